Context: an optimization exercise on an open-source flow, tuned for small area. The choices shown serve that exercise and are no tape-out recipe.
Where RTL was checked, it was by simulation tests only, not by an equivalence proof against the original.
Order is by start time. A run may have started before the one above it ended, and the first run may already hold edits.
Not every run is shown, and edits may drop behaviour that the tests do not exercise.
No functional check of the RTL was part of runs 1, 4 and 5.

## run.sh

```bash
#!/bin/bash
# synth_recipe.tcl (not shown) runs the flow's synth.tcl, then flattens the netlist and writes it again
# the make line also repeats each setting of config.mk as NAME=value (left out here)
make -C /OpenROAD-flow-scripts/flow DESIGN_CONFIG=/design/flow/config.mk WORK_HOME=/design/flow/orfs CLKGATE_MAP_FILE= SYNTH_SCRIPT=/design/flow/synth_recipe.tcl finish
```

## config.mk

```make
export PLATFORM = sky130hd
export DESIGN_NAME = complex_multiplier
export DESIGN_NICKNAME = complex_multiplier
export VERILOG_FILES = /design/flow/design.v
export SDC_FILE = /design/flow/constraint.sdc
export NUM_CORES = 4
export LEC_CHECK = 0
export CAP_MARGIN = 20
export CORE_MARGIN = 2
export CORE_UTILIZATION = 40
export SLEW_MARGIN = 20
```

## constraint.sdc

```tcl
create_clock -name core_clock -period 10.0 [get_ports {i_clk}]
set_input_delay 2.0000 -clock core_clock [delete_from_list [all_inputs] [get_ports {i_clk}]]
set_output_delay 2.0000 -clock core_clock [all_outputs]
set_load 0.01 [all_outputs]
```

## design.v

```verilog
`timescale 1ns / 1ps
module complex_multiplier#(parameter INPUT_DATA_WIDTH = 16)
    (
        input  wire                                    i_clk,
        input  wire                                    i_rst,
        input  wire signed [INPUT_DATA_WIDTH-1:0]      i_real_h,
        input  wire signed [INPUT_DATA_WIDTH-1:0]      i_imag_h,
        input  wire signed [INPUT_DATA_WIDTH-1:0]      i_real_y,
        input  wire signed [INPUT_DATA_WIDTH-1:0]      i_imag_y,
        output reg  signed [INPUT_DATA_WIDTH*2:0]      o_real,
        output reg  signed [INPUT_DATA_WIDTH*2:0]      o_imag
    );
    reg signed [INPUT_DATA_WIDTH*2-1:0] ac;
    reg signed [INPUT_DATA_WIDTH*2-1:0] ad;
    reg signed [INPUT_DATA_WIDTH*2-1:0] cb;
    reg signed [INPUT_DATA_WIDTH*2-1:0] bd;
    always@(posedge i_clk) begin
        if(i_rst)begin
            o_real <= 0;
            o_imag <= 0;
            ac     <= 0;
            ad     <= 0;
            cb     <= 0;
            bd     <= 0;
        end         
        else begin
            ac <= i_real_h * i_real_y;
            ad <= i_real_h * i_imag_y;
            cb <= i_real_y * i_imag_h;
            bd <= i_imag_h * i_imag_y;
            o_real <= ac - bd;
            o_imag <= ad + cb;
        end
    end
endmodule
```

==> results of run 1 <==
## sequential cells by signal, indices dropped and copies added (netlist names)
name / count
ac: 32
ad: 32
bd: 32
cb: 32
o_imag: 33
o_real: 33
## per-stage QoR
stage | std cells | setup WS, ns | utilization, % | hold WS, ns | instance area [sq um]
3_3_place_gp | 6744 | 0.7741 | 43.38 | 0.5325 | 50540
6_report | 6779 | 1.083 | 43.90 | 0.5540 | 51150
3_5_place_dp | 6744 | 0.6766 | 43.38 | 0.5260 | 50540
5_1_grt | 6777 | 0.7429 | 43.89 | 0.5569 | 51140
2_1_floorplan | 5189 | 2.053 | - | 0.4783 | 47160
4_1_cts | 6776 | 1.207 | 43.89 | 0.5456 | 51140
## kinds of logic (layout without fill, tap and decap cells)
| group | after synthesis | count (layout) |
|---|---|---|
| adders and majority gates | 1442 | 1442 |
| DFF | 194 | 194 |
| other | 0 | 3 |
| muxes | 7 | 7 |
| AOI/OAI and AO/OA | 443 | 443 |
| buffers and inverters | 1422 | 1485 |
| xor gates and xnor gates | 160 | 160 |
| and+or+nand+nor | 1521 | 1521 |
## Yosys cell counts, types with 4 or more instances
master     count  area share, %
o41ai_1        5          0.093
a21oi_1      114            1.2
o22ai_1        4          0.053
o31ai_1        8           0.13
o221a_2        4          0.096
nand2b_1      31           0.41
buf_1          4          0.032
o211ai_1       7           0.11
mux2_2         5           0.12
nor3b_1        7           0.11
o2111ai_1      4          0.074
a31oi_1       16           0.21
o21ai_0       76           0.81
a21o_1        64            1.0
inv_1       1204            9.6
nor3_1        50           0.53
and3_1        28           0.37
nor2b_1       40           0.53
or3_1         13           0.17
nor4_1         6          0.080
xnor2_1      104            1.9
a2111oi_0      6           0.11
a211o_1        5          0.093
nand3_1       23           0.24
a21boi_0       4          0.064
ha_1         392             10
nand2_1      531            4.2
nand4_1       14           0.19
o311ai_0       5          0.093
and2_1       514            6.8
nor2_1       244            1.9
o21a_1        35           0.56
o31a_1         4          0.074
dfxtp_1      194            8.2
a211oi_1      25           0.40
clkbuf_1     214            1.7
a41oi_1        4          0.074
fa_1        1050             45
o21bai_1      23           0.37
xor2_1        56            1.0
## layout by cell type (no fill, tap or decap), drive strengths merged, types with 14 or more instances in the layout
cell type	instances
inv	1210
fa	1050
nand2	531
and2	514
ha	392
nor2	244
dfxtp	194
clkdlybuf4s50	130
buf	119
a21oi	114
xnor2	104
o21ai	76
a21o	64
xor2	56
nor3	50
nor2b	41
o21a	35
nand2b	31
and3	28
a211oi	25
o21bai	23
nand3	23
clkbuf	18
a31oi	16
nand4	14
or3	14
## worst register-to-register path, cell delays in order, from the launching register on
cell and delay, ns:
dfxtp_1 0.38, inv_1 0.08, ha_1 0.35, and4_1 0.26, a221oi_1 0.23, o21ai_0 0.18, o21ai_0 0.55, nand3b_1 0.24
a21oi_1 0.38, a21boi_0 0.20, o21a_1 0.20, nor3_1 0.59
## per-layer routing
layer	global-route usage [%]	up-vias	share of wire [%]
met4	5.253	10	2.3
met5	0	-	0.049
li1	-	15540	-
met3	2.752	135	6.2
met1	31.15	17600	45
met2	36.18	882	46
## worst max-delay path by stage
| stage | start | endpoint | slack [ns] |
|---|---|---|---|
| 6_report | i_imag_y[7] | bd[27] | 1.08 |
| 5_1_grt | i_real_y[15] | cb[28] | 0.74 |
| 2_1_floorplan | i_real_h[15] | ad[30] | 2.05 |
| 4_1_cts | i_imag_y[7] | bd[27] | 1.21 |
| 3_5_place_dp | i_imag_y[7] | bd[27] | 0.68 |
| 3_3_place_gp | i_imag_y[7] | bd[27] | 0.77 |
## cell type report
class,instances,area (sq um),share of cell area [%]
repair buffers,249,2286,4.469
clock buffers,18,439.2,0.8586
well taps,1524,1907,3.728
multi-input cells,3573,37940,74.18
inverters,1204,4519,8.836
clock inverters,14,161.4,0.3156
flip-flops and latches,194,3884,7.593
diodes,3,7.507,0.01468
==> results_dict.tcl, run 1 <==
set metrics [dict create \
    crit_type "in2reg" \
    crit_arrival_ns 9.31 \
    cp_top_family "adder cells" \
    synth_compound_area_share_pct 6.344 \
    cp.required_ns 10.39 \
    r2r_start "bd[11]" \
    grt_max_degree 69 \
    fin_setup_tns_ns 0 \
    dr.pass1.iters 6 \
    reg2reg_slack_ns 6.20 \
    cts.clk_slew.worst_paths_ns 0.09 \
    synth_mux_area_share_pct 0.1618 \
    clock_latency_ns 0.50 \
    synth_cell_types 73 \
    post_drt_via_cell_ratio 5.040 \
    cap_viol_max_count 0 \
    cp.buffers_inverters 5 \
    port_buffers 131 \
    synth_fa_ha_area_share_pct 54.97 \
    yosys_warnings 1 \
    top_level_ports 132 \
    die_w_microns 347.4 \
    dieArea_sq_um 120700 \
    grt_pass1_wl_mm 205.6 \
    cts_made_buffers 17 \
    hold_depth 2 \
    status "timing/DRC/antenna clean" \
    critical_path_depth 21 \
    initial_core_util_pct 40.47 \
    grt_pass1_vias 36090 \
    yosys.area_share.xor_xnor_pct 2.971 \
    yosys.area_share.simple_pct 16.00 \
    synth-seq-area-share_pct 8.235 \
    clock_sinks 194 \
    r2r_end "o_real[26]" \
    syn2layout_area_growth_pct 8.455 \
    fmax_mhz 112.1 \
    cts-root-buf "clkbuf_16" \
    routed_wl_mm 127.6 \
    place_congestion 0.9179 \
    cpMaxStageDelayCell "clkdlybuf4s50_1" \
    slew_violations 0 \
    min_from "bd[0]" \
    syn_inst 5189 \
    async_flop_share_pct 0 \
    grtUsageTotal_pct 22.08 \
    nNetsFinal 6747 \
    critPathMaxFanout 17 \
    max_stage_delay_ns 1.23 \
    syn_avg_cell_area_sq_um 9.089 \
    final.min_clock_period_ns 8.918 \
    worstSetupEndpointType "flop" \
    cts_tree "done" \
    grt_setup_unrepaired "false" \
    cts-hold-fix-buffers 0 \
    die_h_microns 347.4 \
    cts_buffer_depth 2 \
    maxSlewHeadroom_pct 22.32 \
    final.period_utilization_pct 89.18 \
    antenna_found_initial 16 \
    cp_cell_sequence "clkdlybuf4s50_1, buf_4, nand2_1, fa_1, inv_1, fa_1, fa_1, fa_1, fa_1, inv_1, fa_1, inv_1, ha_1, a21o_1, a21o_1, a21o_1, or3b_2, o221ai_1, o21ai_0, a21oi_1, mux2_2" \
    synth_top_family_by_area "adder cells" \
    antenna_left 0 \
    fin_skew_ns 0.02930 \
    grt_overflow 0 \
    synthFlopType "dfxtp_1" \
    max_slew.worst_pin.slew_ns 1.162 \
    wl_per_cell_microns 18.83 \
    post-route-drc-count 0 \
    path_common_cell "fa_1" \
    drive_gt1_share_pct 3.446 \
    hold-path-endpoint "o_real[0]" \
    worst_hold_path_type "reg2reg" \
    rows 125 \
    synth_seq_cells 194 \
    hold_viol 0 \
    start_kind "primary input" \
    vias 34170 \
    cts-htree-levels 4 \
    fillers 11350 \
    drt_iter0_markers 2042 \
    core_sq_um 116500 \
    cts_resized 0 \
    post_cts_buffers 0 \
    synth_area_sq_um 47160 \
    reg2reg_depth 11 \
    synth_edf_count 0 \
    final-setup-viol-count 0 \
    hpwl_mm 107.0 \
]
Power of run 1 is not shown: default switching activity piles up to over one toggle a cycle in this logic, so the estimate is an artifact.
## Run 2: large edit since run 1, in outline
design.v: 35 -> 1935 lines; modules unchanged: 0
  complex_multiplier: edited, 34 -> 1927 lines, shown in part
  cm_fa: new, 4 lines
  cm_ha: new, 4 lines
  code outside the modules changed too, not shown
==> module complex_multiplier, changes in run 2, first 49 of 1946 lines <==
@@ -1,4 +1,4 @@
-module complex_multiplier#(parameter INPUT_DATA_WIDTH = 16)
+module complex_multiplier #(parameter INPUT_DATA_WIDTH = 16)
     (
         input  wire                                    i_clk,
         input  wire                                    i_rst,
@@ -9,26 +9,1919 @@
         output reg  signed [INPUT_DATA_WIDTH*2:0]      o_real,
         output reg  signed [INPUT_DATA_WIDTH*2:0]      o_imag
     );
-    reg signed [INPUT_DATA_WIDTH*2-1:0] ac;
-    reg signed [INPUT_DATA_WIDTH*2-1:0] ad;
-    reg signed [INPUT_DATA_WIDTH*2-1:0] cb;
-    reg signed [INPUT_DATA_WIDTH*2-1:0] bd;
-    always@(posedge i_clk) begin
-        if(i_rst)begin
-            o_real <= 0;
-            o_imag <= 0;
-            ac     <= 0;
-            ad     <= 0;
-            cb     <= 0;
-            bd     <= 0;
-        end         
-        else begin
-            ac <= i_real_h * i_real_y;
-            ad <= i_real_h * i_imag_y;
-            cb <= i_real_y * i_imag_h;
-            bd <= i_imag_h * i_imag_y;
-            o_real <= ac - bd;
-            o_imag <= ad + cb;
+    reg [15:0] a, b, c, d;
+    always @(posedge i_clk) begin
+        a <= i_real_h;
+        b <= i_imag_h;
+        if (i_rst) begin
+            c <= 16'd0;
+            d <= 16'd0;
+        end else begin
+            c <= i_real_y;
+            d <= i_imag_y;
+        end
+    end
+    wire c_one0 = c[0] ^ 1'b0;
+    wire c_two0 = (c[1] & ~c[0] & ~1'b0) | (~c[1] & c[0] & 1'b0);
+    wire p1 = (c_one0 & a[0]) ^ c[1];
+    wire p2 = ((c_one0 & a[1]) | (c_two0 & a[0])) ^ c[1];
+    wire p3 = ((c_one0 & a[2]) | (c_two0 & a[1])) ^ c[1];
+    wire p4 = ((c_one0 & a[3]) | (c_two0 & a[2])) ^ c[1];
+    wire p5 = ((c_one0 & a[4]) | (c_two0 & a[3])) ^ c[1];
==> module cm_fa as of run 2 <==
module cm_fa (input wire a, input wire b, input wire ci, output wire s, output wire co);
    assign s  = a ^ b ^ ci;
    assign co = (a & b) | (ci & (a ^ b));
endmodule
==> module cm_ha as of run 2 <==
module cm_ha (input wire a, input wire b, output wire s, output wire co);
    assign s  = a ^ b;
    assign co = a & b;
endmodule
--- a/config.mk
+++ b/config.mk
@@ -5,7 +5,10 @@
 export SDC_FILE = /design/flow/constraint.sdc
 export NUM_CORES = 4
 export LEC_CHECK = 0
+export ABC_AREA = 1
 export CAP_MARGIN = 20
 export CORE_MARGIN = 2
 export CORE_UTILIZATION = 40
 export SLEW_MARGIN = 20
+export SYNTH_HIERARCHICAL = 1
+export SYNTH_MINIMUM_KEEP_SIZE = 0
==> results_dict.tcl, run 2 <==
set metrics [dict create \
    synth_cell_types 33 \
    syn2layout_area_growth_pct 10.11 \
    max_stage_delay_ns 0.60 \
    syn_avg_cell_area_sq_um 9.702 \
    post-route-drc-count 0 \
    synth_top_area_share_pct 40.99 \
    layout_common_cells "fa_1 (522), xor2_1 (480), o22ai_1 (436)" \
    clock_latency_ns 0.54 \
    hpwl_mm 71.97 \
    async_flop_share_pct 0 \
    cts-htree-levels 4 \
    top_level_ports 132 \
    yosysTopAreaCell "fa_1" \
    cts_resized 0 \
    hold_slack_ns 1.012 \
    fillers 6140 \
    fmax_mhz 116.7 \
    nNetsFinal 3277 \
    fin_skew_ns 0.02642 \
    maxSlewHeadroom_pct 27.45 \
    crit_arrival_ns 8.93 \
    top_regs "o_imag x33, o_real x33" \
    routed_wl_mm 103.4 \
    dr.pass1.iters 8 \
    final.min_clock_period_ns 8.572 \
    grt_pass1_wl_mm 152.0 \
    cts-root-buf "clkbuf_16" \
    fin_setup_tns_ns 0 \
    die_h_microns 256.5 \
    path_common_cell "fa_1" \
    wl_per_cell_microns 29.77 \
    multi_input_area_sq_um 20990 \
    seqCellArea_sq_um 2613 \
    antenna_left 0 \
    layout_commonest_cell "fa_1" \
    cts_tree "done" \
    critPathMaxFanout 30 \
    max_slew.worst_pin.slew_ns 1.087 \
    grt_max_degree 70 \
    cts.clk_slew.worst_paths_ns 0.07 \
    grtUsageTotal_pct 31.68 \
    synth-seq-area-share_pct 10.21 \
    vias 21740 \
    cts_buffer_depth 2 \
    port_buffers 131 \
    grt_overflow 0 \
    post_drt_via_cell_ratio 6.259 \
    post_cts_buffers 0 \
    synth_area_sq_um 25500 \
    rows 92 \
    reg2reg_slack_ns 1.43 \
    antenna_found_initial 2 \
    worstSetupEndpointType "flop" \
    clock_sinks 130 \
    final.period_utilization_pct 85.72 \
    yosys_warnings 7 \
    cpMaxStageDelayCell "fa_1" \
    grt_setup_unrepaired "false" \
    cp_top_family "adder cells" \
    synth_area_leaders "fa_1 (41%), xor2_1 (16%), o22ai_1 (11%)" \
    synth_seq_cells 130 \
    start_kind "flop" \
    dieArea_sq_um 65780 \
    drt_iter0_markers 2564 \
    cap_viol_max_count 0 \
    slew_violations 0 \
    worst_hold_path_type "reg2reg" \
    synth.most_common_cell "fa_1" \
    status "timing/DRC/antenna clean" \
    fin_cells 3474 \
    diodes 0 \
    synthFlopType "dfxtp_1" \
    placed_cells 3442 \
    die_w_microns 256.5 \
    drive_gt1_share_pct 9.132 \
    cp.buffers_inverters 2 \
    syn_inst 2628 \
    crit_type "reg2reg" \
    cts-hold-fix-buffers 0 \
    initial_core_util_pct 40.42 \
    place_congestion 1.011 \
    hold_viol 0 \
    core_sq_um 63080 \
    grt_pass1_vias 23320 \
    ys_top_cells_by_count "fa_1 (522), xor2_1 (480), o22ai_1 (436), nor2_1 (166), inv_1 (161)" \
    synth_edf_count 0 \
    fin_util_pct 44.51 \
    final-setup-viol-count 0 \
    cp.required_ns 10.36 \
    cts_made_buffers 17 \
]
-- run 2: changes by cell type after synthesis, sizes merged, moves of 138 or more --
cell,delta
buf,+138
nand2,-378
and2,-514
inv,-1023
fa,-528
xor2,+424
ha,-318
o22ai,+450
-- run 2: worst min-delay path, cell delays in order (launching register included) --
cell and delay (ns):
dfxtp_1 0.39, nand2_1 0.10, xor2_1 0.08, ha_1 0.31, inv_1 0.05, nor2_1 0.03
-- run 2: per-layer routing --
metal  up-vias  track usage, %  part of all wire [%]
met5         -               0                 0.039
li1       8640               -                     -
met2      1685           47.57                    43
met4         6           21.51                   7.8
met1     10950           38.35                    36
met3       468           10.98                    12
-- run 2: cells by family after synthesis --
logic type / count (synthesis) / share of synthesized area, %
AO/OA/AOI/OAI: 601 / 14.60
adder cells (fa/ha/maj): 596 / 44.62
XOR/XNOR: 486 / 16.69
buffers and inverters: 454 / 7.783
AND/OR/NAND/NOR: 359 / 6.065
flip-flops: 130 / 10.21
other: 2 / 0.02945
-- run 2: modules after synthesis (local to each module, per instance) --
module / area (sq um) / cells inside / flip-flops and latches / copies in the design
complex_multiplier: 14200 / 2038 / 130 / 1
cm_fa: 20.02 / 1 / 0 / 522
cm_ha: 12.51 / 1 / 0 / 68
-- run 2: per-stage QoR --
stage          setup WS [ns]  area (sq um)
6_report               1.428         28070
3_5_place_dp           1.474         27500
3_3_place_gp           1.511         27480
5_1_grt                1.111         28070
2_1_floorplan          2.493         25500
4_1_cts                1.486         28070
-- run 2: area by class of cell --
| type | instances | share of cell area [%] |
|---|---|---|
| Clock buffer | 18 | 1.529 |
| Clock inverter | 14 | 0.5081 |
| Inverter | 183 | 2.447 |
| Multi-Input combinational cell | 2046 | 74.75 |
| Sequential cell | 130 | 9.306 |
| Tap cell | 846 | 3.770 |
| Timing Repair Buffer | 237 | 7.692 |
-- run 2: final timing paths --
check	cells after the start	start	to
setup / recovery	26	d[13]	o_imag[26]
hold / removal	5	d[0]	o_imag[0]
setup reg to reg	26	d[13]	o_imag[26]
hold reg to reg	5	d[0]	o_imag[0]
Power of run 2 is left out for the same reason.
==> run 3: too many edits to list; what changed since run 2 <==
design.v: 1935 -> 1807 lines; modules unchanged: 2
  complex_multiplier: edited, 1927 -> 1799 lines, shown in part
==> module complex_multiplier, changes in run 3, first 36 of 3673 lines <==
@@ -9,1912 +9,1784 @@
         output reg  signed [INPUT_DATA_WIDTH*2:0]      o_real,
         output reg  signed [INPUT_DATA_WIDTH*2:0]      o_imag
     );
-    reg [15:0] a, b, c, d;
+    wire [15:0] cg = i_rst ? 16'd0 : i_real_y;
+    wire [15:0] dg = i_rst ? 16'd0 : i_imag_y;
+    wire s_1, c_2;
+    cm_ha us_1 (.a(i_real_h[0]), .b(i_imag_h[0]), .s(s_1), .co(c_2));
+    wire s_3, c_4;
+    cm_fa us_3 (.a(i_real_h[1]), .b(i_imag_h[1]), .ci(c_2), .s(s_3), .co(c_4));
+    wire s_5, c_6;
+    cm_fa us_5 (.a(i_real_h[2]), .b(i_imag_h[2]), .ci(c_4), .s(s_5), .co(c_6));
+    wire s_7, c_8;
+    cm_fa us_7 (.a(i_real_h[3]), .b(i_imag_h[3]), .ci(c_6), .s(s_7), .co(c_8));
+    wire s_9, c_10;
+    cm_fa us_9 (.a(i_real_h[4]), .b(i_imag_h[4]), .ci(c_8), .s(s_9), .co(c_10));
+    wire s_11, c_12;
+    cm_fa us_11 (.a(i_real_h[5]), .b(i_imag_h[5]), .ci(c_10), .s(s_11), .co(c_12));
+    wire s_13, c_14;
+    cm_fa us_13 (.a(i_real_h[6]), .b(i_imag_h[6]), .ci(c_12), .s(s_13), .co(c_14));
+    wire s_15, c_16;
+    cm_fa us_15 (.a(i_real_h[7]), .b(i_imag_h[7]), .ci(c_14), .s(s_15), .co(c_16));
+    wire s_17, c_18;
+    cm_fa us_17 (.a(i_real_h[8]), .b(i_imag_h[8]), .ci(c_16), .s(s_17), .co(c_18));
+    wire s_19, c_20;
+    cm_fa us_19 (.a(i_real_h[9]), .b(i_imag_h[9]), .ci(c_18), .s(s_19), .co(c_20));
+    wire s_21, c_22;
+    cm_fa us_21 (.a(i_real_h[10]), .b(i_imag_h[10]), .ci(c_20), .s(s_21), .co(c_22));
+    wire s_23, c_24;
+    cm_ha us_23 (.a(i_real_h[11]), .b(i_imag_h[11]), .s(s_23), .co(c_24));
+    wire s_25, c_26;
+    cm_fa us_25 (.a(i_real_h[12]), .b(i_imag_h[12]), .ci(c_24), .s(s_25), .co(c_26));
+    wire s_27, c_28;
+    cm_fa us_27 (.a(i_real_h[13]), .b(i_imag_h[13]), .ci(c_26), .s(s_27), .co(c_28));
+    wire s_29, c_30;
==> results_dict.tcl, run 3 <==
set metrics [dict create \
    status "timing/DRC/antenna clean" \
    die_w_microns 247.8 \
    layout_common_cells "fa_1 (508), xor2_1 (419), o22ai_1 (365)" \
    clock_sinks 165 \
    clock_latency_ns 0.50 \
    nNetsFinal 3010 \
    slew_violations 0 \
    layout_commonest_cell "fa_1" \
    max_slew.worst_pin.slew_ns 1.087 \
    synth_area_sq_um 23770 \
    hold_viol 0 \
    synth_area_leaders "fa_1 (43%), xor2_1 (15%), dfxtp_1 (14%)" \
    cts.clk_slew.worst_paths_ns 0.07 \
    die_h_microns 247.8 \
    core_sq_um 58910 \
    post_cts_buffers 0 \
    yosys_warnings 7 \
    rows 89 \
    fin_skew_ns 0.02086 \
    antenna_found_initial 1 \
    cts-root-buf "clkbuf_16" \
    maxSlewHeadroom_pct 27.56 \
    post_drt_via_cell_ratio 5.614 \
    cts-htree-levels 4 \
    grt_max_degree 45 \
    fin_setup_tns_ns 0 \
    grt_pass1_vias 18740 \
    synth.most_common_cell "fa_1" \
    port_buffers 131 \
    fmax_mhz 105.8 \
    dieArea_sq_um 61390 \
    syn2layout_area_growth_pct 10.46 \
    hpwl_mm 58.52 \
    final.period_utilization_pct 94.56 \
    synth_edf_count 0 \
    place_congestion 0.9355 \
    top_regs "o_imag x33, o_real x33" \
    diodes 0 \
    critPathMaxFanout 16 \
    ys_top_cells_by_count "fa_1 (508), xor2_1 (419), o22ai_1 (365), inv_1 (186), dfxtp_1 (165)" \
    initial_core_util_pct 40.35 \
    synth_seq_cells 165 \
    synth_cell_types 34 \
    cts_tree "done" \
    dr.pass1.iters 5 \
    placed_cells 3133 \
    syn_avg_cell_area_sq_um 10.15 \
    grt_setup_unrepaired "false" \
    vias 17770 \
    grt_overflow 0 \
    worstSetupEndpointType "flop" \
    routed_wl_mm 72.01 \
    cts_resized 0 \
    cts_buffer_depth 2 \
    grtUsageTotal_pct 24.35 \
    fin_cells 3165 \
    yosysTopAreaCell "fa_1" \
    crit_arrival_ns 9.81 \
    cap_viol_max_count 0 \
    final.min_clock_period_ns 9.456 \
    drive_gt1_share_pct 5.017 \
    crit_type "reg2reg" \
    start_kind "flop" \
    cts-hold-fix-buffers 0 \
    cp.required_ns 10.36 \
    drt_iter0_markers 1692 \
    synth-seq-area-share_pct 13.90 \
    synthFlopType "dfxtp_1" \
    top_level_ports 132 \
    grt_pass1_wl_mm 110.5 \
    synth_top_area_share_pct 42.79 \
    cts_made_buffers 17 \
    async_flop_share_pct 0 \
    post-route-drc-count 0 \
    antenna_left 0 \
    wl_per_cell_microns 22.75 \
    syn_inst 2341 \
    worst_hold_path_type "reg2reg" \
    final-setup-viol-count 0 \
]
## run 3: cell count changes after synthesis, sizes merged, moves of 16 or more
| cell | delta |
|---|---|
| o22ai | -88 |
| o21ai | -20 |
| nor2 | -34 |
| xor2 | -61 |
| inv | +16 |
| dfxtp | +35 |
| buf | -49 |
| clkbuf | -59 |
| ha | -17 |
## run 3: modules after synthesis, one instance, submodules excluded
module	cells	flip-flops and latches	copies in the design	cell area (sq um)
complex_multiplier	1786	165	1	13010
cm_fa	1	0	508	20.02
cm_ha	1	0	47	12.51
## run 3: critical path, stage by stage, from the launching register on
cell and delay [ns]:
dfxtp_1 0.72, nor2_1 0.21, a21oi_2 0.67, o22ai_1 0.18, xor2_1 0.20, fa_1 0.43, fa_1 0.47, fa_1 0.48
fa_1 0.57, ha_1 0.24, fa_1 0.45, fa_1 0.40, fa_1 0.52, fa_1 0.45, fa_1 0.43, fa_1 0.39
fa_1 0.38, fa_1 0.38, fa_1 0.38, fa_1 0.49, inv_1 0.05, nor2_1 0.14, nand2_2 0.08, nand2_2 0.22
ha_1 0.22, xnor2_1 0.12, nor2_1 0.05
## run 3: per-stage QoR
step,utilization (%),hold WS (ns),setup WS [ns],cell area (sq um)
floorplan,-,0.7466,1.655,23770
global placement,43.59,0.9282,0.7182,25680
detailed placement,43.59,0.9179,0.6170,25680
CTS,44.57,0.9407,0.6169,26250
global route,44.57,0.9697,0.1960,26250
finish,44.57,0.9332,0.5439,26250
## run 3: kinds of logic after synthesis
logic type	share of synthesized area (%)
flops	13.90
other cells	0.01578
fa+ha+maj	45.79
xor+xnor	15.92
compound gates	12.60
simple gates	5.528
buf+inv	6.254
## run 3: path summary, 6_finish.rpt
check                           startpoint          to  slack, ns  cells after the start
worst max-delay path                  c[7]  o_real[26]       0.54                     26
worst min-delay path                 s3[0]   o_real[0]       0.93                      5
worst max register to register        c[7]  o_real[26]       0.54                     26
worst min register to register       s3[0]   o_real[0]       0.93                      5
## run 3: cell type report
class | count | area [sq um]
clock buffer | 18 | 439.2
clock inverter | 14 | 135.1
fill | 5552 | 32650
inverter | 198 | 745.7
multi-input combinational | 1816 | 18980
sequential | 165 | 3303
tap | 773 | 967.2
timing repair buffer | 181 | 1682
## run 3: per-layer routing
| metal | wire length [microns] | global-route usage, % |
|---|---|---|
| met4 | 5269 | 16.48 |
| met2 | 34150 | 38.58 |
| met5 | 0 | 0 |
| met1 | 27590 | 30.52 |
| met3 | 5002 | 4.206 |
Power of run 3 is left out for the same reason.
## Run 4: large edit since run 3, in outline
design.v: 1807 -> 1769 lines; modules unchanged: 2
  complex_multiplier: edited, 1799 -> 1761 lines, shown in part
==> module complex_multiplier, changes in run 4, first 48 of 2614 lines <==
@@ -9,8 +9,8 @@
         output reg  signed [INPUT_DATA_WIDTH*2:0]      o_real,
         output reg  signed [INPUT_DATA_WIDTH*2:0]      o_imag
     );
-    wire [15:0] cg = i_rst ? 16'd0 : i_real_y;
-    wire [15:0] dg = i_rst ? 16'd0 : i_imag_y;
+    wire [15:0] cg = i_real_y;
+    wire [15:0] dg = i_imag_y;
     wire s_1, c_2;
     cm_ha us_1 (.a(i_real_h[0]), .b(i_imag_h[0]), .s(s_1), .co(c_2));
     wire s_3, c_4;
@@ -145,6 +145,7 @@
     wire [16:0] s3_d = {q_129, q_127, q_125, q_123, q_121, q_120, s_107, s_105, s_103, s_101, s_99, s_97, s_95, s_93, s_91, s_89, s_87};
     reg [15:0] a, b, c;
     reg [16:0] s1, s2, s3;
+    reg        r;
     always @(posedge i_clk) begin
         a  <= i_real_h;
         b  <= i_imag_h;
@@ -152,6 +153,7 @@
         s1 <= s1_d;
         s2 <= s2_d;
         s3 <= s3_d;
+        r  <= i_rst;
     end
     wire c_one0 = c[0] ^ 1'b0;
     wire c_two0 = (c[1] & ~c[0] & ~1'b0) | (~c[1] & c[0] & 1'b0);
@@ -321,1474 +323,1434 @@
     wire p_279 = ((c_one7 & s1[16]) | (c_two7 & s1[15])) ^ c[15];
     wire p_280 = ~(((c_one7 & s1[16]) | (c_two7 & s1[16])) ^ c[15]);
     wire g_281 = c[15];
-    wire n_282 = ~p_266;
-    wire n_283 = ~p_267;
-    wire n_284 = ~p_269;
-    wire n_285 = ~p_271;
-    wire n_286 = ~p_273;
-    wire n_287 = ~p_275;
-    wire n_288 = ~p_277;
-    wire n_289 = ~p_279;
+    wire s_282, c_283;
+    cm_fa us_282 (.a(g_243), .b(p_140), .ci(p_157), .s(s_282), .co(c_283));
+    wire s_284, c_285;
+    cm_fa us_284 (.a(p_141), .b(p_158), .ci(p_175), .s(s_284), .co(c_285));
+    wire s_286, c_287;
+    cm_fa us_286 (.a(g_262), .b(p_142), .ci(p_159), .s(s_286), .co(c_287));
+    wire s_288, c_289;
+    cm_fa us_288 (.a(p_176), .b(p_193), .ci(p_210), .s(s_288), .co(c_289));
     wire s_290, c_291;
==> results_dict.tcl, run 4 <==
set metrics [dict create \
    status "timing/DRC/antenna clean" \
    fmax_mhz 110.9 \
    core_sq_um 57920 \
    synth_top_area_share_pct 41.11 \
    die_w_microns 246.5 \
    hold_viol 0 \
    slew_violations 0 \
    reg2reg_depth 26 \
    cts-hold-fix-buffers 0 \
    nNetsFinal 2995 \
    worst_hold_path_type "reg2reg" \
    rows 88 \
    hold_slack_ns 0.8701 \
    top_level_ports 132 \
    final.min_clock_period_ns 9.019 \
    synth_cell_types 32 \
    synth_edf_count 0 \
    fin_area_sq_um 25950 \
    ys_top_cells_by_count "fa_1 (483), xor2_1 (393), o22ai_1 (352), inv_1 (182), dfxtp_1 (166)" \
    place_congestion 0.9387 \
    cts-root-buf "clkbuf_16" \
    crit_arrival_ns 9.40 \
    yosys_warnings 7 \
    routed_wl_mm 72.85 \
    cts_resized 0 \
    synth_seq_cells 166 \
    drive_gt1_share_pct 5.036 \
    hpwl_mm 58.11 \
    diodes 0 \
    post_cts_buffers 0 \
    min_from "b[0]" \
    grt_overflow 0 \
    final-setup-viol-count 0 \
    grt_max_degree 34 \
    initial_core_util_pct 40.62 \
    start_kind "flop" \
    top_regs "o_imag x33, o_real x33" \
    synth_area_sq_um 23520 \
    async_flop_share_pct 0 \
    cts_made_buffers 17 \
    critPathMaxFanout 17 \
    cts.clk_slew.worst_paths_ns 0.07 \
    antenna_found_initial 0 \
    yosysTopAreaCell "fa_1" \
    fin_setup_tns_ns 0 \
    clock_sinks 166 \
    post-route-drc-count 0 \
    worstSetupEndpointType "flop" \
    clock_latency_ns 0.50 \
    layout_common_cells "fa_1 (483), xor2_1 (393), o22ai_1 (352)" \
    r2r_end "o_imag[26]" \
    synth-seq-area-share_pct 14.13 \
    post_dp_cell_area_sq_um 25320 \
    grt_setup_unrepaired "false" \
    final.period_utilization_pct 90.19 \
    grtUsageTotal_pct 24.98 \
    cts_buffer_depth 2 \
    grt_pass1_wl_mm 112.7 \
    maxSlewHeadroom_pct 33.64 \
    hold_depth 5 \
    syn_inst 2343 \
    port_buffers 131 \
    fin_skew_ns 0.01499 \
    hold-path-endpoint "o_real[0]" \
    dieArea_sq_um 60760 \
    reg2reg_slack_ns 0.98 \
    wl_per_cell_microns 23.14 \
    antenna_left 0 \
    grt_pass1_vias 18960 \
    layout_commonest_cell "fa_1" \
    cts_tree "done" \
    drt_iter0_markers 1708 \
    r2r_start "c[5]" \
    crit_type "reg2reg" \
    syn_avg_cell_area_sq_um 10.04 \
    post_drt_via_cell_ratio 5.694 \
    max_slew.worst_pin.slew_ns 0.9954 \
    cts-htree-levels 4 \
    vias 17920 \
    die_h_microns 246.5 \
    syn2layout_area_growth_pct 10.31 \
    cp.required_ns 10.38 \
    synthFlopType "dfxtp_1" \
    synth.most_common_cell "fa_1" \
    synth_area_leaders "fa_1 (41%), xor2_1 (15%), dfxtp_1 (14%)" \
    dr.pass1.iters 5 \
    cap_viol_max_count 0 \
]
-- run 4: area by class of cell --
type,count,area [sq um]
Clock buffer,21,460.4
Tap cell,765,957.2
Sequential cell,166,3323
Fill cell,5607,31970
Inverter,200,750.7
Timing Repair Buffer,169,1597
Clock inverter,10,168.9
Multi-Input combinational cell,1817,18690
-- run 4: metal layers --
metal  global-route usage, %  up-vias  wire length, microns
met5                       0        -                     0
met4                   13.98        0                  4313
met3                   3.791      168                  4988
met2                   39.57      870                 33940
met1                   32.74     9105                 29610
li1                        -     7781                     -
-- run 4: worst max path at each step --
stage / startpoint / to / slack, ns / depth (start not counted)
after floorplan: c[5] / o_imag[26] / 1.89 / 27
after global placement: c[5] / o_real[26] / 1.14 / 25
after detailed placement: c[3] / o_imag[26] / 1.04 / 26
after CTS: c[3] / o_imag[26] / 1.03 / 26
after global routing: c[3] / o_imag[26] / 0.65 / 26
final: c[5] / o_imag[26] / 0.98 / 26
-- run 4: worst max-delay path, stage by stage, from the launching register on --
cell and delay, ns:
dfxtp_1 0.43, buf_4 0.28, a21oi_2 0.67, o22ai_1 0.17, xor2_1 0.22, fa_1 0.47
fa_1 0.45, fa_1 0.54, fa_1 0.42, ha_1 0.33, fa_1 0.45, fa_1 0.52
fa_1 0.42, ha_1 0.20, fa_1 0.39, fa_1 0.39, fa_1 0.39, fa_1 0.40
fa_1 0.39, fa_1 0.48, inv_1 0.05, nor2_1 0.12, nand2_2 0.08, nand2_2 0.21
ha_1 0.22, xnor2_1 0.12, nor2_1 0.07
-- run 4: logic make-up after synthesis --
logic type / count (synthesis) / synth area share, %
adder cells (fa/ha/maj): 558 / 45.10
AO/OA/AOI/OAI: 513 / 13.25
XOR/XNOR: 406 / 15.12
buffers and inverters: 360 / 6.442
AND/OR/NAND/NOR: 340 / 5.968
flip-flops: 166 / 14.13
-- run 4: Yosys stat by module, one instance, submodules excluded --
module              cells inside  flip-flops and latches
cm_fa                          1                       0
cm_ha                          1                       0
complex_multiplier          1811                     166
-- run 4: stage by stage --
stage / worst slack [ns] / util (%) / std cells
6_report: 0.9806 / 44.80 / 3148
3_5_place_dp: 1.040 / 43.72 / 3117
3_3_place_gp: 1.144 / 43.72 / 3117
2_1_floorplan: 1.889 / - / 2343
5_1_grt: 0.6504 / 44.80 / 3148
4_1_cts: 1.026 / 44.80 / 3148
Power of run 4 is left out for the same reason.
==> run 5: changes to the inputs <==
--- a/config.mk
+++ b/config.mk
@@ -9,6 +9,9 @@
 export CAP_MARGIN = 20
 export CORE_MARGIN = 2
 export CORE_UTILIZATION = 40
+export CTS_BUF_LIST = sky130_fd_sc_hd__clkbuf_8
+export CTS_CLUSTER_DIAMETER = 50
+export CTS_CLUSTER_SIZE = 20
 export SLEW_MARGIN = 20
 export SYNTH_HIERARCHICAL = 1
 export SYNTH_MINIMUM_KEEP_SIZE = 0
==> results_dict.tcl, run 5 <==
set metrics [dict create \
    synth_edf_count 0 \
    ys_top_cells_by_count "fa_1 (483), xor2_1 (393), o22ai_1 (352), inv_1 (182), dfxtp_1 (166)" \
    hold_viol 0 \
    critPathMaxFanout 16 \
    placed_cells 3117 \
    synth_cell_types 32 \
    post-route-drc-count 0 \
    syn2layout_area_growth_pct 9.511 \
    initial_core_util_pct 40.62 \
    fin_setup_tns_ns 0 \
    yosys_warnings 7 \
    drive_gt1_share_pct 5.036 \
    cts_tree "done" \
    layout_common_cells "fa_1 (483), xor2_1 (393), o22ai_1 (352)" \
    grt_overflow 0 \
    antenna_left 0 \
    synth_area_leaders "fa_1 (41%), xor2_1 (15%), dfxtp_1 (14%)" \
    async_flop_share_pct 0 \
    core_sq_um 57920 \
    nNetsFinal 2995 \
    cts-htree-levels 4 \
    cts_resized 0 \
    antenna_found_initial 1 \
    grt_pass1_vias 18990 \
    fillers 5626 \
    top_level_ports 132 \
    place_congestion 0.9387 \
    maxSlewHeadroom_pct 36.06 \
    syn_avg_cell_area_sq_um 10.04 \
    synth-seq-area-share_pct 14.13 \
    final.period_utilization_pct 89.97 \
    layout_commonest_cell "fa_1" \
    synth_seq_cells 166 \
    pre_cts_ws_ns 1.040 \
    hpwl_mm 58.11 \
    post_cts_buffers 0 \
    cts.clk_slew.worst_paths_ns 0.10 \
    dieArea_sq_um 60760 \
    grt_setup_unrepaired "false" \
    cts-hold-fix-buffers 0 \
    grt_max_degree 34 \
    finalWorstSetupSlack_ns 1.003 \
    syn_inst 2343 \
    max_slew.worst_pin.slew_ns 0.9589 \
    multi_input_area_sq_um 18690 \
    worstSetupEndpointType "flop" \
    fin_skew_ns 0.01743 \
    synth_top_area_share_pct 41.11 \
    routed_wl_mm 72.64 \
    die_h_microns 246.5 \
    cts-root-buf "clkbuf_8" \
    status "timing/DRC/antenna clean" \
    fin_cells 3149 \
    yosysTopAreaCell "fa_1" \
    drt_iter0_markers 1649 \
    seqCellArea_sq_um 3323 \
    top_regs "o_imag x33, o_real x33" \
    cts_buffer_depth 2 \
    crit_arrival_ns 9.46 \
    hold_slack_ns 0.8639 \
    crit_type "reg2reg" \
    final.min_clock_period_ns 8.997 \
    cts_made_buffers 17 \
    wl_per_cell_microns 23.07 \
    clock_latency_ns 0.58 \
    port_buffers 131 \
    die_w_microns 246.5 \
    worst_hold_path_type "reg2reg" \
    vias 17970 \
    synth_area_sq_um 23520 \
    rows 88 \
    post_drt_via_cell_ratio 5.705 \
    start_kind "flop" \
    final-setup-viol-count 0 \
    clock_sinks 166 \
    cap_viol_max_count 0 \
    slew_violations 0 \
    dr.pass1.iters 5 \
    grtUsageTotal_pct 24.93 \
    cp.required_ns 10.46 \
    grt_pass1_wl_mm 112.7 \
    fmax_mhz 111.1 \
    synthFlopType "dfxtp_1" \
    synth.most_common_cell "fa_1" \
]
==> run 5: cell counts after synthesis <==
No cell type changed its count.
==> run 5: per-module statistics from Yosys, one instance, submodules excluded <==
| module | area (sq um) | copies in the design |
|---|---|---|
| cm_ha | 12.51 | 49 |
| complex_multiplier | 13240 | 1 |
| cm_fa | 20.02 | 483 |
==> run 5: cells by family after synthesis <==
| group | Yosys count | share of synthesized area, % |
|---|---|---|
| adder cells (fa/ha/maj) | 558 | 45.10 |
| AND/OR/NAND/NOR | 340 | 5.968 |
| AO/OA/AOI/OAI | 513 | 13.25 |
| flip-flops | 166 | 14.13 |
| XOR/XNOR | 406 | 15.12 |
| buffers and inverters | 360 | 6.442 |
==> run 5: final cells by class <==
| cell class | count | area share, % |
|---|---|---|
| diodes | 1 | 0.009714 |
| repair buffers | 169 | 6.198 |
| multi-input cells | 1817 | 72.56 |
| clock buffers | 19 | 1.015 |
| clock inverters | 12 | 0.6849 |
| flip-flops and latches | 166 | 12.90 |
| inverters | 200 | 2.914 |
| well taps | 765 | 3.716 |
==> run 5: path summary, 6_finish.rpt <==
kind / startpoint / to / slack (ns) / depth (start not counted)
hold reg to reg: r / o_imag[20] / 0.86 / 4
hold / removal: r / o_imag[20] / 0.86 / 4
setup / recovery: c[5] / o_imag[26] / 1.00 / 26
setup reg to reg: c[5] / o_imag[26] / 1.00 / 26
==> run 5: critical path: stages, from the launching register on <==
cell	delay, ns
dfxtp_1	0.56
nor2_1	0.16
a21oi_2	0.64
o22ai_1	0.17
xor2_1	0.20
fa_1	0.46
fa_1	0.47
fa_1	0.54
fa_1	0.42
ha_1	0.33
fa_1	0.45
fa_1	0.52
fa_1	0.42
ha_1	0.20
fa_1	0.39
fa_1	0.39
fa_1	0.39
fa_1	0.40
fa_1	0.39
fa_1	0.48
inv_1	0.05
nor2_1	0.12
nand2_2	0.08
nand2_2	0.22
ha_1	0.22
xnor2_1	0.12
nor2_1	0.07
==> run 5: metrics by stage <==
step / area (sq um) / utilization [%]
4_1_cts: 25760 / 44.47
6_report: 25760 / 44.48
3_5_place_dp: 25320 / 43.72
3_3_place_gp: 25320 / 43.72
5_1_grt: 25760 / 44.48
2_1_floorplan: 23520 / -
==> run 5: routing by layer <==
metal / vias up / wire, microns / GRT usage, % / part of all wire (%)
met3: 189 / 5145 / 3.606 / 7.1
li1: 7783 / - / - / -
met5: - / 0 / 0 / 0
met1: 9087 / 29250 / 32.70 / 40
met4: 0 / 4596 / 14.71 / 6.3
met2: 907 / 33650 / 39.25 / 46
Power of run 5 is left out for the same reason.
==> run 6: too many edits to list; what changed since run 5 <==
design.v: 1769 -> 1735 lines; modules unchanged: 2
  complex_multiplier: edited, 1761 -> 1727 lines, shown in part
==> module complex_multiplier, changes in run 6, first 32 of 2309 lines <==
@@ -346,715 +346,715 @@
     wire s_302, c_303;
     cm_fa us_302 (.a(p_196), .b(p_213), .ci(p_230), .s(s_302), .co(c_303));
     wire s_304, c_305;
-    cm_fa us_304 (.a(p_146), .b(p_163), .ci(p_180), .s(s_304), .co(c_305));
+    cm_ha us_304 (.a(p_247), .b(p_264), .s(s_304), .co(c_305));
     wire s_306, c_307;
-    cm_fa us_306 (.a(p_197), .b(p_214), .ci(p_231), .s(s_306), .co(c_307));
+    cm_fa us_306 (.a(p_146), .b(p_163), .ci(p_180), .s(s_306), .co(c_307));
     wire s_308, c_309;
-    cm_fa us_308 (.a(p_147), .b(p_164), .ci(p_181), .s(s_308), .co(c_309));
+    cm_fa us_308 (.a(p_197), .b(p_214), .ci(p_231), .s(s_308), .co(c_309));
     wire s_310, c_311;
-    cm_fa us_310 (.a(p_198), .b(p_215), .ci(p_232), .s(s_310), .co(c_311));
+    cm_ha us_310 (.a(p_248), .b(p_265), .s(s_310), .co(c_311));
     wire s_312, c_313;
-    cm_fa us_312 (.a(p_165), .b(p_182), .ci(p_199), .s(s_312), .co(c_313));
+    cm_fa us_312 (.a(p_147), .b(p_164), .ci(p_181), .s(s_312), .co(c_313));
     wire s_314, c_315;
-    cm_fa us_314 (.a(p_216), .b(p_233), .ci(p_250), .s(s_314), .co(c_315));
+    cm_fa us_314 (.a(p_198), .b(p_215), .ci(p_232), .s(s_314), .co(c_315));
     wire s_316, c_317;
-    cm_fa us_316 (.a(p_166), .b(p_183), .ci(p_200), .s(s_316), .co(c_317));
+    cm_ha us_316 (.a(p_249), .b(p_266), .s(s_316), .co(c_317));
     wire s_318, c_319;
-    cm_fa us_318 (.a(p_217), .b(p_234), .ci(p_251), .s(s_318), .co(c_319));
+    cm_fa us_318 (.a(p_165), .b(p_182), .ci(p_199), .s(s_318), .co(c_319));
     wire s_320, c_321;
-    cm_fa us_320 (.a(p_184), .b(p_201), .ci(p_218), .s(s_320), .co(c_321));
+    cm_fa us_320 (.a(p_216), .b(p_233), .ci(p_250), .s(s_320), .co(c_321));
     wire s_322, c_323;
-    cm_fa us_322 (.a(p_185), .b(p_202), .ci(p_219), .s(s_322), .co(c_323));
removed: run.sh
==> flow/run.sh (new file) <==
#!/bin/bash
# Layout flow: the standard flow (standard.sh), except that the port
# buffers use the smallest buffer cell, sky130_fd_sc_hd__buf_1.
set -euo pipefail
echo 'export BUFFER_PORTS_ARGS = -buffer_cell sky130_fd_sc_hd__buf_1' >> config.mk
bash standard.sh > standard.log 2>&1
==> standard.sh (new file) <==
#!/bin/bash
# synth_recipe.tcl (not shown) runs the flow's synth.tcl, then flattens the netlist and writes it again
# the make line also repeats each setting of config.mk as NAME=value (left out here)
make -C /OpenROAD-flow-scripts/flow DESIGN_CONFIG=/design/flow/config.mk WORK_HOME=/design/flow/orfs CLKGATE_MAP_FILE= SYNTH_SCRIPT=/design/flow/synth_recipe.tcl "${@:-finish}"
--- a/config.mk
+++ b/config.mk
@@ -10,8 +10,7 @@
 export CORE_MARGIN = 2
 export CORE_UTILIZATION = 40
 export CTS_BUF_LIST = sky130_fd_sc_hd__clkbuf_8
-export CTS_CLUSTER_DIAMETER = 50
-export CTS_CLUSTER_SIZE = 20
 export SLEW_MARGIN = 20
 export SYNTH_HIERARCHICAL = 1
 export SYNTH_MINIMUM_KEEP_SIZE = 0
+export BUFFER_PORTS_ARGS = -buffer_cell sky130_fd_sc_hd__buf_1
==> results_dict.tcl, run 6 <==
set metrics [dict create \
    status "timing/DRC/antenna clean" \
    yosysTopAreaCell "fa_1" \
    cts-htree-levels 4 \
    nNetsFinal 2944 \
    post_cts_buffers 0 \
    clock_sinks 166 \
    layout_commonest_cell "fa_1" \
    synth-seq-area-share_pct 14.30 \
    seqCellArea_sq_um 3323 \
    grt_overflow 0 \
    yosys_warnings 7 \
    hold_viol 0 \
    synth_mux_area_share_pct 0 \
    final.period_utilization_pct 92.50 \
    crit_arrival_ns 9.68 \
    grt.busiest_layer "met2" \
    yosys.area_share.simple_pct 5.658 \
    cts-root-buf "clkbuf_8" \
    async_flop_share_pct 0 \
    syn2layout_area_growth_pct 6.068 \
    hold-path-endpoint "o_real[32]" \
    cts.clk_slew.worst_paths_ns 0.11 \
    synth_fa_ha_area_share_pct 45.16 \
    vias 17700 \
    clock_latency_ns 0.58 \
    final.min_clock_period_ns 9.250 \
    dr.pass1.iters 8 \
    yosys.area_share.xor_xnor_pct 15.30 \
    cts-hold-fix-buffers 0 \
    final-setup-viol-count 0 \
    die_h_microns 245.0 \
    use_met3_pct 4.155 \
    synth_top_area_share_pct 41.61 \
    synth.most_common_cell "fa_1" \
    ys_top_cells_by_count "fa_1 (483), xor2_1 (393), o22ai_1 (352), inv_1 (182), dfxtp_1 (166)" \
    grt_max_degree 45 \
    path_common_cell "fa_1" \
    synth_compound_area_share_pct 13.17 \
    cap_viol_max_count 0 \
    min_from "r" \
    fillers 5599 \
    grt_setup_unrepaired "false" \
    slew_violations 0 \
    synthFlopType "dfxtp_1" \
    port_buffers 131 \
    r2r_end "o_imag[29]" \
    dieArea_sq_um 60040 \
    die_w_microns 245.0 \
    max_stage_delay_ns 0.82 \
    hpwl_mm 56.49 \
    cts_tree "done" \
    initial_core_util_pct 40.36 \
    synth_top_family_by_area "adder cells" \
    critPathMaxFanout 21 \
    antenna_found_initial 2 \
    multi_input_area_sq_um 18430 \
    synth_area_sq_um 23240 \
    top_level_ports 132 \
    top_regs "o_imag x33, o_real x33" \
    crit_type "reg2reg" \
    rows 88 \
    synth_seq_cells 166 \
    synth_area_leaders "fa_1 (42%), xor2_1 (15%), dfxtp_1 (14%)" \
    post_drt_via_cell_ratio 5.696 \
    post-route-drc-count 0 \
    synth_edf_count 0 \
    antenna_left 0 \
    drt_iter0_markers 1607 \
    maxSlewHeadroom_pct 33.66 \
    use_met1_pct 31.75 \
    fin_setup_tns_ns 0 \
    grt_pass1_wl_mm 109.7 \
    met2_usage_pct 38.25 \
    grt_pass1_vias 18710 \
    grtUsageTotal_pct 24.44 \
    r2r_start "c[1]" \
    fmax_mhz 108.1 \
    cts_made_buffers 17 \
    synth_cell_types 34 \
    max_slew.worst_pin.slew_ns 0.9937 \
    cts_resized 0 \
    hold_depth 4 \
    cp.required_ns 10.43 \
    drive_gt1_share_pct 5.722 \
    start_kind "flop" \
    reg2reg_slack_ns 0.75 \
    reg2reg_depth 28 \
    worst_hold_path_type "reg2reg" \
    worstSetupEndpointType "flop" \
    syn_avg_cell_area_sq_um 10.11 \
    finalWorstSetupSlack_ns 0.7497 \
    cts_buffer_depth 2 \
    syn_inst 2298 \
    place_congestion 0.9242 \
    pre_cts_ws_ns 0.7832 \
    wl_per_cell_microns 22.82 \
    routed_wl_mm 70.92 \
    layout_common_cells "fa_1 (483), xor2_1 (393), o22ai_1 (352)" \
    core_sq_um 57590 \
    fin_skew_ns 0.02442 \
    cpMaxStageDelayCell "dfxtp_1" \
]
## run 6: changes by cell type after synthesis, moves of 3 or more
cell	before	now
buf_4	16	10
buf_2	71	77
nor2_1	148	141
nor2_2	3	10
a21oi_1	76	60
ha_1	75	66
nand4_2	4	1
buf_1	29	26
nand2_1	149	130
o21ai_0	49	46
## run 6: cell families (layout without fill, tap and decap cells)
kind of cell,count (synthesis),count (layout)
and+or+nand+nor,320,320
AOI/OAI and AO/OA,498,498
xor gates and xnor gates,406,406
other,0,1
DFF,166,166
buffers and inverters,359,403
adders and majority gates,549,549
## run 6: final cells by class
type	instances	area share (%)
multi-input combinational	1773	74.77
sequential	166	13.48
tap	765	3.883
timing repair buffer	170	3.183
inverter	201	3.061
clock buffer	17	0.9492
clock inverter	15	0.6649
antenna	1	0.01015
## run 6: metrics by stage
step                      hold WS, ns  instance area, sq um  util (%)  std cells
after detailed placement       0.7766                 24250     42.11       3075
after global routing           0.8504                 24650     42.81       3108
after global placement         0.7762                 24250     42.11       3075
after floorplan                0.5588                 23240         -       2298
after CTS                      0.8092                 24650     42.80       3107
final                          0.8194                 24650     42.81       3108
## run 6: critical path: cells and delay by family, from the launching register on
kind	cells	cell delay, ns
adders and majority gates	16	6.31
and+or+nand+nor	8	0.84
DFF	1	0.82
AOI/OAI and AO/OA	2	0.78
xor gates and xnor gates	2	0.33
## run 6: worst max-delay path by stage
stage                     start         end  slack [ns]  depth (start not counted)
after floorplan            c[1]  o_imag[29]        1.80                         30
after global placement     c[1]  o_real[29]        0.88                         28
after detailed placement   c[1]  o_imag[29]        0.78                         28
after CTS                  c[1]  o_real[29]        0.76                         28
after global routing       c[1]  o_imag[29]        0.26                         28
final                      c[1]  o_imag[29]        0.75                         28
## run 6: modules after synthesis (local to each module, per instance)
module              area [sq um]  copies in the design  cells
complex_multiplier         13070                     1   1775
cm_fa                      20.02                   483      1
cm_ha                      12.51                    40      1
## run 6: routing by layer
layer	wire, microns	up-vias
met3	5294	182
met2	32950	884
met4	4532	2
met5	19	-
met1	28120	8987
li1	-	7648
Power of run 6 is left out for the same reason.
## Run 7: large edit since run 6, in outline
design.v: 1735 -> 1723 lines; modules unchanged: 2
  complex_multiplier: edited, 1727 -> 1715 lines, shown in part
==> module complex_multiplier, changes in run 7, first 37 of 2781 lines <==
@@ -34,115 +34,103 @@
     wire s_21, c_22;
     cm_fa us_21 (.a(i_real_h[10]), .b(i_imag_h[10]), .ci(c_20), .s(s_21), .co(c_22));
     wire s_23, c_24;
-    cm_ha us_23 (.a(i_real_h[11]), .b(i_imag_h[11]), .s(s_23), .co(c_24));
+    cm_fa us_23 (.a(i_real_h[11]), .b(i_imag_h[11]), .ci(c_22), .s(s_23), .co(c_24));
     wire s_25, c_26;
     cm_fa us_25 (.a(i_real_h[12]), .b(i_imag_h[12]), .ci(c_24), .s(s_25), .co(c_26));
     wire s_27, c_28;
-    cm_fa us_27 (.a(i_real_h[13]), .b(i_imag_h[13]), .ci(c_26), .s(s_27), .co(c_28));
+    cm_ha us_27 (.a(i_real_h[13]), .b(i_imag_h[13]), .s(s_27), .co(c_28));
     wire s_29, c_30;
     cm_fa us_29 (.a(i_real_h[14]), .b(i_imag_h[14]), .ci(c_28), .s(s_29), .co(c_30));
     wire s_31, c_32;
     cm_fa us_31 (.a(i_real_h[15]), .b(i_imag_h[15]), .ci(c_30), .s(s_31), .co(c_32));
     wire q_33 = i_real_h[15] ^ i_imag_h[15] ^ c_32;
-    wire q_34 = s_23 ^ c_22;
-    wire q_35 = s_25 ^ (c_22 & s_23);
-    wire t_36 = s_23 & s_25;
-    wire q_37 = s_27 ^ (c_22 & t_36);
-    wire t_38 = t_36 & s_27;
-    wire q_39 = s_29 ^ (c_22 & t_38);
-    wire t_40 = t_38 & s_29;
-    wire q_41 = s_31 ^ (c_22 & t_40);
-    wire t_42 = t_40 & s_31;
-    wire q_43 = q_33 ^ (c_22 & t_42);
-    wire [16:0] s1_d = {q_43, q_41, q_39, q_37, q_35, q_34, s_21, s_19, s_17, s_15, s_13, s_11, s_9, s_7, s_5, s_3, s_1};
-    wire q_44 = ~(dg[0] ^ ~cg[0]);
-    wire k_45 = dg[0] | ~cg[0];
+    wire q_34 = s_27 ^ c_26;
+    wire q_35 = s_29 ^ (c_26 & s_27);
+    wire t_36 = s_27 & s_29;
+    wire q_37 = s_31 ^ (c_26 & t_36);
+    wire t_38 = t_36 & s_31;
+    wire q_39 = q_33 ^ (c_26 & t_38);
+    wire [16:0] s1_d = {q_39, q_37, q_35, q_34, s_25, s_23, s_21, s_19, s_17, s_15, s_13, s_11, s_9, s_7, s_5, s_3, s_1};
+    wire q_40 = ~(dg[0] ^ ~cg[0]);
--- a/config.mk
+++ b/config.mk
@@ -6,11 +6,11 @@
 export NUM_CORES = 4
 export LEC_CHECK = 0
 export ABC_AREA = 1
-export CAP_MARGIN = 20
+export CAP_MARGIN = 0
 export CORE_MARGIN = 2
 export CORE_UTILIZATION = 40
 export CTS_BUF_LIST = sky130_fd_sc_hd__clkbuf_8
-export SLEW_MARGIN = 20
+export SLEW_MARGIN = 0
 export SYNTH_HIERARCHICAL = 1
 export SYNTH_MINIMUM_KEEP_SIZE = 0
 export BUFFER_PORTS_ARGS = -buffer_cell sky130_fd_sc_hd__buf_1
==> results_dict.tcl, run 7 <==
set metrics [dict create \
    status "timing/DRC/antenna clean" \
    cts_tree "done" \
    clock_latency_ns 0.58 \
    cts.clk_slew.worst_paths_ns 0.11 \
    synth_area_leaders "fa_1 (42%), xor2_1 (15%), dfxtp_1 (14%)" \
    grtUsageTotal_pct 24.46 \
    synth-seq-area-share_pct 14.35 \
    port_buffers 131 \
    drt-met1-wl_mm 28.55 \
    rows 88 \
    layout_commonest_cell "fa_1" \
    post-route-drc-count 0 \
    final-setup-viol-count 0 \
    synth_edf_count 0 \
    top_regs "o_imag x33, o_real x33" \
    pre_cts_ws_ns 0.7502 \
    cts-htree-levels 4 \
    start_kind "flop" \
    grt_pass1_vias 18370 \
    max_stage_delay_ns 0.87 \
    top_layer_used "met4" \
    layout_common_cells "fa_1 (483), xor2_1 (389), o22ai_1 (352)" \
    placed_cells 3062 \
    vias 17400 \
    grt_pass1_wl_mm 109.5 \
    cts-root-buf "clkbuf_8" \
    slew_violations 0 \
    synth_area_sq_um 23150 \
    fin_setup_tns_ns 0 \
    synth_seq_cells 166 \
    max_slew.worst_pin.slew_ns 1.060 \
    fillers 5665 \
    clock_sinks 166 \
    syn_inst 2286 \
    dr_wl_met3_mm 5.622 \
    hold_viol 0 \
    die_h_microns 244.6 \
    wl_per_cell_microns 22.72 \
    multi_input_area_sq_um 18330 \
    cts_buffer_depth 2 \
    path_common_cell "fa_1" \
    final.period_utilization_pct 92.63 \
    synthFlopType "dfxtp_1" \
    async_flop_share_pct 0 \
    syn_avg_cell_area_sq_um 10.13 \
    synth_top_area_share_pct 41.77 \
    critPathMaxFanout 21 \
    post_cts_buffers 0 \
    cp.required_ns 10.44 \
    final.min_clock_period_ns 9.263 \
    top_level_ports 132 \
    worstSetupEndpointType "flop" \
    dr.pass1.iters 9 \
    yosys_warnings 7 \
    ys_top_cells_by_count "fa_1 (483), xor2_1 (389), o22ai_1 (352), inv_1 (180), dfxtp_1 (166)" \
    synth_cell_types 30 \
    syn2layout_area_growth_pct 6.139 \
    fmax_mhz 108.0 \
    post_drt_via_cell_ratio 5.621 \
    antenna_left 0 \
    crit_type "reg2reg" \
    drt_iter0_markers 1646 \
    fin_cells 3096 \
    yosysTopAreaCell "fa_1" \
    cts_made_buffers 17 \
    crit_arrival_ns 9.70 \
    r2r_start "c[1]" \
    cpMaxStageDelayCell "dfxtp_1" \
    maxSlewHeadroom_pct 29.21 \
    dieArea_sq_um 59820 \
    grt_setup_unrepaired "false" \
    die_w_microns 244.6 \
    cap_viol_max_count 0 \
    nNetsFinal 2931 \
    worst_hold_path_type "reg2reg" \
    cts_resized 0 \
    finalWorstSetupSlack_ns 0.7372 \
    min_from "r" \
    initial_core_util_pct 40.28 \
    cts-hold-fix-buffers 0 \
    synth.most_common_cell "fa_1" \
    seqCellArea_sq_um 3323 \
    hpwl_mm 56.03 \
    routed_wl_mm 70.34 \
    wl_met2_mm 32.44 \
    fin_skew_ns 0.01972 \
    place_congestion 0.9277 \
    core_sq_um 57480 \
    grt_overflow 0 \
    crit_start "c[1]" \
    antenna_found_initial 2 \
    drive_gt1_share_pct 5.324 \
    grt_max_degree 45 \
    fin_util_pct 42.75 \
]
==> run 7: cell count changes in the layout (fill, tap and decap cells not counted), moves of 3 or more <==
cell	delta
o21ai_0	+3
nor2_1	+4
nand2_1	-5
inv_6	+5
a21oi_1	+5
xor2_1	-4
nor2_2	-5
==> run 7: layout make-up <==
type                       instances  area share [%]
sequential                       166           13.52
inverter                         199           3.040
multi-input combinational       1763           74.61
antenna                            2         0.02037
timing repair buffer             169           3.162
tap                              765           3.895
clock inverter                    15          0.7994
clock buffer                      17          0.9522
==> run 7: logic make-up (layout without fill, tap and decap cells) <==
logic type | Yosys count | after routing | synth area share, %
buf+inv | 357 | 400 | 6.469
fa+ha+maj | 549 | 549 | 45.33
simple gates | 309 | 309 | 5.377
xor+xnor | 401 | 401 | 15.17
other cells | 0 | 2 | 0
compound gates | 504 | 504 | 13.30
flops | 166 | 166 | 14.35
==> run 7: worst max-delay path, delay by kind of cell (launching register included) <==
kind / cells / cell delay, ns
flip-flops: 1 / 0.87
adder cells (fa/ha/maj): 16 / 6.27
XOR/XNOR: 2 / 0.34
AO/OA/AOI/OAI: 2 / 0.75
AND/OR/NAND/NOR: 8 / 0.87
==> run 7: path summary, 6_finish.rpt <==
kind	to	slack (ns)	depth (start not counted)
max reg2reg	o_imag[29]	0.74	28
min reg2reg	o_real[26]	0.78	4
min	o_real[26]	0.78	4
max	o_imag[29]	0.74	28
==> run 7: routing by layer <==
metal	track usage [%]	vias up
met5	0	-
met4	11.94	0
met3	4.763	165
met2	38.34	878
met1	32.46	8756
li1	-	7604
==> run 7: stage by stage <==
| stage | hold WS, ns | area, sq um |
|---|---|---|
| detailed placement | 0.7752 | 24140 |
| finish | 0.7789 | 24570 |
| global placement | 0.7726 | 24140 |
| global route | 0.8476 | 24570 |
| CTS | 0.7907 | 24570 |
| floorplan | 0.5026 | 23150 |
==> run 7: per-module statistics from Yosys (local to each module, per instance) <==
module / cell area [sq um] / times used
complex_multiplier: 12980 / 1
cm_ha: 12.51 / 40
cm_fa: 20.02 / 483
Power of run 7 is left out for the same reason.
==> run 8: changes to the inputs <==
--- a/config.mk
+++ b/config.mk
@@ -6,11 +6,11 @@
 export NUM_CORES = 4
 export LEC_CHECK = 0
 export ABC_AREA = 1
-export CAP_MARGIN = 0
+export CAP_MARGIN = 20
 export CORE_MARGIN = 2
 export CORE_UTILIZATION = 40
 export CTS_BUF_LIST = sky130_fd_sc_hd__clkbuf_8
-export SLEW_MARGIN = 0
+export SLEW_MARGIN = 20
 export SYNTH_HIERARCHICAL = 1
 export SYNTH_MINIMUM_KEEP_SIZE = 0
 export BUFFER_PORTS_ARGS = -buffer_cell sky130_fd_sc_hd__buf_1
==> results_dict.tcl, run 8 <==
set metrics [dict create \
    synth_area_sq_um 23150 \
    yosys.area_share.xor_xnor_pct 15.17 \
    placed_cells 3062 \
    yosys.area_share.simple_pct 5.378 \
    place_congestion 0.9277 \
    crit_type "reg2reg" \
    critical_path_depth 28 \
    yosysTopAreaCell "fa_1" \
    clock_latency_ns 0.58 \
    crit_arrival_ns 9.70 \
    syn_inst 2286 \
    post_drt_via_cell_ratio 5.621 \
    clock_sinks 166 \
    grt_pass1_wl_mm 109.5 \
    routed_wl_mm 70.34 \
    synth_cell_types 30 \
    synthFlopType "dfxtp_1" \
    fmax_mhz 108.0 \
    cts_buffer_depth 2 \
    port_buffers 131 \
    cts-htree-levels 4 \
    layout_commonest_cell "fa_1" \
    syn_avg_cell_area_sq_um 10.13 \
    critPathMaxFanout 21 \
    worstSetupEndpointType "flop" \
    cts-root-buf "clkbuf_8" \
    max_slew.worst_pin.slew_ns 1.060 \
    drt_iter0_markers 1646 \
    cts_tree "done" \
    synth_top_area_share_pct 41.77 \
    fin_setup_tns_ns 0 \
    core_sq_um 57480 \
    grt_pass1_vias 18370 \
    nNetsFinal 2931 \
    yosys_warnings 7 \
    cts_made_buffers 17 \
    maxSlewHeadroom_pct 29.21 \
    antenna_found_initial 2 \
    slew_violations 0 \
    die_w_microns 244.6 \
    cp_top_family "adder cells" \
    final-setup-viol-count 0 \
    worst_hold_path_type "reg2reg" \
    path_common_cell "fa_1" \
    synth_fa_ha_area_share_pct 45.33 \
    wl_met2_mm 32.44 \
    layout_common_cells "fa_1 (483), xor2_1 (389), o22ai_1 (352)" \
    vias 17400 \
    final.min_clock_period_ns 9.263 \
    fin_cells 3096 \
    top_layer_used "met4" \
    hold_depth 4 \
    cpMaxStageDelayCell "dfxtp_1" \
    async_flop_share_pct 0 \
    drt-met1-wl_mm 28.55 \
    antenna_left 0 \
    grt_setup_unrepaired "false" \
    synth_top_family_by_area "adder cells" \
    post_dp_cell_area_sq_um 24140 \
    synth_edf_count 0 \
    post_cts_buffers 0 \
    max_stage_delay_ns 0.87 \
    hold_viol 0 \
    dr.pass1.iters 9 \
    die_h_microns 244.6 \
    initial_core_util_pct 40.28 \
    cp.required_ns 10.44 \
    fin_skew_ns 0.01972 \
    grt_max_degree 45 \
    synth_area_leaders "fa_1 (42%), xor2_1 (15%), dfxtp_1 (14%)" \
    hpwl_mm 56.03 \
    grt_overflow 0 \
    syn2layout_area_growth_pct 6.139 \
    fin_area_sq_um 24570 \
    wl_per_cell_microns 22.72 \
    cts-hold-fix-buffers 0 \
    status "timing/DRC/antenna clean" \
    rows 88 \
    synth_compound_area_share_pct 13.30 \
    cts.clk_slew.worst_paths_ns 0.11 \
    final.period_utilization_pct 92.63 \
    start_kind "flop" \
    reg2reg_depth 28 \
    top_level_ports 132 \
    cp.buffers_inverters 0 \
    cap_viol_max_count 0 \
    dr_wl_met3_mm 5.622 \
    grtUsageTotal_pct 24.46 \
    synth.most_common_cell "fa_1" \
    drive_gt1_share_pct 5.324 \
    synth_mux_area_share_pct 0 \
    top_regs "o_imag x33, o_real x33" \
    cts_resized 0 \
    ys_top_cells_by_count "fa_1 (483), xor2_1 (389), o22ai_1 (352), inv_1 (180), dfxtp_1 (166)" \
    post-route-drc-count 0 \
    synth_seq_cells 166 \
    dieArea_sq_um 59820 \
    synth-seq-area-share_pct 14.35 \
]
==> run 8: cell counts after synthesis <==
Identical to the previous run, type by type.
==> run 8: cells by family after synthesis <==
group,count (synthesis)
fa+ha+maj,549
compound gates,504
xor+xnor,401
buf+inv,357
simple gates,309
flops,166
==> run 8: worst paths after layout <==
path                            slack (ns)  start          to
worst min-delay path                  0.78      r  o_real[26]
worst max register to register        0.74   c[1]  o_imag[29]
worst max-delay path                  0.74   c[1]  o_imag[29]
worst min register to register        0.78      r  o_real[26]
==> run 8: stage by stage <==
stage / hold WS [ns] / utilization (%) / worst slack (ns)
finish: 0.7789 / 42.75 / 0.7372
global route: 0.8476 / 42.75 / 0.2220
CTS: 0.7907 / 42.74 / 0.7354
detailed placement: 0.7752 / 42.00 / 0.7502
global placement: 0.7726 / 42.00 / 0.9167
floorplan: 0.5026 / - / 1.774
==> run 8: worst min-delay path: cells and delay by family, from the launching register on <==
kind / cells / cell delay [ns]
flops: 1 / 0.34
buf+inv: 1 / 0.23
simple gates: 3 / 0.18
==> run 8: layout make-up <==
class | instances | area, sq um
fillers | 5665 | 32900
multi-input cells | 1763 | 18330
flip-flops and latches | 166 | 3323
well taps | 765 | 957.2
repair buffers | 169 | 777.0
inverters | 199 | 747.0
clock buffers | 17 | 234.0
clock inverters | 15 | 196.4
diodes | 2 | 5.005
==> run 8: modules after synthesis (local to each module, per instance) <==
module	copies in the design	flip-flops and latches
complex_multiplier	1	166
cm_ha	40	0
cm_fa	483	0
==> run 8: metal layers <==
layer / global-route usage (%) / up-vias
met5: 0 / -
met4: 11.94 / 0
met3: 4.763 / 165
met2: 38.34 / 878
met1: 32.46 / 8756
li1: - / 7604
Power of run 8 is left out for the same reason.
==> run 9: changes to the inputs <==
==> flow/run.sh (replaced) <==
#!/bin/bash
# Layout flow: the standard flow (standard.sh), except that
#  - the port buffers use the smallest buffer cell, sky130_fd_sc_hd__buf_1;
#  - clock tree synthesis uses clkbuf_8 buffers and inserts no dummy loads.
set -euo pipefail
echo 'export BUFFER_PORTS_ARGS = -buffer_cell sky130_fd_sc_hd__buf_1' >> config.mk
echo 'export CTS_ARGS = -sink_clustering_enable -repair_clock_nets -buf_list sky130_fd_sc_hd__clkbuf_8 -dont_use_dummy_load -sink_clustering_size 25 -sink_clustering_max_diameter 80' >> config.mk
bash standard.sh > standard.log 2>&1
--- a/config.mk
+++ b/config.mk
@@ -14,3 +14,4 @@
 export SYNTH_HIERARCHICAL = 1
 export SYNTH_MINIMUM_KEEP_SIZE = 0
 export BUFFER_PORTS_ARGS = -buffer_cell sky130_fd_sc_hd__buf_1
+export CTS_ARGS = -sink_clustering_enable -repair_clock_nets -buf_list sky130_fd_sc_hd__clkbuf_8 -dont_use_dummy_load -sink_clustering_size 25 -sink_clustering_max_diameter 80
==> results_dict.tcl, run 9 <==
set metrics [dict create \
    post_drt_via_cell_ratio 5.630 \
    synth.most_common_cell "fa_1" \
    dr.pass1.iters 6 \
    drive_gt1_share_pct 4.710 \
    port_buffers 131 \
    cpMaxStageDelayCell "dfxtp_1" \
    cts.clk_slew.worst_paths_ns 0.09 \
    use_met3_pct 4.982 \
    die_h_microns 244.6 \
    antenna_left 0 \
    fmax_mhz 107.9 \
    drt_iter0_markers 1790 \
    synth_top_area_share_pct 41.77 \
    wl_per_cell_microns 22.80 \
    synth_cell_types 30 \
    syn_avg_cell_area_sq_um 10.13 \
    async_flop_share_pct 0 \
    ys_top_cells_by_count "fa_1 (483), xor2_1 (389), o22ai_1 (352), inv_1 (180), dfxtp_1 (166)" \
    die_w_microns 244.6 \
    core_sq_um 57480 \
    clock_sinks 166 \
    post_cts_buffers 0 \
    cts_buffer_depth 2 \
    worst_hold_path_type "reg2reg" \
    path_common_cell "fa_1" \
    start_kind "flop" \
    cts-root-buf "clkbuf_8" \
    nNetsFinal 2931 \
    crit_type "reg2reg" \
    grt_max_degree 45 \
    synth-seq-area-share_pct 14.35 \
    grt_pass1_wl_mm 109.1 \
    cts_tree "done" \
    grtUsageTotal_pct 24.40 \
    rows 88 \
    critPathMaxFanout 21 \
    layout_common_cells "fa_1 (483), xor2_1 (389), o22ai_1 (352)" \
    synth_area_leaders "fa_1 (42%), xor2_1 (15%), dfxtp_1 (14%)" \
    routed_wl_mm 70.22 \
    cts-hold-fix-buffers 0 \
    maxSlewHeadroom_pct 28.75 \
    grt_pass1_vias 18320 \
    hold_viol 0 \
    vias 17340 \
    cts_resized 0 \
    cts-htree-levels 4 \
    synth_edf_count 0 \
    grt.busiest_layer "met2" \
    yosysTopAreaCell "fa_1" \
    layout_commonest_cell "fa_1" \
    post-route-drc-count 0 \
    place_congestion 0.9277 \
    crit_arrival_ns 9.68 \
    cap_viol_max_count 0 \
    synthFlopType "dfxtp_1" \
    top_regs "o_imag x33, o_real x33" \
    grt_setup_unrepaired "false" \
    syn_inst 2286 \
    antenna_found_initial 1 \
    syn2layout_area_growth_pct 5.280 \
    top_level_ports 132 \
    clock_latency_ns 0.57 \
    slew_violations 0 \
    dieArea_sq_um 59820 \
    fin_setup_tns_ns 0 \
    fin_skew_ns 0.04651 \
    final.min_clock_period_ns 9.265 \
    synth_area_sq_um 23150 \
    met2_usage_pct 38.45 \
    use_met1_pct 32.21 \
    hpwl_mm 56.03 \
    grt_overflow 0 \
    max_stage_delay_ns 0.87 \
    max_slew.worst_pin.slew_ns 1.067 \
    cts_made_buffers 17 \
    cp.required_ns 10.42 \
    final-setup-viol-count 0 \
    yosys_warnings 7 \
    initial_core_util_pct 40.28 \
    final.period_utilization_pct 92.65 \
    status "timing/DRC/antenna clean" \
    worstSetupEndpointType "flop" \
    synth_seq_cells 166 \
]
-- run 9: kinds of logic (layout without fill, tap and decap cells) --
logic type               after synthesis  in the layout  synth area share [%]
flip-flops                           166            166                 14.35
adder cells (fa/ha/maj)              549            549                 45.33
other                                  0              1                     0
buffers and inverters                357            385                 6.469
AO/OA/AOI/OAI                        504            504                 13.30
XOR/XNOR                             401            401                 15.17
AND/OR/NAND/NOR                      309            309                 5.377
-- run 9: final cells by class --
type                    instances  area (sq um)
inverters                     199         747.0
multi-input cells            1763         18330
clock buffers                  17         234.0
flip-flops and latches        166          3323
well taps                     765         957.2
fillers                      5680         33100
diodes                          1         2.502
repair buffers                169         777.0
-- run 9: routing by layer --
| layer | routed length (microns) | vias to the layer above | part of all wire, % |
|---|---|---|---|
| li1 | - | 7582 | - |
| met1 | 28690 | 8752 | 41 |
| met2 | 32670 | 859 | 47 |
| met3 | 5404 | 147 | 7.7 |
| met4 | 3462 | 0 | 4.9 |
| met5 | 0 | - | 0 |
-- run 9: final timing paths --
check / start / endpoint / slack, ns / cells past startpoint
worst min register to register: r / o_real[26] / 0.78 / 4
worst max register to register: c[1] / o_real[29] / 0.74 / 28
worst min-delay path: r / o_real[26] / 0.78 / 4
worst max-delay path: c[1] / o_real[29] / 0.74 / 28
-- run 9: metrics by stage --
stage	utilization, %	hold WS (ns)	std cells	area [sq um]	setup WS, ns
after global placement	42.00	0.7726	3062	24140	0.9167
after detailed placement	42.00	0.7752	3062	24140	0.7502
after floorplan	-	0.5026	2286	23150	1.774
final	42.41	0.7758	3080	24370	0.7355
after CTS	42.40	0.7876	3079	24370	0.7274
after global routing	42.41	0.8350	3080	24370	0.2464
-- run 9: critical path: cells and delay by family (launching register included) --
family                   cells  cell delay [ns]
flip-flops                   1             0.87
AO/OA/AOI/OAI                2             0.75
adder cells (fa/ha/maj)     16             6.35
XOR/XNOR                     2             0.34
AND/OR/NAND/NOR              8             0.81
-- run 9: Yosys stat by module (local to each module, per instance) --
module | times used | cells | flip-flops and latches
complex_multiplier | 1 | 1763 | 166
cm_fa | 483 | 1 | 0
cm_ha | 40 | 1 | 0
Power of run 9 is left out for the same reason.
==> run 10: changes to the inputs <==
==> flow/run.sh (replaced) <==
#!/bin/bash
# Layout flow: the standard flow (standard.sh), except that
#  - the port buffers use the smallest buffer cell, sky130_fd_sc_hd__buf_1;
#  - clock tree synthesis uses clkbuf_8 buffers and inserts no dummy loads.
set -euo pipefail
echo 'export BUFFER_PORTS_ARGS = -buffer_cell sky130_fd_sc_hd__buf_1' >> config.mk
echo 'export CTS_ARGS = -sink_clustering_enable -repair_clock_nets -buf_list sky130_fd_sc_hd__clkbuf_8 -dont_use_dummy_load' >> config.mk
bash standard.sh > standard.log 2>&1
--- a/config.mk
+++ b/config.mk
@@ -14,4 +14,4 @@
 export SYNTH_HIERARCHICAL = 1
 export SYNTH_MINIMUM_KEEP_SIZE = 0
 export BUFFER_PORTS_ARGS = -buffer_cell sky130_fd_sc_hd__buf_1
-export CTS_ARGS = -sink_clustering_enable -repair_clock_nets -buf_list sky130_fd_sc_hd__clkbuf_8 -dont_use_dummy_load -sink_clustering_size 25 -sink_clustering_max_diameter 80
+export CTS_ARGS = -sink_clustering_enable -repair_clock_nets -buf_list sky130_fd_sc_hd__clkbuf_8 -dont_use_dummy_load
==> results_dict.tcl, run 10 <==
set metrics [dict create \
    max_stage_delay_ns 0.87 \
    synth_area_sq_um 23150 \
    slew_violations 0 \
    top_level_ports 132 \
    synth_cell_types 30 \
    synth_area_leaders "fa_1 (42%), xor2_1 (15%), dfxtp_1 (14%)" \
    async_flop_share_pct 0 \
    synth_top_area_share_pct 41.77 \
    core_sq_um 57480 \
    layout_commonest_cell "fa_1" \
    clock_sinks 166 \
    yosys_warnings 7 \
    final-setup-viol-count 0 \
    crit_arrival_ns 9.68 \
    final.min_clock_period_ns 9.265 \
    syn_avg_cell_area_sq_um 10.13 \
    crit_type "reg2reg" \
    cpMaxStageDelayCell "dfxtp_1" \
    status "timing/DRC/antenna clean" \
    cts-root-buf "clkbuf_8" \
    synth_edf_count 0 \
    ys_top_cells_by_count "fa_1 (483), xor2_1 (389), o22ai_1 (352), inv_1 (180), dfxtp_1 (166)" \
    syn2layout_area_growth_pct 5.280 \
    hold_viol 0 \
    cts-hold-fix-buffers 0 \
    cts_made_buffers 17 \
    reg2reg_slack_ns 0.74 \
    rows 88 \
    min_from "r" \
    post_cts_buffers 0 \
    fin_setup_tns_ns 0 \
    cts_buffer_depth 2 \
    place_congestion 0.9277 \
    dieArea_sq_um 59820 \
    synth_seq_cells 166 \
    synth.most_common_cell "fa_1" \
    post-route-drc-count 0 \
    critPathMaxFanout 21 \
    final.period_utilization_pct 92.65 \
    grt_overflow 0 \
    cap_viol_max_count 0 \
    hold_depth 4 \
    nNetsFinal 2931 \
    port_buffers 131 \
    cp_top_family "adder cells" \
    antenna_left 0 \
    wl_per_cell_microns 22.80 \
    antenna_found_initial 1 \
    cts_tree "done" \
    die_h_microns 244.6 \
    path_common_cell "fa_1" \
    cp.required_ns 10.42 \
    r2r_end "o_real[29]" \
    fillers 5680 \
    r2r_start "c[1]" \
    routed_wl_mm 70.22 \
    hpwl_mm 56.03 \
    yosysTopAreaCell "fa_1" \
    cts_resized 0 \
    synth-seq-area-share_pct 14.35 \
    worstSetupEndpointType "flop" \
    grt_setup_unrepaired "false" \
    max_slew.worst_pin.slew_ns 1.067 \
    post_drt_via_cell_ratio 5.630 \
    cp.buffers_inverters 0 \
    drt_iter0_markers 1790 \
    cts.clk_slew.worst_paths_ns 0.09 \
    die_w_microns 244.6 \
    grt_max_degree 45 \
    vias 17340 \
    top_regs "o_imag x33, o_real x33" \
    maxSlewHeadroom_pct 28.75 \
    dr.pass1.iters 6 \
    grt_pass1_vias 18320 \
    layout_common_cells "fa_1 (483), xor2_1 (389), o22ai_1 (352)" \
    worst_hold_path_type "reg2reg" \
    drive_gt1_share_pct 4.710 \
    start_kind "flop" \
    fmax_mhz 107.9 \
    clock_latency_ns 0.57 \
    grt_pass1_wl_mm 109.1 \
    fin_skew_ns 0.04651 \
    cts-htree-levels 4 \
    initial_core_util_pct 40.28 \
    synthFlopType "dfxtp_1" \
    syn_inst 2286 \
    hold-path-endpoint "o_real[26]" \
    grtUsageTotal_pct 24.40 \
    reg2reg_depth 28 \
]
[run 10: cell counts in the layout (fill, tap and decap cells not counted)]
Identical to the previous run, type by type.
[run 10: worst max path at each step]
stage | startpoint | end | cells after the start
2_1_floorplan | c[1] | o_imag[29] | 30
3_3_place_gp | c[1] | o_real[29] | 28
3_5_place_dp | c[1] | o_real[29] | 28
4_1_cts | c[1] | o_real[29] | 28
5_1_grt | c[1] | o_real[29] | 28
6_report | c[1] | o_real[29] | 28
[run 10: per-stage QoR]
step | cell area (sq um) | util (%) | hold WS (ns) | instances | setup slack, ns
finish | 24370 | 42.41 | 0.7758 | 3080 | 0.7355
global route | 24370 | 42.41 | 0.8350 | 3080 | 0.2464
CTS | 24370 | 42.40 | 0.7876 | 3079 | 0.7274
detailed placement | 24140 | 42.00 | 0.7752 | 3062 | 0.7502
global placement | 24140 | 42.00 | 0.7726 | 3062 | 0.9167
floorplan | 23150 | - | 0.5026 | 2286 | 1.774
[run 10: layer usage]
layer | up-vias | global-route usage (%) | share of wire [%]
met5 | - | 0 | 0
met4 | 0 | 11.53 | 4.9
met3 | 147 | 4.982 | 7.7
met2 | 859 | 38.45 | 47
met1 | 8752 | 32.21 | 41
li1 | 7582 | - | -
[run 10: cell families (layout without fill, tap and decap cells)]
family / after synthesis / count (layout) / share of synthesized area [%]
adder cells (fa/ha/maj): 549 / 549 / 45.33
AO/OA/AOI/OAI: 504 / 504 / 13.30
XOR/XNOR: 401 / 401 / 15.17
buffers and inverters: 357 / 385 / 6.469
AND/OR/NAND/NOR: 309 / 309 / 5.377
flip-flops: 166 / 166 / 14.35
other: 0 / 1 / 0
[run 10: area by class of cell]
class                   count  area (sq um)  share of cell area (%)
flip-flops and latches    166          3323                   13.63
multi-input cells        1763         18330                   75.22
repair buffers            169         777.0                   3.188
well taps                 765         957.2                   3.927
clock buffers              17         234.0                  0.9600
diodes                      1         2.502                 0.01027
inverters                 199         747.0                   3.065
[run 10: modules after synthesis (local to each module, per instance)]
module | flip-flops and latches | area [sq um] | cells | times used
complex_multiplier | 166 | 12980 | 1763 | 1
cm_fa | 0 | 20.02 | 1 | 483
cm_ha | 0 | 12.51 | 1 | 40
[run 10: worst reg2reg max path: cells and delay by family (launching register included)]
family	cells	cell delay (ns)
AO/OA/AOI/OAI	2	0.75
XOR/XNOR	2	0.34
adder cells (fa/ha/maj)	16	6.35
flip-flops	1	0.87
AND/OR/NAND/NOR	8	0.82
Power of run 10 is left out for the same reason.
==> run 11: too many edits to list; what changed since run 10 <==
design.v: 1723 -> 1699 lines; modules unchanged: 2
  complex_multiplier: edited, 1715 -> 1691 lines, shown in part
==> module complex_multiplier, changes in run 11, first 35 of 2783 lines <==
@@ -6,7 +6,7 @@
         input  wire signed [INPUT_DATA_WIDTH-1:0]      i_imag_h,
         input  wire signed [INPUT_DATA_WIDTH-1:0]      i_real_y,
         input  wire signed [INPUT_DATA_WIDTH-1:0]      i_imag_y,
-        output reg  signed [INPUT_DATA_WIDTH*2:0]      o_real,
+        output wire signed [INPUT_DATA_WIDTH*2:0]      o_real,
         output reg  signed [INPUT_DATA_WIDTH*2:0]      o_imag
     );
     wire [15:0] cg = i_real_y;
@@ -38,99 +38,81 @@
     wire s_25, c_26;
     cm_fa us_25 (.a(i_real_h[12]), .b(i_imag_h[12]), .ci(c_24), .s(s_25), .co(c_26));
     wire s_27, c_28;
-    cm_ha us_27 (.a(i_real_h[13]), .b(i_imag_h[13]), .s(s_27), .co(c_28));
+    cm_fa us_27 (.a(i_real_h[13]), .b(i_imag_h[13]), .ci(c_26), .s(s_27), .co(c_28));
     wire s_29, c_30;
     cm_fa us_29 (.a(i_real_h[14]), .b(i_imag_h[14]), .ci(c_28), .s(s_29), .co(c_30));
     wire s_31, c_32;
     cm_fa us_31 (.a(i_real_h[15]), .b(i_imag_h[15]), .ci(c_30), .s(s_31), .co(c_32));
     wire q_33 = i_real_h[15] ^ i_imag_h[15] ^ c_32;
-    wire q_34 = s_27 ^ c_26;
-    wire q_35 = s_29 ^ (c_26 & s_27);
-    wire t_36 = s_27 & s_29;
-    wire q_37 = s_31 ^ (c_26 & t_36);
-    wire t_38 = t_36 & s_31;
-    wire q_39 = q_33 ^ (c_26 & t_38);
-    wire [16:0] s1_d = {q_39, q_37, q_35, q_34, s_25, s_23, s_21, s_19, s_17, s_15, s_13, s_11, s_9, s_7, s_5, s_3, s_1};
-    wire q_40 = ~(dg[0] ^ ~cg[0]);
-    wire k_41 = dg[0] | ~cg[0];
+    wire [16:0] s1_d = {q_33, s_31, s_29, s_27, s_25, s_23, s_21, s_19, s_17, s_15, s_13, s_11, s_9, s_7, s_5, s_3, s_1};
+    wire q_34 = ~(dg[0] ^ ~cg[0]);
+    wire k_35 = dg[0] | ~cg[0];
+    wire s_36, c_37;
+    cm_fa us_36 (.a(dg[1]), .b(~cg[1]), .ci(k_35), .s(s_36), .co(c_37));
+    wire s_38, c_39;
==> results_dict.tcl, run 11 <==
set metrics [dict create \
    hold-path-endpoint "o_imag[18]" \
    cts_tree "done" \
    synth_edf_count 0 \
    grt_setup_unrepaired "false" \
    cts_resized 0 \
    post_cts_buffers 0 \
    worst_hold_path_type "reg2reg" \
    cts_made_buffers 17 \
    crit_arrival_ns 9.55 \
    r2r_end "real_q[30]" \
    yosysTopAreaCell "fa_1" \
    cts_buffer_depth 2 \
    r2r_start "b[3]" \
    synth-seq-area-share_pct 14.33 \
    cts.clk_slew.worst_paths_ns 0.10 \
    hold_depth 4 \
    grt_overflow 0 \
    start_kind "flop" \
    hpwl_mm 55.77 \
    syn2layout_area_growth_pct 5.535 \
    ys_top_cells_by_count "fa_1 (485), xor2_1 (379), o22ai_1 (335), inv_1 (178), dfxtp_1 (165)" \
    die_w_microns 244.1 \
    fin_cells 3053 \
    dieArea_sq_um 59580 \
    regMostFlops "o_imag" \
    min_from "r" \
    placed_cells 3035 \
    synth_area_sq_um 23060 \
    final-setup-viol-count 0 \
    cpMaxStageDelayCell "o21ai_2" \
    grtUsageTotal_pct 24.17 \
    initial_core_util_pct 40.19 \
    synthFlopType "dfxtp_1" \
    syn_inst 2250 \
    final.min_clock_period_ns 9.133 \
    synth_seq_cells 165 \
    cts-htree-levels 4 \
    critPathMaxFanout 18 \
    yosys_warnings 7 \
    nNetsFinal 2899 \
    grt_max_degree 47 \
    drive_gt1_share_pct 5.772 \
    maxSlewHeadroom_pct 32.45 \
    reg2reg_slack_ns 0.87 \
    post_drt_via_cell_ratio 5.682 \
    final.period_utilization_pct 91.33 \
    hold_viol 0 \
    finalWorstSetupSlack_ns 0.8672 \
    reg2reg_depth 28 \
    die_h_microns 244.1 \
    cts-root-buf "clkbuf_8" \
    fmax_mhz 109.5 \
    synth_cell_types 34 \
    rows 88 \
    cp.required_ns 10.42 \
    cts-hold-fix-buffers 0 \
    post-route-drc-count 0 \
    core_sq_um 57370 \
    synth_area_leaders "fa_1 (42%), xor2_1 (14%), dfxtp_1 (14%)" \
    fin_skew_ns 0.04200 \
    grt_pass1_vias 18020 \
    top_level_ports 132 \
    syn_avg_cell_area_sq_um 10.25 \
    worstSetupEndpointType "flop" \
    layout_common_cells "fa_1 (485), xor2_1 (379), o22ai_1 (335)" \
    status "timing/DRC/antenna clean" \
    drt_iter0_markers 1640 \
    clock_sinks 165 \
    synth.most_common_cell "fa_1" \
    top_regs "o_imag x33, real_q x32" \
    pre_cts_ws_ns 0.8248 \
    place_congestion 0.9405 \
    routed_wl_mm 69.17 \
    clock_latency_ns 0.59 \
    max_stage_delay_ns 0.61 \
    antenna_left 0 \
    slew_violations 0 \
    dr.pass1.iters 5 \
    fin_util_pct 42.42 \
    path_common_cell "fa_1" \
    largest_reg_flops 33 \
    synth_top_area_share_pct 42.11 \
    antenna_found_initial 0 \
    fin_setup_tns_ns 0 \
    grt_pass1_wl_mm 108.2 \
    cap_viol_max_count 0 \
    port_buffers 131 \
    layout_commonest_cell "fa_1" \
    vias 17350 \
    max_slew.worst_pin.slew_ns 1.012 \
    async_flop_share_pct 0 \
    crit_type "reg2reg" \
    wl_per_cell_microns 22.66 \
]
-- run 11: cell count changes in the layout (fill, tap and decap cells not counted), moves of 4 or more --
cell,previous run,this run
o22ai_1,352,335
nor2_1,144,135
o22ai_2,0,17
xor2_1,389,379
nand2_1,125,121
buf_4,38,48
ha_1,66,59
-- run 11: kinds of logic after synthesis --
logic type	share of synthesized area, %
flip-flops	14.33
buffers and inverters	6.523
adder cells (fa/ha/maj)	45.31
AO/OA/AOI/OAI	13.73
AND/OR/NAND/NOR	5.150
XOR/XNOR	14.96
-- run 11: per-module statistics from Yosys, one instance, submodules excluded --
module / copies in the design / cell area [sq um]
cm_fa: 485 / 20.02
cm_ha: 37 / 12.51
complex_multiplier: 1 / 12880
-- run 11: layout make-up --
class | instances | area [sq um]
fill | 5555 | 33030
multi-input combinational | 1731 | 18250
sequential | 165 | 3303
tap | 765 | 957.2
timing repair buffer | 179 | 852.1
inverter | 195 | 732.0
clock buffer | 17 | 234.0
antenna | 1 | 2.502
-- run 11: critical path, delay by kind of cell, from the launching register on --
family / cells / cell delay [ns]
adders and majority gates: 16 / 6.42
and+or+nand+nor: 7 / 0.65
buffers and inverters: 1 / 0.28
DFF: 1 / 0.50
AOI/OAI and AO/OA: 2 / 0.79
xor gates and xnor gates: 2 / 0.34
-- run 11: stage by stage --
stage                     cell area (sq um)  hold slack [ns]
after CTS                             24330           0.7526
after global placement                24100           0.7629
after global routing                  24330           0.7690
after detailed placement              24100           0.7594
final                                 24330           0.7290
after floorplan                       23060           0.5388
-- run 11: per-layer routing --
metal | GRT usage, % | part of all wire [%] | up-vias
met5 | 0 | 0 | -
met4 | 13.15 | 5.8 | 0
met3 | 3.918 | 7.1 | 168
met2 | 38.39 | 47 | 825
met1 | 31.65 | 40 | 8874
li1 | - | - | 7481
-- run 11: how the worst max path moves through the flow --
| stage | to | cells past startpoint | slack, ns | start |
|---|---|---|---|---|
| floorplan | o_imag[30] | 31 | 1.38 | c[1] |
| global placement | o_imag[30] | 30 | 0.96 | c[1] |
| detailed placement | real_q[30] | 28 | 0.82 | b[3] |
| CTS | real_q[30] | 28 | 0.81 | b[3] |
| global route | real_q[30] | 28 | 0.40 | b[3] |
| finish | real_q[30] | 28 | 0.87 | b[3] |
Power of run 11 is left out for the same reason.
==> run 12: changes to the inputs <==
--- a/design.v
+++ b/design.v
@@ -1034,9 +1034,9 @@
     wire s_974, c_975;
     cm_fa us_974 (.a(c_909), .b(s_910), .ci(c_973), .s(s_974), .co(c_975));
     wire s_976, c_977;
-    cm_ha us_976 (.a(c_911), .b(s_912), .s(s_976), .co(c_977));
+    cm_fa us_976 (.a(c_911), .b(s_912), .ci(c_975), .s(s_976), .co(c_977));
     wire s_978, c_979;
-    cm_fa us_978 (.a(c_913), .b(s_914), .ci(c_977), .s(s_978), .co(c_979));
+    cm_ha us_978 (.a(c_913), .b(s_914), .s(s_978), .co(c_979));
     wire s_980, c_981;
     cm_fa us_980 (.a(c_915), .b(s_916), .ci(c_979), .s(s_980), .co(c_981));
     wire s_982, c_983;
@@ -1047,24 +1047,24 @@
     cm_fa us_986 (.a(c_921), .b(s_922), .ci(c_985), .s(s_986), .co(c_987));
     wire s_988, c_989;
     cm_fa us_988 (.a(c_923), .b(s_924), .ci(c_987), .s(s_988), .co(c_989));
-    wire q_990 = s_976 ^ c_975;
-    wire q_991 = s_978 ^ (c_975 & s_976);
-    wire t_992 = s_976 & s_978;
-    wire q_993 = s_980 ^ (c_975 & t_992);
-    wire t_994 = t_992 & s_980;
-    wire q_995 = s_982 ^ (c_975 & t_994);
+    wire s_990, c_991;
+    cm_fa us_990 (.a(c_925), .b(s_926), .ci(c_989), .s(s_990), .co(c_991));
+    wire q_992 = s_978 ^ c_977;
+    wire q_993 = s_980 ^ (c_977 & s_978);
+    wire t_994 = s_978 & s_980;
+    wire q_995 = s_982 ^ (c_977 & t_994);
     wire t_996 = t_994 & s_982;
-    wire q_997 = s_984 ^ (c_975 & t_996);
+    wire q_997 = s_984 ^ (c_977 & t_996);
     wire t_998 = t_996 & s_984;
-    wire q_999 = s_986 ^ (c_975 & t_998);
+    wire q_999 = s_986 ^ (c_977 & t_998);
     wire t_1000 = t_998 & s_986;
-    wire q_1001 = s_988 ^ (c_975 & t_1000);
+    wire q_1001 = s_988 ^ (c_977 & t_1000);
     wire t_1002 = t_1000 & s_988;
-    wire k_1003 = c_989 | (c_975 & t_1002);
-    wire s_1004, c_1005;
-    cm_ha us_1004 (.a(c_925), .b(s_926), .s(s_1004), .co(c_1005));
+    wire q_1003 = s_990 ^ (c_977 & t_1002);
+    wire t_1004 = t_1002 & s_990;
+    wire k_1005 = c_991 | (c_977 & t_1004);
     wire s_1006, c_1007;
-    cm_fa us_1006 (.a(s_928), .b(c_927), .ci(c_1005), .s(s_1006), .co(c_1007));
+    cm_ha us_1006 (.a(s_928), .b(c_927), .s(s_1006), .co(c_1007));
     wire s_1008, c_1009;
     cm_fa us_1008 (.a(c_929), .b(s_930), .ci(c_1007), .s(s_1008), .co(c_1009));
     wire s_1010, c_1011;
@@ -1073,518 +1073,518 @@
     cm_fa us_1012 (.a(c_933), .b(s_934), .ci(c_1011), .s(s_1012), .co(c_1013));
     wire s_1014, c_1015;
     cm_fa us_1014 (.a(c_935), .b(s_936), .ci(c_1013), .s(s_1014), .co(c_1015));
-    wire q_1016 = s_1004 ^ k_1003;
-    wire q_1017 = s_1006 ^ (k_1003 & s_1004);
-    wire t_1018 = s_1004 & s_1006;
-    wire q_1019 = s_1008 ^ (k_1003 & t_1018);
-    wire t_1020 = t_1018 & s_1008;
-    wire q_1021 = s_1010 ^ (k_1003 & t_1020);
-    wire t_1022 = t_1020 & s_1010;
-    wire q_1023 = s_1012 ^ (k_1003 & t_1022);
-    wire t_1024 = t_1022 & s_1012;
-    wire q_1025 = s_1014 ^ (k_1003 & t_1024);
-    wire t_1026 = t_1024 & s_1014;
-    wire k_1027 = c_1015 | (k_1003 & t_1026);
+    wire q_1016 = s_1006 ^ k_1005;
+    wire q_1017 = s_1008 ^ (k_1005 & s_1006);
+    wire t_1018 = s_1006 & s_1008;
+    wire q_1019 = s_1010 ^ (k_1005 & t_1018);
+    wire t_1020 = t_1018 & s_1010;
+    wire q_1021 = s_1012 ^ (k_1005 & t_1020);
+    wire t_1022 = t_1020 & s_1012;
+    wire q_1023 = s_1014 ^ (k_1005 & t_1022);
+    wire t_1024 = t_1022 & s_1014;
+    wire k_1025 = c_1015 | (k_1005 & t_1024);
+    wire s_1026, c_1027;
+    cm_ha us_1026 (.a(s_938), .b(c_937), .s(s_1026), .co(c_1027));
     wire s_1028, c_1029;
-    cm_ha us_1028 (.a(s_938), .b(c_937), .s(s_1028), .co(c_1029));
-    wire s_1030, c_1031;
-    cm_fa us_1030 (.a(s_940), .b(c_939), .ci(c_1029), .s(s_1030), .co(c_1031));
-    wire q_1032 = s_942 ^ c_941 ^ c_1031;
-    wire q_1033 = s_1028 ^ k_1027;
-    wire q_1034 = s_1030 ^ (k_1027 & s_1028);
-    wire t_1035 = s_1028 & s_1030;
-    wire q_1036 = q_1032 ^ (k_1027 & t_1035);
-    wire [31:0] real_w = {q_1036, q_1034, q_1033, q_1025, q_1023, q_1021, q_1019, q_1017, q_1016, q_1001, q_999, q_997, q_995, q_993, q_991, q_990, s_974, s_972, s_970, s_968, s_966, s_964, s_962, s_960, s_958, s_956, s_954, s_952, s_950, s_948, s_946, s_944};
+    cm_fa us_1028 (.a(s_940), .b(c_939), .ci(c_1027), .s(s_1028), .co(c_1029));
+    wire q_1030 = s_942 ^ c_941 ^ c_1029;
+    wire q_1031 = s_1026 ^ k_1025;
+    wire q_1032 = s_1028 ^ (k_1025 & s_1026);
+    wire t_1033 = s_1026 & s_1028;
+    wire q_1034 = q_1030 ^ (k_1025 & t_1033);
+    wire [31:0] real_w = {q_1034, q_1032, q_1031, q_1023, q_1021, q_1019, q_1017, q_1016, q_1003, q_1001, q_999, q_997, q_995, q_993, q_992, s_976, s_974, s_972, s_970, s_968, s_966, s_964, s_962, s_960, s_958, s_956, s_954, s_952, s_950, s_948, s_946, s_944};
     wire a_one0 = a[0] ^ 1'b0;
     wire a_two0 = (a[1] & ~a[0] & ~1'b0) | (~a[1] & a[0] & 1'b0);
-    wire p_1037 = (a_one0 & s2[0]) ^ a[1];
-    wire p_1038 = ((a_one0 & s2[1]) | (a_two0 & s2[0])) ^ a[1];
-    wire p_1039 = ((a_one0 & s2[2]) | (a_two0 & s2[1])) ^ a[1];
-    wire p_1040 = ((a_one0 & s2[3]) | (a_two0 & s2[2])) ^ a[1];
-    wire p_1041 = ((a_one0 & s2[4]) | (a_two0 & s2[3])) ^ a[1];
-    wire p_1042 = ((a_one0 & s2[5]) | (a_two0 & s2[4])) ^ a[1];
-    wire p_1043 = ((a_one0 & s2[6]) | (a_two0 & s2[5])) ^ a[1];
-    wire p_1044 = ((a_one0 & s2[7]) | (a_two0 & s2[6])) ^ a[1];
-    wire p_1045 = ((a_one0 & s2[8]) | (a_two0 & s2[7])) ^ a[1];
-    wire p_1046 = ((a_one0 & s2[9]) | (a_two0 & s2[8])) ^ a[1];
-    wire p_1047 = ((a_one0 & s2[10]) | (a_two0 & s2[9])) ^ a[1];
-    wire p_1048 = ((a_one0 & s2[11]) | (a_two0 & s2[10])) ^ a[1];
-    wire p_1049 = ((a_one0 & s2[12]) | (a_two0 & s2[11])) ^ a[1];
-    wire p_1050 = ((a_one0 & s2[13]) | (a_two0 & s2[12])) ^ a[1];
-    wire p_1051 = ((a_one0 & s2[14]) | (a_two0 & s2[13])) ^ a[1];
-    wire p_1052 = ((a_one0 & s2[15]) | (a_two0 & s2[14])) ^ a[1];
-    wire p_1053 = ((a_one0 & s2[16]) | (a_two0 & s2[15])) ^ a[1];
-    wire p_1054 = ~(((a_one0 & s2[16]) | (a_two0 & s2[16])) ^ a[1]);
-    wire g_1055 = a[1];
+    wire p_1035 = (a_one0 & s2[0]) ^ a[1];
+    wire p_1036 = ((a_one0 & s2[1]) | (a_two0 & s2[0])) ^ a[1];
+    wire p_1037 = ((a_one0 & s2[2]) | (a_two0 & s2[1])) ^ a[1];
+    wire p_1038 = ((a_one0 & s2[3]) | (a_two0 & s2[2])) ^ a[1];
+    wire p_1039 = ((a_one0 & s2[4]) | (a_two0 & s2[3])) ^ a[1];
+    wire p_1040 = ((a_one0 & s2[5]) | (a_two0 & s2[4])) ^ a[1];
+    wire p_1041 = ((a_one0 & s2[6]) | (a_two0 & s2[5])) ^ a[1];
+    wire p_1042 = ((a_one0 & s2[7]) | (a_two0 & s2[6])) ^ a[1];
+    wire p_1043 = ((a_one0 & s2[8]) | (a_two0 & s2[7])) ^ a[1];
+    wire p_1044 = ((a_one0 & s2[9]) | (a_two0 & s2[8])) ^ a[1];
+    wire p_1045 = ((a_one0 & s2[10]) | (a_two0 & s2[9])) ^ a[1];
+    wire p_1046 = ((a_one0 & s2[11]) | (a_two0 & s2[10])) ^ a[1];
+    wire p_1047 = ((a_one0 & s2[12]) | (a_two0 & s2[11])) ^ a[1];
+    wire p_1048 = ((a_one0 & s2[13]) | (a_two0 & s2[12])) ^ a[1];
+    wire p_1049 = ((a_one0 & s2[14]) | (a_two0 & s2[13])) ^ a[1];
+    wire p_1050 = ((a_one0 & s2[15]) | (a_two0 & s2[14])) ^ a[1];
+    wire p_1051 = ((a_one0 & s2[16]) | (a_two0 & s2[15])) ^ a[1];
+    wire p_1052 = ~(((a_one0 & s2[16]) | (a_two0 & s2[16])) ^ a[1]);
+    wire g_1053 = a[1];
     wire a_one1 = a[2] ^ a[1];
     wire a_two1 = (a[3] & ~a[2] & ~a[1]) | (~a[3] & a[2] & a[1]);
-    wire p_1056 = (a_one1 & s2[0]) ^ a[3];
-    wire p_1057 = ((a_one1 & s2[1]) | (a_two1 & s2[0])) ^ a[3];
-    wire p_1058 = ((a_one1 & s2[2]) | (a_two1 & s2[1])) ^ a[3];
-    wire p_1059 = ((a_one1 & s2[3]) | (a_two1 & s2[2])) ^ a[3];
-    wire p_1060 = ((a_one1 & s2[4]) | (a_two1 & s2[3])) ^ a[3];
-    wire p_1061 = ((a_one1 & s2[5]) | (a_two1 & s2[4])) ^ a[3];
-    wire p_1062 = ((a_one1 & s2[6]) | (a_two1 & s2[5])) ^ a[3];
-    wire p_1063 = ((a_one1 & s2[7]) | (a_two1 & s2[6])) ^ a[3];
-    wire p_1064 = ((a_one1 & s2[8]) | (a_two1 & s2[7])) ^ a[3];
-    wire p_1065 = ((a_one1 & s2[9]) | (a_two1 & s2[8])) ^ a[3];
-    wire p_1066 = ((a_one1 & s2[10]) | (a_two1 & s2[9])) ^ a[3];
-    wire p_1067 = ((a_one1 & s2[11]) | (a_two1 & s2[10])) ^ a[3];
-    wire p_1068 = ((a_one1 & s2[12]) | (a_two1 & s2[11])) ^ a[3];
-    wire p_1069 = ((a_one1 & s2[13]) | (a_two1 & s2[12])) ^ a[3];
-    wire p_1070 = ((a_one1 & s2[14]) | (a_two1 & s2[13])) ^ a[3];
-    wire p_1071 = ((a_one1 & s2[15]) | (a_two1 & s2[14])) ^ a[3];
-    wire p_1072 = ((a_one1 & s2[16]) | (a_two1 & s2[15])) ^ a[3];
-    wire p_1073 = ~(((a_one1 & s2[16]) | (a_two1 & s2[16])) ^ a[3]);
-    wire g_1074 = a[3];
+    wire p_1054 = (a_one1 & s2[0]) ^ a[3];
+    wire p_1055 = ((a_one1 & s2[1]) | (a_two1 & s2[0])) ^ a[3];
+    wire p_1056 = ((a_one1 & s2[2]) | (a_two1 & s2[1])) ^ a[3];
+    wire p_1057 = ((a_one1 & s2[3]) | (a_two1 & s2[2])) ^ a[3];
+    wire p_1058 = ((a_one1 & s2[4]) | (a_two1 & s2[3])) ^ a[3];
+    wire p_1059 = ((a_one1 & s2[5]) | (a_two1 & s2[4])) ^ a[3];
+    wire p_1060 = ((a_one1 & s2[6]) | (a_two1 & s2[5])) ^ a[3];
+    wire p_1061 = ((a_one1 & s2[7]) | (a_two1 & s2[6])) ^ a[3];
+    wire p_1062 = ((a_one1 & s2[8]) | (a_two1 & s2[7])) ^ a[3];
+    wire p_1063 = ((a_one1 & s2[9]) | (a_two1 & s2[8])) ^ a[3];
+    wire p_1064 = ((a_one1 & s2[10]) | (a_two1 & s2[9])) ^ a[3];
+    wire p_1065 = ((a_one1 & s2[11]) | (a_two1 & s2[10])) ^ a[3];
+    wire p_1066 = ((a_one1 & s2[12]) | (a_two1 & s2[11])) ^ a[3];
+    wire p_1067 = ((a_one1 & s2[13]) | (a_two1 & s2[12])) ^ a[3];
+    wire p_1068 = ((a_one1 & s2[14]) | (a_two1 & s2[13])) ^ a[3];
+    wire p_1069 = ((a_one1 & s2[15]) | (a_two1 & s2[14])) ^ a[3];
+    wire p_1070 = ((a_one1 & s2[16]) | (a_two1 & s2[15])) ^ a[3];
+    wire p_1071 = ~(((a_one1 & s2[16]) | (a_two1 & s2[16])) ^ a[3]);
+    wire g_1072 = a[3];
     wire a_one2 = a[4] ^ a[3];
     wire a_two2 = (a[5] & ~a[4] & ~a[3]) | (~a[5] & a[4] & a[3]);
-    wire p_1075 = (a_one2 & s2[0]) ^ a[5];
-    wire p_1076 = ((a_one2 & s2[1]) | (a_two2 & s2[0])) ^ a[5];
-    wire p_1077 = ((a_one2 & s2[2]) | (a_two2 & s2[1])) ^ a[5];
-    wire p_1078 = ((a_one2 & s2[3]) | (a_two2 & s2[2])) ^ a[5];
-    wire p_1079 = ((a_one2 & s2[4]) | (a_two2 & s2[3])) ^ a[5];
-    wire p_1080 = ((a_one2 & s2[5]) | (a_two2 & s2[4])) ^ a[5];
-    wire p_1081 = ((a_one2 & s2[6]) | (a_two2 & s2[5])) ^ a[5];
-    wire p_1082 = ((a_one2 & s2[7]) | (a_two2 & s2[6])) ^ a[5];
-    wire p_1083 = ((a_one2 & s2[8]) | (a_two2 & s2[7])) ^ a[5];
-    wire p_1084 = ((a_one2 & s2[9]) | (a_two2 & s2[8])) ^ a[5];
-    wire p_1085 = ((a_one2 & s2[10]) | (a_two2 & s2[9])) ^ a[5];
-    wire p_1086 = ((a_one2 & s2[11]) | (a_two2 & s2[10])) ^ a[5];
-    wire p_1087 = ((a_one2 & s2[12]) | (a_two2 & s2[11])) ^ a[5];
-    wire p_1088 = ((a_one2 & s2[13]) | (a_two2 & s2[12])) ^ a[5];
-    wire p_1089 = ((a_one2 & s2[14]) | (a_two2 & s2[13])) ^ a[5];
-    wire p_1090 = ((a_one2 & s2[15]) | (a_two2 & s2[14])) ^ a[5];
-    wire p_1091 = ((a_one2 & s2[16]) | (a_two2 & s2[15])) ^ a[5];
-    wire p_1092 = ~(((a_one2 & s2[16]) | (a_two2 & s2[16])) ^ a[5]);
-    wire g_1093 = a[5];
+    wire p_1073 = (a_one2 & s2[0]) ^ a[5];
+    wire p_1074 = ((a_one2 & s2[1]) | (a_two2 & s2[0])) ^ a[5];
+    wire p_1075 = ((a_one2 & s2[2]) | (a_two2 & s2[1])) ^ a[5];
+    wire p_1076 = ((a_one2 & s2[3]) | (a_two2 & s2[2])) ^ a[5];
+    wire p_1077 = ((a_one2 & s2[4]) | (a_two2 & s2[3])) ^ a[5];
+    wire p_1078 = ((a_one2 & s2[5]) | (a_two2 & s2[4])) ^ a[5];
+    wire p_1079 = ((a_one2 & s2[6]) | (a_two2 & s2[5])) ^ a[5];
+    wire p_1080 = ((a_one2 & s2[7]) | (a_two2 & s2[6])) ^ a[5];
+    wire p_1081 = ((a_one2 & s2[8]) | (a_two2 & s2[7])) ^ a[5];
+    wire p_1082 = ((a_one2 & s2[9]) | (a_two2 & s2[8])) ^ a[5];
+    wire p_1083 = ((a_one2 & s2[10]) | (a_two2 & s2[9])) ^ a[5];
+    wire p_1084 = ((a_one2 & s2[11]) | (a_two2 & s2[10])) ^ a[5];
+    wire p_1085 = ((a_one2 & s2[12]) | (a_two2 & s2[11])) ^ a[5];
+    wire p_1086 = ((a_one2 & s2[13]) | (a_two2 & s2[12])) ^ a[5];
+    wire p_1087 = ((a_one2 & s2[14]) | (a_two2 & s2[13])) ^ a[5];
+    wire p_1088 = ((a_one2 & s2[15]) | (a_two2 & s2[14])) ^ a[5];
+    wire p_1089 = ((a_one2 & s2[16]) | (a_two2 & s2[15])) ^ a[5];
+    wire p_1090 = ~(((a_one2 & s2[16]) | (a_two2 & s2[16])) ^ a[5]);
+    wire g_1091 = a[5];
     wire a_one3 = a[6] ^ a[5];
     wire a_two3 = (a[7] & ~a[6] & ~a[5]) | (~a[7] & a[6] & a[5]);
-    wire p_1094 = (a_one3 & s2[0]) ^ a[7];
-    wire p_1095 = ((a_one3 & s2[1]) | (a_two3 & s2[0])) ^ a[7];
-    wire p_1096 = ((a_one3 & s2[2]) | (a_two3 & s2[1])) ^ a[7];
-    wire p_1097 = ((a_one3 & s2[3]) | (a_two3 & s2[2])) ^ a[7];
-    wire p_1098 = ((a_one3 & s2[4]) | (a_two3 & s2[3])) ^ a[7];
-    wire p_1099 = ((a_one3 & s2[5]) | (a_two3 & s2[4])) ^ a[7];
-    wire p_1100 = ((a_one3 & s2[6]) | (a_two3 & s2[5])) ^ a[7];
-    wire p_1101 = ((a_one3 & s2[7]) | (a_two3 & s2[6])) ^ a[7];
-    wire p_1102 = ((a_one3 & s2[8]) | (a_two3 & s2[7])) ^ a[7];
-    wire p_1103 = ((a_one3 & s2[9]) | (a_two3 & s2[8])) ^ a[7];
-    wire p_1104 = ((a_one3 & s2[10]) | (a_two3 & s2[9])) ^ a[7];
-    wire p_1105 = ((a_one3 & s2[11]) | (a_two3 & s2[10])) ^ a[7];
-    wire p_1106 = ((a_one3 & s2[12]) | (a_two3 & s2[11])) ^ a[7];
-    wire p_1107 = ((a_one3 & s2[13]) | (a_two3 & s2[12])) ^ a[7];
-    wire p_1108 = ((a_one3 & s2[14]) | (a_two3 & s2[13])) ^ a[7];
-    wire p_1109 = ((a_one3 & s2[15]) | (a_two3 & s2[14])) ^ a[7];
-    wire p_1110 = ((a_one3 & s2[16]) | (a_two3 & s2[15])) ^ a[7];
-    wire p_1111 = ~(((a_one3 & s2[16]) | (a_two3 & s2[16])) ^ a[7]);
-    wire g_1112 = a[7];
+    wire p_1092 = (a_one3 & s2[0]) ^ a[7];
+    wire p_1093 = ((a_one3 & s2[1]) | (a_two3 & s2[0])) ^ a[7];
+    wire p_1094 = ((a_one3 & s2[2]) | (a_two3 & s2[1])) ^ a[7];
+    wire p_1095 = ((a_one3 & s2[3]) | (a_two3 & s2[2])) ^ a[7];
+    wire p_1096 = ((a_one3 & s2[4]) | (a_two3 & s2[3])) ^ a[7];
+    wire p_1097 = ((a_one3 & s2[5]) | (a_two3 & s2[4])) ^ a[7];
+    wire p_1098 = ((a_one3 & s2[6]) | (a_two3 & s2[5])) ^ a[7];
+    wire p_1099 = ((a_one3 & s2[7]) | (a_two3 & s2[6])) ^ a[7];
+    wire p_1100 = ((a_one3 & s2[8]) | (a_two3 & s2[7])) ^ a[7];
+    wire p_1101 = ((a_one3 & s2[9]) | (a_two3 & s2[8])) ^ a[7];
+    wire p_1102 = ((a_one3 & s2[10]) | (a_two3 & s2[9])) ^ a[7];
+    wire p_1103 = ((a_one3 & s2[11]) | (a_two3 & s2[10])) ^ a[7];
+    wire p_1104 = ((a_one3 & s2[12]) | (a_two3 & s2[11])) ^ a[7];
+    wire p_1105 = ((a_one3 & s2[13]) | (a_two3 & s2[12])) ^ a[7];
+    wire p_1106 = ((a_one3 & s2[14]) | (a_two3 & s2[13])) ^ a[7];
+    wire p_1107 = ((a_one3 & s2[15]) | (a_two3 & s2[14])) ^ a[7];
+    wire p_1108 = ((a_one3 & s2[16]) | (a_two3 & s2[15])) ^ a[7];
+    wire p_1109 = ~(((a_one3 & s2[16]) | (a_two3 & s2[16])) ^ a[7]);
+    wire g_1110 = a[7];
     wire a_one4 = a[8] ^ a[7];
     wire a_two4 = (a[9] & ~a[8] & ~a[7]) | (~a[9] & a[8] & a[7]);
-    wire p_1113 = (a_one4 & s2[0]) ^ a[9];
-    wire p_1114 = ((a_one4 & s2[1]) | (a_two4 & s2[0])) ^ a[9];
-    wire p_1115 = ((a_one4 & s2[2]) | (a_two4 & s2[1])) ^ a[9];
-    wire p_1116 = ((a_one4 & s2[3]) | (a_two4 & s2[2])) ^ a[9];
-    wire p_1117 = ((a_one4 & s2[4]) | (a_two4 & s2[3])) ^ a[9];
-    wire p_1118 = ((a_one4 & s2[5]) | (a_two4 & s2[4])) ^ a[9];
-    wire p_1119 = ((a_one4 & s2[6]) | (a_two4 & s2[5])) ^ a[9];
-    wire p_1120 = ((a_one4 & s2[7]) | (a_two4 & s2[6])) ^ a[9];
-    wire p_1121 = ((a_one4 & s2[8]) | (a_two4 & s2[7])) ^ a[9];
-    wire p_1122 = ((a_one4 & s2[9]) | (a_two4 & s2[8])) ^ a[9];
-    wire p_1123 = ((a_one4 & s2[10]) | (a_two4 & s2[9])) ^ a[9];
-    wire p_1124 = ((a_one4 & s2[11]) | (a_two4 & s2[10])) ^ a[9];
-    wire p_1125 = ((a_one4 & s2[12]) | (a_two4 & s2[11])) ^ a[9];
-    wire p_1126 = ((a_one4 & s2[13]) | (a_two4 & s2[12])) ^ a[9];
-    wire p_1127 = ((a_one4 & s2[14]) | (a_two4 & s2[13])) ^ a[9];
-    wire p_1128 = ((a_one4 & s2[15]) | (a_two4 & s2[14])) ^ a[9];
-    wire p_1129 = ((a_one4 & s2[16]) | (a_two4 & s2[15])) ^ a[9];
-    wire p_1130 = ~(((a_one4 & s2[16]) | (a_two4 & s2[16])) ^ a[9]);
-    wire g_1131 = a[9];
+    wire p_1111 = (a_one4 & s2[0]) ^ a[9];
+    wire p_1112 = ((a_one4 & s2[1]) | (a_two4 & s2[0])) ^ a[9];
+    wire p_1113 = ((a_one4 & s2[2]) | (a_two4 & s2[1])) ^ a[9];
+    wire p_1114 = ((a_one4 & s2[3]) | (a_two4 & s2[2])) ^ a[9];
+    wire p_1115 = ((a_one4 & s2[4]) | (a_two4 & s2[3])) ^ a[9];
+    wire p_1116 = ((a_one4 & s2[5]) | (a_two4 & s2[4])) ^ a[9];
+    wire p_1117 = ((a_one4 & s2[6]) | (a_two4 & s2[5])) ^ a[9];
+    wire p_1118 = ((a_one4 & s2[7]) | (a_two4 & s2[6])) ^ a[9];
+    wire p_1119 = ((a_one4 & s2[8]) | (a_two4 & s2[7])) ^ a[9];
+    wire p_1120 = ((a_one4 & s2[9]) | (a_two4 & s2[8])) ^ a[9];
+    wire p_1121 = ((a_one4 & s2[10]) | (a_two4 & s2[9])) ^ a[9];
+    wire p_1122 = ((a_one4 & s2[11]) | (a_two4 & s2[10])) ^ a[9];
+    wire p_1123 = ((a_one4 & s2[12]) | (a_two4 & s2[11])) ^ a[9];
+    wire p_1124 = ((a_one4 & s2[13]) | (a_two4 & s2[12])) ^ a[9];
+    wire p_1125 = ((a_one4 & s2[14]) | (a_two4 & s2[13])) ^ a[9];
+    wire p_1126 = ((a_one4 & s2[15]) | (a_two4 & s2[14])) ^ a[9];
+    wire p_1127 = ((a_one4 & s2[16]) | (a_two4 & s2[15])) ^ a[9];
+    wire p_1128 = ~(((a_one4 & s2[16]) | (a_two4 & s2[16])) ^ a[9]);
+    wire g_1129 = a[9];
     wire a_one5 = a[10] ^ a[9];
     wire a_two5 = (a[11] & ~a[10] & ~a[9]) | (~a[11] & a[10] & a[9]);
-    wire p_1132 = (a_one5 & s2[0]) ^ a[11];
-    wire p_1133 = ((a_one5 & s2[1]) | (a_two5 & s2[0])) ^ a[11];
-    wire p_1134 = ((a_one5 & s2[2]) | (a_two5 & s2[1])) ^ a[11];
-    wire p_1135 = ((a_one5 & s2[3]) | (a_two5 & s2[2])) ^ a[11];
-    wire p_1136 = ((a_one5 & s2[4]) | (a_two5 & s2[3])) ^ a[11];
-    wire p_1137 = ((a_one5 & s2[5]) | (a_two5 & s2[4])) ^ a[11];
-    wire p_1138 = ((a_one5 & s2[6]) | (a_two5 & s2[5])) ^ a[11];
-    wire p_1139 = ((a_one5 & s2[7]) | (a_two5 & s2[6])) ^ a[11];
-    wire p_1140 = ((a_one5 & s2[8]) | (a_two5 & s2[7])) ^ a[11];
-    wire p_1141 = ((a_one5 & s2[9]) | (a_two5 & s2[8])) ^ a[11];
-    wire p_1142 = ((a_one5 & s2[10]) | (a_two5 & s2[9])) ^ a[11];
-    wire p_1143 = ((a_one5 & s2[11]) | (a_two5 & s2[10])) ^ a[11];
-    wire p_1144 = ((a_one5 & s2[12]) | (a_two5 & s2[11])) ^ a[11];
-    wire p_1145 = ((a_one5 & s2[13]) | (a_two5 & s2[12])) ^ a[11];
-    wire p_1146 = ((a_one5 & s2[14]) | (a_two5 & s2[13])) ^ a[11];
-    wire p_1147 = ((a_one5 & s2[15]) | (a_two5 & s2[14])) ^ a[11];
-    wire p_1148 = ((a_one5 & s2[16]) | (a_two5 & s2[15])) ^ a[11];
-    wire p_1149 = ~(((a_one5 & s2[16]) | (a_two5 & s2[16])) ^ a[11]);
-    wire g_1150 = a[11];
+    wire p_1130 = (a_one5 & s2[0]) ^ a[11];
+    wire p_1131 = ((a_one5 & s2[1]) | (a_two5 & s2[0])) ^ a[11];
+    wire p_1132 = ((a_one5 & s2[2]) | (a_two5 & s2[1])) ^ a[11];
+    wire p_1133 = ((a_one5 & s2[3]) | (a_two5 & s2[2])) ^ a[11];
+    wire p_1134 = ((a_one5 & s2[4]) | (a_two5 & s2[3])) ^ a[11];
+    wire p_1135 = ((a_one5 & s2[5]) | (a_two5 & s2[4])) ^ a[11];
+    wire p_1136 = ((a_one5 & s2[6]) | (a_two5 & s2[5])) ^ a[11];
+    wire p_1137 = ((a_one5 & s2[7]) | (a_two5 & s2[6])) ^ a[11];
+    wire p_1138 = ((a_one5 & s2[8]) | (a_two5 & s2[7])) ^ a[11];
+    wire p_1139 = ((a_one5 & s2[9]) | (a_two5 & s2[8])) ^ a[11];
+    wire p_1140 = ((a_one5 & s2[10]) | (a_two5 & s2[9])) ^ a[11];
+    wire p_1141 = ((a_one5 & s2[11]) | (a_two5 & s2[10])) ^ a[11];
+    wire p_1142 = ((a_one5 & s2[12]) | (a_two5 & s2[11])) ^ a[11];
+    wire p_1143 = ((a_one5 & s2[13]) | (a_two5 & s2[12])) ^ a[11];
+    wire p_1144 = ((a_one5 & s2[14]) | (a_two5 & s2[13])) ^ a[11];
+    wire p_1145 = ((a_one5 & s2[15]) | (a_two5 & s2[14])) ^ a[11];
+    wire p_1146 = ((a_one5 & s2[16]) | (a_two5 & s2[15])) ^ a[11];
+    wire p_1147 = ~(((a_one5 & s2[16]) | (a_two5 & s2[16])) ^ a[11]);
+    wire g_1148 = a[11];
     wire a_one6 = a[12] ^ a[11];
     wire a_two6 = (a[13] & ~a[12] & ~a[11]) | (~a[13] & a[12] & a[11]);
-    wire p_1151 = (a_one6 & s2[0]) ^ a[13];
-    wire p_1152 = ((a_one6 & s2[1]) | (a_two6 & s2[0])) ^ a[13];
-    wire p_1153 = ((a_one6 & s2[2]) | (a_two6 & s2[1])) ^ a[13];
-    wire p_1154 = ((a_one6 & s2[3]) | (a_two6 & s2[2])) ^ a[13];
-    wire p_1155 = ((a_one6 & s2[4]) | (a_two6 & s2[3])) ^ a[13];
-    wire p_1156 = ((a_one6 & s2[5]) | (a_two6 & s2[4])) ^ a[13];
-    wire p_1157 = ((a_one6 & s2[6]) | (a_two6 & s2[5])) ^ a[13];
-    wire p_1158 = ((a_one6 & s2[7]) | (a_two6 & s2[6])) ^ a[13];
-    wire p_1159 = ((a_one6 & s2[8]) | (a_two6 & s2[7])) ^ a[13];
-    wire p_1160 = ((a_one6 & s2[9]) | (a_two6 & s2[8])) ^ a[13];
-    wire p_1161 = ((a_one6 & s2[10]) | (a_two6 & s2[9])) ^ a[13];
-    wire p_1162 = ((a_one6 & s2[11]) | (a_two6 & s2[10])) ^ a[13];
-    wire p_1163 = ((a_one6 & s2[12]) | (a_two6 & s2[11])) ^ a[13];
-    wire p_1164 = ((a_one6 & s2[13]) | (a_two6 & s2[12])) ^ a[13];
-    wire p_1165 = ((a_one6 & s2[14]) | (a_two6 & s2[13])) ^ a[13];
-    wire p_1166 = ((a_one6 & s2[15]) | (a_two6 & s2[14])) ^ a[13];
-    wire p_1167 = ((a_one6 & s2[16]) | (a_two6 & s2[15])) ^ a[13];
-    wire p_1168 = ~(((a_one6 & s2[16]) | (a_two6 & s2[16])) ^ a[13]);
-    wire g_1169 = a[13];
+    wire p_1149 = (a_one6 & s2[0]) ^ a[13];
+    wire p_1150 = ((a_one6 & s2[1]) | (a_two6 & s2[0])) ^ a[13];
+    wire p_1151 = ((a_one6 & s2[2]) | (a_two6 & s2[1])) ^ a[13];
+    wire p_1152 = ((a_one6 & s2[3]) | (a_two6 & s2[2])) ^ a[13];
+    wire p_1153 = ((a_one6 & s2[4]) | (a_two6 & s2[3])) ^ a[13];
+    wire p_1154 = ((a_one6 & s2[5]) | (a_two6 & s2[4])) ^ a[13];
+    wire p_1155 = ((a_one6 & s2[6]) | (a_two6 & s2[5])) ^ a[13];
+    wire p_1156 = ((a_one6 & s2[7]) | (a_two6 & s2[6])) ^ a[13];
+    wire p_1157 = ((a_one6 & s2[8]) | (a_two6 & s2[7])) ^ a[13];
+    wire p_1158 = ((a_one6 & s2[9]) | (a_two6 & s2[8])) ^ a[13];
+    wire p_1159 = ((a_one6 & s2[10]) | (a_two6 & s2[9])) ^ a[13];
+    wire p_1160 = ((a_one6 & s2[11]) | (a_two6 & s2[10])) ^ a[13];
+    wire p_1161 = ((a_one6 & s2[12]) | (a_two6 & s2[11])) ^ a[13];
+    wire p_1162 = ((a_one6 & s2[13]) | (a_two6 & s2[12])) ^ a[13];
+    wire p_1163 = ((a_one6 & s2[14]) | (a_two6 & s2[13])) ^ a[13];
+    wire p_1164 = ((a_one6 & s2[15]) | (a_two6 & s2[14])) ^ a[13];
+    wire p_1165 = ((a_one6 & s2[16]) | (a_two6 & s2[15])) ^ a[13];
+    wire p_1166 = ~(((a_one6 & s2[16]) | (a_two6 & s2[16])) ^ a[13]);
+    wire g_1167 = a[13];
     wire a_one7 = a[14] ^ a[13];
     wire a_two7 = (a[15] & ~a[14] & ~a[13]) | (~a[15] & a[14] & a[13]);
-    wire p_1170 = (a_one7 & s2[0]) ^ a[15];
-    wire p_1171 = ((a_one7 & s2[1]) | (a_two7 & s2[0])) ^ a[15];
-    wire p_1172 = ((a_one7 & s2[2]) | (a_two7 & s2[1])) ^ a[15];
-    wire p_1173 = ((a_one7 & s2[3]) | (a_two7 & s2[2])) ^ a[15];
-    wire p_1174 = ((a_one7 & s2[4]) | (a_two7 & s2[3])) ^ a[15];
-    wire p_1175 = ((a_one7 & s2[5]) | (a_two7 & s2[4])) ^ a[15];
-    wire p_1176 = ((a_one7 & s2[6]) | (a_two7 & s2[5])) ^ a[15];
-    wire p_1177 = ((a_one7 & s2[7]) | (a_two7 & s2[6])) ^ a[15];
-    wire p_1178 = ((a_one7 & s2[8]) | (a_two7 & s2[7])) ^ a[15];
-    wire p_1179 = ((a_one7 & s2[9]) | (a_two7 & s2[8])) ^ a[15];
-    wire p_1180 = ((a_one7 & s2[10]) | (a_two7 & s2[9])) ^ a[15];
-    wire p_1181 = ((a_one7 & s2[11]) | (a_two7 & s2[10])) ^ a[15];
-    wire p_1182 = ((a_one7 & s2[12]) | (a_two7 & s2[11])) ^ a[15];
-    wire p_1183 = ((a_one7 & s2[13]) | (a_two7 & s2[12])) ^ a[15];
-    wire p_1184 = ((a_one7 & s2[14]) | (a_two7 & s2[13])) ^ a[15];
-    wire p_1185 = ((a_one7 & s2[15]) | (a_two7 & s2[14])) ^ a[15];
-    wire p_1186 = ((a_one7 & s2[16]) | (a_two7 & s2[15])) ^ a[15];
-    wire p_1187 = ~(((a_one7 & s2[16]) | (a_two7 & s2[16])) ^ a[15]);
-    wire g_1188 = a[15];
+    wire p_1168 = (a_one7 & s2[0]) ^ a[15];
+    wire p_1169 = ((a_one7 & s2[1]) | (a_two7 & s2[0])) ^ a[15];
+    wire p_1170 = ((a_one7 & s2[2]) | (a_two7 & s2[1])) ^ a[15];
+    wire p_1171 = ((a_one7 & s2[3]) | (a_two7 & s2[2])) ^ a[15];
+    wire p_1172 = ((a_one7 & s2[4]) | (a_two7 & s2[3])) ^ a[15];
+    wire p_1173 = ((a_one7 & s2[5]) | (a_two7 & s2[4])) ^ a[15];
+    wire p_1174 = ((a_one7 & s2[6]) | (a_two7 & s2[5])) ^ a[15];
+    wire p_1175 = ((a_one7 & s2[7]) | (a_two7 & s2[6])) ^ a[15];
+    wire p_1176 = ((a_one7 & s2[8]) | (a_two7 & s2[7])) ^ a[15];
+    wire p_1177 = ((a_one7 & s2[9]) | (a_two7 & s2[8])) ^ a[15];
+    wire p_1178 = ((a_one7 & s2[10]) | (a_two7 & s2[9])) ^ a[15];
+    wire p_1179 = ((a_one7 & s2[11]) | (a_two7 & s2[10])) ^ a[15];
+    wire p_1180 = ((a_one7 & s2[12]) | (a_two7 & s2[11])) ^ a[15];
+    wire p_1181 = ((a_one7 & s2[13]) | (a_two7 & s2[12])) ^ a[15];
+    wire p_1182 = ((a_one7 & s2[14]) | (a_two7 & s2[13])) ^ a[15];
+    wire p_1183 = ((a_one7 & s2[15]) | (a_two7 & s2[14])) ^ a[15];
+    wire p_1184 = ((a_one7 & s2[16]) | (a_two7 & s2[15])) ^ a[15];
+    wire p_1185 = ~(((a_one7 & s2[16]) | (a_two7 & s2[16])) ^ a[15]);
+    wire g_1186 = a[15];
+    wire s_1187, c_1188;
+    cm_fa us_1187 (.a(g_1167), .b(p_1047), .ci(p_1064), .s(s_1187), .co(c_1188));
     wire s_1189, c_1190;
-    cm_fa us_1189 (.a(g_1169), .b(p_1049), .ci(p_1066), .s(s_1189), .co(c_1190));
+    cm_fa us_1189 (.a(p_1048), .b(p_1065), .ci(p_1082), .s(s_1189), .co(c_1190));
     wire s_1191, c_1192;
-    cm_fa us_1191 (.a(p_1050), .b(p_1067), .ci(p_1084), .s(s_1191), .co(c_1192));
+    cm_fa us_1191 (.a(g_1186), .b(p_1049), .ci(p_1066), .s(s_1191), .co(c_1192));
     wire s_1193, c_1194;
-    cm_fa us_1193 (.a(g_1188), .b(p_1051), .ci(p_1068), .s(s_1193), .co(c_1194));
+    cm_fa us_1193 (.a(p_1083), .b(p_1100), .ci(p_1117), .s(s_1193), .co(c_1194));
     wire s_1195, c_1196;
-    cm_fa us_1195 (.a(p_1085), .b(p_1102), .ci(p_1119), .s(s_1195), .co(c_1196));
+    cm_fa us_1195 (.a(p_1050), .b(p_1067), .ci(p_1084), .s(s_1195), .co(c_1196));
     wire s_1197, c_1198;
-    cm_fa us_1197 (.a(p_1052), .b(p_1069), .ci(p_1086), .s(s_1197), .co(c_1198));
+    cm_fa us_1197 (.a(p_1101), .b(p_1118), .ci(p_1135), .s(s_1197), .co(c_1198));
     wire s_1199, c_1200;
-    cm_fa us_1199 (.a(p_1103), .b(p_1120), .ci(p_1137), .s(s_1199), .co(c_1200));
+    cm_fa us_1199 (.a(p_1051), .b(p_1068), .ci(p_1085), .s(s_1199), .co(c_1200));
     wire s_1201, c_1202;
-    cm_fa us_1201 (.a(p_1053), .b(p_1070), .ci(p_1087), .s(s_1201), .co(c_1202));
+    cm_fa us_1201 (.a(p_1102), .b(p_1119), .ci(p_1136), .s(s_1201), .co(c_1202));
     wire s_1203, c_1204;
-    cm_fa us_1203 (.a(p_1104), .b(p_1121), .ci(p_1138), .s(s_1203), .co(c_1204));
+    cm_fa us_1203 (.a(p_1052), .b(p_1069), .ci(p_1086), .s(s_1203), .co(c_1204));
     wire s_1205, c_1206;
-    cm_fa us_1205 (.a(p_1054), .b(p_1071), .ci(p_1088), .s(s_1205), .co(c_1206));
-    wire s_1207, c_1208;
-    cm_fa us_1207 (.a(p_1105), .b(p_1122), .ci(p_1139), .s(s_1207), .co(c_1208));
-    wire s_1209 = ~(p_1072 ^ p_1089);
-    wire c_1210 = p_1072 | p_1089;
-    wire s_1211, c_1212;
-    cm_fa us_1211 (.a(p_1106), .b(p_1123), .ci(p_1140), .s(s_1211), .co(c_1212));
-    wire s_1213 = ~(p_1073 ^ p_1090);
-    wire c_1214 = p_1073 | p_1090;
+    cm_fa us_1205 (.a(p_1103), .b(p_1120), .ci(p_1137), .s(s_1205), .co(c_1206));
+    wire s_1207 = ~(p_1070 ^ p_1087);
+    wire c_1208 = p_1070 | p_1087;
+    wire s_1209, c_1210;
+    cm_fa us_1209 (.a(p_1104), .b(p_1121), .ci(p_1138), .s(s_1209), .co(c_1210));
+    wire s_1211 = ~(p_1071 ^ p_1088);
+    wire c_1212 = p_1071 | p_1088;
+    wire s_1213, c_1214;
+    cm_fa us_1213 (.a(p_1105), .b(p_1122), .ci(p_1139), .s(s_1213), .co(c_1214));
     wire s_1215, c_1216;
-    cm_fa us_1215 (.a(p_1107), .b(p_1124), .ci(p_1141), .s(s_1215), .co(c_1216));
-    wire s_1217, c_1218;
-    cm_fa us_1217 (.a(p_1091), .b(p_1108), .ci(p_1125), .s(s_1217), .co(c_1218));
-    wire s_1219 = ~(p_1092 ^ p_1109);
-    wire c_1220 = p_1092 | p_1109;
+    cm_fa us_1215 (.a(p_1089), .b(p_1106), .ci(p_1123), .s(s_1215), .co(c_1216));
+    wire s_1217 = ~(p_1090 ^ p_1107);
+    wire c_1218 = p_1090 | p_1107;
+    wire s_1219, c_1220;
+    cm_fa us_1219 (.a(g_1110), .b(p_1041), .ci(p_1058), .s(s_1219), .co(c_1220));
     wire s_1221, c_1222;
-    cm_fa us_1221 (.a(g_1112), .b(p_1043), .ci(p_1060), .s(s_1221), .co(c_1222));
+    cm_fa us_1221 (.a(p_1042), .b(p_1059), .ci(p_1076), .s(s_1221), .co(c_1222));
     wire s_1223, c_1224;
-    cm_fa us_1223 (.a(p_1044), .b(p_1061), .ci(p_1078), .s(s_1223), .co(c_1224));
+    cm_fa us_1223 (.a(g_1129), .b(p_1043), .ci(p_1060), .s(s_1223), .co(c_1224));
     wire s_1225, c_1226;
-    cm_fa us_1225 (.a(g_1131), .b(p_1045), .ci(p_1062), .s(s_1225), .co(c_1226));
+    cm_fa us_1225 (.a(p_1077), .b(p_1094), .ci(p_1111), .s(s_1225), .co(c_1226));
     wire s_1227, c_1228;
-    cm_fa us_1227 (.a(p_1079), .b(p_1096), .ci(p_1113), .s(s_1227), .co(c_1228));
+    cm_fa us_1227 (.a(p_1044), .b(p_1061), .ci(p_1078), .s(s_1227), .co(c_1228));
     wire s_1229, c_1230;
-    cm_fa us_1229 (.a(p_1046), .b(p_1063), .ci(p_1080), .s(s_1229), .co(c_1230));
+    cm_fa us_1229 (.a(p_1095), .b(p_1112), .ci(c_433), .s(s_1229), .co(c_1230));
     wire s_1231, c_1232;
-    cm_fa us_1231 (.a(p_1097), .b(p_1114), .ci(c_433), .s(s_1231), .co(c_1232));
+    cm_fa us_1231 (.a(g_1148), .b(p_1045), .ci(p_1062), .s(s_1231), .co(c_1232));
     wire s_1233, c_1234;
-    cm_fa us_1233 (.a(g_1150), .b(p_1047), .ci(p_1064), .s(s_1233), .co(c_1234));
+    cm_fa us_1233 (.a(p_1079), .b(p_1096), .ci(p_1113), .s(s_1233), .co(c_1234));
     wire s_1235, c_1236;
-    cm_fa us_1235 (.a(p_1081), .b(p_1098), .ci(p_1115), .s(s_1235), .co(c_1236));
+    cm_fa us_1235 (.a(p_1130), .b(c_435), .ci(s_436), .s(s_1235), .co(c_1236));
     wire s_1237, c_1238;
-    cm_fa us_1237 (.a(p_1132), .b(c_435), .ci(s_436), .s(s_1237), .co(c_1238));
+    cm_fa us_1237 (.a(p_1046), .b(p_1063), .ci(p_1080), .s(s_1237), .co(c_1238));
     wire s_1239, c_1240;
-    cm_fa us_1239 (.a(p_1048), .b(p_1065), .ci(p_1082), .s(s_1239), .co(c_1240));
+    cm_fa us_1239 (.a(p_1097), .b(p_1114), .ci(p_1131), .s(s_1239), .co(c_1240));
     wire s_1241, c_1242;
-    cm_fa us_1241 (.a(p_1099), .b(p_1116), .ci(p_1133), .s(s_1241), .co(c_1242));
+    cm_fa us_1241 (.a(p_1081), .b(p_1098), .ci(p_1115), .s(s_1241), .co(c_1242));
     wire s_1243, c_1244;
-    cm_fa us_1243 (.a(p_1083), .b(p_1100), .ci(p_1117), .s(s_1243), .co(c_1244));
+    cm_fa us_1243 (.a(p_1132), .b(p_1149), .ci(s_1187), .s(s_1243), .co(c_1244));
     wire s_1245, c_1246;
-    cm_fa us_1245 (.a(p_1134), .b(p_1151), .ci(s_1189), .s(s_1245), .co(c_1246));
+    cm_fa us_1245 (.a(p_1099), .b(p_1116), .ci(p_1133), .s(s_1245), .co(c_1246));
     wire s_1247, c_1248;
-    cm_fa us_1247 (.a(p_1101), .b(p_1118), .ci(p_1135), .s(s_1247), .co(c_1248));
+    cm_fa us_1247 (.a(p_1150), .b(c_1188), .ci(s_1189), .s(s_1247), .co(c_1248));
     wire s_1249, c_1250;
-    cm_fa us_1249 (.a(p_1152), .b(c_1190), .ci(s_1191), .s(s_1249), .co(c_1250));
+    cm_fa us_1249 (.a(p_1134), .b(p_1151), .ci(p_1168), .s(s_1249), .co(c_1250));
     wire s_1251, c_1252;
-    cm_fa us_1251 (.a(p_1136), .b(p_1153), .ci(p_1170), .s(s_1251), .co(c_1252));
+    cm_fa us_1251 (.a(c_1190), .b(s_1191), .ci(s_1193), .s(s_1251), .co(c_1252));
     wire s_1253, c_1254;
-    cm_fa us_1253 (.a(c_1192), .b(s_1193), .ci(s_1195), .s(s_1253), .co(c_1254));
+    cm_fa us_1253 (.a(p_1152), .b(p_1169), .ci(c_1192), .s(s_1253), .co(c_1254));
     wire s_1255, c_1256;
-    cm_fa us_1255 (.a(p_1154), .b(p_1171), .ci(c_1194), .s(s_1255), .co(c_1256));
+    cm_fa us_1255 (.a(c_1194), .b(s_1195), .ci(s_1197), .s(s_1255), .co(c_1256));
     wire s_1257, c_1258;
-    cm_fa us_1257 (.a(c_1196), .b(s_1197), .ci(s_1199), .s(s_1257), .co(c_1258));
+    cm_fa us_1257 (.a(p_1153), .b(p_1170), .ci(c_1196), .s(s_1257), .co(c_1258));
     wire s_1259, c_1260;
-    cm_fa us_1259 (.a(p_1155), .b(p_1172), .ci(c_1198), .s(s_1259), .co(c_1260));
+    cm_fa us_1259 (.a(c_1198), .b(s_1199), .ci(s_1201), .s(s_1259), .co(c_1260));
     wire s_1261, c_1262;
-    cm_fa us_1261 (.a(c_1200), .b(s_1201), .ci(s_1203), .s(s_1261), .co(c_1262));
+    cm_fa us_1261 (.a(p_1154), .b(p_1171), .ci(c_1200), .s(s_1261), .co(c_1262));
     wire s_1263, c_1264;
-    cm_fa us_1263 (.a(p_1156), .b(p_1173), .ci(c_1202), .s(s_1263), .co(c_1264));
+    cm_fa us_1263 (.a(c_1202), .b(s_1203), .ci(s_1205), .s(s_1263), .co(c_1264));
     wire s_1265, c_1266;
-    cm_fa us_1265 (.a(c_1204), .b(s_1205), .ci(s_1207), .s(s_1265), .co(c_1266));
+    cm_fa us_1265 (.a(p_1155), .b(p_1172), .ci(c_1204), .s(s_1265), .co(c_1266));
     wire s_1267, c_1268;
-    cm_fa us_1267 (.a(p_1157), .b(p_1174), .ci(c_1206), .s(s_1267), .co(c_1268));
+    cm_fa us_1267 (.a(c_1206), .b(s_1207), .ci(s_1209), .s(s_1267), .co(c_1268));
     wire s_1269, c_1270;
-    cm_fa us_1269 (.a(c_1208), .b(s_1209), .ci(s_1211), .s(s_1269), .co(c_1270));
+    cm_fa us_1269 (.a(p_1156), .b(p_1173), .ci(c_1208), .s(s_1269), .co(c_1270));
     wire s_1271, c_1272;
-    cm_fa us_1271 (.a(p_1158), .b(p_1175), .ci(c_1210), .s(s_1271), .co(c_1272));
+    cm_fa us_1271 (.a(c_1210), .b(s_1211), .ci(s_1213), .s(s_1271), .co(c_1272));
     wire s_1273, c_1274;
-    cm_fa us_1273 (.a(c_1212), .b(s_1213), .ci(s_1215), .s(s_1273), .co(c_1274));
+    cm_fa us_1273 (.a(p_1140), .b(p_1157), .ci(p_1174), .s(s_1273), .co(c_1274));
     wire s_1275, c_1276;
-    cm_fa us_1275 (.a(p_1142), .b(p_1159), .ci(p_1176), .s(s_1275), .co(c_1276));
+    cm_fa us_1275 (.a(c_1212), .b(c_1214), .ci(s_1215), .s(s_1275), .co(c_1276));
     wire s_1277, c_1278;
-    cm_fa us_1277 (.a(c_1214), .b(c_1216), .ci(s_1217), .s(s_1277), .co(c_1278));
+    cm_fa us_1277 (.a(p_1124), .b(p_1141), .ci(p_1158), .s(s_1277), .co(c_1278));
     wire s_1279, c_1280;
-    cm_fa us_1279 (.a(p_1126), .b(p_1143), .ci(p_1160), .s(s_1279), .co(c_1280));
+    cm_fa us_1279 (.a(p_1175), .b(c_1216), .ci(s_1217), .s(s_1279), .co(c_1280));
     wire s_1281, c_1282;
-    cm_fa us_1281 (.a(p_1177), .b(c_1218), .ci(s_1219), .s(s_1281), .co(c_1282));
+    cm_fa us_1281 (.a(p_1108), .b(p_1125), .ci(p_1142), .s(s_1281), .co(c_1282));
     wire s_1283, c_1284;
-    cm_fa us_1283 (.a(p_1110), .b(p_1127), .ci(p_1144), .s(s_1283), .co(c_1284));
-    wire s_1285, c_1286;
-    cm_fa us_1285 (.a(p_1161), .b(p_1178), .ci(c_1220), .s(s_1285), .co(c_1286));
-    wire s_1287 = ~(p_1111 ^ p_1128);
-    wire c_1288 = p_1111 | p_1128;
+    cm_fa us_1283 (.a(p_1159), .b(p_1176), .ci(c_1218), .s(s_1283), .co(c_1284));
+    wire s_1285 = ~(p_1109 ^ p_1126);
+    wire c_1286 = p_1109 | p_1126;
+    wire s_1287, c_1288;
+    cm_fa us_1287 (.a(p_1143), .b(p_1160), .ci(p_1177), .s(s_1287), .co(c_1288));
     wire s_1289, c_1290;
-    cm_fa us_1289 (.a(p_1145), .b(p_1162), .ci(p_1179), .s(s_1289), .co(c_1290));
-    wire s_1291, c_1292;
-    cm_fa us_1291 (.a(p_1129), .b(p_1146), .ci(p_1163), .s(s_1291), .co(c_1292));
-    wire s_1293 = ~(p_1130 ^ p_1147);
-    wire c_1294 = p_1130 | p_1147;
+    cm_fa us_1289 (.a(p_1127), .b(p_1144), .ci(p_1161), .s(s_1289), .co(c_1290));
+    wire s_1291 = ~(p_1128 ^ p_1145);
+    wire c_1292 = p_1128 | p_1145;
+    wire s_1293, c_1294;
+    cm_fa us_1293 (.a(g_1091), .b(p_1039), .ci(p_1056), .s(s_1293), .co(c_1294));
     wire s_1295, c_1296;
-    cm_fa us_1295 (.a(g_1093), .b(p_1041), .ci(p_1058), .s(s_1295), .co(c_1296));
+    cm_fa us_1295 (.a(p_1040), .b(p_1057), .ci(p_1074), .s(s_1295), .co(c_1296));
     wire s_1297, c_1298;
-    cm_fa us_1297 (.a(p_1042), .b(p_1059), .ci(p_1076), .s(s_1297), .co(c_1298));
+    cm_fa us_1297 (.a(p_1075), .b(p_1092), .ci(s_1219), .s(s_1297), .co(c_1298));
     wire s_1299, c_1300;
-    cm_fa us_1299 (.a(p_1077), .b(p_1094), .ci(s_1221), .s(s_1299), .co(c_1300));
+    cm_fa us_1299 (.a(p_1093), .b(c_1220), .ci(s_1221), .s(s_1299), .co(c_1300));
     wire s_1301, c_1302;
-    cm_fa us_1301 (.a(p_1095), .b(c_1222), .ci(s_1223), .s(s_1301), .co(c_1302));
+    cm_fa us_1301 (.a(c_1222), .b(s_1223), .ci(s_1225), .s(s_1301), .co(c_1302));
     wire s_1303, c_1304;
-    cm_fa us_1303 (.a(c_1224), .b(s_1225), .ci(s_1227), .s(s_1303), .co(c_1304));
+    cm_fa us_1303 (.a(c_1224), .b(c_1226), .ci(s_1227), .s(s_1303), .co(c_1304));
     wire s_1305, c_1306;
-    cm_fa us_1305 (.a(c_1226), .b(c_1228), .ci(s_1229), .s(s_1305), .co(c_1306));
+    cm_fa us_1305 (.a(c_1228), .b(s_1231), .ci(s_1233), .s(s_1305), .co(c_1306));
     wire s_1307, c_1308;
-    cm_fa us_1307 (.a(c_1230), .b(s_1233), .ci(s_1235), .s(s_1307), .co(c_1308));
+    cm_fa us_1307 (.a(c_1232), .b(c_1234), .ci(s_1237), .s(s_1307), .co(c_1308));
     wire s_1309, c_1310;
-    cm_fa us_1309 (.a(c_1234), .b(c_1236), .ci(s_1239), .s(s_1309), .co(c_1310));
+    cm_fa us_1309 (.a(s_1239), .b(c_437), .ci(s_438), .s(s_1309), .co(c_1310));
     wire s_1311, c_1312;
-    cm_fa us_1311 (.a(s_1241), .b(c_437), .ci(s_438), .s(s_1311), .co(c_1312));
+    cm_fa us_1311 (.a(c_1238), .b(c_1240), .ci(s_1241), .s(s_1311), .co(c_1312));
     wire s_1313, c_1314;
-    cm_fa us_1313 (.a(c_1240), .b(c_1242), .ci(s_1243), .s(s_1313), .co(c_1314));
+    cm_fa us_1313 (.a(s_1243), .b(c_439), .ci(s_440), .s(s_1313), .co(c_1314));
     wire s_1315, c_1316;
-    cm_fa us_1315 (.a(s_1245), .b(c_439), .ci(s_440), .s(s_1315), .co(c_1316));
+    cm_fa us_1315 (.a(c_1242), .b(s_1245), .ci(c_1244), .s(s_1315), .co(c_1316));
     wire s_1317, c_1318;
-    cm_fa us_1317 (.a(c_1244), .b(s_1247), .ci(c_1246), .s(s_1317), .co(c_1318));
+    cm_fa us_1317 (.a(s_1247), .b(c_441), .ci(s_442), .s(s_1317), .co(c_1318));
     wire s_1319, c_1320;
-    cm_fa us_1319 (.a(s_1249), .b(c_441), .ci(s_442), .s(s_1319), .co(c_1320));
+    cm_fa us_1319 (.a(c_1246), .b(s_1249), .ci(c_1248), .s(s_1319), .co(c_1320));
     wire s_1321, c_1322;
-    cm_fa us_1321 (.a(c_1248), .b(s_1251), .ci(c_1250), .s(s_1321), .co(c_1322));
+    cm_fa us_1321 (.a(s_1251), .b(c_443), .ci(s_444), .s(s_1321), .co(c_1322));
     wire s_1323, c_1324;
-    cm_fa us_1323 (.a(s_1253), .b(c_443), .ci(s_444), .s(s_1323), .co(c_1324));
+    cm_fa us_1323 (.a(c_1250), .b(c_1252), .ci(s_1253), .s(s_1323), .co(c_1324));
     wire s_1325, c_1326;
-    cm_fa us_1325 (.a(c_1252), .b(c_1254), .ci(s_1255), .s(s_1325), .co(c_1326));
+    cm_fa us_1325 (.a(s_1255), .b(c_445), .ci(s_446), .s(s_1325), .co(c_1326));
     wire s_1327, c_1328;
-    cm_fa us_1327 (.a(s_1257), .b(c_445), .ci(s_446), .s(s_1327), .co(c_1328));
+    cm_fa us_1327 (.a(c_1254), .b(c_1256), .ci(s_1257), .s(s_1327), .co(c_1328));
     wire s_1329, c_1330;
-    cm_fa us_1329 (.a(c_1256), .b(c_1258), .ci(s_1259), .s(s_1329), .co(c_1330));
+    cm_fa us_1329 (.a(s_1259), .b(c_447), .ci(s_448), .s(s_1329), .co(c_1330));
     wire s_1331, c_1332;
-    cm_fa us_1331 (.a(s_1261), .b(c_447), .ci(s_448), .s(s_1331), .co(c_1332));
+    cm_fa us_1331 (.a(c_1258), .b(c_1260), .ci(s_1261), .s(s_1331), .co(c_1332));
     wire s_1333, c_1334;
-    cm_fa us_1333 (.a(c_1260), .b(c_1262), .ci(s_1263), .s(s_1333), .co(c_1334));
+    cm_fa us_1333 (.a(s_1263), .b(c_449), .ci(s_450), .s(s_1333), .co(c_1334));
     wire s_1335, c_1336;
-    cm_fa us_1335 (.a(s_1265), .b(c_449), .ci(s_450), .s(s_1335), .co(c_1336));
+    cm_fa us_1335 (.a(c_1262), .b(c_1264), .ci(s_1265), .s(s_1335), .co(c_1336));
     wire s_1337, c_1338;
-    cm_fa us_1337 (.a(c_1264), .b(c_1266), .ci(s_1267), .s(s_1337), .co(c_1338));
+    cm_fa us_1337 (.a(s_1267), .b(c_451), .ci(s_452), .s(s_1337), .co(c_1338));
     wire s_1339, c_1340;
-    cm_fa us_1339 (.a(s_1269), .b(c_451), .ci(s_452), .s(s_1339), .co(c_1340));
+    cm_fa us_1339 (.a(c_1266), .b(c_1268), .ci(s_1269), .s(s_1339), .co(c_1340));
     wire s_1341, c_1342;
-    cm_fa us_1341 (.a(c_1268), .b(c_1270), .ci(s_1271), .s(s_1341), .co(c_1342));
+    cm_fa us_1341 (.a(s_1271), .b(c_453), .ci(s_454), .s(s_1341), .co(c_1342));
     wire s_1343, c_1344;
-    cm_fa us_1343 (.a(s_1273), .b(c_453), .ci(s_454), .s(s_1343), .co(c_1344));
+    cm_fa us_1343 (.a(s_1273), .b(c_1270), .ci(c_1272), .s(s_1343), .co(c_1344));
     wire s_1345, c_1346;
-    cm_fa us_1345 (.a(s_1275), .b(c_1272), .ci(c_1274), .s(s_1345), .co(c_1346));
+    cm_fa us_1345 (.a(s_1275), .b(c_455), .ci(s_456), .s(s_1345), .co(c_1346));
     wire s_1347, c_1348;
-    cm_fa us_1347 (.a(s_1277), .b(c_455), .ci(s_456), .s(s_1347), .co(c_1348));
+    cm_fa us_1347 (.a(c_1274), .b(s_1277), .ci(c_1276), .s(s_1347), .co(c_1348));
     wire s_1349, c_1350;
-    cm_fa us_1349 (.a(c_1276), .b(s_1279), .ci(c_1278), .s(s_1349), .co(c_1350));
+    cm_fa us_1349 (.a(s_1279), .b(c_457), .ci(s_458), .s(s_1349), .co(c_1350));
     wire s_1351, c_1352;
-    cm_fa us_1351 (.a(s_1281), .b(c_457), .ci(s_458), .s(s_1351), .co(c_1352));
+    cm_fa us_1351 (.a(c_1278), .b(s_1281), .ci(c_1280), .s(s_1351), .co(c_1352));
     wire s_1353, c_1354;
-    cm_fa us_1353 (.a(c_1280), .b(s_1283), .ci(c_1282), .s(s_1353), .co(c_1354));
+    cm_fa us_1353 (.a(s_1283), .b(c_459), .ci(s_460), .s(s_1353), .co(c_1354));
     wire s_1355, c_1356;
-    cm_fa us_1355 (.a(s_1285), .b(c_459), .ci(s_460), .s(s_1355), .co(c_1356));
+    cm_fa us_1355 (.a(c_1282), .b(s_1285), .ci(s_1287), .s(s_1355), .co(c_1356));
     wire s_1357, c_1358;
-    cm_fa us_1357 (.a(c_1284), .b(s_1287), .ci(s_1289), .s(s_1357), .co(c_1358));
+    cm_fa us_1357 (.a(c_1284), .b(c_461), .ci(s_462), .s(s_1357), .co(c_1358));
     wire s_1359, c_1360;
-    cm_fa us_1359 (.a(c_1286), .b(c_461), .ci(s_462), .s(s_1359), .co(c_1360));
+    cm_fa us_1359 (.a(p_1178), .b(c_1286), .ci(c_1288), .s(s_1359), .co(c_1360));
     wire s_1361, c_1362;
-    cm_fa us_1361 (.a(p_1180), .b(c_1288), .ci(c_1290), .s(s_1361), .co(c_1362));
+    cm_fa us_1361 (.a(s_1289), .b(s_464), .ci(c_463), .s(s_1361), .co(c_1362));
     wire s_1363, c_1364;
-    cm_fa us_1363 (.a(s_1291), .b(s_464), .ci(c_463), .s(s_1363), .co(c_1364));
+    cm_fa us_1363 (.a(p_1162), .b(p_1179), .ci(c_1290), .s(s_1363), .co(c_1364));
     wire s_1365, c_1366;
-    cm_fa us_1365 (.a(p_1164), .b(p_1181), .ci(c_1292), .s(s_1365), .co(c_1366));
+    cm_fa us_1365 (.a(s_1291), .b(s_466), .ci(c_465), .s(s_1365), .co(c_1366));
     wire s_1367, c_1368;
-    cm_fa us_1367 (.a(s_1293), .b(s_466), .ci(c_465), .s(s_1367), .co(c_1368));
+    cm_fa us_1367 (.a(p_1146), .b(p_1163), .ci(p_1180), .s(s_1367), .co(c_1368));
     wire s_1369, c_1370;
-    cm_fa us_1369 (.a(p_1148), .b(p_1165), .ci(p_1182), .s(s_1369), .co(c_1370));
-    wire s_1371, c_1372;
-    cm_fa us_1371 (.a(c_1294), .b(c_467), .ci(s_468), .s(s_1371), .co(c_1372));
-    wire s_1373 = ~(p_1149 ^ p_1166);
-    wire c_1374 = p_1149 | p_1166;
+    cm_fa us_1369 (.a(c_1292), .b(c_467), .ci(s_468), .s(s_1369), .co(c_1370));
+    wire s_1371 = ~(p_1147 ^ p_1164);
+    wire c_1372 = p_1147 | p_1164;
+    wire s_1373, c_1374;
+    cm_fa us_1373 (.a(p_1181), .b(s_470), .ci(c_469), .s(s_1373), .co(c_1374));
     wire s_1375, c_1376;
-    cm_fa us_1375 (.a(p_1183), .b(s_470), .ci(c_469), .s(s_1375), .co(c_1376));
-    wire s_1377, c_1378;
-    cm_fa us_1377 (.a(p_1167), .b(p_1184), .ci(c_471), .s(s_1377), .co(c_1378));
-    wire s_1379 = ~(p_1168 ^ p_1185);
-    wire c_1380 = p_1168 | p_1185;
+    cm_fa us_1375 (.a(p_1165), .b(p_1182), .ci(c_471), .s(s_1375), .co(c_1376));
+    wire s_1377 = ~(p_1166 ^ p_1183);
+    wire c_1378 = p_1166 | p_1183;
+    wire s_1379, c_1380;
+    cm_fa us_1379 (.a(g_1053), .b(g_118), .ci(p_100), .s(s_1379), .co(c_1380));
     wire s_1381, c_1382;
-    cm_fa us_1381 (.a(g_1055), .b(g_118), .ci(p_100), .s(s_1381), .co(c_1382));
+    cm_fa us_1381 (.a(g_1072), .b(p_1037), .ci(p_1054), .s(s_1381), .co(c_1382));
     wire s_1383, c_1384;
-    cm_fa us_1383 (.a(g_1074), .b(p_1039), .ci(p_1056), .s(s_1383), .co(c_1384));
+    cm_fa us_1383 (.a(p_1038), .b(p_1055), .ci(s_422), .s(s_1383), .co(c_1384));
     wire s_1385, c_1386;
-    cm_fa us_1385 (.a(p_1040), .b(p_1057), .ci(s_422), .s(s_1385), .co(c_1386));
+    cm_fa us_1385 (.a(p_1073), .b(c_423), .ci(s_1293), .s(s_1385), .co(c_1386));
     wire s_1387, c_1388;
-    cm_fa us_1387 (.a(p_1075), .b(c_423), .ci(s_1295), .s(s_1387), .co(c_1388));
+    cm_fa us_1387 (.a(c_1294), .b(s_1295), .ci(c_425), .s(s_1387), .co(c_1388));
     wire s_1389, c_1390;
-    cm_fa us_1389 (.a(c_1296), .b(s_1297), .ci(c_425), .s(s_1389), .co(c_1390));
+    cm_fa us_1389 (.a(c_1296), .b(c_427), .ci(s_1297), .s(s_1389), .co(c_1390));
     wire s_1391, c_1392;
-    cm_fa us_1391 (.a(c_1298), .b(c_427), .ci(s_1299), .s(s_1391), .co(c_1392));
+    cm_fa us_1391 (.a(c_1298), .b(s_1299), .ci(c_429), .s(s_1391), .co(c_1392));
     wire s_1393, c_1394;
-    cm_fa us_1393 (.a(c_1300), .b(s_1301), .ci(c_429), .s(s_1393), .co(c_1394));
+    cm_fa us_1393 (.a(c_1300), .b(s_1301), .ci(c_431), .s(s_1393), .co(c_1394));
     wire s_1395, c_1396;
-    cm_fa us_1395 (.a(c_1302), .b(s_1303), .ci(c_431), .s(s_1395), .co(c_1396));
+    cm_fa us_1395 (.a(c_1302), .b(s_1303), .ci(s_434), .s(s_1395), .co(c_1396));
     wire s_1397, c_1398;
-    cm_fa us_1397 (.a(c_1304), .b(s_1305), .ci(s_434), .s(s_1397), .co(c_1398));
+    cm_fa us_1397 (.a(c_1304), .b(s_1305), .ci(c_1230), .s(s_1397), .co(c_1398));
     wire s_1399, c_1400;
-    cm_fa us_1399 (.a(c_1306), .b(s_1307), .ci(c_1232), .s(s_1399), .co(c_1400));
+    cm_fa us_1399 (.a(c_1306), .b(s_1307), .ci(c_1236), .s(s_1399), .co(c_1400));
     wire s_1401, c_1402;
-    cm_fa us_1401 (.a(c_1308), .b(s_1309), .ci(c_1238), .s(s_1401), .co(c_1402));
+    cm_fa us_1401 (.a(c_1308), .b(s_1311), .ci(c_1310), .s(s_1401), .co(c_1402));
     wire s_1403, c_1404;
-    cm_fa us_1403 (.a(c_1310), .b(s_1313), .ci(c_1312), .s(s_1403), .co(c_1404));
+    cm_fa us_1403 (.a(c_1312), .b(s_1315), .ci(c_1314), .s(s_1403), .co(c_1404));
     wire s_1405, c_1406;
-    cm_fa us_1405 (.a(c_1314), .b(s_1317), .ci(c_1316), .s(s_1405), .co(c_1406));
+    cm_fa us_1405 (.a(c_1316), .b(s_1319), .ci(c_1318), .s(s_1405), .co(c_1406));
     wire s_1407, c_1408;
-    cm_fa us_1407 (.a(c_1318), .b(s_1321), .ci(c_1320), .s(s_1407), .co(c_1408));
+    cm_fa us_1407 (.a(c_1320), .b(s_1323), .ci(c_1322), .s(s_1407), .co(c_1408));
     wire s_1409, c_1410;
-    cm_fa us_1409 (.a(c_1322), .b(s_1325), .ci(c_1324), .s(s_1409), .co(c_1410));
+    cm_fa us_1409 (.a(c_1324), .b(s_1327), .ci(c_1326), .s(s_1409), .co(c_1410));
     wire s_1411, c_1412;
-    cm_fa us_1411 (.a(c_1326), .b(s_1329), .ci(c_1328), .s(s_1411), .co(c_1412));
+    cm_fa us_1411 (.a(c_1328), .b(s_1331), .ci(c_1330), .s(s_1411), .co(c_1412));
     wire s_1413, c_1414;
-    cm_fa us_1413 (.a(c_1330), .b(s_1333), .ci(c_1332), .s(s_1413), .co(c_1414));
+    cm_fa us_1413 (.a(c_1332), .b(s_1335), .ci(c_1334), .s(s_1413), .co(c_1414));
     wire s_1415, c_1416;
-    cm_fa us_1415 (.a(c_1334), .b(s_1337), .ci(c_1336), .s(s_1415), .co(c_1416));
+    cm_fa us_1415 (.a(c_1336), .b(s_1339), .ci(c_1338), .s(s_1415), .co(c_1416));
     wire s_1417, c_1418;
-    cm_fa us_1417 (.a(c_1338), .b(s_1341), .ci(c_1340), .s(s_1417), .co(c_1418));
+    cm_fa us_1417 (.a(c_1340), .b(s_1343), .ci(c_1342), .s(s_1417), .co(c_1418));
     wire s_1419, c_1420;
-    cm_fa us_1419 (.a(c_1342), .b(s_1345), .ci(c_1344), .s(s_1419), .co(c_1420));
+    cm_fa us_1419 (.a(c_1344), .b(s_1347), .ci(c_1346), .s(s_1419), .co(c_1420));
     wire s_1421, c_1422;
-    cm_fa us_1421 (.a(c_1346), .b(s_1349), .ci(c_1348), .s(s_1421), .co(c_1422));
+    cm_fa us_1421 (.a(c_1348), .b(s_1351), .ci(c_1350), .s(s_1421), .co(c_1422));
     wire s_1423, c_1424;
-    cm_fa us_1423 (.a(c_1350), .b(s_1353), .ci(c_1352), .s(s_1423), .co(c_1424));
+    cm_fa us_1423 (.a(s_1355), .b(c_1352), .ci(c_1354), .s(s_1423), .co(c_1424));
     wire s_1425, c_1426;
-    cm_fa us_1425 (.a(s_1357), .b(c_1354), .ci(c_1356), .s(s_1425), .co(c_1426));
+    cm_fa us_1425 (.a(c_1356), .b(s_1359), .ci(c_1358), .s(s_1425), .co(c_1426));
     wire s_1427, c_1428;
-    cm_fa us_1427 (.a(c_1358), .b(s_1361), .ci(c_1360), .s(s_1427), .co(c_1428));
+    cm_fa us_1427 (.a(c_1360), .b(s_1363), .ci(s_1365), .s(s_1427), .co(c_1428));
     wire s_1429, c_1430;
-    cm_fa us_1429 (.a(c_1362), .b(s_1365), .ci(s_1367), .s(s_1429), .co(c_1430));
+    cm_fa us_1429 (.a(s_1367), .b(c_1364), .ci(c_1366), .s(s_1429), .co(c_1430));
     wire s_1431, c_1432;
-    cm_fa us_1431 (.a(s_1369), .b(c_1366), .ci(c_1368), .s(s_1431), .co(c_1432));
+    cm_fa us_1431 (.a(c_1368), .b(s_1371), .ci(c_1370), .s(s_1431), .co(c_1432));
     wire s_1433, c_1434;
-    cm_fa us_1433 (.a(c_1370), .b(s_1373), .ci(c_1372), .s(s_1433), .co(c_1434));
+    cm_fa us_1433 (.a(c_1372), .b(s_472), .ci(s_1375), .s(s_1433), .co(c_1434));
     wire s_1435, c_1436;
-    cm_fa us_1435 (.a(c_1374), .b(s_472), .ci(s_1377), .s(s_1435), .co(c_1436));
+    cm_fa us_1435 (.a(s_474), .b(s_1377), .ci(c_473), .s(s_1435), .co(c_1436));
     wire s_1437, c_1438;
-    cm_fa us_1437 (.a(s_474), .b(s_1379), .ci(c_473), .s(s_1437), .co(c_1438));
-    wire s_1439, c_1440;
-    cm_fa us_1439 (.a(p_1186), .b(p_249), .ci(c_475), .s(s_1439), .co(c_1440));
-    wire s_1441 = ~(p_1187 ^ p_250);
-    wire c_1442 = p_1187 | p_250;
+    cm_fa us_1437 (.a(p_1184), .b(p_249), .ci(c_475), .s(s_1437), .co(c_1438));
+    wire s_1439 = ~(p_1185 ^ p_250);
+    wire c_1440 = p_1185 | p_250;
+    wire s_1441, c_1442;
+    cm_fa us_1441 (.a(p_101), .b(p_1036), .ci(c_1380), .s(s_1441), .co(c_1442));
     wire s_1443, c_1444;
-    cm_fa us_1443 (.a(p_101), .b(p_1038), .ci(c_1382), .s(s_1443), .co(c_1444));
+    cm_ha us_1443 (.a(s_1381), .b(s_420), .s(s_1443), .co(c_1444));
     wire s_1445, c_1446;
-    cm_ha us_1445 (.a(s_1383), .b(s_420), .s(s_1445), .co(c_1446));
+    cm_fa us_1445 (.a(c_1382), .b(c_421), .ci(s_1383), .s(s_1445), .co(c_1446));
     wire s_1447, c_1448;
-    cm_fa us_1447 (.a(c_1384), .b(c_421), .ci(s_1385), .s(s_1447), .co(c_1448));
+    cm_fa us_1447 (.a(c_1384), .b(s_424), .ci(s_1385), .s(s_1447), .co(c_1448));
     wire s_1449, c_1450;
-    cm_fa us_1449 (.a(c_1386), .b(s_424), .ci(s_1387), .s(s_1449), .co(c_1450));
+    cm_fa us_1449 (.a(s_426), .b(c_1386), .ci(s_1387), .s(s_1449), .co(c_1450));
     wire s_1451, c_1452;
-    cm_fa us_1451 (.a(s_426), .b(c_1388), .ci(s_1389), .s(s_1451), .co(c_1452));
+    cm_fa us_1451 (.a(c_1388), .b(s_428), .ci(s_1389), .s(s_1451), .co(c_1452));
     wire s_1453, c_1454;
-    cm_fa us_1453 (.a(c_1390), .b(s_428), .ci(s_1391), .s(s_1453), .co(c_1454));
+    cm_fa us_1453 (.a(s_430), .b(c_1390), .ci(s_1391), .s(s_1453), .co(c_1454));
     wire s_1455, c_1456;
-    cm_fa us_1455 (.a(s_430), .b(c_1392), .ci(s_1393), .s(s_1455), .co(c_1456));
+    cm_fa us_1455 (.a(s_432), .b(c_1392), .ci(s_1393), .s(s_1455), .co(c_1456));
     wire s_1457, c_1458;
-    cm_fa us_1457 (.a(s_432), .b(c_1394), .ci(s_1395), .s(s_1457), .co(c_1458));
+    cm_fa us_1457 (.a(c_1394), .b(s_1229), .ci(s_1395), .s(s_1457), .co(c_1458));
     wire s_1459, c_1460;
-    cm_fa us_1459 (.a(c_1396), .b(s_1231), .ci(s_1397), .s(s_1459), .co(c_1460));
+    cm_fa us_1459 (.a(c_1396), .b(s_1235), .ci(s_1397), .s(s_1459), .co(c_1460));
     wire s_1461, c_1462;
-    cm_fa us_1461 (.a(c_1398), .b(s_1237), .ci(s_1399), .s(s_1461), .co(c_1462));
+    cm_fa us_1461 (.a(c_1398), .b(s_1309), .ci(s_1399), .s(s_1461), .co(c_1462));
     wire s_1463, c_1464;
-    cm_fa us_1463 (.a(c_1400), .b(s_1311), .ci(s_1401), .s(s_1463), .co(c_1464));
+    cm_fa us_1463 (.a(s_1313), .b(c_1400), .ci(s_1401), .s(s_1463), .co(c_1464));
     wire s_1465, c_1466;
-    cm_fa us_1465 (.a(s_1315), .b(c_1402), .ci(s_1403), .s(s_1465), .co(c_1466));
+    cm_fa us_1465 (.a(s_1317), .b(c_1402), .ci(s_1403), .s(s_1465), .co(c_1466));
     wire s_1467, c_1468;
-    cm_fa us_1467 (.a(s_1319), .b(c_1404), .ci(s_1405), .s(s_1467), .co(c_1468));
+    cm_fa us_1467 (.a(s_1321), .b(c_1404), .ci(s_1405), .s(s_1467), .co(c_1468));
     wire s_1469, c_1470;
-    cm_fa us_1469 (.a(s_1323), .b(c_1406), .ci(s_1407), .s(s_1469), .co(c_1470));
+    cm_fa us_1469 (.a(s_1325), .b(c_1406), .ci(s_1407), .s(s_1469), .co(c_1470));
     wire s_1471, c_1472;
-    cm_fa us_1471 (.a(s_1327), .b(c_1408), .ci(s_1409), .s(s_1471), .co(c_1472));
+    cm_fa us_1471 (.a(s_1329), .b(c_1408), .ci(s_1409), .s(s_1471), .co(c_1472));
     wire s_1473, c_1474;
-    cm_fa us_1473 (.a(s_1331), .b(c_1410), .ci(s_1411), .s(s_1473), .co(c_1474));
+    cm_fa us_1473 (.a(s_1333), .b(c_1410), .ci(s_1411), .s(s_1473), .co(c_1474));
     wire s_1475, c_1476;
-    cm_fa us_1475 (.a(s_1335), .b(c_1412), .ci(s_1413), .s(s_1475), .co(c_1476));
+    cm_fa us_1475 (.a(s_1337), .b(c_1412), .ci(s_1413), .s(s_1475), .co(c_1476));
     wire s_1477, c_1478;
-    cm_fa us_1477 (.a(s_1339), .b(c_1414), .ci(s_1415), .s(s_1477), .co(c_1478));
+    cm_fa us_1477 (.a(s_1341), .b(c_1414), .ci(s_1415), .s(s_1477), .co(c_1478));
     wire s_1479, c_1480;
-    cm_fa us_1479 (.a(s_1343), .b(c_1416), .ci(s_1417), .s(s_1479), .co(c_1480));
+    cm_fa us_1479 (.a(s_1345), .b(c_1416), .ci(s_1417), .s(s_1479), .co(c_1480));
     wire s_1481, c_1482;
-    cm_fa us_1481 (.a(s_1347), .b(c_1418), .ci(s_1419), .s(s_1481), .co(c_1482));
+    cm_fa us_1481 (.a(s_1349), .b(c_1418), .ci(s_1419), .s(s_1481), .co(c_1482));
     wire s_1483, c_1484;
-    cm_fa us_1483 (.a(s_1351), .b(c_1420), .ci(s_1421), .s(s_1483), .co(c_1484));
+    cm_fa us_1483 (.a(s_1353), .b(c_1420), .ci(s_1421), .s(s_1483), .co(c_1484));
     wire s_1485, c_1486;
-    cm_fa us_1485 (.a(s_1355), .b(c_1422), .ci(s_1423), .s(s_1485), .co(c_1486));
+    cm_fa us_1485 (.a(s_1357), .b(c_1422), .ci(s_1423), .s(s_1485), .co(c_1486));
     wire s_1487, c_1488;
-    cm_fa us_1487 (.a(s_1359), .b(c_1424), .ci(s_1425), .s(s_1487), .co(c_1488));
+    cm_fa us_1487 (.a(s_1361), .b(c_1424), .ci(s_1425), .s(s_1487), .co(c_1488));
     wire s_1489, c_1490;
-    cm_fa us_1489 (.a(s_1363), .b(c_1426), .ci(s_1427), .s(s_1489), .co(c_1490));
+    cm_fa us_1489 (.a(c_1362), .b(s_1427), .ci(c_1426), .s(s_1489), .co(c_1490));
     wire s_1491, c_1492;
-    cm_fa us_1491 (.a(c_1364), .b(s_1429), .ci(c_1428), .s(s_1491), .co(c_1492));
+    cm_fa us_1491 (.a(s_1369), .b(c_1428), .ci(s_1429), .s(s_1491), .co(c_1492));
     wire s_1493, c_1494;
-    cm_fa us_1493 (.a(s_1371), .b(c_1430), .ci(s_1431), .s(s_1493), .co(c_1494));
+    cm_fa us_1493 (.a(s_1373), .b(c_1430), .ci(s_1431), .s(s_1493), .co(c_1494));
     wire s_1495, c_1496;
-    cm_fa us_1495 (.a(s_1375), .b(c_1432), .ci(s_1433), .s(s_1495), .co(c_1496));
+    cm_fa us_1495 (.a(s_1433), .b(c_1374), .ci(c_1432), .s(s_1495), .co(c_1496));
     wire s_1497, c_1498;
-    cm_fa us_1497 (.a(s_1435), .b(c_1376), .ci(c_1434), .s(s_1497), .co(c_1498));
+    cm_fa us_1497 (.a(c_1376), .b(s_1435), .ci(c_1434), .s(s_1497), .co(c_1498));
     wire s_1499, c_1500;
     cm_fa us_1499 (.a(c_1378), .b(s_1437), .ci(c_1436), .s(s_1499), .co(c_1500));
     wire s_1501, c_1502;
-    cm_fa us_1501 (.a(c_1380), .b(s_1439), .ci(c_1438), .s(s_1501), .co(c_1502));
+    cm_ha us_1501 (.a(s_1439), .b(c_1438), .s(s_1501), .co(c_1502));
     wire s_1503, c_1504;
-    cm_ha us_1503 (.a(s_1441), .b(c_1440), .s(s_1503), .co(c_1504));
+    cm_ha us_1503 (.a(p_1035), .b(s_1379), .s(s_1503), .co(c_1504));
     wire s_1505, c_1506;
-    cm_ha us_1505 (.a(p_1037), .b(s_1381), .s(s_1505), .co(c_1506));
+    cm_ha us_1505 (.a(s_1441), .b(c_1504), .s(s_1505), .co(c_1506));
     wire s_1507, c_1508;
-    cm_ha us_1507 (.a(s_1443), .b(c_1506), .s(s_1507), .co(c_1508));
+    cm_fa us_1507 (.a(s_1443), .b(c_1442), .ci(c_1506), .s(s_1507), .co(c_1508));
     wire s_1509, c_1510;
-    cm_fa us_1509 (.a(s_1445), .b(c_1444), .ci(c_1508), .s(s_1509), .co(c_1510));
+    cm_fa us_1509 (.a(c_1444), .b(s_1445), .ci(c_1508), .s(s_1509), .co(c_1510));
     wire s_1511, c_1512;
     cm_fa us_1511 (.a(c_1446), .b(s_1447), .ci(c_1510), .s(s_1511), .co(c_1512));
     wire s_1513, c_1514;
@@ -1640,43 +1640,39 @@
     wire t_1563 = t_1561 & s_1549;
     wire k_1564 = c_1550 | (c_1536 & t_1563);
     wire s_1565, c_1566;
-    cm_ha us_1565 (.a(c_1486), .b(s_1487), .s(s_1565), .co(c_1566));
+    cm_ha us_1565 (.a(s_1487), .b(c_1486), .s(s_1565), .co(c_1566));
     wire s_1567, c_1568;
-    cm_fa us_1567 (.a(s_1489), .b(c_1488), .ci(c_1566), .s(s_1567), .co(c_1568));
+    cm_fa us_1567 (.a(c_1488), .b(s_1489), .ci(c_1566), .s(s_1567), .co(c_1568));
     wire s_1569, c_1570;
-    cm_fa us_1569 (.a(c_1490), .b(s_1491), .ci(c_1568), .s(s_1569), .co(c_1570));
+    cm_fa us_1569 (.a(s_1491), .b(c_1490), .ci(c_1568), .s(s_1569), .co(c_1570));
     wire s_1571, c_1572;
-    cm_fa us_1571 (.a(s_1493), .b(c_1492), .ci(c_1570), .s(s_1571), .co(c_1572));
+    cm_fa us_1571 (.a(c_1492), .b(s_1493), .ci(c_1570), .s(s_1571), .co(c_1572));
     wire s_1573, c_1574;
     cm_fa us_1573 (.a(c_1494), .b(s_1495), .ci(c_1572), .s(s_1573), .co(c_1574));
-    wire s_1575, c_1576;
-    cm_fa us_1575 (.a(c_1496), .b(s_1497), .ci(c_1574), .s(s_1575), .co(c_1576));
-    wire q_1577 = s_1565 ^ k_1564;
-    wire q_1578 = s_1567 ^ (k_1564 & s_1565);
-    wire t_1579 = s_1565 & s_1567;
-    wire q_1580 = s_1569 ^ (k_1564 & t_1579);
-    wire t_1581 = t_1579 & s_1569;
-    wire q_1582 = s_1571 ^ (k_1564 & t_1581);
-    wire t_1583 = t_1581 & s_1571;
-    wire q_1584 = s_1573 ^ (k_1564 & t_1583);
-    wire t_1585 = t_1583 & s_1573;
-    wire q_1586 = s_1575 ^ (k_1564 & t_1585);
-    wire t_1587 = t_1585 & s_1575;
-    wire k_1588 = c_1576 | (k_1564 & t_1587);
+    wire q_1575 = s_1565 ^ k_1564;
+    wire q_1576 = s_1567 ^ (k_1564 & s_1565);
+    wire t_1577 = s_1565 & s_1567;
+    wire q_1578 = s_1569 ^ (k_1564 & t_1577);
+    wire t_1579 = t_1577 & s_1569;
+    wire q_1580 = s_1571 ^ (k_1564 & t_1579);
+    wire t_1581 = t_1579 & s_1571;
+    wire q_1582 = s_1573 ^ (k_1564 & t_1581);
+    wire t_1583 = t_1581 & s_1573;
+    wire k_1584 = c_1574 | (k_1564 & t_1583);
+    wire s_1585, c_1586;
+    cm_ha us_1585 (.a(s_1497), .b(c_1496), .s(s_1585), .co(c_1586));
+    wire s_1587, c_1588;
+    cm_fa us_1587 (.a(s_1499), .b(c_1498), .ci(c_1586), .s(s_1587), .co(c_1588));
     wire s_1589, c_1590;
-    cm_ha us_1589 (.a(s_1499), .b(c_1498), .s(s_1589), .co(c_1590));
-    wire s_1591, c_1592;
-    cm_fa us_1591 (.a(s_1501), .b(c_1500), .ci(c_1590), .s(s_1591), .co(c_1592));
-    wire s_1593, c_1594;
-    cm_fa us_1593 (.a(s_1503), .b(c_1502), .ci(c_1592), .s(s_1593), .co(c_1594));
-    wire q_1595 = c_1442 ^ c_1504 ^ c_1594;
-    wire q_1596 = s_1589 ^ k_1588;
-    wire q_1597 = s_1591 ^ (k_1588 & s_1589);
-    wire t_1598 = s_1589 & s_1591;
-    wire q_1599 = s_1593 ^ (k_1588 & t_1598);
-    wire t_1600 = t_1598 & s_1593;
-    wire q_1601 = q_1595 ^ (k_1588 & t_1600);
-    wire [32:0] imag_w = {q_1601, q_1599, q_1597, q_1596, q_1586, q_1584, q_1582, q_1580, q_1578, q_1577, q_1562, q_1560, q_1558, q_1556, q_1554, q_1552, q_1551, s_1535, s_1533, s_1531, s_1529, s_1527, s_1525, s_1523, s_1521, s_1519, s_1517, s_1515, s_1513, s_1511, s_1509, s_1507, s_1505};
+    cm_fa us_1589 (.a(s_1501), .b(c_1500), .ci(c_1588), .s(s_1589), .co(c_1590));
+    wire q_1591 = c_1440 ^ c_1502 ^ c_1590;
+    wire q_1592 = s_1585 ^ k_1584;
+    wire q_1593 = s_1587 ^ (k_1584 & s_1585);
+    wire t_1594 = s_1585 & s_1587;
+    wire q_1595 = s_1589 ^ (k_1584 & t_1594);
+    wire t_1596 = t_1594 & s_1589;
+    wire q_1597 = q_1591 ^ (k_1584 & t_1596);
+    wire [32:0] imag_w = {q_1597, q_1595, q_1593, q_1592, q_1582, q_1580, q_1578, q_1576, q_1575, q_1562, q_1560, q_1558, q_1556, q_1554, q_1552, q_1551, s_1535, s_1533, s_1531, s_1529, s_1527, s_1525, s_1523, s_1521, s_1519, s_1517, s_1515, s_1513, s_1511, s_1509, s_1507, s_1505, s_1503};
     reg [31:0] real_q;
     assign o_real = {real_q[31], real_q};
     always @(posedge i_clk) begin
==> results_dict.tcl, run 12 <==
set metrics [dict create \
    grt_pass1_wl_mm 107.0 \
    synth_area_sq_um 22900 \
    seqCellArea_sq_um 3303 \
    hpwl_mm 55.58 \
    dieArea_sq_um 59190 \
    antenna_found_initial 1 \
    vias 17200 \
    cap_viol_max_count 0 \
    dr_wl_met3_mm 5.195 \
    grt_overflow 0 \
    post-route-drc-count 0 \
    ys_top_cells_by_count "fa_1 (485), xor2_1 (379), o22ai_1 (352), inv_1 (183), dfxtp_1 (165)" \
    max_slew.worst_pin.slew_ns 0.9455 \
    rows 87 \
    core_sq_um 56500 \
    clock_latency_ns 0.59 \
    reg2reg_slack_ns 0.62 \
    hold_viol 0 \
    cpMaxStageDelayCell "fa_1" \
    path_common_cell "fa_1" \
    top_regs "o_imag x33, real_q x32" \
    fin_area_sq_um 24320 \
    multi_input_area_sq_um 18100 \
    cts-hold-fix-buffers 0 \
    final.period_utilization_pct 93.78 \
    port_buffers 131 \
    synth_area_leaders "fa_1 (42%), xor2_1 (14%), dfxtp_1 (14%)" \
    cts_made_buffers 17 \
    place_congestion 0.9393 \
    regMostFlops "o_imag" \
    dr.pass1.iters 6 \
    cts_tree "done" \
    layout_commonest_cell "fa_1" \
    drive_gt1_share_pct 5.601 \
    async_flop_share_pct 0 \
    synth_seq_cells 165 \
    cts_resized 0 \
    grt_pass1_vias 18060 \
    antenna_left 0 \
    grt_setup_unrepaired "false" \
    top_level_ports 132 \
    hold_depth 4 \
    post_drt_via_cell_ratio 5.622 \
    clock_sinks 165 \
    synth_edf_count 0 \
    fin_util_pct 43.04 \
    fin_skew_ns 0.03972 \
    largest_reg_flops 33 \
    maxSlewHeadroom_pct 36.96 \
    synth.most_common_cell "fa_1" \
    die_h_microns 243.3 \
    die_w_microns 243.3 \
    syn_avg_cell_area_sq_um 10.19 \
    grtUsageTotal_pct 24.07 \
    cp.required_ns 10.44 \
    synth_top_area_share_pct 42.39 \
    final-setup-viol-count 0 \
    cts_buffer_depth 2 \
    drt_iter0_markers 1509 \
    reg2reg_depth 32 \
    slew_violations 0 \
    routed_wl_mm 68.79 \
    critPathMaxFanout 18 \
    max_stage_delay_ns 0.52 \
    syn2layout_area_growth_pct 6.173 \
    grt_max_degree 49 \
    wl_met2_mm 31.88 \
    worstSetupEndpointType "flop" \
    worst_hold_path_type "reg2reg" \
    wl_per_cell_microns 22.48 \
    synth_cell_types 31 \
    fin_setup_tns_ns 0 \
    status "timing/DRC/antenna clean" \
    yosysTopAreaCell "fa_1" \
    start_kind "flop" \
    cts-root-buf "clkbuf_8" \
    initial_core_util_pct 40.54 \
    drt-met1-wl_mm 27.80 \
    cts-htree-levels 4 \
    fillers 5498 \
    synthFlopType "dfxtp_1" \
    post_cts_buffers 0 \
    syn_inst 2248 \
    layout_common_cells "fa_1 (485), xor2_1 (379), o22ai_1 (352)" \
    top_layer_used "met4" \
    fmax_mhz 106.6 \
    crit_type "reg2reg" \
    crit_arrival_ns 9.82 \
    cts.clk_slew.worst_paths_ns 0.08 \
    yosys_warnings 7 \
    synth-seq-area-share_pct 14.42 \
    post_dp_cell_area_sq_um 24080 \
    nNetsFinal 2915 \
    final.min_clock_period_ns 9.378 \
]
-- run 12: per-module statistics from Yosys (local to each module, per instance) --
module | times used | cells
cm_fa | 485 | 1
cm_ha | 37 | 1
complex_multiplier | 1 | 1726
-- run 12: final timing paths --
kind,startpoint,end
setup reg to reg,c[1],o_imag[30]
hold / removal,r,real_q[27]
hold reg to reg,r,real_q[27]
setup / recovery,c[1],o_imag[30]
-- run 12: layout make-up --
type	instances	share of cell area, %
Inverter	197	3.041
Clock buffer	17	0.9622
Antenna cell	1	0.01029
Timing Repair Buffer	197	4.060
Multi-Input combinational cell	1727	74.45
Tap cell	756	3.890
Sequential cell	165	13.58
-- run 12: through the flow --
step           std cells  setup slack, ns  hold WS, ns
3_5_place_dp        3042           0.5700       0.7514
5_1_grt             3060           0.1339       0.7700
3_3_place_gp        3042           0.6703       0.7464
2_1_floorplan       2248           0.9979       0.5314
4_1_cts             3059           0.5795       0.7608
6_report            3060           0.6218       0.7526
-- run 12: kinds of logic after synthesis --
logic type	after synthesis	synth area share [%]
compound gates	498	13.27
xor+xnor	393	15.06
fa+ha+maj	544	45.62
buf+inv	356	6.539
flops	165	14.42
simple gates	292	5.091
-- run 12: metal layers --
layer	vias to the layer above	GRT usage (%)
li1	7496	-
met1	8756	31.21
met2	806	37.48
met3	144	5.144
met4	0	13.50
met5	-	0
-- run 12: critical path, delay by kind of cell, from the launching register on --
| kind | cells | cell delay, ns |
|---|---|---|
| XOR/XNOR | 2 | 0.34 |
| AND/OR/NAND/NOR | 9 | 0.93 |
| flip-flops | 1 | 0.44 |
| buffers and inverters | 2 | 0.32 |
| AO/OA/AOI/OAI | 1 | 0.19 |
| adder cells (fa/ha/maj) | 18 | 7.00 |
Power of run 12 is left out for the same reason.
==> run 13: changes to the inputs <==
--- a/config.mk
+++ b/config.mk
@@ -10,6 +10,7 @@
 export CORE_MARGIN = 2
 export CORE_UTILIZATION = 40
 export CTS_BUF_LIST = sky130_fd_sc_hd__clkbuf_8
+export GPL_TIMING_DRIVEN = 0
 export SLEW_MARGIN = 20
 export SYNTH_HIERARCHICAL = 1
 export SYNTH_MINIMUM_KEEP_SIZE = 0
==> results_dict.tcl, run 13 <==
set metrics [dict create \
    dr.pass1.iters 6 \
    cts-htree-levels 4 \
    reg2reg_depth 30 \
    cap_viol_max_count 0 \
    final-setup-viol-count 0 \
    syn_avg_cell_area_sq_um 10.19 \
    fmax_mhz 104.8 \
    place_congestion 0.9881 \
    grt_pass1_vias 18530 \
    maxSlewHeadroom_pct 27.88 \
    cts_tree "done" \
    antenna_left 0 \
    async_flop_share_pct 0 \
    yosys_warnings 7 \
    synthFlopType "dfxtp_1" \
    min_from "r" \
    synth_edf_count 0 \
    syn_inst 2248 \
    max_stage_delay_ns 0.53 \
    port_buffers 131 \
    cts.clk_slew.worst_paths_ns 0.08 \
    hold-path-endpoint "real_q[20]" \
    drive_gt1_share_pct 6.839 \
    layout_commonest_cell "fa_1" \
    regMostFlops "o_imag" \
    initial_core_util_pct 40.54 \
    cts_buffer_depth 2 \
    nNetsFinal 3010 \
    final.min_clock_period_ns 9.545 \
    ys_top_cells_by_count "fa_1 (485), xor2_1 (379), o22ai_1 (352), inv_1 (183), dfxtp_1 (165)" \
    top_regs "o_imag x33, real_q x32" \
    worst_hold_path_type "reg2reg" \
    crit_type "reg2reg" \
    wl_per_cell_microns 24.57 \
    r2r_end "real_q[30]" \
    hold_depth 3 \
    synth_cell_types 31 \
    synth_top_area_share_pct 42.39 \
    cts_made_buffers 17 \
    vias 17650 \
    yosysTopAreaCell "fa_1" \
    cp.required_ns 10.42 \
    grtUsageTotal_pct 27.16 \
    status "timing/DRC/antenna clean" \
    worstSetupEndpointType "flop" \
    fin_util_pct 43.65 \
    fin_skew_ns 0.03543 \
    synth_area_leaders "fa_1 (42%), xor2_1 (14%), dfxtp_1 (14%)" \
    cts-root-buf "clkbuf_8" \
    pre_cts_ws_ns -0.04719 \
    synth.most_common_cell "fa_1" \
    dieArea_sq_um 59190 \
    synth-seq-area-share_pct 14.42 \
    path_common_cell "fa_1" \
    finalWorstSetupSlack_ns 0.4548 \
    synth_area_sq_um 22900 \
    clock_latency_ns 0.59 \
    max_slew.worst_pin.slew_ns 1.082 \
    layout_common_cells "fa_1 (484), xor2_1 (379), o22ai_1 (352)" \
    post_drt_via_cell_ratio 5.593 \
    slew_violations 0 \
    rows 87 \
    antenna_found_initial 2 \
    grt_max_degree 19 \
    post-route-drc-count 0 \
    top_level_ports 132 \
    clock_sinks 165 \
    grt_overflow 0 \
    syn2layout_area_growth_pct 7.664 \
    grt_pass1_wl_mm 117.2 \
    reg2reg_slack_ns 0.45 \
    die_h_microns 243.3 \
    hpwl_mm 66.64 \
    final.period_utilization_pct 95.45 \
    crit_arrival_ns 9.96 \
    hold_viol 0 \
    cpMaxStageDelayCell "fa_1" \
    routed_wl_mm 77.53 \
    largest_reg_flops 33 \
    drt_iter0_markers 1752 \
    synth_seq_cells 165 \
    critPathMaxFanout 10 \
    start_kind "flop" \
    core_sq_um 56500 \
    die_w_microns 243.3 \
    r2r_start "s1[1]" \
]
==> run 13: kinds of logic (layout without fill, tap and decap cells) <==
family	after synthesis	after routing	share of synthesized area, %
other cells	0	2	0
compound gates	498	498	13.27
fa+ha+maj	544	544	45.62
buf+inv	356	506	6.539
xor+xnor	393	393	15.06
flops	165	165	14.42
simple gates	292	292	5.091
==> run 13: through the flow <==
step	hold WS, ns	std cells	area (sq um)	TNS, ns
floorplan	0.5314	2248	22900	0
global placement	0.8049	3135	24340	-0.01029
detailed placement	0.5797	3136	24350	-0.04719
CTS	0.5909	3153	24590	0
global route	0.6437	3155	24660	-0.01346
finish	0.5922	3156	24660	0
==> run 13: worst max-delay path by stage <==
stage	start	endpoint	depth (start not counted)
6_report	s1[1]	real_q[30]	30
5_1_grt	a[1]	o_imag[30]	33
4_1_cts	c[1]	o_imag[30]	31
3_5_place_dp	c[1]	o_imag[30]	32
3_3_place_gp	c[1]	o_imag[30]	32
2_1_floorplan	c[1]	o_imag[30]	32
==> run 13: layout make-up <==
class                           count  area, sq um
Buffer                            159        778.2
Tap cell                          756        945.9
Inverter                          197        743.2
Fill cell                        5487        31840
Clock buffer                       17        234.0
Timing Repair Buffer              133        506.7
Antenna cell                        2        5.005
Sequential cell                   165         3307
Multi-Input combinational cell   1727        18140
==> run 13: per-layer routing <==
| metal | part of all wire, % | vias to the layer above | routed length (microns) | track usage (%) |
|---|---|---|---|---|
| met1 | 43 | 8968 | 33640 | 38.07 |
| met5 | 0 | - | 0 | 0 |
| met3 | 6.7 | 129 | 5190 | 3.889 |
| met4 | 5.7 | 0 | 4416 | 14.51 |
| li1 | - | 7707 | - | - |
| met2 | 44 | 846 | 34280 | 40.75 |
==> run 13: critical path: cells and delay by family, from the launching register on <==
kind | cells | cell delay (ns)
XOR/XNOR | 2 | 0.32
flip-flops | 1 | 0.33
AND/OR/NAND/NOR | 7 | 0.71
buffers and inverters | 2 | 0.69
adder cells (fa/ha/maj) | 18 | 7.15
AO/OA/AOI/OAI | 1 | 0.19
==> run 13: repair_timing <==
action,4_1_cts,5_1_grt
hold buffers,0,0
endpoints found under the setup margin,1,15
setup buffers,0,1
resized for setup,2,25
==> run 13: Yosys stat by module (local to each module, per instance) <==
module	times used	flip-flops and latches
cm_fa	485	0
complex_multiplier	1	165
cm_ha	37	0
Power of run 13 is left out for the same reason.
==> run 14: changes to the inputs <==
==> design.v: back to that of run 11 <==
--- a/config.mk
+++ b/config.mk
@@ -8,9 +8,8 @@
 export ABC_AREA = 1
 export CAP_MARGIN = 20
 export CORE_MARGIN = 2
-export CORE_UTILIZATION = 40
+export CORE_UTILIZATION = 60
 export CTS_BUF_LIST = sky130_fd_sc_hd__clkbuf_8
-export GPL_TIMING_DRIVEN = 0
 export SLEW_MARGIN = 20
 export SYNTH_HIERARCHICAL = 1
 export SYNTH_MINIMUM_KEEP_SIZE = 0
==> results_dict.tcl, run 14 <==
set metrics [dict create \
    maxSlewHeadroom_pct 26.78 \
    reg2reg_depth 30 \
    cts-root-buf "clkbuf_8" \
    drive_gt1_share_pct 5.648 \
    antenna_found_initial 1 \
    yosysTopAreaCell "fa_1" \
    wl_per_cell_microns 24.12 \
    cp_top_family "adder cells" \
    hold_viol 0 \
    post-route-drc-count 0 \
    yosys.area_share.simple_pct 5.150 \
    top_regs "o_imag x33, real_q x32" \
    place_congestion 0.9476 \
    dr.pass1.iters 5 \
    synthFlopType "dfxtp_1" \
    regMostFlops "o_imag" \
    cp.required_ns 10.42 \
    cts.clk_slew.worst_paths_ns 0.08 \
    start_kind "flop" \
    antenna_left 0 \
    die_w_microns 200.0 \
    synth_edf_count 0 \
    synth_area_leaders "fa_1 (42%), xor2_1 (14%), dfxtp_1 (14%)" \
    cp.buffers_inverters 1 \
    core_sq_um 37760 \
    vias 17320 \
    critPathMaxFanout 17 \
    nNetsFinal 2896 \
    path_common_cell "fa_1" \
    worst_hold_path_type "reg2reg" \
    grt_max_degree 47 \
    syn_inst 2250 \
    initial_core_util_pct 61.07 \
    hpwl_mm 53.36 \
    crit_type "reg2reg" \
    post_cts_buffers 0 \
    routed_wl_mm 67.43 \
    cts_tree "done" \
    slew_violations 0 \
    hold-path-endpoint "real_q[31]" \
    crit_arrival_ns 9.66 \
    synth_seq_cells 165 \
    rows 71 \
    final.min_clock_period_ns 9.248 \
    hold_depth 3 \
    fmax_mhz 108.1 \
    post_drt_via_cell_ratio 6.193 \
    synth.most_common_cell "fa_1" \
    drt_iter0_markers 1766 \
    clock_latency_ns 0.59 \
    grt_pass1_wl_mm 104.3 \
    layout_common_cells "fa_1 (485), xor2_1 (379), o22ai_1 (335)" \
    max_stage_delay_ns 0.53 \
    ys_top_cells_by_count "fa_1 (485), xor2_1 (379), o22ai_1 (335), inv_1 (178), dfxtp_1 (165)" \
    status "timing/DRC/antenna clean" \
    synth_compound_area_share_pct 13.73 \
    fin_setup_tns_ns 0 \
    cap_viol_max_count 0 \
    final.period_utilization_pct 92.48 \
    cpMaxStageDelayCell "fa_1" \
    clock_sinks 165 \
    async_flop_share_pct 0 \
    worstSetupEndpointType "flop" \
    cts-hold-fix-buffers 0 \
    grtUsageTotal_pct 35.95 \
    die_h_microns 200.0 \
    top_level_ports 132 \
    r2r_start "c[1]" \
    min_from "r" \
    grt_pass1_vias 17890 \
    cts_resized 0 \
    syn_avg_cell_area_sq_um 10.25 \
    synth_fa_ha_area_share_pct 45.31 \
    grt_setup_unrepaired "false" \
    cts_buffer_depth 2 \
    cts_made_buffers 17 \
    cts-htree-levels 4 \
    synth_area_sq_um 23060 \
    synth_top_family_by_area "adder cells" \
    final-setup-viol-count 0 \
    max_slew.worst_pin.slew_ns 1.098 \
    syn2layout_area_growth_pct 4.081 \
    yosys.area_share.xor_xnor_pct 14.96 \
    layout_commonest_cell "fa_1" \
    largest_reg_flops 33 \
    synth_top_area_share_pct 42.11 \
    fin_skew_ns 0.03341 \
    synth_cell_types 34 \
    reg2reg_slack_ns 0.75 \
    grt_overflow 0 \
    port_buffers 131 \
    synth_mux_area_share_pct 0 \
    r2r_end "o_imag[30]" \
    dieArea_sq_um 40010 \
    synth-seq-area-share_pct 14.33 \
    yosys_warnings 7 \
]
-- run 14: changes by cell type in the layout (fill, tap and decap cells not counted), sizes merged --
cell and change:
a31oi +2, buf -76, clkbuf -40, clkinv +2, clkinvlp -1, diode -1, inv -3, nand3 +2
-- run 14: worst max path at each step --
stage | slack, ns | to | from | cells after the start
finish | 0.75 | o_imag[30] | c[1] | 30
global route | 0.21 | o_imag[30] | c[1] | 30
CTS | 0.74 | o_imag[30] | c[1] | 30
detailed placement | 0.76 | o_imag[30] | c[1] | 30
global placement | 0.96 | real_q[30] | b[0] | 29
floorplan | 1.38 | o_imag[30] | c[1] | 31
-- run 14: worst reg2reg max path: cells and delay by family (launching register included) --
family / cells / cell delay [ns]
fa+ha+maj: 17 / 6.75
simple gates: 9 / 1.41
flops: 1 / 0.36
xor+xnor: 2 / 0.32
compound gates: 1 / 0.17
buf+inv: 1 / 0.07
-- run 14: metrics by stage --
stage | utilization (%) | std cells | setup WS (ns) | hold slack [ns] | instance area (sq um)
detailed placement | 62.92 | 2778 | 0.7634 | 0.7284 | 23760
global placement | 62.92 | 2778 | 0.9565 | 0.7207 | 23760
floorplan | - | 2250 | 1.379 | 0.5388 | 23060
global route | 63.56 | 2796 | 0.2089 | 0.7057 | 24000
CTS | 63.54 | 2795 | 0.7360 | 0.7418 | 23990
finish | 63.56 | 2796 | 0.7521 | 0.6618 | 24000
-- run 14: cell families after synthesis --
| group | after synthesis |
|---|---|
| AO/OA/AOI/OAI | 500 |
| XOR/XNOR | 393 |
| adder cells (fa/ha/maj) | 544 |
| buffers and inverters | 354 |
| flip-flops | 165 |
| AND/OR/NAND/NOR | 294 |
-- run 14: cell type report --
type	count	area, sq um
antenna	1	2.502
multi-input combinational	1731	18260
inverter	195	732.0
timing repair buffer	176	829.5
fill	3218	13760
sequential	165	3303
tap	511	639.4
clock buffer	17	234.0
-- run 14: layer usage --
layer | part of all wire (%) | global-route usage (%)
met4 | 8.4 | 26.45
met5 | 0 | 0
met1 | 39 | 47.52
met2 | 45 | 53.81
met3 | 7.8 | 6.099
-- run 14: per-module statistics from Yosys (local to each module, per instance) --
module | copies in the design | cells
cm_fa | 485 | 1
complex_multiplier | 1 | 1728
cm_ha | 37 | 1
Power of run 14 is left out for the same reason.
==> run 15: changes to the inputs <==
==> flow/run.sh (replaced) <==
#!/bin/bash
# Layout flow: the standard flow (standard.sh), except that
#  - the port buffers use the smallest buffer cell, sky130_fd_sc_hd__buf_1;
#  - clock tree synthesis uses clkbuf_8 buffers and inserts no dummy loads;
#  - timing-driven global placement does not keep the buffers and resizing
#    of its internal timing repair (repair_timing after CTS and global
#    routing still fixes any real violation).
set -euo pipefail
echo 'export BUFFER_PORTS_ARGS = -buffer_cell sky130_fd_sc_hd__buf_1' >> config.mk
echo 'export CTS_ARGS = -sink_clustering_enable -repair_clock_nets -buf_list sky130_fd_sc_hd__clkbuf_8 -dont_use_dummy_load' >> config.mk
echo 'export GPL_KEEP_OVERFLOW = 0' >> config.mk
bash standard.sh > standard.log 2>&1
--- a/config.mk
+++ b/config.mk
@@ -8,10 +8,11 @@
 export ABC_AREA = 1
 export CAP_MARGIN = 20
 export CORE_MARGIN = 2
-export CORE_UTILIZATION = 60
+export CORE_UTILIZATION = 40
 export CTS_BUF_LIST = sky130_fd_sc_hd__clkbuf_8
 export SLEW_MARGIN = 20
 export SYNTH_HIERARCHICAL = 1
 export SYNTH_MINIMUM_KEEP_SIZE = 0
 export BUFFER_PORTS_ARGS = -buffer_cell sky130_fd_sc_hd__buf_1
 export CTS_ARGS = -sink_clustering_enable -repair_clock_nets -buf_list sky130_fd_sc_hd__clkbuf_8 -dont_use_dummy_load
+export GPL_KEEP_OVERFLOW = 0
==> results_dict.tcl, run 15 <==
set metrics [dict create \
    status "timing/DRC/antenna clean" \
    post-route-drc-count 0 \
    hold_viol 0 \
    cts-root-buf "clkbuf_8" \
    syn_avg_cell_area_sq_um 10.25 \
    synth_area_sq_um 23060 \
    fmax_mhz 105.1 \
    initial_core_util_pct 40.19 \
    cts_buffer_depth 2 \
    wl_per_cell_microns 22.67 \
    final.min_clock_period_ns 9.519 \
    yosys_warnings 7 \
    antenna_found_initial 2 \
    max_stage_delay_ns 0.73 \
    max_slew.worst_pin.slew_ns 1.048 \
    clock_sinks 165 \
    synth_area_leaders "fa_1 (42%), xor2_1 (14%), dfxtp_1 (14%)" \
    dr.pass1.iters 6 \
    grt_max_degree 47 \
    synthFlopType "dfxtp_1" \
    post_drt_via_cell_ratio 5.723 \
    worstSetupEndpointType "flop" \
    drive_gt1_share_pct 4.600 \
    finalWorstSetupSlack_ns 0.4807 \
    path_common_cell "fa_1" \
    synth_seq_cells 165 \
    grt_pass1_vias 17700 \
    synth_cell_types 34 \
    syn2layout_area_growth_pct 4.173 \
    top_regs "o_imag x33, real_q x32" \
    drt_iter0_markers 1731 \
    cap_viol_max_count 0 \
    syn_inst 2250 \
    cp_top_family "adder cells" \
    synth-seq-area-share_pct 14.33 \
    routed_wl_mm 68.14 \
    place_congestion 0.9076 \
    reg2reg_depth 28 \
    cts_made_buffers 17 \
    core_sq_um 57370 \
    synth_top_area_share_pct 42.11 \
    critical_path_depth 28 \
    cts-htree-levels 4 \
    pre_cts_ws_ns 0.05220 \
    grt_overflow 0 \
    reg2reg_slack_ns 0.48 \
    layout_common_cells "fa_1 (485), xor2_1 (379), o22ai_1 (335)" \
    cpMaxStageDelayCell "dfxtp_2" \
    worst_hold_path_type "reg2reg" \
    final.period_utilization_pct 95.19 \
    dieArea_sq_um 59580 \
    cp.buffers_inverters 1 \
    antenna_left 0 \
    crit_type "reg2reg" \
    rows 88 \
    r2r_end "o_imag[30]" \
    ys_top_cells_by_count "fa_1 (485), xor2_1 (379), o22ai_1 (335), inv_1 (178), dfxtp_1 (165)" \
    crit_start "a[3]" \
    final-setup-viol-count 0 \
    r2r_start "a[3]" \
    crit_arrival_ns 9.96 \
    endpoint "o_imag[30]" \
    layout_commonest_cell "fa_1" \
    slew_violations 0 \
    async_flop_share_pct 0 \
    clock_latency_ns 0.58 \
    fin_skew_ns 0.03147 \
    maxSlewHeadroom_pct 30.17 \
    regMostFlops "o_imag" \
    yosysTopAreaCell "fa_1" \
    nNetsFinal 2851 \
    cp.required_ns 10.44 \
    die_w_microns 244.1 \
    grtUsageTotal_pct 23.52 \
    top_level_ports 132 \
    cts_tree "done" \
    synth_edf_count 0 \
    vias 17200 \
    hpwl_mm 54.10 \
    grt_setup_unrepaired "false" \
    critPathMaxFanout 21 \
    largest_reg_flops 33 \
    die_h_microns 244.1 \
    synth.most_common_cell "fa_1" \
    grt_pass1_wl_mm 105.5 \
    start_kind "flop" \
    port_buffers 131 \
    cts.clk_slew.worst_paths_ns 0.10 \
]
[run 15: changes by cell type in the layout (fill, tap and decap cells not counted), sizes merged]
cell,delta
buf,-45
clkinv,-1
clkinvlp,+1
[run 15: how the worst min path moves through the flow]
stage,startpoint,endpoint,slack [ns],depth (start not counted)
6_report,r,o_imag[28],0.68,3
5_1_grt,r,o_imag[25],0.71,3
4_1_cts,r,o_imag[28],0.69,3
3_5_place_dp,r,real_q[28],0.68,3
3_3_place_gp,b[0],real_q[0],0.88,5
2_1_floorplan,r,o_imag[17],0.54,3
[run 15: layout make-up]
class                   instances  area, sq um
diodes                          1        2.502
clock buffers                  17        234.0
fillers                      5525        33350
inverters                     195        738.2
multi-input cells            1731        18270
flip-flops and latches        165         3323
well taps                     765        957.2
repair buffers                131        491.7
[run 15: stage by stage]
stage | util [%] | instances | hold slack [ns] | TNS, ns | instance area, sq um
final | 41.87 | 3005 | 0.6787 | 0 | 24020
after global routing | 41.87 | 3005 | 0.7090 | 0 | 24020
after global placement | 41.37 | 2987 | 0.8820 | -0.6164 | 23730
after floorplan | - | 2250 | 0.5388 | 0 | 23060
after detailed placement | 41.43 | 2987 | 0.6773 | 0 | 23760
after CTS | 41.83 | 3004 | 0.6921 | 0 | 24000
[run 15: kinds of logic (layout without fill, tap and decap cells)]
group                      Yosys count  in the layout  share of synthesized area (%)
AOI/OAI and AO/OA                  500            500                          13.73
adders and majority gates          544            544                          45.31
other                                0              1                              0
and+or+nand+nor                    294            294                          5.150
xor gates and xnor gates           393            393                          14.96
buffers and inverters              354            343                          6.523
DFF                                165            165                          14.33
[run 15: timing repair]
| action | in CTS | in global routing |
|---|---|---|
| setup endpoints to repair | 0 | 5 |
| buffers inserted | 0 | 0 |
| gates resized for setup | 0 | 4 |
| hold endpoints to repair | 0 | 0 |
| hold buffers | 0 | 0 |
[run 15: worst min-delay path: cells and delay by family (launching register included)]
family	cells	cell delay, ns
flip-flops	1	0.36
AND/OR/NAND/NOR	2	0.25
AO/OA/AOI/OAI	1	0.03
[run 15: per-module statistics from Yosys, one instance, submodules excluded]
| module | times used | flops+latches | area [sq um] | cells |
|---|---|---|---|---|
| cm_ha | 37 | 0 | 12.51 | 1 |
| complex_multiplier | 1 | 165 | 12880 | 1728 |
| cm_fa | 485 | 0 | 20.02 | 1 |
[run 15: per-layer routing]
metal / vias to the layer above / routed length, microns / global-route usage, %
met1: 8705 / 26370 / 30.12
li1: 7381 / - / -
met2: 937 / 32110 / 37.22
met3: 174 / 5507 / 4.576
met5: - / 13 / 0
met4: 2 / 4130 / 13.52
Power of run 15 is left out for the same reason.
==> run 16: changes to the inputs <==
==> flow/run.sh (replaced) <==
#!/bin/bash
# Layout flow: the standard flow (standard.sh), except that
#  - the port buffers use the smallest buffer cell, sky130_fd_sc_hd__buf_1;
#  - clock tree synthesis uses a clkbuf_8 root and clkbuf_4 or clkbuf_8 buffers and inserts no dummy loads;
#  - timing-driven global placement does not keep the buffers and resizing
#    of its internal timing repair (repair_timing after CTS and global
#    routing still fixes any real violation).
set -euo pipefail
echo 'export BUFFER_PORTS_ARGS = -buffer_cell sky130_fd_sc_hd__buf_1' >> config.mk
echo "export CTS_ARGS = -sink_clustering_enable -repair_clock_nets -root_buf sky130_fd_sc_hd__clkbuf_8 -buf_list {sky130_fd_sc_hd__clkbuf_4 sky130_fd_sc_hd__clkbuf_8} -dont_use_dummy_load" >> config.mk
echo 'export GPL_KEEP_OVERFLOW = 0' >> config.mk
bash standard.sh > standard.log 2>&1
--- a/config.mk
+++ b/config.mk
@@ -14,5 +14,5 @@
 export SYNTH_HIERARCHICAL = 1
 export SYNTH_MINIMUM_KEEP_SIZE = 0
 export BUFFER_PORTS_ARGS = -buffer_cell sky130_fd_sc_hd__buf_1
-export CTS_ARGS = -sink_clustering_enable -repair_clock_nets -buf_list sky130_fd_sc_hd__clkbuf_8 -dont_use_dummy_load
+export CTS_ARGS = -sink_clustering_enable -repair_clock_nets -root_buf sky130_fd_sc_hd__clkbuf_8 -buf_list {sky130_fd_sc_hd__clkbuf_4 sky130_fd_sc_hd__clkbuf_8} -dont_use_dummy_load
 export GPL_KEEP_OVERFLOW = 0
==> results_dict.tcl, run 16 <==
set metrics [dict create \
    syn_inst 2250 \
    hold-path-endpoint "o_imag[28]" \
    cts-hold-fix-buffers 0 \
    top_level_ports 132 \
    reg2reg_depth 28 \
    dr.pass1.iters 6 \
    grtUsageTotal_pct 23.52 \
    routed_wl_mm 68.14 \
    yosysTopAreaCell "fa_1" \
    hold_viol 0 \
    final.min_clock_period_ns 9.519 \
    synthFlopType "dfxtp_1" \
    critPathMaxFanout 21 \
    cts.clk_slew.worst_paths_ns 0.10 \
    synth_area_sq_um 23060 \
    final.period_utilization_pct 95.19 \
    reg2reg_slack_ns 0.48 \
    clock_sinks 165 \
    synth_seq_cells 165 \
    start_kind "flop" \
    synth_area_leaders "fa_1 (42%), xor2_1 (14%), dfxtp_1 (14%)" \
    grt_pass1_vias 17700 \
    synth.most_common_cell "fa_1" \
    antenna_found_initial 2 \
    grt_overflow 0 \
    synth_edf_count 0 \
    vias 17200 \
    die_w_microns 244.1 \
    crit_arrival_ns 9.96 \
    worstSetupEndpointType "flop" \
    core_sq_um 57370 \
    layout_common_cells "fa_1 (485), xor2_1 (379), o22ai_1 (335)" \
    ys_top_cells_by_count "fa_1 (485), xor2_1 (379), o22ai_1 (335), inv_1 (178), dfxtp_1 (165)" \
    fmax_mhz 105.1 \
    cts_made_buffers 17 \
    min_from "r" \
    maxSlewHeadroom_pct 30.17 \
    place_congestion 0.9076 \
    syn_avg_cell_area_sq_um 10.25 \
    drive_gt1_share_pct 4.600 \
    fin_setup_tns_ns 0 \
    antenna_left 0 \
    cts_buffer_depth 2 \
    largest_reg_flops 33 \
    placed_cells 2987 \
    cts-root-buf "clkbuf_8" \
    cap_viol_max_count 0 \
    grt_pass1_wl_mm 105.5 \
    fin_util_pct 41.87 \
    fin_skew_ns 0.03147 \
    layout_commonest_cell "fa_1" \
    cts_tree "done" \
    synth-seq-area-share_pct 14.33 \
    final-setup-viol-count 0 \
    slew_violations 0 \
    worst_hold_path_type "reg2reg" \
    clock_latency_ns 0.58 \
    syn2layout_area_growth_pct 4.173 \
    fin_cells 3005 \
    initial_core_util_pct 40.19 \
    grt_max_degree 47 \
    rows 88 \
    top_regs "o_imag x33, real_q x32" \
    synth_fa_ha_area_share_pct 45.31 \
    crit_type "reg2reg" \
    yosys.area_share.simple_pct 5.150 \
    regMostFlops "o_imag" \
    synth_cell_types 34 \
    drt_iter0_markers 1731 \
    grt_setup_unrepaired "false" \
    path_common_cell "fa_1" \
    yosys.area_share.xor_xnor_pct 14.96 \
    status "timing/DRC/antenna clean" \
    post_drt_via_cell_ratio 5.723 \
    cts_resized 0 \
    synth_compound_area_share_pct 13.73 \
    wl_per_cell_microns 22.67 \
    hpwl_mm 54.10 \
    post_cts_buffers 0 \
    yosys_warnings 7 \
    synth_mux_area_share_pct 0 \
    port_buffers 131 \
    r2r_end "o_imag[30]" \
    post-route-drc-count 0 \
    cts-htree-levels 4 \
    max_stage_delay_ns 0.73 \
    hold_depth 3 \
    cp.required_ns 10.44 \
    async_flop_share_pct 0 \
    die_h_microns 244.1 \
    max_slew.worst_pin.slew_ns 1.048 \
    r2r_start "a[3]" \
    synth_top_area_share_pct 42.11 \
    nNetsFinal 2851 \
    cpMaxStageDelayCell "dfxtp_2" \
    synth_top_family_by_area "adder cells" \
    dieArea_sq_um 59580 \
]
==> run 16: cell counts after synthesis <==
No cell type changed its count.
==> run 16: per-stage QoR <==
stage | instance area, sq um | hold slack [ns] | setup slack, ns
floorplan | 23060 | 0.5388 | 1.379
global placement | 23730 | 0.8820 | -0.2870
detailed placement | 23760 | 0.6773 | 0.05220
CTS | 24000 | 0.6921 | 0.08292
global route | 24020 | 0.7090 | 0.02711
finish | 24020 | 0.6787 | 0.4807
==> run 16: worst max path at each step <==
stage,startpoint,to,cells after the start
after global routing,a[3],o_imag[30],28
after detailed placement,a[3],o_imag[30],28
final,a[3],o_imag[30],28
after global placement,a[3],o_imag[30],28
after CTS,a[3],o_imag[30],28
after floorplan,c[1],o_imag[30],31
==> run 16: per-module statistics from Yosys (local to each module, per instance) <==
| module | flip-flops and latches | times used | cells |
|---|---|---|---|
| cm_fa | 0 | 485 | 1 |
| cm_ha | 0 | 37 | 1 |
| complex_multiplier | 165 | 1 | 1728 |
==> run 16: cells by family (layout without fill, tap and decap cells) <==
group / count (synthesis) / in the layout
compound gates: 500 / 500
xor+xnor: 393 / 393
fa+ha+maj: 544 / 544
buf+inv: 354 / 343
flops: 165 / 165
other cells: 0 / 1
simple gates: 294 / 294
==> run 16: worst max-delay path, delay by kind of cell (launching register included) <==
family / cells / cell delay, ns
AOI/OAI and AO/OA: 2 / 0.88
xor gates and xnor gates: 2 / 0.41
adders and majority gates: 16 / 6.41
buffers and inverters: 1 / 0.22
DFF: 1 / 0.73
and+or+nand+nor: 7 / 0.72
==> run 16: area by class of cell <==
cell class | instances | area, sq um
multi-input cells | 1731 | 18270
flip-flops and latches | 165 | 3323
inverters | 195 | 738.2
diodes | 1 | 2.502
repair buffers | 131 | 491.7
well taps | 765 | 957.2
clock buffers | 17 | 234.0
fillers | 5525 | 33350
==> run 16: per-layer routing <==
layer	global-route usage, %	vias up	wire [microns]
met1	30.12	8705	26370
met5	0	-	13
met4	13.52	2	4130
li1	-	7381	-
met2	37.22	937	32110
met3	4.576	174	5507
Power of run 16 is left out for the same reason.
==> run 17: changes to the inputs <==
==> design.v: back to that of run 12 <==
==> flow/run.sh (replaced) <==
#!/bin/bash
# Layout flow: the standard flow (standard.sh), except that
#  - the port buffers use the smallest buffer cell, sky130_fd_sc_hd__buf_1;
#  - clock tree synthesis uses clkbuf_8 buffers and inserts no dummy loads;
#  - timing-driven global placement does not keep the buffers and resizing
#    of its internal timing repair (repair_timing after CTS and global
#    routing still fixes any real violation).
set -euo pipefail
echo 'export BUFFER_PORTS_ARGS = -buffer_cell sky130_fd_sc_hd__buf_1' >> config.mk
echo 'export CTS_ARGS = -sink_clustering_enable -repair_clock_nets -buf_list sky130_fd_sc_hd__clkbuf_8 -dont_use_dummy_load' >> config.mk
echo 'export GPL_KEEP_OVERFLOW = 0' >> config.mk
bash standard.sh > standard.log 2>&1
--- a/config.mk
+++ b/config.mk
@@ -14,5 +14,5 @@
 export SYNTH_HIERARCHICAL = 1
 export SYNTH_MINIMUM_KEEP_SIZE = 0
 export BUFFER_PORTS_ARGS = -buffer_cell sky130_fd_sc_hd__buf_1
-export CTS_ARGS = -sink_clustering_enable -repair_clock_nets -root_buf sky130_fd_sc_hd__clkbuf_8 -buf_list {sky130_fd_sc_hd__clkbuf_4 sky130_fd_sc_hd__clkbuf_8} -dont_use_dummy_load
+export CTS_ARGS = -sink_clustering_enable -repair_clock_nets -buf_list sky130_fd_sc_hd__clkbuf_8 -dont_use_dummy_load
 export GPL_KEEP_OVERFLOW = 0
==> results_dict.tcl, run 17 <==
set metrics [dict create \
    maxSlewHeadroom_pct 33.79 \
    wl_met2_mm 32.36 \
    antenna_left 0 \
    cts-root-buf "clkbuf_8" \
    cts-htree-levels 4 \
    wl_per_cell_microns 22.86 \
    top_layer_used "met4" \
    grtUsageTotal_pct 23.87 \
    synth_edf_count 0 \
    cap_viol_max_count 0 \
    syn2layout_area_growth_pct 4.731 \
    cts_buffer_depth 2 \
    synth-seq-area-share_pct 14.42 \
    synth_area_leaders "fa_1 (42%), xor2_1 (14%), dfxtp_1 (14%)" \
    cts_tree "done" \
    vias 17130 \
    post_dp_cell_area_sq_um 23630 \
    synth_cell_types 31 \
    dr.pass1.iters 7 \
    cts-hold-fix-buffers 0 \
    worstSetupEndpointType "flop" \
    grt_pass1_wl_mm 106.7 \
    die_w_microns 243.3 \
    cts.clk_slew.worst_paths_ns 0.10 \
    post-route-drc-count 0 \
    path_common_cell "fa_1" \
    max_slew.worst_pin.slew_ns 0.9917 \
    final-setup-viol-count 0 \
    hpwl_mm 54.95 \
    cts_made_buffers 17 \
    final.period_utilization_pct 95.03 \
    grt_max_degree 49 \
    synth_seq_cells 165 \
    fin_skew_ns 0.04182 \
    max_stage_delay_ns 0.52 \
    post_drt_via_cell_ratio 5.707 \
    dieArea_sq_um 59190 \
    grt_pass1_vias 17800 \
    nNetsFinal 2856 \
    core_sq_um 56500 \
    hold_viol 0 \
    cp.required_ns 10.43 \
    seqCellArea_sq_um 3332 \
    crit_arrival_ns 9.93 \
    dr_wl_met3_mm 4.394 \
    fin_area_sq_um 23990 \
    port_buffers 131 \
    clock_latency_ns 0.59 \
    crit_type "reg2reg" \
    finalWorstSetupSlack_ns 0.4973 \
    status "timing/DRC/antenna clean" \
    yosys_warnings 7 \
    top_regs "o_imag x33, real_q x32" \
    clock_sinks 165 \
    yosysTopAreaCell "fa_1" \
    slew_violations 0 \
    grt_overflow 0 \
    cp.buffers_inverters 1 \
    pre_cts_ws_ns -0.5397 \
    antenna_found_initial 0 \
    drive_gt1_share_pct 4.189 \
    syn_inst 2248 \
    layout_commonest_cell "fa_1" \
    place_congestion 0.9114 \
    fillers 5506 \
    async_flop_share_pct 0 \
    worst_hold_path_type "reg2reg" \
    start_kind "flop" \
    synthFlopType "dfxtp_1" \
    routed_wl_mm 68.62 \
    multi_input_area_sq_um 18170 \
    synth.most_common_cell "fa_1" \
    synth_top_area_share_pct 42.39 \
    cpMaxStageDelayCell "fa_1" \
    cp_top_family "adder cells" \
    die_h_microns 243.3 \
    synth_area_sq_um 22900 \
    syn_avg_cell_area_sq_um 10.19 \
    largest_reg_flops 33 \
    fin_cells 3002 \
    drt_iter0_markers 1664 \
    fmax_mhz 105.2 \
    layout_common_cells "fa_1 (485), xor2_1 (379), o22ai_1 (352)" \
    final.min_clock_period_ns 9.503 \
    grt_setup_unrepaired "true" \
    rows 87 \
    regMostFlops "o_imag" \
    top_level_ports 132 \
    critPathMaxFanout 21 \
    placed_cells 2978 \
    drt-met1-wl_mm 28.01 \
    ys_top_cells_by_count "fa_1 (485), xor2_1 (379), o22ai_1 (352), inv_1 (183), dfxtp_1 (165)" \
    initial_core_util_pct 40.54 \
    fin_util_pct 42.46 \
]
-- run 17: cell count changes after synthesis, moves of 3 or more --
cell,change
buf_2,+4
buf_4,-3
inv_1,+5
o22ai_1,+17
o22ai_2,-17
-- run 17: cell type report --
cell class,instances,share of cell area [%]
multi-input cells,1727,75.74
flip-flops and latches,165,13.89
well taps,756,3.943
inverters,197,3.114
repair buffers,138,2.316
clock buffers,17,0.9754
diodes,2,0.02086
-- run 17: logic make-up (layout without fill, tap and decap cells) --
family	after synthesis	in the layout	share of synthesized area [%]
AOI/OAI and AO/OA	498	498	13.27
xor gates and xnor gates	393	393	15.06
adders and majority gates	544	544	45.62
buffers and inverters	356	352	6.539
DFF	165	165	14.42
other	0	2	0
and+or+nand+nor	292	292	5.091
-- run 17: per-module statistics from Yosys, one instance, submodules excluded --
module | copies in the design | flops+latches
cm_ha | 37 | 0
complex_multiplier | 1 | 165
cm_fa | 485 | 0
-- run 17: stage by stage --
stage	TNS, ns	hold WS, ns
3_5_place_dp	-3.674	0.5906
5_1_grt	-0.01930	0.6262
2_1_floorplan	0	0.5314
3_3_place_gp	-2.230	0.8941
4_1_cts	0	0.5996
6_report	0	0.5810
-- run 17: final timing paths --
path | startpoint | to | slack (ns) | depth (start not counted)
worst max-delay path | c[1] | real_q[30] | 0.50 | 31
worst min-delay path | r | real_q[19] | 0.58 | 3
worst max register to register | c[1] | real_q[30] | 0.50 | 31
worst min register to register | r | real_q[19] | 0.58 | 3
-- run 17: worst min-delay path, stage by stage (launching register included) --
cell and delay, ns:
dfxtp_1 0.32, nor2_2 0.10, nand2_1 0.09, a21oi_1 0.04
-- run 17: routing by layer --
metal | GRT usage (%) | vias up
li1 | - | 7386
met1 | 31.79 | 8740
met2 | 37.69 | 847
met3 | 3.217 | 159
met4 | 13.24 | 0
met5 | 0 | -
-- run 17: timing repair --
item / in CTS / in global routing
resized for setup: 6 / 17
endpoints found under the setup margin: 17 / 15
pin swaps: 0 / 1
buffers inserted: 0 / 5
Power of run 17 is left out for the same reason.
==> run 18: changes to the inputs <==
--- a/config.mk
+++ b/config.mk
@@ -8,7 +8,7 @@
 export ABC_AREA = 1
 export CAP_MARGIN = 20
 export CORE_MARGIN = 2
-export CORE_UTILIZATION = 40
+export CORE_UTILIZATION = 60
 export CTS_BUF_LIST = sky130_fd_sc_hd__clkbuf_8
 export SLEW_MARGIN = 20
 export SYNTH_HIERARCHICAL = 1
==> results_dict.tcl, run 18 <==
set metrics [dict create \
    cap_viol_max_count 0 \
    antenna_left 0 \
    cts_made_buffers 17 \
    antenna_found_initial 0 \
    wl_per_cell_microns 23.93 \
    synth_edf_count 0 \
    regMostFlops "o_imag" \
    rows 71 \
    synth_seq_cells 165 \
    synth_cell_types 31 \
    drt_iter0_markers 1633 \
    fin_skew_ns 0.03352 \
    grt_overflow 0 \
    ys_top_cells_by_count "fa_1 (485), xor2_1 (379), o22ai_1 (352), inv_1 (183), dfxtp_1 (165)" \
    final-setup-viol-count 0 \
    die_w_microns 199.4 \
    layout_common_cells "fa_1 (485), xor2_1 (379), o22ai_1 (352)" \
    final.min_clock_period_ns 9.643 \
    post_drt_via_cell_ratio 6.210 \
    grtUsageTotal_pct 35.38 \
    dieArea_sq_um 39750 \
    fin_setup_tns_ns 0 \
    yosys_warnings 7 \
    r2r_end "real_q[30]" \
    worst_hold_path_type "reg2reg" \
    fin_area_sq_um 23640 \
    grt_max_degree 38 \
    dr.pass1.iters 5 \
    synthFlopType "dfxtp_1" \
    cts-htree-levels 4 \
    hold_depth 3 \
    clock_sinks 165 \
    max_stage_delay_ns 0.62 \
    critPathMaxFanout 18 \
    drive_gt1_share_pct 4.148 \
    post-route-drc-count 0 \
    cp.required_ns 10.45 \
    synth_area_sq_um 22900 \
    place_congestion 0.9393 \
    vias 17100 \
    synth_area_leaders "fa_1 (42%), xor2_1 (14%), dfxtp_1 (14%)" \
    largest_reg_flops 33 \
    hold-path-endpoint "real_q[27]" \
    reg2reg_depth 29 \
    crit_arrival_ns 10.09 \
    crit_type "reg2reg" \
    synth_top_area_share_pct 42.39 \
    slew_violations 0 \
    synth.most_common_cell "fa_1" \
    cts_tree "done" \
    cpMaxStageDelayCell "o21ai_2" \
    hold_slack_ns 0.5879 \
    grt_setup_unrepaired "false" \
    cts.clk_slew.worst_paths_ns 0.09 \
    pre_cts_ws_ns -0.4134 \
    syn_avg_cell_area_sq_um 10.19 \
    layout_commonest_cell "fa_1" \
    diodes 0 \
    hpwl_mm 52.22 \
    cts-root-buf "clkbuf_8" \
    grt_pass1_wl_mm 102.5 \
    fmax_mhz 103.7 \
    synth-seq-area-share_pct 14.42 \
    routed_wl_mm 65.89 \
    async_flop_share_pct 0 \
    max_slew.worst_pin.slew_ns 1.057 \
    path_common_cell "fa_1" \
    finalWorstSetupSlack_ns 0.3567 \
    initial_core_util_pct 60.81 \
    r2r_start "b[3]" \
    syn_inst 2248 \
    start_kind "flop" \
    maxSlewHeadroom_pct 29.55 \
    cts_buffer_depth 2 \
    core_sq_um 37670 \
    port_buffers 131 \
    top_regs "o_imag x33, real_q x32" \
    grt_pass1_vias 17700 \
    top_level_ports 132 \
    nNetsFinal 2854 \
    hold_viol 0 \
    yosysTopAreaCell "fa_1" \
    reg2reg_slack_ns 0.36 \
    clock_latency_ns 0.58 \
    fillers 3225 \
    syn2layout_area_growth_pct 3.212 \
    final.period_utilization_pct 96.43 \
    min_from "r" \
    post_dp_cell_area_sq_um 23330 \
    status "timing/DRC/antenna clean" \
    die_h_microns 199.4 \
    worstSetupEndpointType "flop" \
]
[run 18: cell counts after synthesis]
Identical to the previous run, type by type.
[run 18: final cells by class]
| cell class | count | area, sq um | share of cell area (%) |
|---|---|---|---|
| multi-input combinational | 1727 | 18140 | 76.73 |
| timing repair buffer | 136 | 549.3 | 2.324 |
| tap | 511 | 639.4 | 2.705 |
| sequential | 165 | 3334 | 14.11 |
| inverter | 197 | 744.5 | 3.149 |
| clock buffer | 17 | 234.0 | 0.9898 |
[run 18: per-stage QoR]
stage,util [%],std cells
after floorplan,-,2248
after global placement,61.80,2731
after detailed placement,61.95,2733
after CTS,62.59,2750
after global routing,62.76,2753
final,62.76,2753
[run 18: layer usage]
layer | wire length, microns | share of wire, % | track usage, % | up-vias
li1 | - | - | - | 7375
met1 | 25840 | 39 | 46.71 | 8572
met2 | 28960 | 44 | 52.32 | 926
met3 | 5413 | 8.2 | 6.127 | 223
met4 | 5682 | 8.6 | 27.08 | 0
met5 | 0 | 0 | 0 | -
[run 18: logic make-up (layout without fill, tap and decap cells)]
logic type	after synthesis	count (layout)	share of synthesized area [%]
adders and majority gates	544	544	45.62
AOI/OAI and AO/OA	498	498	13.27
xor gates and xnor gates	393	393	15.06
buffers and inverters	356	350	6.539
and+or+nand+nor	292	292	5.091
DFF	165	165	14.42
[run 18: per-module statistics from Yosys, one instance, submodules excluded]
module | flops+latches | cell area (sq um) | cells | times used
cm_fa | 0 | 20.02 | 1 | 485
cm_ha | 0 | 12.51 | 1 | 37
complex_multiplier | 165 | 12730 | 1726 | 1
[run 18: worst max-delay path by stage]
stage / startpoint / to / slack, ns / cells after the start
3_3_place_gp: a[3] / o_imag[30] / -0.71 / 29
6_report: b[3] / real_q[30] / 0.36 / 29
4_1_cts: c[3] / o_imag[30] / 0.03 / 30
3_5_place_dp: a[3] / o_imag[30] / -0.41 / 29
2_1_floorplan: c[1] / o_imag[30] / 1.0 / 32
5_1_grt: a[5] / o_imag[30] / 0.002 / 28
[run 18: critical path, delay by kind of cell, from the launching register on]
family                   cells  cell delay, ns
AND/OR/NAND/NOR              7            0.71
AO/OA/AOI/OAI                2            0.79
buffers and inverters        1            0.27
flip-flops                   1            0.49
XOR/XNOR                     2            0.45
adder cells (fa/ha/maj)     17            6.81
[run 18: timing repair]
item,in CTS,in global routing
resized for setup,5,13
pin swaps,0,0
endpoints found under the setup margin,17,17
hold buffers,0,0
buffers inserted,0,3
Power of run 18 is left out for the same reason.

what the ideal ports hide:
No port has a modelled driver above. Below, the same layouts with a new extraction and two added sets of constraints. Step 1 (the two cells are an assumption about what drives the block):
set clk [get_ports {i_clk}]
set_driving_cell -lib_cell sky130_fd_sc_hd__clkbuf_16 $clk
set_driving_cell -lib_cell sky130_fd_sc_hd__buf_2 [delete_from_list [all_inputs] $clk]
Step 2 moves the port delays by t, midway between the first and last clock arrival at a register: inputs arrive t later, outputs are due t later. That takes back most of the time a late clock gives input paths. Three values: ideal, step 1, step 2; two values: the first two.
| run | t (ns) | setup WS [ns] | worst slew at a driven data input, ns |
|---|---|---|---|
| run 1 | 0.562 | 1.083 / 1.119 / 0.557 | 0.21 |
| run 2 | 0.585 | 1.428 / 1.428 / 1.428 | 0.07 |
| run 3 | 0.542 | 0.544 / 0.544 / 0.544 | 0.04 |
| run 4 | 0.552 | 0.981 / 0.981 / 0.981 | 0.04 |
| run 5 | 0.625 | 1.003 / 1.003 / 1.003 | 0.04 |
| run 6 | 0.627 | 0.750 / 0.750 / 0.750 | 0.05 |
| run 7 | 0.626 | 0.737 / 0.737 / 0.737 | 0.05 |
| run 8 | 0.626 | 0.737 / 0.737 / 0.737 | 0.05 |
| run 9 | 0.605 | 0.735 / 0.735 / 0.735 | 0.05 |
| run 10 | 0.605 | 0.735 / 0.735 / 0.735 | 0.05 |
| run 11 | 0.623 | 0.867 / 0.867 / 0.867 | 0.05 |
| run 12 | 0.619 | 0.622 / 0.622 / 0.622 | 0.04 |
| run 13 | 0.621 | 0.455 / 0.455 / 0.455 | 0.04 |
| run 14 | 0.632 | 0.752 / 0.752 / 0.752 | 0.04 |
| run 15 | 0.623 | 0.481 / 0.481 / 0.481 | 0.05 |
| run 16 | 0.623 | 0.481 / 0.481 / 0.481 | 0.05 |
| run 17 | 0.619 | 0.497 / 0.497 / 0.497 | 0.05 |
| run 18 | 0.615 | 0.357 / 0.357 / 0.357 | 0.06 |
After both steps setup and hold are still met in every run listed. The setup slack of run 1, which loses most, moves by +0.036 ns with the drivers and by -0.526 ns with both steps.
